Source: an optimization exercise on an open RTL-to-GDS flow (aim: a short achievable clock period and few clock cycles). Production flows keep margins and buffers that such runs may drop.
Where RTL was checked, it was by simulation tests only, not by an equivalence proof against the original.
Runs are listed by start time; runs that overlapped did not see each other's results, and the first one shown may already differ from the original design.
The series may have gaps, and a smaller design here may also do less where the tests do not look.
No functional check of the RTL was part of runs 3 to 5, 7, 13, 14 and 16.
Power and IR drop assume default switching activity.

==> design/flow/design.v <==
`timescale 1ns / 1ps
module cpu(
input clk,
input reset,
input [15:0] din,
output reg [15:0] dout,
output reg dout_valid,
output [15:0] imem_addr,
input [31:0] imem_data,
output halted
    );
 reg [31:0] IR;
 reg [15:0] GPR[31:0];
 reg [15:0] SGPR;
 reg carry,zero,sign,overflow;
 wire [4:0] opcode = IR[31:27];
 reg jump_flag,stop_flag;
 wire decode_x;
 reg [15:0] PC;
 assign imem_addr = PC;
 reg [15:0] data_mem[15:0];
 integer  j;
 wire [15:0] opa = GPR[IR[21:17]];
 wire [15:0] opb = (IR[16] == 1) ? IR[15:0] : GPR[IR[15:11]];
 wire [16:0] sum  = {1'b0,opa} + {1'b0,opb};
 wire [15:0] diff = opa - opb;
 wire [31:0] prod = opa * opb;
 reg  [15:0] alu_res;
 always @(*)
 begin
    case(opcode)
    5'b00000: alu_res = SGPR;
    5'b00001:     alu_res = (IR[16] == 1) ? IR[15:0] : opa;
    5'b00010:     alu_res = sum[15:0];
    5'b00011:     alu_res = diff;
    5'b00100:     alu_res = prod[15:0];
    5'b00101:     alu_res = opa | opb;
    5'b00110:    alu_res = opa & opb;
    5'b00111:    alu_res = opa ^ opb;
    5'b01000:   alu_res = opa ~^ opb;
    5'b01001:   alu_res = ~(opa & opb);
    5'b01010:    alu_res = ~(opa | opb);
    5'b01011:    alu_res = (IR[16] == 1) ? ~(IR[15:0]) : ~opa;
    default:  alu_res = 16'd0;
    endcase
 end
  always @(posedge clk)
  begin
  if(reset) begin
    SGPR<=16'd0;
    for(j=0;j<32;j=j+1)
      GPR[j]<=16'd0;
    carry<=1'b0;
    zero<=1'b1;
    sign<=1'b0;
    overflow<=1'b0;
    dout_valid<=1'b0;
  end
  else
  begin
    dout_valid <= 1'b0;
    if (decode_x)
    begin
    jump_flag <= 0;
    stop_flag <=0;
    if (opcode <= 5'b01011) begin
       if (opcode == 5'b00100) begin
          zero <= ~(|prod);
          sign <= prod[31];
       end
       else begin
          zero <= ~(|alu_res);
          sign <= alu_res[15];
       end
       carry <= (opcode == 5'b00010) ? sum[16] : 1'b0;
       if (opcode == 5'b00010)
          overflow <= (opa[15] == opb[15]) && (alu_res[15] != opa[15]);
       else if (opcode == 5'b00011)
          overflow <= (opa[15] != opb[15]) && (alu_res[15] != opa[15]);
       else
          overflow <= 1'b0;
       if (opcode == 5'b00100)
          SGPR <= prod[31:16];
       GPR[IR[26:22]] <= alu_res;
    end
    case(opcode)
    5'b01101: data_mem[IR[3:0]] <= GPR[IR[21:17]];
    5'b01110: data_mem[IR[3:0]] <= din;
    5'b01111: GPR[IR[26:22]] <= data_mem[IR[3:0]];
    5'b10001: begin
         dout <= data_mem[IR[3:0]];
         dout_valid <= 1'b1;
       end
    5'b10010:        jump_flag <= 1;
    5'b10011:     jump_flag <= carry;
    5'b10100:    jump_flag <= ~carry;
    5'b10101:      jump_flag <= sign;
    5'b10110:     jump_flag <= ~sign;
    5'b10111:      jump_flag <= zero;
    5'b11000:     jump_flag <= ~zero;
    5'b11001:  jump_flag <= overflow;
    5'b11010: jump_flag <= ~overflow;
    5'b11011: stop_flag<=1;
    default: ;
    endcase
    end
  end
  end
 parameter Idle =0,Fetch=1,Decode=2,UpdatePC = 3,SenseHalt=4;
 reg [2:0] cs,ns;
 assign decode_x = (cs == Decode);
 assign halted = (cs == SenseHalt) && stop_flag;
 always@(posedge clk)
    if(reset) cs <=Idle;
    else cs<=ns;
 always@(*)
 begin
    case(cs)
        Idle:      ns = Fetch;
        Fetch:     ns = Decode;
        Decode:    ns = UpdatePC;
        UpdatePC:  ns = SenseHalt;
        SenseHalt: ns = stop_flag ? SenseHalt : Fetch;
        default:   ns = Idle;
    endcase
 end
 always@(posedge clk)
    if(reset) begin
        IR <= 32'd0;
        PC <= 16'd0;
    end
    else begin
        if (cs == Fetch)
            IR <= imem_data;
        if (cs == UpdatePC)
            PC <= jump_flag ? IR[15:0] : PC + 16'd1;
    end
endmodule
==> design/flow/run.sh <==
#!/bin/bash
# synth_recipe.tcl (not shown) runs the flow's synth.tcl, then flattens the netlist and writes it again
# the make line also repeats each setting of config.mk as NAME=value (left out here)
make -C /OpenROAD-flow-scripts/flow DESIGN_CONFIG=/design/flow/config.mk WORK_HOME=/design/flow/orfs CLKGATE_MAP_FILE= SYNTH_SCRIPT=/design/flow/synth_recipe.tcl finish
==> design/flow/config.mk <==
export PLATFORM = sky130hd
export DESIGN_NAME = cpu
export DESIGN_NICKNAME = cpu
export VERILOG_FILES = /design/flow/design.v
export SDC_FILE = /design/flow/constraint.sdc
export NUM_CORES = 4
export LEC_CHECK = 0
export CAP_MARGIN = 20
export CORE_MARGIN = 2
export CORE_UTILIZATION = 40
export PLACE_DENSITY = 0.6
export SLEW_MARGIN = 20
==> design/flow/constraint.sdc <==
create_clock -name core_clock -period 11.0 [get_ports {clk}]
set_input_delay 2.2000 -clock core_clock [delete_from_list [all_inputs] [get_ports {clk}]]
set_output_delay 2.2000 -clock core_clock [all_outputs]
set_load 0.01 [all_outputs]
==> results of run 1 <==
## report_power, final
group / total (W) / internal (W) / switching, W
Combinational: 0.00763 / 0.00270 / 0.00493
Sequential: 0.00387 / 0.00375 / 0.000118
Clock: 0.00331 / 0.00189 / 0.00143
Total: 0.0148 / 0.00834 / 0.00647
## layout by cell type (no fill, tap or decap), types with 77 or more instances in the layout
cell / synthesis / routed
mux4_2: 339 / 339
buf_4: 5 / 161
o21ai_0: 87 / 86
fa_1: 195 / 195
nor2_1: 781 / 768
edfxtp_1: 786 / 786
mux2i_1: 78 / 77
inv_1: 283 / 283
a21oi_1: 157 / 141
clkbuf_16: 0 / 93
nand2_1: 353 / 353
clkdlybuf4s50_1: 0 / 82
ha_1: 154 / 154
## cell type report
| class | count | share of cell area |
|---|---|---|
| Sequential cell | 872 | 0.431 |
| Multi-Input combinational cell | 2764 | 0.420 |
| Clock buffer | 107 | 0.0407 |
| Timing Repair Buffer | 253 | 0.0380 |
| Tap cell | 1742 | 0.0371 |
| Inverter | 297 | 0.0190 |
| Clock inverter | 65 | 0.0136 |
| Antenna cell | 1 | 0.0000426 |
## routing by layer
metal | share of wire | wire [microns]
met5 | 0.00036 | 69
met4 | 0.064 | 12100
met3 | 0.11 | 20500
met2 | 0.44 | 84300
met1 | 0.38 | 72800
## cell families after synthesis
family,Yosys count,synth area share
XOR/XNOR,32,0.00538
AO/OA/AOI/OAI,514,0.0654
multiplexers,439,0.168
flip-flops,872,0.486
adder cells (fa/ha/maj),349,0.112
AND/OR/NAND/NOR,1430,0.117
buffers and inverters,594,0.0464
## sequential cells by signal, summed over array words and instances (netlist names), 3 cells and up, named ones only
register and count:
IR 32, data_mem 256, dout 16, cs 3, SGPR 16, GPR 512, PC 16
## worst max-delay path: cells and delay by family, from the launching register on
family,cells,cell delay (ns)
muxes,3,1.43
AOI/OAI and AO/OA,5,1.23
and+or+nand+nor,6,1.62
DFF,1,0.74
adders and majority gates,8,3.66
buffers and inverters,7,1.14
xor gates and xnor gates,1,0.18
## metrics by stage
step           power (W)  setup WS (ns)
6_report          0.0148          0.877
5_1_grt           0.0156          0.367
4_1_cts           0.0147          0.901
3_5_place_dp      0.0114          0.962
2_1_floorplan    0.00894           2.07
3_3_place_gp      0.0113           1.23
## how the worst max path moves through the flow
stage | from | to | slack, ns | cells past startpoint
floorplan | flop | zero | 2.07 | 29
global placement | flop | zero | 1.23 | 30
detailed placement | flop | zero | 0.96 | 30
CTS | flop | zero | 0.90 | 30
global route | flop | zero | 0.37 | 30
finish | flop | zero | 0.88 | 30
==> impl_metrics.yaml, run 1 <==
outcome:
  status: "no timing/DRC/antenna violations"
setup_path:
  r2r-end: "zero"
  required_ns: 11.62
  reg2reg_slack_ns: 0.88
  worst_setup_path_end_kind: "flop"
  critPathMaxStageDelay_ns: 0.74
  crit_slowest_cell: "dfxtp_4"
  cp_common_cell: "fa_1"
  crit_type: "flop to flop"
  arrival_ns: 10.75
  cp_max_fo: 25
  critPathLaunchType: "flop"
  ff2ff_path_depth: 30
synth:
  ys_warn_count: 1
  ys_seq_area_frac: 0.486
  yosysTopAreaCell: "edfxtp_1"
  yosys-top-cells-area: "edfxtp_1 (45%), mux4_2 (15%), fa_1 (7.5%)"
  netlist_top_cells_count: "edfxtp_1 (786), nor2_1 (781), nand2_1 (353), mux4_2 (339), inv_1 (283)"
  ys_seq_elements: 872
  synth_area_sq_um: 52100
  synthDominantCellAreaShare: 0.453
  syn_inst: 4230
  synthFlopType: "edfxtp_1"
  avgSynthCellArea_sq_um: 12.3
  yosys.cell_types.count: 95
  synthesis.nets: 4629
  yosysMostFrequentCell: "edfxtp_1"
  synth_edf_count: 786
  synthArstFlopShare: 0
cts:
  holdBufCountCts: 0
  clock_latency_ns: 0.74
  cts.clk_slew.worst_paths_ns: 0.07
  cts.sinks: 872
  cts-root-buf: "clkbuf_16"
  numCtsBuffers: 93
  htree_levels: 3
  post_cts_buffers: 0
  clockBufferDepth: 3
  post_cts_resized: 0
  cts_tree: "done"
layout:
  stdcell_count: 6101
  nFillCells: 11700
  multi_input_area_sq_um: 24700
  area_delta_synth_final_pct: 12.8
  design_area_sq_um: 58800
  seqCellArea_sq_um: 25400
  finish.utilization: 0.454
  drive_gt1_frac: 0.173
  fin_nets: 4680
route:
  wl_per_cell_microns: 31.1
  wirelength_microns: 190000
  ant_nets: 0
  viasPerCell: 6.11
  first_iter_violations: 5079
  vias: 37300
  drc_errors: 0
  first_pass_iters: 8
power_and_ir_drop:
  powerDensity_nw_per_um2: 252
  power.leakage_nw: 20.9
  peakVddDrop_mv: 0.368
sta:
  maxSlewViolCount: 0
  slew_headroom: 0.183
  fin_crit_sh: 0.920
  max_freq_mhz: 98.8
  hold-worst-slack_ns: 0.467
  fin_tns_setup_ns: 0
  worst_pin_slew_ns: 1.21
  timing_hold_violations_final: 0
  rsz0062_at_grt: "no"
  finalSetupViolations: 0
  fin_skew_ns: 0.0547
  fin_crit_ns: 10.12
placement:
  place_congestion: 1.04
  place_area_sq_um: 55600
  portBuffers: 83
  dpl.hpwl_microns: 135000
  dp.cells: 5928
hold_path:
  hold_class: "flop to flop"
  min-delay-start: "IR[19]"
  whs_path_depth: 2
grt:
  met2_usage: 0.432
  use_met3: 0.0663
  grt_pass1_wl_microns: 269000
  grt_overflow_total: 0
  grt_antenna_before_repair: 9
  grt_max_degree: 54
  grt_usage: 0.285
  globalRoute.busiestLayer: "met2"
  grtUsageMet1: 0.377
  grt_pass1_vias: 36500
die:
  io_pins: 84
  die_w_microns: 365
  die_h_microns: 365
  dieArea_sq_um: 133000
  coreArea_sq_um: 129000
  fp-row-count: 132
  start_util: 0.403
run:
  drv_cap: 0
==> run 2: changes to the inputs <==
==> design/flow/design.v (replaced) <==
`timescale 1ns / 1ps
module cpu(
input clk,
input reset,
input [15:0] din,
output reg [15:0] dout,
output reg dout_valid,
output [15:0] imem_addr,
input [31:0] imem_data,
output halted
    );
 reg [15:0] PC;
 reg [31:0] IR;
 reg        irv;
 reg        halt_r;
 reg [15:0] GPR [0:31];
 reg [15:0] SGPR;
 reg        carry, zero, sign, overflow;
 reg [15:0] data_mem [0:15];
 reg [15:0] din_r;
 reg        mv;
 reg [15:0] mA, mB;
 reg [4:0]  mrd;
 reg        mzero;
 integer j;
 assign imem_addr = PC;
 assign halted    = halt_r;
 wire [4:0]  op    = IR[31:27];
 wire [4:0]  rd    = IR[26:22];
 wire [4:0]  rs1   = IR[21:17];
 wire        mode  = IR[16];
 wire [4:0]  rs2   = IR[15:11];
 wire [15:0] imm   = IR[15:0];
 wire [15:0] opa = GPR[rs1];
 wire [15:0] opb = mode ? imm : GPR[rs2];
 wire is_alu = (op <= 5'b01011);
 wire is_mul = (op == 5'b00100);
 wire rd_a   = is_alu | (op == 5'b01101);
 wire hazard = mv & ((op == 5'b00000) |
                     (rd_a & (rs1 == mrd)) |
                     (rd_a & ~mode & (rs2 == mrd)));
 wire stall_e = irv & hazard;
 wire ex      = irv & ~hazard;
 wire [16:0] sum  = {1'b0, opa} + {1'b0, opb};
 wire [15:0] diff = opa - opb;
 reg  [15:0] alu_res;
 always @(*) begin
    case (op)
    5'b00000: alu_res = SGPR;
    5'b00001:     alu_res = mode ? imm : opa;
    5'b00010:     alu_res = sum[15:0];
    5'b00011:     alu_res = diff;
    5'b00101:      alu_res = opa | opb;
    5'b00110:     alu_res = opa & opb;
    5'b00111:     alu_res = opa ^ opb;
    5'b01000:    alu_res = opa ~^ opb;
    5'b01001:    alu_res = ~(opa & opb);
    5'b01010:     alu_res = ~(opa | opb);
    5'b01011:     alu_res = mode ? ~imm : ~opa;
    default:     alu_res = 16'd0;
    endcase
 end
 wire z_add = ((opa ^ opb) == {opa[14:0] | opb[14:0], 1'b0});
 wire z_sub = (opa == opb);
 wire n_zero = (op == 5'b00010) ? z_add :
               (op == 5'b00011) ? z_sub : ~(|alu_res);
 wire n_sign = alu_res[15];
 wire n_carry = (op == 5'b00010) & sum[16];
 wire n_ovf   = ((op == 5'b00010) & (opa[15] == opb[15]) & (sum[15] != opa[15])) |
                ((op == 5'b00011) & (opa[15] != opb[15]) & (diff[15] != opa[15]));
 wire alu_flags = ex & is_alu & ~is_mul;
 wire f_zero  = alu_flags ? n_zero  : zero;
 wire f_sign  = alu_flags ? n_sign  : sign;
 wire f_carry = alu_flags ? n_carry : carry;
 wire f_ovf   = alu_flags ? n_ovf   : overflow;
 wire [31:0] prod = mA * mB;
 wire [4:0] fop = imem_data[31:27];
 wire f_cond = (fop >= 5'b10011) && (fop <= 5'b11010);
 reg  f_take;
 always @(*) begin
    case (fop)
    5'b10010: f_take = 1'b1;
    5'b10011:  f_take = f_carry;
    5'b10100: f_take = ~f_carry;
    5'b10101:  f_take = f_sign;
    5'b10110: f_take = ~f_sign;
    5'b10111:  f_take = f_zero;
    5'b11000: f_take = ~f_zero;
    5'b11001:  f_take = f_ovf;
    5'b11010: f_take = ~f_ovf;
    default: f_take = 1'b0;
    endcase
 end
 wire f_wait = f_cond & (mv | (irv & is_mul));
 wire acc    = ~halt_r & ~stall_e & ~f_wait;
 always @(posedge clk) begin
    din_r <= din;
    if (reset) begin
       PC     <= 16'd0;
       IR     <= 32'd0;
       irv    <= 1'b0;
       halt_r <= 1'b0;
    end else begin
       if (acc) begin
          IR <= imem_data;
          PC <= f_take ? imem_data[15:0] : PC + 16'd1;
          if (fop == 5'b11011)
             halt_r <= 1'b1;
       end
       irv <= acc | stall_e;
    end
 end
 always @(posedge clk) begin
    mA  <= opa;
    mB  <= opb;
    mrd <= rd;
    mzero <= (opa == 16'd0) | (opb == 16'd0);
    if (reset) begin
       SGPR <= 16'd0;
       for (j = 0; j < 32; j = j + 1)
          GPR[j] <= 16'd0;
       carry      <= 1'b0;
       zero       <= 1'b1;
       sign       <= 1'b0;
       overflow   <= 1'b0;
       dout_valid <= 1'b0;
       mv         <= 1'b0;
    end else begin
       dout_valid <= 1'b0;
       mv <= ex & is_mul;
       if (mv) begin
          GPR[mrd] <= prod[15:0];
          SGPR     <= prod[31:16];
          zero     <= mzero;
          sign     <= prod[31];
          carry    <= 1'b0;
          overflow <= 1'b0;
       end
       if (alu_flags) begin
          GPR[rd]  <= alu_res;
          zero     <= n_zero;
          sign     <= n_sign;
          carry    <= n_carry;
          overflow <= n_ovf;
       end
       if (ex) begin
          case (op)
          5'b01101:  data_mem[IR[3:0]] <= opa;
          5'b01110:  data_mem[IR[3:0]] <= din_r;
          5'b01111:  GPR[rd] <= data_mem[IR[3:0]];
          5'b10001: begin
                dout       <= data_mem[IR[3:0]];
                dout_valid <= 1'b1;
             end
          default: ;
          endcase
       end
    end
 end
endmodule
==> run 2 against run 1 <==
  * Still clean
  * First-iteration DRC count grew 25%
  * Critical path depth shrank 9
  * Die area is 11% higher
  * Setup slack gained 2.2 ns
  * Global-route usage fell by 1.3 points
  * Flip-flop and latch count rose by 52
  * Sequential share of layout area shrank 2.2 points
  * Fmax rose by 28%
  * Critical path type unchanged
  * Largest cell class is now multi-input gates
  * Highest routed layer unchanged
==> impl_metrics.yaml, run 2 <==
sta:
  hold-worst-slack_ns: 0.465
  fin_crit_ns: 7.90
  timing_hold_violations_final: 0
  fin_crit_sh: 0.718
  slew_headroom: 0.173
  fin_tns_setup_ns: 0
  fin_skew_ns: 0.0290
  rsz0062_at_grt: "no"
  maxSlewViolCount: 0
  worst_pin_slew_ns: 1.24
  max_freq_mhz: 127
  finalSetupViolations: 0
grt:
  grt_pass1_wl_microns: 296000
  grt_antenna_before_repair: 11
  grtUsageMet1: 0.365
  globalRoute.busiestLayer: "met2"
  use_met3: 0.0552
  grt_overflow_total: 0
  grt_pass1_vias: 43000
  grt_max_degree: 70
  grt_usage: 0.272
  met2_usage: 0.411
die:
  start_util: 0.404
  fp-row-count: 139
  dieArea_sq_um: 148000
  io_pins: 84
  coreArea_sq_um: 144000
  die_h_microns: 385
  die_w_microns: 385
synth:
  synth_area_sq_um: 58100
  yosys.cell_types.count: 94
  synthesis.nets: 5480
  synthArstFlopShare: 0
  syn_inst: 5082
  ys_seq_area_frac: 0.453
  yosys-top-cells-area: "edfxtp_1 (41%), mux4_2 (12%), fa_1 (6.8%)"
  ys_seq_elements: 924
  netlist_top_cells_count: "edfxtp_1 (784), nand2_1 (586), nand3_1 (417), o21ai_0 (382), clkbuf_1 (355)"
  yosysTopAreaCell: "edfxtp_1"
  synthDominantCellAreaShare: 0.405
  ys_warn_count: 1
  synth_edf_count: 784
  yosysMostFrequentCell: "edfxtp_1"
  synthFlopType: "edfxtp_1"
  avgSynthCellArea_sq_um: 11.4
cts:
  cts.clk_slew.worst_paths_ns: 0.07
  holdBufCountCts: 0
  numCtsBuffers: 97
  post_cts_buffers: 0
  clock_latency_ns: 0.75
  cts-root-buf: "clkbuf_16"
  cts.sinks: 924
  clockBufferDepth: 3
  cts_tree: "done"
  post_cts_resized: 0
  htree_levels: 3
setup_path:
  critPathLaunchType: "flop"
  arrival_ns: 8.56
  worst_setup_path_end_kind: "flop"
  crit_type: "flop to flop"
  cp_max_fo: 26
  required_ns: 11.66
outcome:
  status: "no timing/DRC/antenna violations"
power_and_ir_drop:
  powerDensity_nw_per_um2: 306
  peakVddDrop_mv: 1.51
  power.leakage_nw: 22.5
hold_path:
  hold_class: "flop to flop"
layout:
  design_area_sq_um: 64400
  final_cell_mix: "edfxtp_1 (784), nand2_1 (585), nand3_1 (399)"
  largest_register: "GPR"
  largest_reg_flops: 512
  area_delta_synth_final_pct: 10.8
  fin_nets: 5341
  nFillCells: 13000
  drive_gt1_frac: 0.143
  stdcell_count: 6934
  mostFrequentLayoutCell: "edfxtp_1"
route:
  wl_per_cell_microns: 29.3
  ant_nets: 0
  first_iter_violations: 6342
  vias: 44300
  viasPerCell: 6.39
  wirelength_microns: 203000
  first_pass_iters: 6
  drc_errors: 0
placement:
  dp.cells: 6744
  place_area_sq_um: 60800
  dpl.hpwl_microns: 141000
  portBuffers: 83
  place_congestion: 0.988
run:
  drv_cap: 0
## run 2: cell count changes in the layout (fill, tap and decap cells not counted), sizes merged, moves of 84 or more
cell,change
nor2,-576
nand3,+374
o21ai,+292
nand2,+233
o31ai,+192
and2,+84
## run 2: stage by stage
step,power [W],util,worst slack (ns)
2_1_floorplan,0.0111,-,4.24
3_3_place_gp,0.0158,0.422,3.22
3_5_place_dp,0.0159,0.423,3.22
4_1_cts,0.0195,0.447,3.20
5_1_grt,0.0206,0.448,2.86
6_report,0.0197,0.448,3.10
## run 2: area by class of cell
class | instances | area, sq um | share of cell area
multi-input cells | 3426 | 29300 | 0.454
flip-flops and latches | 924 | 26400 | 0.410
clock buffers | 121 | 2570 | 0.0399
well taps | 1903 | 2380 | 0.0370
repair buffers | 208 | 1900 | 0.0296
inverters | 286 | 1070 | 0.0167
clock inverters | 58 | 805 | 0.0125
diodes | 8 | 20.0 | 0.000311
## run 2: final timing paths
check	start	end	slack, ns	cells after the start
setup / recovery	flop	PC[1]	3.10	21
hold / removal	IR[7]	IR[7]	0.47	2
setup reg to reg	flop	PC[1]	3.10	21
hold reg to reg	IR[7]	IR[7]	0.47	2
## run 2: critical path, stage by stage, from the launching register on
cell,delay [ns]
dfxtp_4,0.69
buf_4,0.55
mux4_2,0.58
mux4_2,0.53
mux2i_1,0.41
nor2_1,0.08
a21oi_1,0.41
inv_1,0.13
ha_1,0.37
or4_1,0.58
a211o_1,0.28
a31o_2,0.26
a21o_1,0.21
a221o_1,0.36
a211oi_1,0.36
o2111a_1,0.23
and4_1,0.27
a21oi_2,0.09
a2111oi_4,0.36
or2_1,0.60
a211oi_1,0.17
nor4_1,0.26
## run 2: layer usage
metal | vias up | part of all wire
met3 | 574 | 0.11
met5 | - | 0.00010
met1 | 22100 | 0.38
met2 | 2851 | 0.45
li1 | 18700 | -
met4 | 4 | 0.062
## run 2: where the power goes
| part | internal (W) | switching [W] |
|---|---|---|
| Combinational | 0.00333 | 0.00863 |
| Sequential | 0.00397 | 0.000220 |
| Clock | 0.00203 | 0.00151 |
## run 2: cell families after synthesis
kind of cell	count (synthesis)	synth area share
AND/OR/NAND/NOR	1558	0.127
AO/OA/AOI/OAI	1006	0.110
flip-flops	924	0.453
buffers and inverters	732	0.0500
multiplexers	457	0.150
adder cells (fa/ha/maj)	348	0.100
XOR/XNOR	57	0.00859
Testbench counts for the RTL of run 2, summed over its fixed seeds: cycles 213,892.
==> run 3: changes to the inputs <==
==> design/flow/design.v (replaced) <==
`timescale 1ns / 1ps
module cpu(
input clk,
input reset,
input [15:0] din,
output reg [15:0] dout,
output reg dout_valid,
output [15:0] imem_addr,
input [31:0] imem_data,
output halted
    );
 integer j;
 reg [15:0] PC;
 reg        halt_r;
 reg        dv;             
 reg [31:0] IR;
 reg        d_pred;         
 reg [15:0] d_pcinc;        
 reg        ev;             
 reg [4:0]  e_rd;
 reg [3:0]  e_addr;
 reg [15:0] ea, eb;         
 reg        e_wr, e_flg, e_mul, e_st, e_stdin, e_ld;
 reg        s_sgpr, s_pa, s_pb, s_na, s_nb, s_add, s_sub, s_or, s_and,
            s_xor, s_xnor, s_nand, s_nor;
 reg [15:0] mA, mB;         
 reg        mv;             
 reg [4:0]  mrd;
 reg        mzero;
 reg [31:0] mr0, mr1, mr2;  
 reg [15:0] GPR [0:31];
 reg [15:0] SGPR;
 reg        carry, zero, sign, overflow;
 reg [15:0] data_mem [0:15];
 reg [15:0] din_r;
 assign imem_addr = PC;
 assign halted    = halt_r;
 wire [16:0] sum  = {1'b0, ea} + {1'b0, eb};
 wire [15:0] diff = ea - eb;
 wire [15:0] ld_data = data_mem[e_addr];
 wire [15:0] log_res =
      ({16{s_sgpr}} & SGPR)      | ({16{s_pa}}  & ea)            |
      ({16{s_pb}}   & eb)        | ({16{s_na}}  & ~ea)           |
      ({16{s_nb}}   & ~eb)       | ({16{s_or}}  & (ea | eb))     |
      ({16{s_and}}  & (ea & eb)) | ({16{s_xor}} & (ea ^ eb))     |
      ({16{s_xnor}} & ~(ea ^ eb))| ({16{s_nand}} & ~(ea & eb))   |
      ({16{s_nor}}  & ~(ea | eb));
 wire [15:0] alu_res = log_res | ({16{s_add}} & sum[15:0]) | ({16{s_sub}} & diff);
 wire [15:0] e_res = e_ld ? ld_data : alu_res;
 wire z_add = ((ea ^ eb) == {ea[14:0] | eb[14:0], 1'b0});
 wire z_sub = (ea == eb);
 wire n_zero  = s_add ? z_add : s_sub ? z_sub : ~(|log_res);
 wire n_sign  = s_add ? sum[15] : s_sub ? diff[15] : log_res[15];
 wire n_carry = s_add & sum[16];
 wire n_ovf   = (s_add & (ea[15] == eb[15]) & (sum[15] != ea[15])) |
                (s_sub & (ea[15] != eb[15]) & (diff[15] != ea[15]));
 wire e_wr_now  = ev & e_wr;
 wire e_flg_now = ev & e_flg;
 wire e_mul_now = ev & e_mul;
 wire [18:0] bz = {2'b00, mB, 1'b0};
 wire [31:0] pp [0:8];
 wire [8:0]  bneg;
 genvar gi;
 generate
   for (gi = 0; gi < 9; gi = gi + 1) begin : g_booth
     wire b2 = bz[2*gi+2], b1 = bz[2*gi+1], b0 = bz[2*gi];
     wire one = b1 ^ b0;
     wire two = (b2 & ~b1 & ~b0) | (~b2 & b1 & b0);
     wire [16:0] mag = ({17{one}} & {1'b0, mA}) | ({17{two}} & {mA, 1'b0});
     wire [31:0] row = ({15'd0, mag} ^ {32{b2}}) << (2*gi);
     assign bneg[gi] = b2;
     if (gi == 0) begin : g_first
       assign pp[gi] = row;
     end else begin : g_rest
       assign pp[gi] = row | ({31'd0, bneg[gi-1]} << (2*gi-2));
     end
   end
 endgenerate
 function [63:0] csa;
   input [31:0] a, b, c;
   begin
     csa[63:32] = a ^ b ^ c;
     csa[31:0]  = {(a[30:0] & b[30:0]) | (a[30:0] & c[30:0]) | (b[30:0] & c[30:0]), 1'b0};
   end
 endfunction
 wire [63:0] l1a = csa(pp[0], pp[1], pp[2]);
 wire [63:0] l1b = csa(pp[3], pp[4], pp[5]);
 wire [63:0] l1c = csa(pp[6], pp[7], pp[8]);
 wire [63:0] l2a = csa(l1a[63:32], l1a[31:0], l1b[63:32]);
 wire [63:0] l2b = csa(l1b[31:0], l1c[63:32], l1c[31:0]);
 wire [63:0] l3a = csa(l2a[63:32], l2a[31:0], l2b[63:32]);
 wire [63:0] l4a  = csa(mr0, mr1, mr2);
 wire [31:0] prod = l4a[63:32] + l4a[31:0];
 wire [4:0]  op   = IR[31:27];
 wire [4:0]  rd   = IR[26:22];
 wire [4:0]  rs1  = IR[21:17];
 wire        mode = IR[16];
 wire [4:0]  rs2  = IR[15:11];
 wire [15:0] imm  = IR[15:0];
 wire d_alu   = (op <= 5'b01011);
 wire d_mul   = (op == 5'b00100);
 wire d_cond  = (op >= 5'b10011) && (op <= 5'b11010);
 wire d_two   = (op >= 5'b00010) && (op <= 5'b01010);           
 wire reads_a = d_two | (op == 5'b01101) |
                (((op == 5'b00001) | (op == 5'b01011)) & ~mode);
 wire reads_b = d_two & ~mode;
 wire stall_d = dv & (
     (e_mul_now & ((reads_a & (rs1 == e_rd)) | (reads_b & (rs2 == e_rd)) |
                   (op == 5'b00000))) |
     (d_cond & (e_mul_now | (mv & ~e_flg_now))));
 wire go_d = dv & ~stall_d;
 wire [15:0] ra = GPR[rs1];
 wire [15:0] rb = GPR[rs2];
 wire [15:0] fa = (e_wr_now & (e_rd == rs1)) ? e_res :
                  (mv & (mrd == rs1)) ? prod[15:0] : ra;
 wire [15:0] fb = (e_wr_now & (e_rd == rs2)) ? e_res :
                  (mv & (mrd == rs2)) ? prod[15:0] : rb;
 wire [15:0] na = fa;
 wire [15:0] nb = mode ? imm : fb;
 wire c_zero  = e_flg_now ? n_zero  : zero;
 wire c_sign  = e_flg_now ? n_sign  : sign;
 wire c_carry = e_flg_now ? n_carry : carry;
 wire c_ovf   = e_flg_now ? n_ovf   : overflow;
 reg  taken;
 always @(*) begin
    case (op)
    5'b10011:  taken = c_carry;
    5'b10100: taken = ~c_carry;
    5'b10101:  taken = c_sign;
    5'b10110: taken = ~c_sign;
    5'b10111:  taken = c_zero;
    5'b11000: taken = ~c_zero;
    5'b11001:  taken = c_ovf;
    5'b11010: taken = ~c_ovf;
    default: taken = 1'b0;
    endcase
 end
 wire mis = go_d & d_cond & (taken != d_pred);
 wire        st_hit  = ev & e_st & (e_addr == IR[3:0]);
 wire [15:0] st_data = e_stdin ? din_r : ea;
 wire [15:0] out_data = st_hit ? st_data : data_mem[IR[3:0]];
 wire [4:0]  fop  = imem_data[31:27];
 wire [15:0] fimm = imem_data[15:0];
 wire f_cond = (fop >= 5'b10011) && (fop <= 5'b11010);
 wire f_pred = (fop == 5'b10010) | (f_cond & (fimm <= PC));
 wire [15:0] pc_inc = PC + 16'd1;
 always @(posedge clk) begin
    din_r <= din;
    if (reset) begin
       PC     <= 16'd0;
       halt_r <= 1'b0;
       dv     <= 1'b0;
    end else if (mis) begin
       PC <= d_pred ? d_pcinc : IR[15:0];
       dv <= 1'b0;
    end else if (~stall_d) begin
       if (~halt_r) begin
          PC     <= f_pred ? fimm : pc_inc;
          IR     <= imem_data;
          d_pred <= f_pred;
          d_pcinc <= pc_inc;
          if (fop == 5'b11011)
             halt_r <= 1'b1;
       end
       dv <= ~halt_r;
    end
 end
 always @(posedge clk) begin
    if (reset)
       ev <= 1'b0;
    else
       ev <= go_d;
    e_rd   <= rd;
    e_addr <= IR[3:0];
    ea     <= na;
    eb     <= nb;
    if (go_d & d_mul) begin
       mA <= na;
       mB <= nb;
    end
    e_wr    <= (d_alt_w(op));
    e_flg   <= d_alu & ~d_mul;
    e_mul   <= d_mul;
    e_st    <= (op == 5'b01101) | (op == 5'b01110);
    e_stdin <= (op == 5'b01110);
    e_ld    <= (op == 5'b01111);
    s_sgpr  <= (op == 5'b00000);
    s_pa    <= (op == 5'b00001) & ~mode;
    s_pb    <= (op == 5'b00001) & mode;
    s_na    <= (op == 5'b01011) & ~mode;
    s_nb    <= (op == 5'b01011) & mode;
    s_add   <= (op == 5'b00010);
    s_sub   <= (op == 5'b00011);
    s_or    <= (op == 5'b00101);
    s_and   <= (op == 5'b00110);
    s_xor   <= (op == 5'b00111);
    s_xnor  <= (op == 5'b01000);
    s_nand  <= (op == 5'b01001);
    s_nor   <= (op == 5'b01010);
 end
 function d_alt_w;
   input [4:0] o;
   d_alt_w = ((o <= 5'b01011) && (o != 5'b00100)) || (o == 5'b01111);
 endfunction
 always @(posedge clk) begin
    if (reset)
       mv <= 1'b0;
    else
       mv <= e_mul_now;
    mrd   <= e_rd;
    mzero <= (mA == 16'd0) | (mB == 16'd0);
    mr0   <= l3a[63:32];
    mr1   <= l3a[31:0];
    mr2   <= l2b[31:0];
 end
 always @(posedge clk) begin
    if (reset) begin
       SGPR <= 16'd0;
       for (j = 0; j < 32; j = j + 1)
          GPR[j] <= 16'd0;
       carry      <= 1'b0;
       zero       <= 1'b1;
       sign       <= 1'b0;
       overflow   <= 1'b0;
       dout_valid <= 1'b0;
    end else begin
       dout_valid <= go_d & (op == 5'b10001);
       if (go_d & (op == 5'b10001))
          dout <= out_data;
       if (mv) begin
          GPR[mrd] <= prod[15:0];
          SGPR     <= prod[31:16];
          zero     <= mzero;
          sign     <= prod[31];
          carry    <= 1'b0;
          overflow <= 1'b0;
       end
       if (e_wr_now)
          GPR[e_rd] <= e_res;
       if (e_flg_now) begin
          zero     <= n_zero;
          sign     <= n_sign;
          carry    <= n_carry;
          overflow <= n_ovf;
       end
       if (ev & e_st)
          data_mem[e_addr] <= st_data;
    end
 end
endmodule
==> design/flow/flow/run.sh (new file) <==
#!/bin/bash
# Standard ORFS layout; timing repair aims well below the clock period so the
# design is optimised for the period it can reach, not just for 11 ns.
set -o pipefail
export SETUP_SLACK_MARGIN=8.0
export TNS_END_PERCENT=5
export BUFFER_PORTS_ARGS="-buffer_cell sky130_fd_sc_hd__buf_4"
bash standard.sh > flow_standard.log 2>&1
==> design/flow/standard.sh (new file) <==
#!/bin/bash
# synth_recipe.tcl (not shown) runs the flow's synth.tcl, then flattens the netlist and writes it again
# the make line also repeats each setting of config.mk as NAME=value (left out here)
make -C /OpenROAD-flow-scripts/flow DESIGN_CONFIG=/design/flow/config.mk WORK_HOME=/design/flow/orfs CLKGATE_MAP_FILE= SYNTH_SCRIPT=/design/flow/synth_recipe.tcl "${@:-finish}"
--- a/design/flow/config.mk
+++ b/design/flow/config.mk
@@ -5,6 +5,7 @@
 export SDC_FILE = /design/flow/constraint.sdc
 export NUM_CORES = 4
 export LEC_CHECK = 0
+export ABC_CLOCK_PERIOD_IN_PS = 1000
 export CAP_MARGIN = 20
 export CORE_MARGIN = 2
 export CORE_UTILIZATION = 40
removed: design/flow/run.sh
==> run 3 against run 2 <==
  * Hold slack got worse by 0.13 ns
  * Flip-flop and latch count rose by 154
  * Count of clock-buffer cells in the layout rose by 20
  * Final cell count rose by 14%
  * Core utilization rose by 2.3 points
  * Synthesized area rose by 13%
  * Sequential share of layout area fell by 1.4 points
  * Register-to-register slack improved by 3.7 ns
  * Critical path type is now input port to flop
  * Largest cell class unchanged
==> impl_metrics.yaml, run 3 <==
outcome:
  status: "no timing/DRC/antenna violations"
placement:
  dp.cells: 7442
  portBuffers: 83
  place_congestion: 0.961
  dpl.hpwl_microns: 156000
  place_area_sq_um: 68600
die:
  io_pins: 84
  fp-row-count: 148
  die_w_microns: 409
  dieArea_sq_um: 167000
  coreArea_sq_um: 163000
  start_util: 0.403
  die_h_microns: 409
power_and_ir_drop:
  power_frac_clock: 0.303
  power.leakage_nw: 26.5
  power_frac_comb: 0.326
  finalPower_w: 0.0131
  powerDensity_nw_per_um2: 170
  seqPwrFrac: 0.371
  intPower_w: 0.00833
  switchingPower_w: 0.00474
  p_sw_frac: 0.363
  peakVddDrop_mv: 0.146
route:
  ant_nets: 0
  wl_per_cell_microns: 32.0
  viasPerCell: 6.60
  first_iter_violations: 8184
  first_pass_iters: 7
  drc_errors: 0
  wirelength_microns: 252000
  vias: 52000
layout:
  final_cell_mix: "edfxtp_1 (865), o21ai_0 (482), mux4_2 (480)"
  nFillCells: 14400
  seqCellArea_sq_um: 30300
  design_area_sq_um: 76600
  fin_nets: 5896
  drive_gt1_frac: 0.271
  mostFrequentLayoutCell: "edfxtp_1"
  area_delta_synth_final_pct: 17.0
  largest_reg_flops: 512
  multi_input_area_sq_um: 34300
  largest_register: "GPR"
  stdcell_count: 7873
sta:
  rsz0062_at_grt: "yes"
  timing_hold_violations_final: 0
  worst_pin_slew_ns: 1.26
  slew_headroom: 0.153
  maxSlewViolCount: 0
  fin_crit_ns: 4.17
  max_freq_mhz: 240
  fin_skew_ns: 0.0441
  fin_tns_setup_ns: 0
  fin_crit_sh: 0.379
  finalSetupViolations: 0
run:
  drv_cap: 0
cts:
  cts.sinks: 1078
  cts.clk_slew.worst_paths_ns: 0.07
  clock_latency_ns: 0.80
  htree_levels: 3
  cts_tree: "done"
  clockBufferDepth: 3
  cts-root-buf: "clkbuf_16"
  holdBufCountCts: 0
  numCtsBuffers: 114
setup_path:
  worst_setup_path_end_kind: "flop"
  crit_type: "input port to flop"
  r2r-start: "ea[11]"
  required_ns: 11.67
  reg2reg_slack_ns: 6.84
  ff2ff_path_depth: 15
  cp_max_fo: 5
  critPathLaunchType: "input port"
  arrival_ns: 4.83
synth:
  synthDominantCellAreaShare: 0.396
  yosys-top-cells-area: "edfxtp_1 (40%), mux4_2 (16%), dfxtp_1 (6.5%)"
  synthArstFlopShare: 0
  yosys.cell_types.count: 82
  synthFlopType: "edfxtp_1"
  ys_seq_elements: 1078
  yosysMostFrequentCell: "edfxtp_1"
  synth_area_sq_um: 65500
  avgSynthCellArea_sq_um: 11.7
  ys_warn_count: 1
  syn_inst: 5578
  yosysTopAreaCell: "edfxtp_1"
  synthesis.nets: 5879
  ys_seq_area_frac: 0.461
  netlist_top_cells_count: "edfxtp_1 (865), o21ai_0 (519), mux4_2 (480), clkbuf_1 (461), nand2_1 (432)"
  synth_edf_count: 865
grt:
  grt_max_degree: 77
  grt_usage: 0.285
  grt_pass1_wl_microns: 347000
  grt_overflow_total: 0
  grt_antenna_before_repair: 22
  grt_pass1_vias: 48000
hold_path:
  hold_class: "flop to flop"
  min-delay-start: "IR[23]"
  min_to: "e_rd[1]"
  whs_path_depth: 0
run 3: cell count changes after synthesis, moves of 110 or more:
cell	change
o31ai_1	-184
nand2_1	-154
mux4_2	+162
o21ai_0	+137
o22ai_1	+201
nor2_1	+110
run 3: routing by layer:
metal | part of all wire | vias up | track usage
met2 | 0.42 | 3769 | 0.405
met1 | 0.38 | 26200 | 0.395
li1 | - | 21400 | -
met5 | 0.00032 | - | 0
met4 | 0.053 | 12 | 0.131
met3 | 0.14 | 622 | 0.0893
run 3: layout make-up:
cell class / count / share of cell area
multi-input combinational: 3730 / 0.448
timing repair buffer: 454 / 0.0597
sequential: 1078 / 0.396
antenna: 4 / 0.000131
tap: 2175 / 0.0355
inverter: 214 / 0.0113
timing repair inverter: 3 / 0.000294
clock buffer: 141 / 0.0407
clock inverter: 74 / 0.00862
run 3: timing repair:
| action | CTS | global route |
|---|---|---|
| gates cloned | 13 | 23 |
| gates resized for setup | 253 | 272 |
| setup endpoints to repair | 1600 | 1604 |
| buffers inserted | 79 | 96 |
| hold endpoints to repair | 0 | 0 |
| pin swaps | 47 | 61 |
run 3: power groups by stage:
stage / clock network, W / logic (W) / registers (W)
2_1_floorplan: 0 / 0.00209 / 0.00483
3_3_place_gp: 0 / 0.00355 / 0.00493
3_5_place_dp: 0 / 0.00358 / 0.00494
4_1_cts: 0.00395 / 0.00383 / 0.00485
5_1_grt: 0.00412 / 0.00431 / 0.00486
6_report: 0.00396 / 0.00426 / 0.00485
run 3: kinds of logic (layout without fill, tap and decap cells):
| logic type | after synthesis | count (layout) | synth area share |
|---|---|---|---|
| xor gates and xnor gates | 138 | 138 | 0.0184 |
| buffers and inverters | 773 | 886 | 0.0449 |
| other | 0 | 4 | 0 |
| AOI/OAI and AO/OA | 1282 | 1282 | 0.119 |
| DFF | 1078 | 1078 | 0.461 |
| adders and majority gates | 302 | 302 | 0.0712 |
| and+or+nand+nor | 1367 | 1370 | 0.0950 |
| muxes | 638 | 638 | 0.191 |
run 3: worst max path at each step:
stage,from,to,slack [ns],cells after the start
after CTS,imem_data[7],PC[5],6.87,14
final,imem_data[7],PC[7],6.83,15
after detailed placement,reset,GPR[5][6],4.89,9
after global placement,reset,GPR[5][11],4.94,9
after global routing,imem_data[7],PC[5],6.74,15
after floorplan,imem_data[12],PC[2],6.50,13
run 3: through the flow:
step	hold slack (ns)	setup WS (ns)	util
2_1_floorplan	0.323	6.50	-
4_1_cts	0.341	6.87	0.456
3_3_place_gp	0.328	4.94	0.421
5_1_grt	0.342	6.74	0.471
6_report	0.340	6.83	0.471
3_5_place_dp	0.328	4.89	0.421
run 3: worst max-delay path: stages:
cell and delay (ns):
buf_8 0.10, ha_4 0.25, nand4_1 0.09, or4_4 0.56
a21oi_4 0.17, nor4_4 0.07, a211oi_2 0.18, nor3_2 0.06
nand2_2 0.17, buf_12 0.15, clkinvlp_4 0.09, buf_6 0.14
o31a_1 0.30, o22ai_2 0.18, a2111oi_2 0.10
==> run 4: changes to the inputs <==
--- a/design/flow/design.v
+++ b/design/flow/design.v
@@ -14,7 +14,6 @@
  reg        halt_r;
  reg        dv;             
  reg [31:0] IR;
- reg        d_pred;         
  reg [15:0] d_pcinc;        
  reg        ev;             
  reg [4:0]  e_rd;
@@ -35,8 +34,10 @@
  reg [15:0] din_r;
  assign imem_addr = PC;
  assign halted    = halt_r;
- wire [16:0] sum  = {1'b0, ea} + {1'b0, eb};
- wire [15:0] diff = ea - eb;
+ wire [15:0] ebx  = eb ^ {16{s_sub}};
+ wire [17:0] asum = {1'b0, ea, 1'b1} + {1'b0, ebx, s_sub};
+ wire [15:0] ares = asum[16:1];
+ wire        s_arith = s_add | s_sub;
  wire [15:0] ld_data = data_mem[e_addr];
  wire [15:0] log_res =
       ({16{s_sgpr}} & SGPR)      | ({16{s_pa}}  & ea)            |
@@ -45,15 +46,14 @@
       ({16{s_and}}  & (ea & eb)) | ({16{s_xor}} & (ea ^ eb))     |
       ({16{s_xnor}} & ~(ea ^ eb))| ({16{s_nand}} & ~(ea & eb))   |
       ({16{s_nor}}  & ~(ea | eb));
- wire [15:0] alu_res = log_res | ({16{s_add}} & sum[15:0]) | ({16{s_sub}} & diff);
+ wire [15:0] alu_res = s_arith ? ares : log_res;
  wire [15:0] e_res = e_ld ? ld_data : alu_res;
  wire z_add = ((ea ^ eb) == {ea[14:0] | eb[14:0], 1'b0});
  wire z_sub = (ea == eb);
  wire n_zero  = s_add ? z_add : s_sub ? z_sub : ~(|log_res);
- wire n_sign  = s_add ? sum[15] : s_sub ? diff[15] : log_res[15];
- wire n_carry = s_add & sum[16];
- wire n_ovf   = (s_add & (ea[15] == eb[15]) & (sum[15] != ea[15])) |
-                (s_sub & (ea[15] != eb[15]) & (diff[15] != ea[15]));
+ wire n_sign  = s_arith ? ares[15] : log_res[15];
+ wire n_carry = s_add & asum[17];
+ wire n_ovf   = s_arith & (ea[15] == ebx[15]) & (ares[15] != ea[15]);
  wire e_wr_now  = ev & e_wr;
  wire e_flg_now = ev & e_flg;
  wire e_mul_now = ev & e_mul;
@@ -135,30 +135,30 @@
     default: taken = 1'b0;
     endcase
  end
- wire mis = go_d & d_cond & (taken != d_pred);
+ wire mis = go_d & d_cond & ~taken;
  wire        st_hit  = ev & e_st & (e_addr == IR[3:0]);
  wire [15:0] st_data = e_stdin ? din_r : ea;
  wire [15:0] out_data = st_hit ? st_data : data_mem[IR[3:0]];
  wire [4:0]  fop  = imem_data[31:27];
  wire [15:0] fimm = imem_data[15:0];
- wire f_cond = (fop >= 5'b10011) && (fop <= 5'b11010);
- wire f_pred = (fop == 5'b10010) | (f_cond & (fimm <= PC));
+ wire f_pred = (fop >= 5'b10010) && (fop <= 5'b11010);
  wire [15:0] pc_inc = PC + 16'd1;
  always @(posedge clk) begin
     din_r <= din;
+    if (~stall_d) begin
+       IR      <= imem_data;
+       d_pcinc <= pc_inc;
+    end
     if (reset) begin
        PC     <= 16'd0;
        halt_r <= 1'b0;
        dv     <= 1'b0;
     end else if (mis) begin
-       PC <= d_pred ? d_pcinc : IR[15:0];
+       PC <= d_pcinc;
        dv <= 1'b0;
     end else if (~stall_d) begin
        if (~halt_r) begin
-          PC     <= f_pred ? fimm : pc_inc;
-          IR     <= imem_data;
-          d_pred <= f_pred;
-          d_pcinc <= pc_inc;
+          PC <= f_pred ? fimm : pc_inc;
           if (fop == 5'b11011)
              halt_r <= 1'b1;
        end
@@ -178,7 +178,7 @@
        mA <= na;
        mB <= nb;
     end
-    e_wr    <= (d_alt_w(op));
+    e_wr    <= d_wr_dec(op);
     e_flg   <= d_alu & ~d_mul;
     e_mul   <= d_mul;
     e_st    <= (op == 5'b01101) | (op == 5'b01110);
@@ -198,9 +198,9 @@
     s_nand  <= (op == 5'b01001);
     s_nor   <= (op == 5'b01010);
  end
- function d_alt_w;
+ function d_wr_dec;
    input [4:0] o;
-   d_alt_w = ((o <= 5'b01011) && (o != 5'b00100)) || (o == 5'b01111);
+   d_wr_dec = ((o <= 5'b01011) && (o != 5'b00100)) || (o == 5'b01111);
  endfunction
  always @(posedge clk) begin
     if (reset)
==> run 4 against run 3 <==
  * The layout now fails its checks (capacitance limit, slew limit)
  * Die area decreased by 1.7%
  * First-iteration DRC count up 12%
  * Combinational power decreased by about 30%
  * Fmax increased by 7.5%
  * Synthesized area fell by 1.7%
  * Setup slack improved by 0.29 ns
==> impl_metrics.yaml, run 4 <==
outcome:
  status: "failed layout checks"
  so.violations: "capacitance limit, slew limit"
synth:
  avgSynthCellArea_sq_um: 11.9
  synthDominantCellAreaShare: 0.403
  synth_edf_count: 864
  synthFlopType: "edfxtp_1"
  yosys.cell_types.count: 79
  yosysMostFrequentCell: "edfxtp_1"
  netlist_top_cells_count: "edfxtp_1 (864), o21ai_0 (512), mux4_2 (480), nand2_1 (449), clkbuf_1 (411)"
  synth_area_sq_um: 64400
  ys_seq_area_frac: 0.469
  synthArstFlopShare: 0
  synthesis.nets: 5675
  ys_warn_count: 1
  yosysTopAreaCell: "edfxtp_1"
  yosys-top-cells-area: "edfxtp_1 (40%), mux4_2 (17%), dfxtp_1 (6.6%)"
  ys_seq_elements: 1077
  syn_inst: 5391
layout:
  seqCellArea_sq_um: 30300
  mostFrequentLayoutCell: "edfxtp_1"
  multi_input_area_sq_um: 34400
  largest_reg_flops: 512
  area_delta_synth_final_pct: 22.1
  final_cell_mix: "edfxtp_1 (864), mux4_2 (480), o21ai_0 (433)"
  drive_gt1_frac: 0.318
  fin_nets: 5804
  largest_register: "GPR"
  nFillCells: 13600
  stdcell_count: 7790
sta:
  maxSlewViolCount: 6
  finalSetupViolations: 0
  timing_hold_violations_final: 0
  hold-worst-slack_ns: 0.322
  rsz0062_at_grt: "yes"
  fin_skew_ns: 0.0495
  max_freq_mhz: 258
  fin_crit_ns: 3.88
  worst_pin_slew_ns: 1.63
  slew_headroom: -0.0918
  fin_tns_setup_ns: 0
  fin_crit_sh: 0.352
cts:
  htree_levels: 3
  clock_latency_ns: 0.80
  clockBufferDepth: 3
  cts-root-buf: "clkbuf_16"
  cts_tree: "done"
  cts.clk_slew.worst_paths_ns: 0.07
  holdBufCountCts: 0
  cts.sinks: 1077
  numCtsBuffers: 113
grt:
  grt_antenna_before_repair: 13
  grt_max_degree: 84
  grt_usage: 0.281
  grt_pass1_wl_microns: 335000
  grt_pass1_vias: 46100
  grt_overflow_total: 0
die:
  start_util: 0.402
  die_h_microns: 405
  fp-row-count: 147
  io_pins: 84
  die_w_microns: 405
  dieArea_sq_um: 164000
  coreArea_sq_um: 160000
setup_path:
  cp_max_fo: 26
  ff2ff_path_depth: 15
  required_ns: 11.50
  crit_type: "input port to flop"
  critPathLaunchType: "input port"
  worst_setup_path_end_kind: "flop"
  arrival_ns: 4.38
route:
  first_pass_iters: 8
  ant_nets: 0
  first_iter_violations: 9200
  wirelength_microns: 261000
  drc_errors: 0
  wl_per_cell_microns: 33.5
  viasPerCell: 6.73
  vias: 52500
power_and_ir_drop:
  finalPower_w: 0.0117
  power_frac_comb: 0.253
  seqPwrFrac: 0.404
  p_sw_frac: 0.325
  switchingPower_w: 0.00381
  power_frac_clock: 0.343
  powerDensity_nw_per_um2: 149
  intPower_w: 0.00791
  power.leakage_nw: 27.4
  peakVddDrop_mv: 0.145
placement:
  place_congestion: 0.999
  portBuffers: 83
  dp.cells: 7239
  dpl.hpwl_microns: 147000
hold_path:
  hold_class: "flop to flop"
  whs_path_depth: 0
run:
  drv_cap: 1
-- run 4: changes by cell type after synthesis, moves of 14 or more --
cell	before	now
ha_1	116	101
inv_1	209	181
a21oi_1	189	166
mux2_2	34	65
xor2_1	65	79
a31oi_1	29	10
nor3_1	67	32
nand3_1	354	336
clkbuf_1	461	411
buf_2	15	39
nand2_1	432	449
o21bai_1	17	2
-- run 4: power groups by stage --
stage / Sequential, W / Clock, W / Combinational [W]
floorplan: 0.00472 / 0 / 0.00126
global placement: 0.00481 / 0 / 0.00211
detailed placement: 0.00482 / 0 / 0.00212
CTS: 0.00472 / 0.00400 / 0.00227
global route: 0.00474 / 0.00415 / 0.00296
finish: 0.00473 / 0.00402 / 0.00297
-- run 4: layer usage --
metal / up-vias / GRT usage / routed length, microns
met4: 16 / 0.126 / 18500
li1: 20900 / - / -
met2: 4536 / 0.412 / 109000
met5: - / 0.00684 / 411
met1: 26000 / 0.383 / 92400
met3: 1022 / 0.0867 / 40000
-- run 4: final timing paths --
kind / endpoint / slack [ns] / start
max: GPR[16][14] / 7.12 / reset
min: e_rd[2] / 0.32 / IR[24]
max reg2reg: PC[0] / 7.26 / s_sub
min reg2reg: e_rd[2] / 0.32 / IR[24]
-- run 4: repair_timing --
action                      CTS  global route
gates cloned                 10            64
resized for setup           222           679
setup endpoints to repair  1606          1605
pin swaps                    27           165
setup buffers                42           210
-- run 4: cell families after synthesis --
family                   Yosys count  share of synthesized area
AO/OA/AOI/OAI                   1191                      0.110
XOR/XNOR                         148                     0.0201
adder cells (fa/ha/maj)          286                     0.0690
buffers and inverters            724                     0.0437
flip-flops                      1077                      0.469
multiplexers                     667                      0.198
AND/OR/NAND/NOR                 1298                     0.0903
-- run 4: layout make-up --
type,instances,share of cell area
clock inverters,76,0.0105
clock buffers,136,0.0376
diodes,13,0.000414
repair buffers,548,0.0838
inverters,182,0.00953
multi-input cells,3597,0.438
flip-flops and latches,1077,0.386
well taps,2160,0.0344
repair inverters,1,0.000143
-- run 4: stage by stage --
| step | util | worst slack [ns] | cell area (sq um) |
|---|---|---|---|
| 3_3_place_gp | 0.421 | 5.29 | 67400 |
| 3_5_place_dp | 0.421 | 5.21 | 67400 |
| 2_1_floorplan | - | 7.11 | 64800 |
| 6_report | 0.491 | 7.12 | 78600 |
| 4_1_cts | 0.455 | 7.19 | 72800 |
| 5_1_grt | 0.491 | 7.11 | 78600 |
-- run 4: critical path, stage by stage --
cell and delay, ns:
buf_16 0.16, nor4_4 0.23, buf_4 0.37, nand2_1 0.70, nand2_2 0.51, o22ai_1 0.16
==> run 5: changes to the inputs <==
--- a/design/flow/design.v
+++ b/design/flow/design.v
@@ -26,17 +26,18 @@
  reg        mv;             
  reg [4:0]  mrd;
  reg        mzero;
- reg [31:0] mr0, mr1, mr2;  
+ reg [31:0] mr0, mr1, mr2, mr3;  
  reg [15:0] GPR [0:31];
  reg [15:0] SGPR;
  reg        carry, zero, sign, overflow;
  reg [15:0] data_mem [0:15];
  reg [15:0] din_r;
+ reg        reset_r;        
  assign imem_addr = PC;
  assign halted    = halt_r;
- wire [15:0] ebx  = eb ^ {16{s_sub}};
- wire [17:0] asum = {1'b0, ea, 1'b1} + {1'b0, ebx, s_sub};
- wire [15:0] ares = asum[16:1];
+ wire [16:0] sum  = {1'b0, ea} + {1'b0, eb};
+ wire [16:0] dif  = {1'b0, ea} - {1'b0, eb};
+ wire [15:0] ares = s_sub ? dif[15:0] : sum[15:0];
  wire        s_arith = s_add | s_sub;
  wire [15:0] ld_data = data_mem[e_addr];
  wire [15:0] log_res =
@@ -51,9 +52,10 @@
  wire z_add = ((ea ^ eb) == {ea[14:0] | eb[14:0], 1'b0});
  wire z_sub = (ea == eb);
  wire n_zero  = s_add ? z_add : s_sub ? z_sub : ~(|log_res);
- wire n_sign  = s_arith ? ares[15] : log_res[15];
- wire n_carry = s_add & asum[17];
- wire n_ovf   = s_arith & (ea[15] == ebx[15]) & (ares[15] != ea[15]);
+ wire n_sign  = s_add ? sum[15] : s_sub ? dif[15] : log_res[15];
+ wire n_carry = s_add & sum[16];
+ wire n_ovf   = (s_add & (ea[15] == eb[15]) & (sum[15] != ea[15])) |
+                (s_sub & (ea[15] != eb[15]) & (dif[15] != ea[15]));
  wire e_wr_now  = ev & e_wr;
  wire e_flg_now = ev & e_flg;
  wire e_mul_now = ev & e_mul;
@@ -88,8 +90,8 @@
  wire [63:0] l1c = csa(pp[6], pp[7], pp[8]);
  wire [63:0] l2a = csa(l1a[63:32], l1a[31:0], l1b[63:32]);
  wire [63:0] l2b = csa(l1b[31:0], l1c[63:32], l1c[31:0]);
- wire [63:0] l3a = csa(l2a[63:32], l2a[31:0], l2b[63:32]);
- wire [63:0] l4a  = csa(mr0, mr1, mr2);
+ wire [63:0] l3a  = csa(mr0, mr1, mr2);
+ wire [63:0] l4a  = csa(l3a[63:32], l3a[31:0], mr3);
  wire [31:0] prod = l4a[63:32] + l4a[31:0];
  wire [4:0]  op   = IR[31:27];
  wire [4:0]  rd   = IR[26:22];
@@ -209,12 +211,14 @@
        mv <= e_mul_now;
     mrd   <= e_rd;
     mzero <= (mA == 16'd0) | (mB == 16'd0);
-    mr0   <= l3a[63:32];
-    mr1   <= l3a[31:0];
-    mr2   <= l2b[31:0];
- end
- always @(posedge clk) begin
-    if (reset) begin
+    mr0   <= l2a[63:32];
+    mr1   <= l2a[31:0];
+    mr2   <= l2b[63:32];
+    mr3   <= l2b[31:0];
+ end
+ always @(posedge clk) begin
+    reset_r <= reset;
+    if (reset_r) begin
        SGPR <= 16'd0;
        for (j = 0; j < 32; j = j + 1)
           GPR[j] <= 16'd0;
@@ -222,11 +226,7 @@
        zero       <= 1'b1;
        sign       <= 1'b0;
        overflow   <= 1'b0;
-       dout_valid <= 1'b0;
     end else begin
-       dout_valid <= go_d & (op == 5'b10001);
-       if (go_d & (op == 5'b10001))
-          dout <= out_data;
        if (mv) begin
           GPR[mrd] <= prod[15:0];
           SGPR     <= prod[31:16];
@@ -243,8 +243,15 @@
           carry    <= n_carry;
           overflow <= n_ovf;
        end
-       if (ev & e_st)
-          data_mem[e_addr] <= st_data;
-    end
+    end
+ end
+ always @(posedge clk) begin
+    if (ev & e_st)
+       data_mem[e_addr] <= st_data;
+    dout <= out_data;    
+    if (reset)
+       dout_valid <= 1'b0;
+    else
+       dout_valid <= go_d & (op == 5'b10001);
  end
 endmodule
==> design/flow/config.mk (replaced) <==
export PLATFORM = sky130hd
export DESIGN_NAME = cpu
export DESIGN_NICKNAME = cpu
export VERILOG_FILES = /design/flow/design.v
export SDC_FILE = /design/flow/constraint.sdc
export NUM_CORES = 4
export LEC_CHECK = 0
export ABC_CLOCK_PERIOD_IN_PS = 1000
export CAP_MARGIN = 35
export CORE_MARGIN = 2
export CORE_UTILIZATION = 55
export CTS_CLUSTER_DIAMETER = 100
export CTS_CLUSTER_SIZE = 30
export PLACE_DENSITY = 0.7
export SLEW_MARGIN = 35
==> run 5 against run 4 <==
  * Synthesized area is 2.8% lower
  * The run now fails in detailed routing
  * Synthesized cell count is 2.2% lower
  * Global-route usage is 9.0 points higher
==> impl_metrics.yaml, run 5 <==
cts:
  htree_levels: 2
  cts.sinks: 1080
  holdBufCountCts: 0
  cts-root-buf: "clkbuf_16"
  numCtsBuffers: 45
  clockBufferDepth: 3
synth:
  yosysMostFrequentCell: "edfxtp_1"
  synthArstFlopShare: 0
  synthFlopType: "edfxtp_1"
  ys_seq_elements: 1080
  yosysTopAreaCell: "edfxtp_1"
  ys_warn_count: 1
  netlist_top_cells_count: "edfxtp_1 (848), o21ai_0 (502), clkbuf_1 (413), mux4_2 (400), nand2_1 (399)"
  synth_area_sq_um: 62600
  synthesis.nets: 5559
  syn_inst: 5274
  ys_seq_area_frac: 0.481
  yosys-top-cells-area: "edfxtp_1 (41%), mux4_2 (14%), dfxtp_1 (7.4%)"
  synthDominantCellAreaShare: 0.407
  yosys.cell_types.count: 89
  avgSynthCellArea_sq_um: 11.9
  synth_edf_count: 848
sta:
  timing.grt.repair.worst_endpoint: "dout[14]"
  worstEndpointType: "output port"
placement:
  place_congestion: 0.977
  portBuffers: 83
  dp_slack_ns: 6.10
  dp.cells: 6511
  dpl.hpwl_microns: 142000
grt:
  grt_max_degree: 80
  grt_overflow_total: 0
  grt_pass1_vias: 45400
  grt_antenna_before_repair: 18
  grt_pass1_wl_microns: 314000
  grt_usage: 0.371
outcome:
  status: "aborted with a tool error"
  stop_error: "[ERROR DRT-1231] Pin _8397_/A does not have access point"
  haltStage: "detailed routing"
die:
  die_h_microns: 341
  io_pins: 84
  fp-row-count: 123
  start_util: 0.556
  die_w_microns: 341
==> run 5: kinds of logic after synthesis <==
family,Yosys count,synth area share
muxes,544,0.168
DFF,1080,0.481
and+or+nand+nor,1261,0.0947
AOI/OAI and AO/OA,1288,0.123
adders and majority gates,295,0.0727
xor gates and xnor gates,130,0.0182
buffers and inverters,676,0.0421
==> run 5: through the flow <==
stage	total power, W	utilization	cell area (sq um)
5_1_grt	0.00966	0.618	69600
3_3_place_gp	0.00667	0.575	64700
3_5_place_dp	0.00674	0.576	64900
2_1_floorplan	0.00599	-	62700
4_1_cts	0.00911	0.606	68200
==> run 5: power groups by stage <==
stage | registers [W] | logic, W | clock network, W
after detailed placement | 0.00479 | 0.00195 | 0
after global placement | 0.00478 | 0.00189 | 0
after floorplan | 0.00471 | 0.00128 | 0
after CTS | 0.00470 | 0.00219 | 0.00223
after global routing | 0.00471 | 0.00259 | 0.00236
==> run 5: layer usage <==
layer / GRT usage
met1: 0.496
met2: 0.520
met3: 0.157
met4: 0.180
met5: 0
==> run 5: timing repair <==
action / in CTS / in global routing
gates resized for setup: 191 / 122
buffers inserted: 61 / 59
pin swaps: 32 / 38
cloned: 15 / 9
setup endpoints to repair: 1207 / 1299
hold endpoints to repair: 0 / 0
==> run 5: worst max-delay path by stage <==
stage	from	end	slack [ns]	depth (start not counted)
floorplan	e_addr[0]	dout[12]	7.08	5
CTS	e_addr[0]	dout[7]	6.04	4
global route	e_addr[0]	dout[14]	5.98	5
detailed placement	ea[0]	mA[14]	6.10	11
global placement	e_addr[0]	dout[7]	5.91	4
==> run 6: changes to the inputs <==
--- a/design/flow/design.v
+++ b/design/flow/design.v
@@ -248,7 +248,8 @@
  always @(posedge clk) begin
     if (ev & e_st)
        data_mem[e_addr] <= st_data;
-    dout <= out_data;    
+    if (go_d & (op == 5'b10001))
+       dout <= out_data;
     if (reset)
        dout_valid <= 1'b0;
     else
==> design/flow/config.mk (replaced) <==
export PLATFORM = sky130hd
export DESIGN_NAME = cpu
export DESIGN_NICKNAME = cpu
export VERILOG_FILES = /design/flow/design.v
export SDC_FILE = /design/flow/constraint.sdc
export NUM_CORES = 4
export LEC_CHECK = 0
export ABC_CLOCK_PERIOD_IN_PS = 1000
export CAP_MARGIN = 20
export CORE_MARGIN = 2
export CORE_UTILIZATION = 40
export PLACE_DENSITY = 0.6
export SLEW_MARGIN = 20
==> run 6 against run 5 <==
  * The run now finishes clean
  * Synthesized cell count up 4.0%
  * Global-route usage down 8.8 points
  * Synthesized area up 4.4%
==> impl_metrics.yaml, run 6 <==
outcome:
  status: "no timing/DRC/antenna violations"
grt:
  grt_usage: 0.283
  grt_overflow_total: 0
  grt_antenna_before_repair: 13
  grt_max_degree: 80
  grt_pass1_wl_microns: 347000
  grt_pass1_vias: 48900
placement:
  dp.cells: 7384
  portBuffers: 83
  place_area_sq_um: 68500
  dpl.hpwl_microns: 149000
  place_congestion: 0.938
synth:
  netlist_top_cells_count: "edfxtp_1 (864), o21ai_0 (529), mux4_2 (480), clkbuf_1 (441), nand2_1 (404)"
  syn_inst: 5485
  yosys-top-cells-area: "edfxtp_1 (40%), mux4_2 (17%), dfxtp_1 (7.1%)"
  yosys.cell_types.count: 86
  avgSynthCellArea_sq_um: 11.9
  synth_edf_count: 864
  synthArstFlopShare: 0
  ys_seq_elements: 1096
  ys_seq_area_frac: 0.468
  yosysMostFrequentCell: "edfxtp_1"
  yosysTopAreaCell: "edfxtp_1"
  synthesis.nets: 5770
  synthFlopType: "edfxtp_1"
  synth_area_sq_um: 65400
  ys_warn_count: 1
  synthDominantCellAreaShare: 0.397
layout:
  diodes: 0
  stdcell_count: 7781
  design_area_sq_um: 76700
  mostFrequentLayoutCell: "edfxtp_1"
  largest_reg_flops: 512
  fin_nets: 5791
  final_cell_mix: "edfxtp_1 (864), o21ai_0 (496), mux4_2 (480)"
  largest_register: "GPR"
  area_delta_synth_final_pct: 17.3
  drive_gt1_frac: 0.269
setup_path:
  ff2ff_path_depth: 13
  critPathMaxStageDelay_ns: 0.70
  required_ns: 8.80
  arrival_ns: 1.66
  path_buf_inv: 1
  cp_num_cells: 1
  worst_setup_path_end_kind: "output port"
  critPathLaunchType: "flop"
  crit_type: "flop to output port"
  r2r-end: "mB[10]"
  r2r-start: "eb[0]"
  cp_top_family: "flip-flops"
  reg2reg_slack_ns: 7.40
  cp_max_fo: 1
  path_cells: "buf_6"
  crit_slowest_cell: "edfxtp_1"
power_and_ir_drop:
  peakVddDrop_mv: 0.148
  power.leakage_nw: 26.6
  powerDensity_nw_per_um2: 155
sta:
  maxSlewViolCount: 0
  finalSetupViolations: 0
  fin_crit_sh: 0.351
  fin_crit_ns: 3.86
  fin_tns_setup_ns: 0
  timing_hold_violations_final: 0
  slew_headroom: 0.209
  max_freq_mhz: 259
  fin_skew_ns: 0.0818
  rsz0062_at_grt: "yes"
  worst_pin_slew_ns: 1.18
die:
  start_util: 0.402
  die_h_microns: 408
  dieArea_sq_um: 167000
  coreArea_sq_um: 163000
  die_w_microns: 408
  fp-row-count: 148
  io_pins: 84
route:
  wl_per_cell_microns: 31.1
  drc_errors: 0
  vias: 50800
  first_iter_violations: 7479
  wirelength_microns: 242000
  ant_nets: 0
  first_pass_iters: 9
  viasPerCell: 6.53
hold_path:
  min-delay-start: "IR[22]"
  min_to: "e_rd[0]"
  hold_class: "flop to flop"
  whs_path_depth: 0
run:
  drv_cap: 0
cts:
  cts.sinks: 1096
  htree_levels: 3
  cts_tree: "done"
  clock_latency_ns: 0.81
  clockBufferDepth: 3
  holdBufCountCts: 0
  numCtsBuffers: 114
  cts.clk_slew.worst_paths_ns: 0.06
  cts-root-buf: "clkbuf_16"
[run 6: repair_timing]
item	4_1_cts	5_1_grt
setup endpoints to repair	1449	1314
gates cloned	23	6
resized for setup	388	99
pin swaps	78	40
setup buffers	122	29
[run 6: metrics by stage]
| stage | worst slack, ns | power, W | util | hold slack [ns] |
|---|---|---|---|---|
| after CTS | 7.17 | 0.0116 | 0.467 | 0.346 |
| after global routing | 7.20 | 0.0121 | 0.472 | 0.359 |
| after global placement | 6.43 | 0.00689 | 0.421 | 0.328 |
| after floorplan | 7.36 | 0.00612 | - | 0.323 |
| after detailed placement | 6.46 | 0.00692 | 0.421 | 0.327 |
| final | 7.14 | 0.0119 | 0.472 | 0.343 |
[run 6: cell families (layout without fill, tap and decap cells)]
group	after synthesis	after routing	share of synthesized area
mux	682	682	0.198
flops	1096	1096	0.468
compound gates	1258	1266	0.113
simple gates	1307	1308	0.0908
fa+ha+maj	295	295	0.0697
buf+inv	718	830	0.0428
xor+xnor	129	129	0.0173
[run 6: worst max path at each step]
stage	startpoint	end	slack [ns]
after CTS	dout[2]	dout[2]	7.17
final	dout[2]	dout[2]	7.14
after floorplan	imem_data[28]	PC[10]	7.36
after global placement	eb[9]	PC[11]	6.43
after detailed placement	ea[5]	mB[15]	6.46
after global routing	dout[2]	dout[2]	7.20
[run 6: power by group]
group	total (W)	switching, W	internal [W]
combinational	0.00303	0.00176	0.00126
sequential	0.00476	0.000122	0.00463
clock	0.00411	0.00179	0.00231
total	0.0119	0.00368	0.00821
[run 6: layer usage]
metal,part of all wire,track usage
met1,0.38,0.382
met4,0.058,0.142
met3,0.14,0.0843
met5,0.00038,0.00259
met2,0.43,0.414
[run 6: final cells by class]
type                    instances  area [sq um]
flip-flops and latches       1096         30700
inverters                     151           582
clock buffers                 156          3240
well taps                    2175          2720
fillers                     14400         85900
clock inverters                60           699
multi-input cells            3680         33900
repair buffers                463          4780
Testbench counts for the RTL of run 6, summed over its fixed seeds: cycles 218,010.
==> run 7: changes to the inputs <==
--- a/design/flow/design.v
+++ b/design/flow/design.v
@@ -10,6 +10,54 @@
 output halted
     );
  integer j;
+ function [16:0] ks16;
+   input [15:0] a, b;
+   input        cin;
+   reg   [15:0] g, p, gg, pp;
+   integer i, d;
+   begin
+     g = a & b;
+     p = a ^ b;
+     gg = g;
+     pp = p;
+     gg[0] = g[0] | (p[0] & cin);
+     for (d = 1; d < 16; d = d * 2)
+       for (i = 15; i >= d; i = i - 1) begin
+         gg[i] = gg[i] | (pp[i] & gg[i-d]);
+         pp[i] = pp[i] & pp[i-d];
+       end
+     ks16[0] = p[0] ^ cin;
+     for (i = 1; i < 16; i = i + 1)
+       ks16[i] = p[i] ^ gg[i-1];
+     ks16[16] = gg[15];
+   end
+ endfunction
+ function [31:0] ks32;
+   input [31:0] a, b;
+   reg   [31:0] g, p, gg, pp;
+   integer i, d;
+   begin
+     g = a & b;
+     p = a ^ b;
+     gg = g;
+     pp = p;
+     for (d = 1; d < 32; d = d * 2)
+       for (i = 31; i >= d; i = i - 1) begin
+         gg[i] = gg[i] | (pp[i] & gg[i-d]);
+         pp[i] = pp[i] & pp[i-d];
+       end
+     ks32[0] = p[0];
+     for (i = 1; i < 32; i = i + 1)
+       ks32[i] = p[i] ^ gg[i-1];
+   end
+ endfunction
+ function [63:0] csa;
+   input [31:0] a, b, c;
+   begin
+     csa[63:32] = a ^ b ^ c;
+     csa[31:0]  = {(a[30:0] & b[30:0]) | (a[30:0] & c[30:0]) | (b[30:0] & c[30:0]), 1'b0};
+   end
+ endfunction
  reg [15:0] PC;
  reg        halt_r;
  reg        dv;             
@@ -23,23 +71,23 @@
  reg        s_sgpr, s_pa, s_pb, s_na, s_nb, s_add, s_sub, s_or, s_and,
             s_xor, s_xnor, s_nand, s_nor;
  reg [15:0] mA, mB;         
+ reg        wv;             
  reg        mv;             
- reg [4:0]  mrd;
+ reg [4:0]  w_rd;
+ reg [15:0] w_data;
  reg        mzero;
- reg [31:0] mr0, mr1, mr2, mr3;  
+ reg [31:0] mr0, mr1, mr2;  
  reg [15:0] GPR [0:31];
  reg [15:0] SGPR;
  reg        carry, zero, sign, overflow;
- reg [15:0] data_mem [0:15];
+ reg [255:0] dmem;         
  reg [15:0] din_r;
  reg        reset_r;        
  assign imem_addr = PC;
  assign halted    = halt_r;
- wire [16:0] sum  = {1'b0, ea} + {1'b0, eb};
- wire [16:0] dif  = {1'b0, ea} - {1'b0, eb};
- wire [15:0] ares = s_sub ? dif[15:0] : sum[15:0];
- wire        s_arith = s_add | s_sub;
- wire [15:0] ld_data = data_mem[e_addr];
+ wire [16:0] sum = ks16(ea, eb, 1'b0);
+ wire [16:0] dif = ks16(ea, ~eb, 1'b1);      
+ wire [15:0] ld_data = dmem[16*e_addr +: 16];
  wire [15:0] log_res =
       ({16{s_sgpr}} & SGPR)      | ({16{s_pa}}  & ea)            |
       ({16{s_pb}}   & eb)        | ({16{s_na}}  & ~ea)           |
@@ -47,8 +95,8 @@
       ({16{s_and}}  & (ea & eb)) | ({16{s_xor}} & (ea ^ eb))     |
       ({16{s_xnor}} & ~(ea ^ eb))| ({16{s_nand}} & ~(ea & eb))   |
       ({16{s_nor}}  & ~(ea | eb));
- wire [15:0] alu_res = s_arith ? ares : log_res;
- wire [15:0] e_res = e_ld ? ld_data : alu_res;
+ wire [15:0] e_res = s_add ? sum[15:0] : s_sub ? dif[15:0] :
+                     e_ld ? ld_data : log_res;
  wire z_add = ((ea ^ eb) == {ea[14:0] | eb[14:0], 1'b0});
  wire z_sub = (ea == eb);
  wire n_zero  = s_add ? z_add : s_sub ? z_sub : ~(|log_res);
@@ -78,21 +126,15 @@
      end
    end
  endgenerate
- function [63:0] csa;
-   input [31:0] a, b, c;
-   begin
-     csa[63:32] = a ^ b ^ c;
-     csa[31:0]  = {(a[30:0] & b[30:0]) | (a[30:0] & c[30:0]) | (b[30:0] & c[30:0]), 1'b0};
-   end
- endfunction
  wire [63:0] l1a = csa(pp[0], pp[1], pp[2]);
  wire [63:0] l1b = csa(pp[3], pp[4], pp[5]);
  wire [63:0] l1c = csa(pp[6], pp[7], pp[8]);
  wire [63:0] l2a = csa(l1a[63:32], l1a[31:0], l1b[63:32]);
  wire [63:0] l2b = csa(l1b[31:0], l1c[63:32], l1c[31:0]);
- wire [63:0] l3a  = csa(mr0, mr1, mr2);
- wire [63:0] l4a  = csa(l3a[63:32], l3a[31:0], mr3);
- wire [31:0] prod = l4a[63:32] + l4a[31:0];
+ wire [63:0] l3a = csa(l2a[63:32], l2a[31:0], l2b[63:32]);
+ wire [63:0] l4a  = csa(mr0, mr1, mr2);
+ wire [31:0] prod = ks32(l4a[63:32], l4a[31:0]);
+ wire [15:0] w_res = mv ? prod[15:0] : w_data;
  wire [4:0]  op   = IR[31:27];
  wire [4:0]  rd   = IR[26:22];
  wire [4:0]  rs1  = IR[21:17];
@@ -106,19 +148,22 @@
  wire reads_a = d_two | (op == 5'b01101) |
                 (((op == 5'b00001) | (op == 5'b01011)) & ~mode);
  wire reads_b = d_two & ~mode;
+ wire d_wr    = (d_alu & ~d_mul) | (op == 5'b01111);
  wire stall_d = dv & (
      (e_mul_now & ((reads_a & (rs1 == e_rd)) | (reads_b & (rs2 == e_rd)) |
                    (op == 5'b00000))) |
      (d_cond & (e_mul_now | (mv & ~e_flg_now))));
  wire go_d = dv & ~stall_d;
+ wire e_fa = e_wr_now & (e_rd == rs1);
+ wire e_fb = e_wr_now & (e_rd == rs2) & ~mode;
+ wire w_fa = wv & (w_rd == rs1);
+ wire w_fb = wv & (w_rd == rs2);
  wire [15:0] ra = GPR[rs1];
  wire [15:0] rb = GPR[rs2];
- wire [15:0] fa = (e_wr_now & (e_rd == rs1)) ? e_res :
-                  (mv & (mrd == rs1)) ? prod[15:0] : ra;
- wire [15:0] fb = (e_wr_now & (e_rd == rs2)) ? e_res :
-                  (mv & (mrd == rs2)) ? prod[15:0] : rb;
- wire [15:0] na = fa;
- wire [15:0] nb = mode ? imm : fb;
+ wire [15:0] na_early = w_fa ? w_res : ra;
+ wire [15:0] nb_early = mode ? imm : w_fb ? w_res : rb;
+ wire [15:0] na = e_fa ? e_res : na_early;
+ wire [15:0] nb = e_fb ? e_res : nb_early;
  wire c_zero  = e_flg_now ? n_zero  : zero;
  wire c_sign  = e_flg_now ? n_sign  : sign;
  wire c_carry = e_flg_now ? n_carry : carry;
@@ -138,12 +183,12 @@
     endcase
  end
  wire mis = go_d & d_cond & ~taken;
- wire        st_hit  = ev & e_st & (e_addr == IR[3:0]);
- wire [15:0] st_data = e_stdin ? din_r : ea;
- wire [15:0] out_data = st_hit ? st_data : data_mem[IR[3:0]];
- wire [4:0]  fop  = imem_data[31:27];
- wire [15:0] fimm = imem_data[15:0];
- wire f_pred = (fop >= 5'b10010) && (fop <= 5'b11010);
+ wire        st_hit   = ev & e_st & (e_addr == IR[3:0]);
+ wire [15:0] st_data  = e_stdin ? din_r : ea;
+ wire [15:0] out_data = st_hit ? st_data : dmem[16*IR[3:0] +: 16];
+ wire [4:0]  fop    = imem_data[31:27];
+ wire [15:0] fimm   = imem_data[15:0];
+ wire        f_pred = (fop >= 5'b10010) && (fop <= 5'b11010);
  wire [15:0] pc_inc = PC + 16'd1;
  always @(posedge clk) begin
     din_r <= din;
@@ -180,7 +225,7 @@
        mA <= na;
        mB <= nb;
     end
-    e_wr    <= d_wr_dec(op);
+    e_wr    <= d_wr;
     e_flg   <= d_alu & ~d_mul;
     e_mul   <= d_mul;
     e_st    <= (op == 5'b01101) | (op == 5'b01110);
@@ -200,21 +245,20 @@
     s_nand  <= (op == 5'b01001);
     s_nor   <= (op == 5'b01010);
  end
- function d_wr_dec;
-   input [4:0] o;
-   d_wr_dec = ((o <= 5'b01011) && (o != 5'b00100)) || (o == 5'b01111);
- endfunction
- always @(posedge clk) begin
-    if (reset)
+ always @(posedge clk) begin
+    if (reset) begin
+       wv <= 1'b0;
        mv <= 1'b0;
-    else
+    end else begin
+       wv <= e_wr_now | e_mul_now;
        mv <= e_mul_now;
-    mrd   <= e_rd;
-    mzero <= (mA == 16'd0) | (mB == 16'd0);
-    mr0   <= l2a[63:32];
-    mr1   <= l2a[31:0];
-    mr2   <= l2b[63:32];
-    mr3   <= l2b[31:0];
+    end
+    w_rd   <= e_rd;
+    w_data <= e_res;
+    mzero  <= (mA == 16'd0) | (mB == 16'd0);
+    mr0    <= l3a[63:32];
+    mr1    <= l3a[31:0];
+    mr2    <= l2b[31:0];
  end
  always @(posedge clk) begin
     reset_r <= reset;
@@ -227,16 +271,15 @@
        sign       <= 1'b0;
        overflow   <= 1'b0;
     end else begin
+       if (wv)
+          GPR[w_rd] <= w_res;
        if (mv) begin
-          GPR[mrd] <= prod[15:0];
           SGPR     <= prod[31:16];
           zero     <= mzero;
           sign     <= prod[31];
           carry    <= 1'b0;
           overflow <= 1'b0;
        end
-       if (e_wr_now)
-          GPR[e_rd] <= e_res;
        if (e_flg_now) begin
           zero     <= n_zero;
           sign     <= n_sign;
@@ -246,10 +289,10 @@
     end
  end
  always @(posedge clk) begin
-    if (ev & e_st)
-       data_mem[e_addr] <= st_data;
-    if (go_d & (op == 5'b10001))
-       dout <= out_data;
+    for (j = 0; j < 16; j = j + 1)
+       if (ev & e_st & (e_addr == j))
+          dmem[16*j +: 16] <= st_data;
+    dout <= out_data;    
     if (reset)
        dout_valid <= 1'b0;
     else
==> design/flow/flow/run.sh (replaced) <==
#!/bin/bash
# Standard ORFS layout; timing repair aims well below the clock period so the
# design is optimised for the period it can reach, not just for 11 ns.
set -o pipefail
export SETUP_SLACK_MARGIN=8.0
export TNS_END_PERCENT=100
export BUFFER_PORTS_ARGS="-buffer_cell sky130_fd_sc_hd__buf_4"
bash standard.sh > flow_standard.log 2>&1
==> design/flow/config.mk (replaced) <==
export PLATFORM = sky130hd
export DESIGN_NAME = cpu
export DESIGN_NICKNAME = cpu
export VERILOG_FILES = /design/flow/design.v
export SDC_FILE = /design/flow/constraint.sdc
export NUM_CORES = 4
export LEC_CHECK = 0
export ABC_CLOCK_PERIOD_IN_PS = 1000
export CAP_MARGIN = 35
export CORE_MARGIN = 2
export CORE_UTILIZATION = 50
export PLACE_DENSITY = 0.65
export SLEW_MARGIN = 35
==> run 7 against run 6 <==
  * Clock skew rose by 0.014 ns
  * Still clean
  * Clock power fell by 2%
  * Critical path depth rose by 15
  * Final area rose by 1.3%
  * Fmax rose by 3.1%
  * Largest cell class unchanged
  * Final cell count fell by 9.1%
  * Highest routed layer unchanged
  * Sequential power barely moved
  * Register-to-register slack got worse by 0.14 ns
  * Via count fell by 8.7%
  * Critical endpoint is now PC[11]
  * Wire length fell by 13%
  * Count of clock-buffer cells in the layout fell by 10
==> impl_metrics.yaml, run 7 <==
sta:
  max_freq_mhz: 267
  slew_headroom: 0.384
  worst_pin_slew_ns: 0.923
  fin_crit_ns: 3.74
  maxSlewViolCount: 0
  finalSetupViolations: 0
  setup_ws_ns: 7.26
  timing_hold_violations_final: 0
  fin_skew_ns: 0.0962
  fin_tns_setup_ns: 0
  fin_crit_sh: 0.340
  rsz0062_at_grt: "yes"
layout:
  diodes: 0
  largest_reg_flops: 512
  drive_gt1_frac: 0.378
  area_delta_synth_final_pct: 24.9
  mostFrequentLayoutCell: "edfxtp_1"
  nFillCells: 9108
  design_area_sq_um: 77700
  largest_register: "GPR"
  multi_input_area_sq_um: 32800
  seqCellArea_sq_um: 30600
  fin_nets: 5625
  final_cell_mix: "edfxtp_1 (848), nor2_1 (699), mux4_2 (480)"
synth:
  synthDominantCellAreaShare: 0.409
  syn_inst: 5044
  ys_warn_count: 1
  synthArstFlopShare: 0
  ys_seq_area_frac: 0.489
  synth_edf_count: 848
  netlist_top_cells_count: "edfxtp_1 (848), nor2_1 (802), mux4_2 (480), clkbuf_1 (364), nand2_1 (325)"
  yosys-top-cells-area: "edfxtp_1 (41%), mux4_2 (17%), dfxtp_1 (7.9%)"
  yosysMostFrequentCell: "edfxtp_1"
  yosysTopAreaCell: "edfxtp_1"
  synthesis.nets: 5329
  ys_seq_elements: 1095
  synth_area_sq_um: 62200
  avgSynthCellArea_sq_um: 12.3
  synthFlopType: "edfxtp_1"
  yosys.cell_types.count: 85
placement:
  portBuffers: 83
  dpl.hpwl_microns: 124000
  place_congestion: 0.961
  place_area_sq_um: 64800
  dp_slack_ns: 6.08
cts:
  clockBufferDepth: 3
  numCtsBuffers: 114
  cts.clk_slew.worst_paths_ns: 0.06
  htree_levels: 3
  clock_latency_ns: 0.79
  cts-root-buf: "clkbuf_16"
  cts_tree: "done"
  holdBufCountCts: 0
  cts.sinks: 1095
setup_path:
  required_ns: 11.66
  arrival_ns: 4.40
  crit_type: "flop to flop"
  critPathMaxStageDelay_ns: 0.56
  critPathLaunchType: "flop"
  r2r-start: "eb[9]"
  reg2reg_slack_ns: 7.26
  cp_max_fo: 5
  worst_setup_path_end_kind: "flop"
  r2r-end: "PC[11]"
  crit_slowest_cell: "or4_4"
  path_cells: "inv_2 > ha_4 > or4_4 > or3_4 > a221oi_4 > buf_12 > o21a_4 > a2111oi_4 > a211oi_2 > mux2i_1 > o211ai_2 > nor2_4 > buf_12 > buf_16 > buf_6 > mux2i_1"
  ff2ff_path_depth: 16
power_and_ir_drop:
  peakVddDrop_mv: 0.167
  power.leakage_nw: 27.9
  powerDensity_nw_per_um2: 142
grt:
  grt_max_degree: 75
  grt_pass1_vias: 44500
  grt_usage: 0.319
  grt_overflow_total: 0
  grt_antenna_before_repair: 3
  grt_pass1_wl_microns: 298000
route:
  drc_errors: 0
  wl_per_cell_microns: 29.8
  first_pass_iters: 6
  ant_nets: 0
  viasPerCell: 6.56
  wirelength_microns: 211000
  vias: 46400
  first_iter_violations: 6273
hold_path:
  min_to: "e_rd[2]"
  whs_path_depth: 0
  min-delay-start: "IR[24]"
  hold_class: "flop to flop"
die:
  fp-row-count: 129
  die_h_microns: 357
  io_pins: 84
  coreArea_sq_um: 124000
  start_util: 0.503
  dieArea_sq_um: 127000
  die_w_microns: 357
outcome:
  status: "no timing/DRC/antenna violations"
run:
  drv_cap: 0
[run 7: changes by cell type in the layout (fill, tap and decap cells not counted), moves of 34 or more]
| cell | previous run | this run |
|---|---|---|
| nor2_1 | 288 | 699 |
| o21ai_0 | 496 | 116 |
| nand3_1 | 368 | 44 |
| o22ai_1 | 238 | 6 |
| nand2_1 | 389 | 291 |
| buf_6 | 19 | 112 |
| nor2_4 | 6 | 62 |
| fa_1 | 133 | 95 |
| fa_2 | 2 | 40 |
| inv_2 | 14 | 48 |
| o21ai_1 | 18 | 52 |
[run 7: worst max-delay path by stage]
stage | startpoint | end | slack, ns | cells after the start
finish | eb[9] | PC[11] | 7.26 | 16
global route | eb[9] | PC[10] | 7.18 | 16
CTS | ea[6] | PC[10] | 7.28 | 14
detailed placement | ea[4] | PC[0] | 6.08 | 12
global placement | ea[4] | PC[0] | 6.20 | 12
floorplan | eb[10] | PC[5] | 7.55 | 14
[run 7: what timing repair did]
item / in CTS / in global routing
gates cloned: 43 / 18
endpoints found under the setup margin: 676 / 646
pin swaps: 168 / 211
setup buffers: 212 / 142
gates resized for setup: 710 / 466
[run 7: per-layer routing]
metal | wire length [microns] | global-route usage
met4 | 12500 | 0.153
met5 | 13 | 0
met2 | 98600 | 0.502
met1 | 77600 | 0.433
met3 | 22100 | 0.0548
[run 7: metrics by stage]
step                       util  instances  total power [W]  hold WS (ns)
after floorplan               -       5044          0.00591         0.323
after global placement    0.523       6440          0.00648         0.334
after detailed placement  0.524       6446          0.00650         0.334
after CTS                 0.601       6916           0.0108         0.348
after global routing      0.628       7076           0.0113         0.357
final                     0.628       7076           0.0110         0.339
[run 7: cell families after synthesis]
kind of cell    Yosys count  synth area share
simple gates           1464             0.101
mux                     631             0.199
flops                  1095             0.489
buf+inv                 661            0.0405
fa+ha+maj               289            0.0723
xor+xnor                132            0.0186
compound gates          772            0.0792
[run 7: power by group]
group | internal, W | total [W] | leakage, nW | switching, W
clock network | 0.00226 | 0.00401 | 1.88 | 0.00175
registers | 0.00464 | 0.00478 | 10.5 | 0.000140
logic | 0.00101 | 0.00225 | 15.5 | 0.00124
[run 7: layout make-up]
type / count / area share
sequential: 1095 / 0.393
inverter: 205 / 0.0108
multi-input combinational: 3290 / 0.422
clock inverter: 69 / 0.00912
tap: 1637 / 0.0264
clock buffer: 146 / 0.0408
timing repair buffer: 634 / 0.0977
[run 7: critical path: cells and delay by family (launching register included)]
kind	cells	cell delay [ns]
buf+inv	5	0.57
compound gates	5	0.88
flops	1	0.38
simple gates	3	1.13
fa+ha+maj	1	0.25
mux	2	0.41
==> run 8: changes to the inputs <==
--- a/design/flow/design.v
+++ b/design/flow/design.v
@@ -66,11 +66,17 @@
  reg        ev;             
  reg [4:0]  e_rd;
  reg [3:0]  e_addr;
- reg [15:0] ea, eb;         
+ reg [15:0] aA, aB;         
+ reg [15:0] sA, sB;         
+ reg [15:0] lA, lB;         
+ reg [15:0] stA;            
  reg        e_wr, e_flg, e_mul, e_st, e_stdin, e_ld;
  reg        s_sgpr, s_pa, s_pb, s_na, s_nb, s_add, s_sub, s_or, s_and,
             s_xor, s_xnor, s_nand, s_nor;
  reg [15:0] mA, mB;         
+ reg        e_br;           
+ reg [4:0]  e_op;
+ reg [15:0] e_pcinc;
  reg        wv;             
  reg        mv;             
  reg [4:0]  w_rd;
@@ -85,25 +91,39 @@
  reg        reset_r;        
  assign imem_addr = PC;
  assign halted    = halt_r;
- wire [16:0] sum = ks16(ea, eb, 1'b0);
- wire [16:0] dif = ks16(ea, ~eb, 1'b1);      
+ wire [16:0] sum = ks16(aA, aB, 1'b0);
+ wire [16:0] dif = ks16(sA, ~sB, 1'b1);      
  wire [15:0] ld_data = dmem[16*e_addr +: 16];
  wire [15:0] log_res =
-      ({16{s_sgpr}} & SGPR)      | ({16{s_pa}}  & ea)            |
-      ({16{s_pb}}   & eb)        | ({16{s_na}}  & ~ea)           |
-      ({16{s_nb}}   & ~eb)       | ({16{s_or}}  & (ea | eb))     |
-      ({16{s_and}}  & (ea & eb)) | ({16{s_xor}} & (ea ^ eb))     |
-      ({16{s_xnor}} & ~(ea ^ eb))| ({16{s_nand}} & ~(ea & eb))   |
-      ({16{s_nor}}  & ~(ea | eb));
- wire [15:0] e_res = s_add ? sum[15:0] : s_sub ? dif[15:0] :
-                     e_ld ? ld_data : log_res;
- wire z_add = ((ea ^ eb) == {ea[14:0] | eb[14:0], 1'b0});
- wire z_sub = (ea == eb);
+      ({16{s_sgpr}} & SGPR)      | ({16{s_pa}}  & lA)            |
+      ({16{s_pb}}   & lB)        | ({16{s_na}}  & ~lA)           |
+      ({16{s_nb}}   & ~lB)       | ({16{s_or}}  & (lA | lB))     |
+      ({16{s_and}}  & (lA & lB)) | ({16{s_xor}} & (lA ^ lB))     |
+      ({16{s_xnor}} & ~(lA ^ lB))| ({16{s_nand}} & ~(lA & lB))   |
+      ({16{s_nor}}  & ~(lA | lB));
+ wire [15:0] e_res = sum[15:0] | dif[15:0] | log_res | ({16{e_ld}} & ld_data);
+ wire z_add = ((aA ^ aB) == {aA[14:0] | aB[14:0], 1'b0});
+ wire z_sub = (sA == sB);
  wire n_zero  = s_add ? z_add : s_sub ? z_sub : ~(|log_res);
- wire n_sign  = s_add ? sum[15] : s_sub ? dif[15] : log_res[15];
- wire n_carry = s_add & sum[16];
- wire n_ovf   = (s_add & (ea[15] == eb[15]) & (sum[15] != ea[15])) |
-                (s_sub & (ea[15] != eb[15]) & (dif[15] != ea[15]));
+ wire n_sign  = sum[15] | dif[15] | log_res[15];
+ wire n_carry = sum[16];
+ wire n_ovf   = ((aA[15] == aB[15]) & (sum[15] != aA[15])) |
+                ((sA[15] != sB[15]) & (dif[15] != sA[15]));
+ reg  e_taken;
+ always @(*) begin
+    case (e_op)
+    5'b10011:  e_taken = carry;
+    5'b10100: e_taken = ~carry;
+    5'b10101:  e_taken = sign;
+    5'b10110: e_taken = ~sign;
+    5'b10111:  e_taken = zero;
+    5'b11000: e_taken = ~zero;
+    5'b11001:  e_taken = overflow;
+    5'b11010: e_taken = ~overflow;
+    default: e_taken = 1'b1;
+    endcase
+ end
+ wire e_mis = ev & e_br & ~e_taken;
  wire e_wr_now  = ev & e_wr;
  wire e_flg_now = ev & e_flg;
  wire e_mul_now = ev & e_mul;
@@ -149,11 +169,15 @@
                 (((op == 5'b00001) | (op == 5'b01011)) & ~mode);
  wire reads_b = d_two & ~mode;
  wire d_wr    = (d_alu & ~d_mul) | (op == 5'b01111);
+ wire d_log   = (op == 5'b00001) | (op == 5'b01011) |
+                ((op >= 5'b00101) && (op <= 5'b01010));
  wire stall_d = dv & (
      (e_mul_now & ((reads_a & (rs1 == e_rd)) | (reads_b & (rs2 == e_rd)) |
                    (op == 5'b00000))) |
      (d_cond & (e_mul_now | (mv & ~e_flg_now))));
- wire go_d = dv & ~stall_d;
+ wire d_zc    = (op == 5'b10111) | (op == 5'b11000);
+ wire defer_d = d_cond & e_flg_now & ~(d_zc & s_sub);
+ wire go_d    = dv & ~stall_d & ~e_mis;
  wire e_fa = e_wr_now & (e_rd == rs1);
  wire e_fb = e_wr_now & (e_rd == rs2) & ~mode;
  wire w_fa = wv & (w_rd == rs1);
@@ -164,32 +188,30 @@
  wire [15:0] nb_early = mode ? imm : w_fb ? w_res : rb;
  wire [15:0] na = e_fa ? e_res : na_early;
  wire [15:0] nb = e_fb ? e_res : nb_early;
- wire c_zero  = e_flg_now ? n_zero  : zero;
- wire c_sign  = e_flg_now ? n_sign  : sign;
- wire c_carry = e_flg_now ? n_carry : carry;
- wire c_ovf   = e_flg_now ? n_ovf   : overflow;
+ wire z_d = e_flg_now ? z_sub : zero;
  reg  taken;
  always @(*) begin
     case (op)
-    5'b10011:  taken = c_carry;
-    5'b10100: taken = ~c_carry;
-    5'b10101:  taken = c_sign;
-    5'b10110: taken = ~c_sign;
-    5'b10111:  taken = c_zero;
-    5'b11000: taken = ~c_zero;
-    5'b11001:  taken = c_ovf;
-    5'b11010: taken = ~c_ovf;
+    5'b10011:  taken = carry;
+    5'b10100: taken = ~carry;
+    5'b10101:  taken = sign;
+    5'b10110: taken = ~sign;
+    5'b10111:  taken = z_d;
+    5'b11000: taken = ~z_d;
+    5'b11001:  taken = overflow;
+    5'b11010: taken = ~overflow;
     default: taken = 1'b0;
     endcase
  end
- wire mis = go_d & d_cond & ~taken;
+ wire mis = go_d & d_cond & ~defer_d & ~taken;
  wire        st_hit   = ev & e_st & (e_addr == IR[3:0]);
- wire [15:0] st_data  = e_stdin ? din_r : ea;
+ wire [15:0] st_data  = stA | ({16{e_stdin}} & din_r);
  wire [15:0] out_data = st_hit ? st_data : dmem[16*IR[3:0] +: 16];
  wire [4:0]  fop    = imem_data[31:27];
  wire [15:0] fimm   = imem_data[15:0];
  wire        f_pred = (fop >= 5'b10010) && (fop <= 5'b11010);
  wire [15:0] pc_inc = PC + 16'd1;
+ wire f_hold = dv & defer_d & (fop == 5'b11011);
  always @(posedge clk) begin
     din_r <= din;
     if (~stall_d) begin
@@ -200,16 +222,19 @@
        PC     <= 16'd0;
        halt_r <= 1'b0;
        dv     <= 1'b0;
+    end else if (e_mis) begin
+       PC <= e_pcinc;
+       dv <= 1'b0;
     end else if (mis) begin
        PC <= d_pcinc;
        dv <= 1'b0;
     end else if (~stall_d) begin
-       if (~halt_r) begin
+       if (~halt_r & ~f_hold) begin
           PC <= f_pred ? fimm : pc_inc;
           if (fop == 5'b11011)
              halt_r <= 1'b1;
        end
-       dv <= ~halt_r;
+       dv <= ~halt_r & ~f_hold;
     end
  end
  always @(posedge clk) begin
@@ -219,12 +244,18 @@
        ev <= go_d;
     e_rd   <= rd;
     e_addr <= IR[3:0];
-    ea     <= na;
-    eb     <= nb;
-    if (go_d & d_mul) begin
-       mA <= na;
-       mB <= nb;
-    end
+    e_br   <= go_d & defer_d;
+    e_op   <= op;
+    e_pcinc <= d_pcinc;
+    aA     <= (go_d & (op == 5'b00010)) ? na : 16'd0;
+    aB     <= (go_d & (op == 5'b00010)) ? nb : 16'd0;
+    sA     <= (go_d & (op == 5'b00011)) ? na : 16'd0;
+    sB     <= (go_d & (op == 5'b00011)) ? nb : 16'd0;
+    lA     <= (go_d & d_log) ? na : 16'd0;
+    lB     <= (go_d & d_log) ? nb : 16'd0;
+    stA    <= (go_d & (op == 5'b01101)) ? na : 16'd0;
+    mA     <= (go_d & d_mul) ? na : 16'd0;
+    mB     <= (go_d & d_mul) ? nb : 16'd0;
     e_wr    <= d_wr;
     e_flg   <= d_alu & ~d_mul;
     e_mul   <= d_mul;
==> run 8 against run 7 <==
  * Critical endpoint is now imem_addr[8]
  * Largest cell class unchanged
  * Hold slack improved by 0.0026 ns
  * Still clean on timing, DRC and antenna
  * Via count grew 3.9%
  * Critical path depth fell by 15
  * Non-clock buffer count down 126
==> impl_metrics.yaml, run 8 <==
outcome:
  status: "no timing/DRC/antenna violations"
setup_path:
  crit_slowest_cell: "dfxtp_4"
  worst_setup_path_end_kind: "output port"
  cp_top_family: "flip-flops"
  reg2reg_slack_ns: 7.74
  critPathMaxStageDelay_ns: 0.37
  critPathLaunchType: "flop"
  startpoint: "PC[8]"
  arrival_ns: 1.24
  r2r-start: "mr0[11]"
  path_cells: "buf_6"
  crit_type: "flop to output port"
  path_buf_inv: 1
  required_ns: 8.80
  cp_max_fo: 4
hold_path:
  hold_class: "flop to flop"
  min-delay-start: "IR[26]"
placement:
  place_congestion: 0.947
  portBuffers: 83
  dpl.hpwl_microns: 130000
route:
  wirelength_microns: 228000
  wl_per_cell_microns: 31.1
  first_pass_iters: 7
  first_iter_violations: 6713
  vias: 48300
  viasPerCell: 6.58
  ant_nets: 0
  drc_errors: 0
synth:
  synth_area_sq_um: 64900
  ys_seq_elements: 1197
  netlist_top_cells_count: "nor2_1 (907), edfxtp_1 (816), mux4_2 (479), dfxtp_1 (381)"
  yosys.cell_types.count: 92
  yosysMostFrequentCell: "nor2_1"
  synthArstFlopShare: 0
  syn_inst: 5305
  ys_warn_count: 1
  ys_seq_area_frac: 0.495
  synth_edf_count: 816
  synthesis.nets: 5621
  yosysTopAreaCell: "edfxtp_1"
  synthDominantCellAreaShare: 0.377
  synthFlopType: "edfxtp_1"
  yosys-top-cells-area: "edfxtp_1 (38%), mux4_2 (17%), dfxtp_1 (12%)"
  avgSynthCellArea_sq_um: 12.2
sta:
  finalSetupViolations: 0
  fin_crit_ns: 3.44
  rsz0062_at_grt: "yes"
  fin_skew_ns: 0.0436
  slew_headroom: 0.283
  max_freq_mhz: 291
  fin_crit_sh: 0.313
  worst_pin_slew_ns: 1.07
  timing_hold_violations_final: 0
  fin_tns_setup_ns: 0
  maxSlewViolCount: 0
layout:
  mostFrequentLayoutCell: "nor2_1"
  finish.utilization: 0.610
  fin_nets: 5805
  largest_register: "GPR"
  largest_reg_flops: 512
  area_delta_synth_final_pct: 21.3
  nFillCells: 9824
  final_cell_mix: "nor2_1 (872), edfxtp_1 (816), mux4_2 (479)"
  drive_gt1_frac: 0.321
  diodes: 0
cts:
  clock_latency_ns: 0.77
  cts.clk_slew.worst_paths_ns: 0.07
  cts-root-buf: "clkbuf_16"
  numCtsBuffers: 119
  clockBufferDepth: 3
  cts_tree: "done"
  cts.sinks: 1197
  htree_levels: 3
power_and_ir_drop:
  intPower_w: 0.00790
  power.leakage_nw: 27.8
  power_frac_clock: 0.407
  power_frac_comb: 0.119
  peakVddDrop_mv: 0.139
  switchingPower_w: 0.00264
  seqPwrFrac: 0.474
  powerDensity_nw_per_um2: 134
  p_sw_frac: 0.251
grt:
  grt_usage: 0.325
  grt_pass1_vias: 45900
  grt_antenna_before_repair: 5
  grt_max_degree: 74
  grt_pass1_wl_microns: 314000
  grt_overflow_total: 0
run:
  drv_cap: 0
die:
  start_util: 0.503
  fp-row-count: 132
  dieArea_sq_um: 133000
  coreArea_sq_um: 129000
  die_h_microns: 364
  die_w_microns: 364
  io_pins: 84
run 8: cell types whose count changed after synthesis, moves of 21 or more:
cell / previous run / this run
mux2_2: 38 / 60
edfxtp_1: 848 / 816
o21ai_0: 202 / 167
clkbuf_1: 364 / 339
nor2_1: 802 / 907
a211oi_1: 98 / 77
dfxtp_1: 247 / 381
ha_1: 100 / 131
a21oi_1: 204 / 183
mux2i_1: 109 / 77
buf_1: 79 / 58
inv_1: 200 / 245
buf_2: 10 / 42
run 8: through the flow:
| stage | total power [W] | hold WS, ns | setup slack [ns] | instances | cell area (sq um) |
|---|---|---|---|---|---|
| after floorplan | 0.00568 | 0.323 | 7.60 | 5305 | 65100 |
| after global routing | 0.0108 | 0.348 | 7.53 | 7333 | 78700 |
| after global placement | 0.00604 | 0.330 | 6.50 | 6800 | 67200 |
| final | 0.0105 | 0.342 | 7.56 | 7333 | 78700 |
| after CTS | 0.0104 | 0.342 | 7.51 | 7167 | 75200 |
| after detailed placement | 0.00606 | 0.335 | 6.49 | 6804 | 67400 |
run 8: layout make-up:
cell class	instances	area, sq um	share of cell area
clock inverters	56	663	0.00842
well taps	1742	2180	0.0277
repair buffers	508	6450	0.0819
flip-flops and latches	1197	32300	0.411
clock buffers	167	3430	0.0436
inverters	253	1000	0.0127
multi-input cells	3410	32700	0.415
run 8: logic make-up (layout without fill, tap and decap cells):
family | count (synthesis) | count (layout) | share of synthesized area
DFF | 1197 | 1197 | 0.495
buffers and inverters | 702 | 984 | 0.0423
adders and majority gates | 319 | 319 | 0.0750
xor gates and xnor gates | 126 | 126 | 0.0170
muxes | 616 | 616 | 0.188
AOI/OAI and AO/OA | 772 | 773 | 0.0786
and+or+nand+nor | 1573 | 1576 | 0.104
run 8: worst paths after layout:
path / end / depth (start not counted)
worst max-delay path: imem_addr[8] / 1
worst min-delay path: e_rd[4] / 0
worst max register to register: sB[14] / 10
worst min register to register: e_rd[4] / 0
run 8: layer usage:
| layer | part of all wire | GRT usage | vias up |
|---|---|---|---|
| li1 | - | - | 19900 |
| met1 | 0.36 | 0.426 | 24100 |
| met2 | 0.45 | 0.509 | 3367 |
| met3 | 0.12 | 0.0703 | 820 |
| met4 | 0.070 | 0.171 | 4 |
| met5 | 0.00038 | 0 | - |
run 8: power by group through the flow:
stage	Clock, W	Sequential (W)	Combinational [W]
after detailed placement	0	0.00511	0.000946
after global routing	0.00448	0.00501	0.00129
after CTS	0.00430	0.00500	0.00113
after global placement	0	0.00511	0.000928
final	0.00429	0.00500	0.00126
after floorplan	0	0.00505	0.000625
run 8: timing repair:
item                                    CTS  global route
resized for setup                       432           421
hold buffers                              0             0
cloned                                   33            41
endpoints found under the setup margin  744           360
buffers inserted                        107           124
pin swaps                                44           218
Testbench counts for the RTL of run 8, summed over its fixed seeds: cycles 218,753.
==> run 9: changes to the inputs <==
--- a/design/flow/design.v
+++ b/design/flow/design.v
@@ -74,9 +74,6 @@
  reg        s_sgpr, s_pa, s_pb, s_na, s_nb, s_add, s_sub, s_or, s_and,
             s_xor, s_xnor, s_nand, s_nor;
  reg [15:0] mA, mB;         
- reg        e_br;           
- reg [4:0]  e_op;
- reg [15:0] e_pcinc;
  reg        wv;             
  reg        mv;             
  reg [4:0]  w_rd;
@@ -109,21 +106,6 @@
  wire n_carry = sum[16];
  wire n_ovf   = ((aA[15] == aB[15]) & (sum[15] != aA[15])) |
                 ((sA[15] != sB[15]) & (dif[15] != sA[15]));
- reg  e_taken;
- always @(*) begin
-    case (e_op)
-    5'b10011:  e_taken = carry;
-    5'b10100: e_taken = ~carry;
-    5'b10101:  e_taken = sign;
-    5'b10110: e_taken = ~sign;
-    5'b10111:  e_taken = zero;
-    5'b11000: e_taken = ~zero;
-    5'b11001:  e_taken = overflow;
-    5'b11010: e_taken = ~overflow;
-    default: e_taken = 1'b1;
-    endcase
- end
- wire e_mis = ev & e_br & ~e_taken;
  wire e_wr_now  = ev & e_wr;
  wire e_flg_now = ev & e_flg;
  wire e_mul_now = ev & e_mul;
@@ -175,9 +157,7 @@
      (e_mul_now & ((reads_a & (rs1 == e_rd)) | (reads_b & (rs2 == e_rd)) |
                    (op == 5'b00000))) |
      (d_cond & (e_mul_now | (mv & ~e_flg_now))));
- wire d_zc    = (op == 5'b10111) | (op == 5'b11000);
- wire defer_d = d_cond & e_flg_now & ~(d_zc & s_sub);
- wire go_d    = dv & ~stall_d & ~e_mis;
+ wire go_d = dv & ~stall_d;
  wire e_fa = e_wr_now & (e_rd == rs1);
  wire e_fb = e_wr_now & (e_rd == rs2) & ~mode;
  wire w_fa = wv & (w_rd == rs1);
@@ -188,22 +168,25 @@
  wire [15:0] nb_early = mode ? imm : w_fb ? w_res : rb;
  wire [15:0] na = e_fa ? e_res : na_early;
  wire [15:0] nb = e_fb ? e_res : nb_early;
- wire z_d = e_flg_now ? z_sub : zero;
+ wire c_zero  = e_flg_now ? n_zero  : zero;
+ wire c_sign  = e_flg_now ? n_sign  : sign;
+ wire c_carry = e_flg_now ? n_carry : carry;
+ wire c_ovf   = e_flg_now ? n_ovf   : overflow;
  reg  taken;
  always @(*) begin
     case (op)
-    5'b10011:  taken = carry;
-    5'b10100: taken = ~carry;
-    5'b10101:  taken = sign;
-    5'b10110: taken = ~sign;
-    5'b10111:  taken = z_d;
-    5'b11000: taken = ~z_d;
-    5'b11001:  taken = overflow;
-    5'b11010: taken = ~overflow;
+    5'b10011:  taken = c_carry;
+    5'b10100: taken = ~c_carry;
+    5'b10101:  taken = c_sign;
+    5'b10110: taken = ~c_sign;
+    5'b10111:  taken = c_zero;
+    5'b11000: taken = ~c_zero;
+    5'b11001:  taken = c_ovf;
+    5'b11010: taken = ~c_ovf;
     default: taken = 1'b0;
     endcase
  end
- wire mis = go_d & d_cond & ~defer_d & ~taken;
+ wire mis = go_d & d_cond & ~taken;
  wire        st_hit   = ev & e_st & (e_addr == IR[3:0]);
  wire [15:0] st_data  = stA | ({16{e_stdin}} & din_r);
  wire [15:0] out_data = st_hit ? st_data : dmem[16*IR[3:0] +: 16];
@@ -211,7 +194,6 @@
  wire [15:0] fimm   = imem_data[15:0];
  wire        f_pred = (fop >= 5'b10010) && (fop <= 5'b11010);
  wire [15:0] pc_inc = PC + 16'd1;
- wire f_hold = dv & defer_d & (fop == 5'b11011);
  always @(posedge clk) begin
     din_r <= din;
     if (~stall_d) begin
@@ -222,19 +204,16 @@
        PC     <= 16'd0;
        halt_r <= 1'b0;
        dv     <= 1'b0;
-    end else if (e_mis) begin
-       PC <= e_pcinc;
-       dv <= 1'b0;
     end else if (mis) begin
        PC <= d_pcinc;
        dv <= 1'b0;
     end else if (~stall_d) begin
-       if (~halt_r & ~f_hold) begin
+       if (~halt_r) begin
           PC <= f_pred ? fimm : pc_inc;
           if (fop == 5'b11011)
              halt_r <= 1'b1;
        end
-       dv <= ~halt_r & ~f_hold;
+       dv <= ~halt_r;
     end
  end
  always @(posedge clk) begin
@@ -244,9 +223,6 @@
        ev <= go_d;
     e_rd   <= rd;
     e_addr <= IR[3:0];
-    e_br   <= go_d & defer_d;
-    e_op   <= op;
-    e_pcinc <= d_pcinc;
     aA     <= (go_d & (op == 5'b00010)) ? na : 16'd0;
     aB     <= (go_d & (op == 5'b00010)) ? nb : 16'd0;
     sA     <= (go_d & (op == 5'b00011)) ? na : 16'd0;
==> run 9 against run 8 <==
  * Still clean on timing, DRC and antenna
  * Count of clock-buffer cells in the layout shrank 4
  * Flip-flop and latch count is 22 lower
  * Critical path depth unchanged
  * Die area down 0.94%
  * Final area grew 2.0%
  * Clock power about the same
  * Synthesized cell count decreased by 1.3%
  * Clock skew grew 0.021 ns
  * Final cell count shrank 0.33%
  * Combinational power is 6% higher
  * Sequential share of layout area shrank 1.3 points
  * Largest power group unchanged
==> impl_metrics.yaml, run 9 <==
sta:
  finalSetupViolations: 0
  fin_crit_sh: 0.317
  timing_hold_violations_final: 0
  setup_ws_ns: 7.52
  fin_tns_setup_ns: 0
  max_freq_mhz: 287
  fin_skew_ns: 0.0649
  fin_crit_ns: 3.48
  worst_pin_slew_ns: 1.01
  rsz0062_at_grt: "yes"
  maxSlewViolCount: 0
  slew_headroom: 0.330
route:
  vias: 48600
  drc_errors: 0
  ant_nets: 0
  viasPerCell: 6.65
  wirelength_microns: 227000
  first_iter_violations: 6649
  first_pass_iters: 8
  wl_per_cell_microns: 31.1
synth:
  ys_warn_count: 1
  yosys.cell_types.count: 84
  netlist_top_cells_count: "nor2_1 (894), edfxtp_1 (816), mux4_2 (476), dfxtp_1 (359), clkbuf_1 (337)"
  synth_area_sq_um: 64300
  ys_seq_area_frac: 0.493
  synthesis.nets: 5554
  synthArstFlopShare: 0
  yosysMostFrequentCell: "nor2_1"
  yosysTopAreaCell: "edfxtp_1"
  ys_seq_elements: 1175
  synthFlopType: "edfxtp_1"
  synth_edf_count: 816
  syn_inst: 5238
  synthDominantCellAreaShare: 0.381
  yosys-top-cells-area: "edfxtp_1 (38%), mux4_2 (17%), dfxtp_1 (11%)"
  avgSynthCellArea_sq_um: 12.3
cts:
  numCtsBuffers: 119
  cts_tree: "done"
  cts-root-buf: "clkbuf_16"
  cts.clk_slew.worst_paths_ns: 0.07
  cts.sinks: 1175
  htree_levels: 3
  holdBufCountCts: 0
  clock_latency_ns: 0.79
  clockBufferDepth: 3
setup_path:
  cp_top_family: "flip-flops"
  r2r-end: "SGPR[15]"
  required_ns: 8.80
  crit_path_end: "imem_addr[3]"
  crit_slowest_cell: "dfxtp_4"
  path_cells: "buf_6"
  cp_num_cells: 1
  cp_max_fo: 5
  startpoint: "PC[3]"
  reg2reg_slack_ns: 7.69
  critPathLaunchType: "flop"
  worst_setup_path_end_kind: "output port"
  arrival_ns: 1.28
  r2r-start: "mr2[13]"
  ff2ff_path_depth: 14
  crit_type: "flop to output port"
  path_buf_inv: 1
  critPathMaxStageDelay_ns: 0.40
layout:
  finish.utilization: 0.629
  fin_nets: 5852
  drive_gt1_frac: 0.360
  mostFrequentLayoutCell: "nor2_1"
  area_delta_synth_final_pct: 24.9
  design_area_sq_um: 80300
  final_cell_mix: "nor2_1 (844), edfxtp_1 (816), mux4_2 (476)"
  nFillCells: 9016
  largest_register: "GPR"
  largest_reg_flops: 512
grt:
  grt_pass1_vias: 46000
  grt_antenna_before_repair: 12
  grt_overflow_total: 0
  grt_usage: 0.324
  grt_max_degree: 74
  grt_pass1_wl_microns: 311000
placement:
  dp_slack_ns: 6.74
  portBuffers: 83
  dpl.hpwl_microns: 126000
  place_area_sq_um: 66700
  place_congestion: 0.895
outcome:
  status: "no timing/DRC/antenna violations"
power_and_ir_drop:
  peakVddDrop_mv: 0.144
  finalPower_w: 0.0105
  powerDensity_nw_per_um2: 131
  power.leakage_nw: 28.4
die:
  die_w_microns: 363
  die_h_microns: 363
  start_util: 0.504
  coreArea_sq_um: 128000
  dieArea_sq_um: 132000
  io_pins: 84
  fp-row-count: 131
hold_path:
  hold_class: "flop to flop"
run:
  drv_cap: 0
-- run 9: changes by cell type in the layout (fill, tap and decap cells not counted), moves of 28 or more --
cell / change
buf_6: +38
dfxtp_1: -56
nand2_1: -29
buf_4: +43
nor2_1: -28
buf_12: +31
-- run 9: power breakdown --
group          total (W)  switching (W)  internal [W]
sequential       0.00493       0.000105       0.00482
clock            0.00426        0.00184       0.00243
combinational    0.00134       0.000742      0.000598
-- run 9: layout make-up --
cell class              instances  area (sq um)  share of cell area
clock inverters                62           749             0.00933
flip-flops and latches       1175         32000               0.398
multi-input cells            3374         33400               0.415
well taps                    1662          2080              0.0259
diodes                          7          17.5            0.000218
inverters                     245           975              0.0121
repair buffers                621          7850              0.0978
clock buffers                 163          3330              0.0414
-- run 9: metrics by stage --
stage                     hold slack [ns]  instances
after floorplan                     0.323       5238
after global placement              0.328       6652
after detailed placement            0.333       6663
after CTS                           0.346       7102
after global routing                0.349       7309
final                               0.345       7309
-- run 9: timing repair --
| action | CTS | global route |
|---|---|---|
| buffers inserted | 172 | 169 |
| gates cloned | 42 | 31 |
| resized for setup | 616 | 542 |
| pin swaps | 101 | 279 |
| setup endpoints to repair | 645 | 450 |
-- run 9: cells by family after synthesis --
| kind of cell | after synthesis | synth area share |
|---|---|---|
| AOI/OAI and AO/OA | 789 | 0.0813 |
| xor gates and xnor gates | 123 | 0.0168 |
| adders and majority gates | 319 | 0.0758 |
| buffers and inverters | 697 | 0.0432 |
| DFF | 1175 | 0.493 |
| muxes | 609 | 0.189 |
| and+or+nand+nor | 1526 | 0.102 |
-- run 9: per-layer routing --
layer | track usage | vias up | wire length (microns)
met1 | 0.425 | 24300 | 79100
met4 | 0.181 | 10 | 17300
li1 | - | 19900 | -
met3 | 0.0661 | 883 | 26300
met2 | 0.507 | 3520 | 104000
met5 | 0 | - | 51
-- run 9: worst min path at each step --
stage | end | startpoint | depth (start not counted)
floorplan | e_rd[0] | IR[22] | 0
global placement | e_rd[1] | IR[23] | 0
detailed placement | e_rd[0] | IR[22] | 0
CTS | e_rd[0] | IR[22] | 0
global route | e_rd[0] | IR[22] | 0
finish | e_rd[0] | IR[22] | 0
Testbench counts for the RTL of run 9, summed over its fixed seeds: cycles 218,010.
==> run 10: changes to the inputs <==
--- a/design/flow/config.mk
+++ b/design/flow/config.mk
@@ -9,5 +9,7 @@
 export CAP_MARGIN = 35
 export CORE_MARGIN = 2
 export CORE_UTILIZATION = 50
+export CTS_CLUSTER_DIAMETER = 100
+export CTS_CLUSTER_SIZE = 20
 export PLACE_DENSITY = 0.65
 export SLEW_MARGIN = 35
==> run 10 against run 9 <==
  * Synthesized cell count did not move
  * Flip-flop and latch count did not move
  * Critical endpoint unchanged
  * Final cell count fell by 1.4%
  * Combinational power barely moved
  * Non-clock buffer count up 16
  * Sequential share of layout area is 0.95 points higher
  * First-iteration DRC count increased by 1.5%
  * Highest routed layer unchanged
==> impl_metrics.yaml, run 10 <==
outcome:
  status: "no timing/DRC/antenna violations"
sta:
  maxSlewViolCount: 0
  worst_pin_slew_ns: 0.971
  fin_crit_ns: 3.41
  timing_hold_violations_final: 0
  finalSetupViolations: 0
  fin_skew_ns: 0.0360
  fin_crit_sh: 0.310
  rsz0062_at_grt: "yes"
  slew_headroom: 0.353
  max_freq_mhz: 294
  fin_tns_setup_ns: 0
die:
  die_h_microns: 363
  coreArea_sq_um: 128000
  dieArea_sq_um: 132000
  start_util: 0.504
  io_pins: 84
  die_w_microns: 363
  fp-row-count: 131
route:
  first_iter_violations: 6749
  first_pass_iters: 9
  drc_errors: 0
  wirelength_microns: 224000
  wl_per_cell_microns: 31.1
  ant_nets: 0
  viasPerCell: 6.69
  vias: 48200
synth:
  synth_area_sq_um: 64300
  yosys.cell_types.count: 84
  yosys-top-cells-area: "edfxtp_1 (38%), mux4_2 (17%), dfxtp_1 (11%)"
  yosys.area_share.xor_xnor: 0.0168
  netlist_top_cells_count: "nor2_1 (894), edfxtp_1 (816), mux4_2 (476), dfxtp_1 (359), clkbuf_1 (337)"
  synthFlopType: "edfxtp_1"
  ys_warn_count: 1
  synth_top_family_by_area: "multiplexers"
  synthesis.nets: 5554
  muxShareOfSynthArea: 0.189
  syn_inst: 5238
  synth_compound_area_frac: 0.0813
  synthAdderAreaFrac: 0.0758
  yosysMostFrequentCell: "nor2_1"
  avgSynthCellArea_sq_um: 12.3
  ys_seq_elements: 1175
  synthSimpleGateAreaFrac: 0.102
  yosysTopAreaCell: "edfxtp_1"
  synthDominantCellAreaShare: 0.381
  ys_seq_area_frac: 0.493
  synth_edf_count: 816
  synthArstFlopShare: 0
grt:
  globalRoute.busiestLayer: "met2"
  grt_antenna_before_repair: 8
  grtUsageMet1: 0.424
  grt_pass1_vias: 45400
  use_met3: 0.0617
  grt_overflow_total: 0
  grt_usage: 0.322
  grt_max_degree: 74
  grt_pass1_wl_microns: 309000
  met2_usage: 0.509
hold_path:
  hold_class: "flop to flop"
setup_path:
  cp_top_family: "flip-flops"
  critPathMaxStageDelay_ns: 0.41
  required_ns: 8.80
  path_buf_inv: 1
  crit_type: "flop to output port"
  cp_max_fo: 4
  crit_slowest_cell: "dfxtp_4"
  critPathLaunchType: "flop"
  arrival_ns: 1.21
  worst_setup_path_end_kind: "output port"
  path_cells: "buf_6"
cts:
  cts_tree: "done"
  cts-root-buf: "clkbuf_16"
  numCtsBuffers: 69
  clock_latency_ns: 0.68
  htree_levels: 3
  clockBufferDepth: 3
  cts.clk_slew.worst_paths_ns: 0.09
  cts.sinks: 1175
layout:
  largest_register: "GPR"
  mostFrequentLayoutCell: "nor2_1"
  fin_nets: 5817
  largest_reg_flops: 512
  nFillCells: 9294
  stdcell_count: 7204
  final_cell_mix: "nor2_1 (834), edfxtp_1 (816), mux4_2 (476)"
  area_delta_synth_final_pct: 22.0
  drive_gt1_frac: 0.350
run:
  drv_cap: 0
power_and_ir_drop:
  peakVddDrop_mv: 0.149
  power.leakage_nw: 27.4
  powerDensity_nw_per_um2: 115
placement:
  place_congestion: 0.895
  dpl.hpwl_microns: 126000
  dp.cells: 6663
  portBuffers: 83
[run 10: changes by cell type in the layout (fill, tap and decap cells not counted), sizes merged, moves of 2 or more]
| cell | change |
|---|---|
| buf | +10 |
| bufbuf | +2 |
| bufinv | -13 |
| clkbuf | -56 |
| clkinv | -42 |
| clkinvlp | -5 |
| diode | -3 |
| inv | +3 |
[run 10: cell type report]
cell class / instances / area [sq um] / share of cell area
Multi-Input combinational cell: 3373 / 33400 / 0.426
Inverter: 245 / 975 / 0.0124
Tap cell: 1662 / 2080 / 0.0265
Antenna cell: 4 / 10.0 / 0.000128
Clock buffer: 103 / 1960 / 0.0250
Sequential cell: 1175 / 32000 / 0.407
Timing Repair Buffer: 637 / 8010 / 0.102
Clock inverter: 5 / 63.8 / 0.000813
[run 10: logic make-up after synthesis]
| logic type | Yosys count |
|---|---|
| and+or+nand+nor | 1526 |
| DFF | 1175 |
| AOI/OAI and AO/OA | 789 |
| buffers and inverters | 697 |
| muxes | 609 |
| adders and majority gates | 319 |
| xor gates and xnor gates | 123 |
[run 10: final timing paths]
path,start,endpoint,slack (ns),cells after the start
max,PC[3],imem_addr[3],7.59,1
min reg2reg,IR[22],e_rd[0],0.34,0
max reg2reg,aA[10],PC[4],7.69,15
min,IR[22],e_rd[0],0.34,0
[run 10: power by group]
part | switching (W) | leakage, nW | total [W] | internal [W]
logic | 0.000740 | 15.7 | 0.00135 | 0.000608
clock network | 0.00150 | 0.974 | 0.00275 | 0.00125
registers | 0.000104 | 10.7 | 0.00492 | 0.00482
[run 10: per-layer routing]
metal	share of wire	vias up
li1	-	19800
met1	0.35	23900
met2	0.46	3596
met3	0.12	870
met4	0.070	8
met5	0.00025	-
[run 10: timing repair]
item	4_1_cts	5_1_grt
hold buffers	0	0
gates resized for setup	599	546
endpoints found under the setup margin	644	479
pin swaps	100	270
buffers inserted	176	174
cloned	43	35
[run 10: per-stage QoR]
step	util	setup WS, ns	total power (W)	cell area [sq um]	hold WS [ns]
after floorplan	-	7.41	0.00560	64400	0.323
after global placement	0.520	6.52	0.00595	66400	0.328
after detailed placement	0.522	6.74	0.00597	66700	0.333
after CTS	0.580	7.56	0.00885	74000	0.341
after global routing	0.614	7.57	0.00923	78400	0.364
final	0.614	7.59	0.00902	78400	0.343
==> run 11: changes to the inputs <==
==> design/flow/design.v: back to that of run 8 <==
==> run 11 against run 10 <==
  * Synthesized cell count increased by 1.3%
  * Largest cell class unchanged
  * First-iteration DRC count increased by 1.8%
  * Highest routed layer unchanged
  * Critical endpoint is now dout_valid
  * Fmax about the same
  * Die area increased by 0.95%
  * Sequential share of layout area increased by 1.3 points
  * Largest power group unchanged
==> impl_metrics.yaml, run 11 <==
cts:
  clock_latency_ns: 0.73
  cts.clk_slew.worst_paths_ns: 0.08
  clockBufferDepth: 3
  cts.sinks: 1197
  holdBufCountCts: 0
  htree_levels: 3
  numCtsBuffers: 70
  cts_tree: "done"
  cts-root-buf: "clkbuf_16"
grt:
  grt_antenna_before_repair: 8
  grt_pass1_vias: 45500
  grt_max_degree: 74
  grt_pass1_wl_microns: 311000
  grt_overflow_total: 0
  grt_usage: 0.322
layout:
  fin_nets: 5770
  final_cell_mix: "nor2_1 (862), edfxtp_1 (816), mux4_2 (479)"
  finish.utilization: 0.595
  nFillCells: 10000
  drive_gt1_frac: 0.311
  area_delta_synth_final_pct: 18.4
  design_area_sq_um: 76900
  largest_register: "GPR"
  largest_reg_flops: 512
  mostFrequentLayoutCell: "nor2_1"
outcome:
  status: "no timing/DRC/antenna violations"
synth:
  synth_area_sq_um: 64900
  yosysTopAreaCell: "edfxtp_1"
  avgSynthCellArea_sq_um: 12.2
  synthesis.nets: 5621
  synthFlopType: "edfxtp_1"
  ys_seq_area_frac: 0.495
  ys_warn_count: 1
  yosysMostFrequentCell: "nor2_1"
  syn_inst: 5305
  yosys-top-cells-area: "edfxtp_1 (38%), mux4_2 (17%), dfxtp_1 (12%)"
  synth_edf_count: 816
  yosys.cell_types.count: 92
  netlist_top_cells_count: "nor2_1 (907), edfxtp_1 (816), mux4_2 (479), dfxtp_1 (381)"
  synthDominantCellAreaShare: 0.377
  ys_seq_elements: 1197
  synthArstFlopShare: 0
sta:
  finalSetupViolations: 0
  maxSlewViolCount: 0
  fin_tns_setup_ns: 0
  max_freq_mhz: 294
  worst_pin_slew_ns: 1.07
  slew_headroom: 0.288
  timing_hold_violations_final: 0
  fin_crit_sh: 0.309
  fin_skew_ns: 0.0397
  rsz0062_at_grt: "yes"
  fin_crit_ns: 3.40
setup_path:
  r2r-start: "mr0[11]"
  path_cells: "buf_6"
  path_buf_inv: 1
  critPathMaxStageDelay_ns: 0.39
  startpoint: "dout_valid"
  critPathLaunchType: "flop"
  crit_type: "flop to output port"
  crit_slowest_cell: "dfxtp_4"
  arrival_ns: 1.20
  ff2ff_path_depth: 11
  r2r-end: "sB[14]"
  cp_top_family: "flip-flops"
  worst_setup_path_end_kind: "output port"
  cp_max_fo: 1
  crit_path_end: "dout_valid"
  required_ns: 8.80
  reg2reg_slack_ns: 7.79
  cp_num_cells: 1
power_and_ir_drop:
  peakVddDrop_mv: 0.136
  powerDensity_nw_per_um2: 118
  power.leakage_nw: 26.8
run:
  drv_cap: 0
route:
  first_iter_violations: 6872
  wirelength_microns: 226000
  vias: 47800
  ant_nets: 0
  drc_errors: 0
  wl_per_cell_microns: 31.2
  viasPerCell: 6.61
  first_pass_iters: 8
die:
  fp-row-count: 132
  io_pins: 84
  die_w_microns: 364
  dieArea_sq_um: 133000
  die_h_microns: 364
  start_util: 0.503
  coreArea_sq_um: 129000
placement:
  dpl.hpwl_microns: 130000
  place_area_sq_um: 67400
  portBuffers: 83
  place_congestion: 0.947
hold_path:
  hold_class: "flop to flop"
-- run 11: worst min-delay path by stage --
stage,from,endpoint,slack (ns),depth (start not counted)
after detailed placement,IR[26],e_rd[4],0.33,0
after floorplan,IR[22],e_rd[0],0.32,0
final,IR[26],e_rd[4],0.35,0
after global routing,IR[26],e_rd[4],0.35,0
after CTS,IR[26],e_rd[4],0.35,0
after global placement,IR[26],e_rd[4],0.33,0
-- run 11: metal layers --
metal  vias up  share of wire  track usage
met5         -        0.00027            0
met1     23900           0.35        0.418
met2      3314           0.45        0.504
met3       782           0.12       0.0777
met4        10          0.070        0.169
li1      19800              -            -
-- run 11: report_power, final --
| group | internal [W] | switching [W] | leakage (nW) |
|---|---|---|---|
| sequential | 0.00490 | 0.0000933 | 10.9 |
| clock | 0.00122 | 0.00154 | 0.970 |
| combinational | 0.000548 | 0.000732 | 15.0 |
| total | 0.00667 | 0.00237 | 26.8 |
-- run 11: cells by family after synthesis --
family | share of synthesized area
simple gates | 0.104
flops | 0.495
compound gates | 0.0786
buf+inv | 0.0423
mux | 0.188
fa+ha+maj | 0.0750
xor+xnor | 0.0170
-- run 11: through the flow --
step / std cells / hold WS [ns] / power (W) / worst slack [ns]
3_3_place_gp: 6800 / 0.330 / 0.00604 / 6.50
3_5_place_dp: 6804 / 0.335 / 0.00606 / 6.49
5_1_grt: 7235 / 0.354 / 0.00924 / 7.56
4_1_cts: 7071 / 0.346 / 0.00892 / 7.56
2_1_floorplan: 5305 / 0.323 / 0.00568 / 7.60
6_report: 7236 / 0.347 / 0.00904 / 7.60
-- run 11: worst register-to-register path: stages (launching register included) --
cell      delay (ns)
dfxtp_2         0.33
fa_1            0.58
ha_4            0.22
a21o_1          0.16
a21o_1          0.15
a21o_1          0.19
buf_6           0.14
a31o_4          0.22
or3_4           0.40
a222oi_1        0.32
mux2i_1         0.20
nor2b_2         0.20
-- run 11: timing repair --
action                     4_1_cts  5_1_grt
pin swaps                       78      178
gates resized for setup        466      411
cloned                          33       41
setup buffers                  123      123
setup endpoints to repair      732      448
-- run 11: cell type report --
type / instances / area, sq um / share of cell area
clock buffer: 99 / 1860 / 0.0242
clock inverter: 12 / 153 / 0.00199
sequential: 1197 / 32300 / 0.421
timing repair buffer: 522 / 6640 / 0.0864
multi-input combinational: 3410 / 32700 / 0.425
antenna: 1 / 2.50 / 0.0000326
tap: 1742 / 2180 / 0.0284
inverter: 253 / 996 / 0.0130
Testbench counts for the RTL of run 11, summed over its fixed seeds: cycles 218,753.
==> run 12: changes to the inputs <==
--- a/design/flow/config.mk
+++ b/design/flow/config.mk
@@ -11,5 +11,6 @@
 export CORE_UTILIZATION = 50
 export CTS_CLUSTER_DIAMETER = 100
 export CTS_CLUSTER_SIZE = 20
+export GPL_TIMING_DRIVEN = 1
 export PLACE_DENSITY = 0.65
 export SLEW_MARGIN = 35
==> run 12 against run 11 <==
  * Still clean
  * Flip-flop and latch count did not move
  * Clock power barely moved
  * Non-clock buffer count is the same
  * Wire length stayed put
  * Largest cell class unchanged
==> impl_metrics.yaml, run 12 <==
setup_path:
  path_buf_inv: 1
  required_ns: 8.80
  arrival_ns: 1.20
  cp_max_fo: 1
  cp_top_family: "flip-flops"
  crit_type: "flop to output port"
  critPathMaxStageDelay_ns: 0.39
  worst_setup_path_end_kind: "output port"
  critPathLaunchType: "flop"
  path_cells: "buf_6"
  crit_slowest_cell: "dfxtp_4"
synth:
  synthArstFlopShare: 0
  avgSynthCellArea_sq_um: 12.2
  muxShareOfSynthArea: 0.188
  ys_warn_count: 1
  synth_area_sq_um: 64900
  yosysMostFrequentCell: "nor2_1"
  synthesis.nets: 5621
  ys_seq_elements: 1197
  synthFlopType: "edfxtp_1"
  ys_seq_area_frac: 0.495
  synth_top_family_by_area: "multiplexers"
  netlist_top_cells_count: "nor2_1 (907), edfxtp_1 (816), mux4_2 (479), dfxtp_1 (381)"
  yosys.cell_types.count: 92
  synth_edf_count: 816
  syn_inst: 5305
  synth_compound_area_frac: 0.0786
  synthAdderAreaFrac: 0.0750
  synthSimpleGateAreaFrac: 0.104
  yosys-top-cells-area: "edfxtp_1 (38%), mux4_2 (17%), dfxtp_1 (12%)"
  yosysTopAreaCell: "edfxtp_1"
  yosys.area_share.xor_xnor: 0.0170
  synthDominantCellAreaShare: 0.377
sta:
  finalSetupViolations: 0
  fin_crit_sh: 0.309
  maxSlewViolCount: 0
  timing_hold_violations_final: 0
  hold-worst-slack_ns: 0.347
  fin_skew_ns: 0.0397
  worst_pin_slew_ns: 1.07
  max_freq_mhz: 294
  rsz0062_at_grt: "yes"
  fin_crit_ns: 3.40
  fin_tns_setup_ns: 0
  slew_headroom: 0.288
placement:
  dpl.hpwl_microns: 130000
  portBuffers: 83
  dp.cells: 6804
  place_congestion: 0.947
layout:
  largest_register: "GPR"
  largest_reg_flops: 512
  area_delta_synth_final_pct: 18.4
  mostFrequentLayoutCell: "nor2_1"
  final_cell_mix: "nor2_1 (862), edfxtp_1 (816), mux4_2 (479)"
  drive_gt1_frac: 0.311
  stdcell_count: 7236
  fin_nets: 5770
die:
  fp-row-count: 132
  coreArea_sq_um: 129000
  die_w_microns: 364
  dieArea_sq_um: 133000
  io_pins: 84
  die_h_microns: 364
  start_util: 0.503
run:
  drv_cap: 0
grt:
  grt_usage: 0.322
  grt_overflow_total: 0
  grt_pass1_vias: 45500
  grt_antenna_before_repair: 8
  grt_pass1_wl_microns: 311000
  grt_max_degree: 74
cts:
  clock_latency_ns: 0.73
  cts.clk_slew.worst_paths_ns: 0.08
  htree_levels: 3
  cts-root-buf: "clkbuf_16"
  cts.sinks: 1197
  numCtsBuffers: 70
  clockBufferDepth: 3
  cts_tree: "done"
route:
  viasPerCell: 6.61
  first_pass_iters: 8
  vias: 47800
  drc_errors: 0
  first_iter_violations: 6872
  ant_nets: 0
  wirelength_microns: 226000
  wl_per_cell_microns: 31.2
power_and_ir_drop:
  peakVddDrop_mv: 0.136
  power.leakage_nw: 26.8
  finalPower_w: 0.00904
  powerDensity_nw_per_um2: 118
hold_path:
  hold_class: "flop to flop"
outcome:
  status: "no timing/DRC/antenna violations"
==> run 12: final timing paths <==
kind	depth (start not counted)	end	from	slack [ns]
min	0	e_rd[4]	IR[26]	0.35
max	1	dout_valid	dout_valid	7.60
min reg2reg	0	e_rd[4]	IR[26]	0.35
max reg2reg	11	sB[14]	mr0[11]	7.79
==> run 12: cell type report <==
class / instances / area (sq um)
Antenna cell: 1 / 2.50
Clock buffer: 99 / 1860
Clock inverter: 12 / 153
Fill cell: 10000 / 52300
Inverter: 253 / 996
Multi-Input combinational cell: 3410 / 32700
Sequential cell: 1197 / 32300
Tap cell: 1742 / 2180
Timing Repair Buffer: 522 / 6640
==> run 12: power breakdown <==
group | total (W) | switching, W | internal (W)
Clock | 0.00276 | 0.00154 | 0.00122
Sequential | 0.00499 | 0.0000933 | 0.00490
Combinational | 0.00128 | 0.000732 | 0.000548
==> run 12: kinds of logic after synthesis <==
family | after synthesis
buf+inv | 702
xor+xnor | 126
simple gates | 1573
mux | 616
fa+ha+maj | 319
compound gates | 772
flops | 1197
==> run 12: through the flow <==
stage	instance area, sq um	util	setup WS, ns
3_5_place_dp	67400	0.522	6.49
4_1_cts	73300	0.568	7.56
6_report	76900	0.595	7.60
3_3_place_gp	67200	0.520	6.50
5_1_grt	76900	0.595	7.56
2_1_floorplan	65100	-	7.60
==> run 12: repair_timing <==
action | CTS | global route
hold endpoints to repair | 0 | 0
hold buffers | 0 | 0
resized for setup | 466 | 411
setup endpoints to repair | 732 | 448
buffers inserted | 123 | 123
gates cloned | 33 | 41
pin swaps | 78 | 178
==> run 12: metal layers <==
metal | wire [microns] | global-route usage | up-vias | share of wire
met4 | 15800 | 0.169 | 10 | 0.070
li1 | - | - | 19800 | -
met3 | 27600 | 0.0777 | 782 | 0.12
met1 | 79700 | 0.418 | 23900 | 0.35
met2 | 103000 | 0.504 | 3314 | 0.45
met5 | 62 | 0 | - | 0.00027
==> run 13: changes to the inputs <==
--- a/design/flow/design.v
+++ b/design/flow/design.v
@@ -63,6 +63,7 @@
  reg        dv;             
  reg [31:0] IR;
  reg [15:0] d_pcinc;        
+ reg        d_same;         
  reg        ev;             
  reg [4:0]  e_rd;
  reg [3:0]  e_addr;
@@ -74,9 +75,6 @@
  reg        s_sgpr, s_pa, s_pb, s_na, s_nb, s_add, s_sub, s_or, s_and,
             s_xor, s_xnor, s_nand, s_nor;
  reg [15:0] mA, mB;         
- reg        e_br;           
- reg [4:0]  e_op;
- reg [15:0] e_pcinc;
  reg        wv;             
  reg        mv;             
  reg [4:0]  w_rd;
@@ -109,21 +107,7 @@
  wire n_carry = sum[16];
  wire n_ovf   = ((aA[15] == aB[15]) & (sum[15] != aA[15])) |
                 ((sA[15] != sB[15]) & (dif[15] != sA[15]));
- reg  e_taken;
- always @(*) begin
-    case (e_op)
-    5'b10011:  e_taken = carry;
-    5'b10100: e_taken = ~carry;
-    5'b10101:  e_taken = sign;
-    5'b10110: e_taken = ~sign;
-    5'b10111:  e_taken = zero;
-    5'b11000: e_taken = ~zero;
-    5'b11001:  e_taken = overflow;
-    5'b11010: e_taken = ~overflow;
-    default: e_taken = 1'b1;
-    endcase
- end
- wire e_mis = ev & e_br & ~e_taken;
+ wire mz_now = (mA == 16'd0) | (mB == 16'd0);    
  wire e_wr_now  = ev & e_wr;
  wire e_flg_now = ev & e_flg;
  wire e_mul_now = ev & e_mul;
@@ -164,6 +148,7 @@
  wire d_alu   = (op <= 5'b01011);
  wire d_mul   = (op == 5'b00100);
  wire d_cond  = (op >= 5'b10011) && (op <= 5'b11010);
+ wire d_sgn   = (op == 5'b10101) | (op == 5'b10110);
  wire d_two   = (op >= 5'b00010) && (op <= 5'b01010);           
  wire reads_a = d_two | (op == 5'b01101) |
                 (((op == 5'b00001) | (op == 5'b01011)) & ~mode);
@@ -174,10 +159,8 @@
  wire stall_d = dv & (
      (e_mul_now & ((reads_a & (rs1 == e_rd)) | (reads_b & (rs2 == e_rd)) |
                    (op == 5'b00000))) |
-     (d_cond & (e_mul_now | (mv & ~e_flg_now))));
- wire d_zc    = (op == 5'b10111) | (op == 5'b11000);
- wire defer_d = d_cond & e_flg_now & ~(d_zc & s_sub);
- wire go_d    = dv & ~stall_d & ~e_mis;
+     (d_sgn & (e_mul_now | (mv & ~e_flg_now))));
+ wire go_d = dv & ~stall_d;
  wire e_fa = e_wr_now & (e_rd == rs1);
  wire e_fb = e_wr_now & (e_rd == rs2) & ~mode;
  wire w_fa = wv & (w_rd == rs1);
@@ -188,22 +171,26 @@
  wire [15:0] nb_early = mode ? imm : w_fb ? w_res : rb;
  wire [15:0] na = e_fa ? e_res : na_early;
  wire [15:0] nb = e_fb ? e_res : nb_early;
- wire z_d = e_flg_now ? z_sub : zero;
+ wire mul_flg = e_mul_now | (mv & ~e_flg_now);
+ wire c_zero  = e_flg_now ? n_zero  : e_mul_now ? mz_now : mv ? mzero : zero;
+ wire c_sign  = e_flg_now ? n_sign  : sign;
+ wire c_carry = e_flg_now ? n_carry : ~mul_flg & carry;
+ wire c_ovf   = e_flg_now ? n_ovf   : ~mul_flg & overflow;
  reg  taken;
  always @(*) begin
     case (op)
-    5'b10011:  taken = carry;
-    5'b10100: taken = ~carry;
-    5'b10101:  taken = sign;
-    5'b10110: taken = ~sign;
-    5'b10111:  taken = z_d;
-    5'b11000: taken = ~z_d;
-    5'b11001:  taken = overflow;
-    5'b11010: taken = ~overflow;
+    5'b10011:  taken = c_carry;
+    5'b10100: taken = ~c_carry;
+    5'b10101:  taken = c_sign;
+    5'b10110: taken = ~c_sign;
+    5'b10111:  taken = c_zero;
+    5'b11000: taken = ~c_zero;
+    5'b11001:  taken = c_ovf;
+    5'b11010: taken = ~c_ovf;
     default: taken = 1'b0;
     endcase
  end
- wire mis = go_d & d_cond & ~defer_d & ~taken;
+ wire mis = go_d & d_cond & ~taken & ~d_same;
  wire        st_hit   = ev & e_st & (e_addr == IR[3:0]);
  wire [15:0] st_data  = stA | ({16{e_stdin}} & din_r);
  wire [15:0] out_data = st_hit ? st_data : dmem[16*IR[3:0] +: 16];
@@ -211,30 +198,28 @@
  wire [15:0] fimm   = imem_data[15:0];
  wire        f_pred = (fop >= 5'b10010) && (fop <= 5'b11010);
  wire [15:0] pc_inc = PC + 16'd1;
- wire f_hold = dv & defer_d & (fop == 5'b11011);
+ wire        f_same = (fimm == pc_inc);
  always @(posedge clk) begin
     din_r <= din;
     if (~stall_d) begin
        IR      <= imem_data;
        d_pcinc <= pc_inc;
+       d_same  <= f_same;
     end
     if (reset) begin
        PC     <= 16'd0;
        halt_r <= 1'b0;
        dv     <= 1'b0;
-    end else if (e_mis) begin
-       PC <= e_pcinc;
-       dv <= 1'b0;
     end else if (mis) begin
        PC <= d_pcinc;
        dv <= 1'b0;
     end else if (~stall_d) begin
-       if (~halt_r & ~f_hold) begin
+       if (~halt_r) begin
           PC <= f_pred ? fimm : pc_inc;
           if (fop == 5'b11011)
              halt_r <= 1'b1;
        end
-       dv <= ~halt_r & ~f_hold;
+       dv <= ~halt_r;
     end
  end
  always @(posedge clk) begin
@@ -244,9 +229,6 @@
        ev <= go_d;
     e_rd   <= rd;
     e_addr <= IR[3:0];
-    e_br   <= go_d & defer_d;
-    e_op   <= op;
-    e_pcinc <= d_pcinc;
     aA     <= (go_d & (op == 5'b00010)) ? na : 16'd0;
     aB     <= (go_d & (op == 5'b00010)) ? nb : 16'd0;
     sA     <= (go_d & (op == 5'b00011)) ? na : 16'd0;
@@ -286,7 +268,7 @@
     end
     w_rd   <= e_rd;
     w_data <= e_res;
-    mzero  <= (mA == 16'd0) | (mB == 16'd0);
+    mzero  <= mz_now;
     mr0    <= l3a[63:32];
     mr1    <= l3a[31:0];
     mr2    <= l2b[31:0];
--- a/design/flow/config.mk
+++ b/design/flow/config.mk
@@ -11,6 +11,5 @@
 export CORE_UTILIZATION = 50
 export CTS_CLUSTER_DIAMETER = 100
 export CTS_CLUSTER_SIZE = 20
-export GPL_TIMING_DRIVEN = 1
 export PLACE_DENSITY = 0.65
 export SLEW_MARGIN = 35
==> run 13 against run 12 <==
  * Synthesized cell count down 2.8%
  * Critical path depth up 14
  * Wire length down 3.4%
  * Still clean
==> impl_metrics.yaml, run 13 <==
sta:
  fin_crit_ns: 3.64
  fin_skew_ns: 0.0444
  rsz0062_at_grt: "yes"
  fin_crit_sh: 0.331
  maxSlewViolCount: 0
  max_freq_mhz: 275
  setup_ws_ns: 7.36
  worst_pin_slew_ns: 0.932
  timing_hold_violations_final: 0
  slew_headroom: 0.378
  fin_tns_setup_ns: 0
  finalSetupViolations: 0
synth:
  avgSynthCellArea_sq_um: 12.4
  yosys.area_share.xor_xnor: 0.0170
  ys_seq_area_frac: 0.497
  ys_seq_elements: 1176
  synthDominantCellAreaShare: 0.384
  synthAdderAreaFrac: 0.0703
  yosys.cell_types.count: 86
  yosysMostFrequentCell: "nor2_1"
  muxShareOfSynthArea: 0.191
  synth_edf_count: 817
  synthArstFlopShare: 0
  synth_compound_area_frac: 0.0834
  synth_top_family_by_area: "multiplexers"
  synth_area_sq_um: 63900
  yosys-top-cells-area: "edfxtp_1 (38%), mux4_2 (17%), dfxtp_1 (11%)"
  netlist_top_cells_count: "nor2_1 (874), edfxtp_1 (817), mux4_2 (480), dfxtp_1 (359), clkbuf_1 (346)"
  syn_inst: 5154
  yosysTopAreaCell: "edfxtp_1"
  synthesis.nets: 5470
  ys_warn_count: 1
  synthSimpleGateAreaFrac: 0.0997
  synthFlopType: "edfxtp_1"
cts:
  htree_levels: 3
  clockBufferDepth: 3
  clock_latency_ns: 0.71
  cts-root-buf: "clkbuf_16"
  cts.sinks: 1176
  numCtsBuffers: 69
  cts_tree: "done"
  holdBufCountCts: 0
  cts.clk_slew.worst_paths_ns: 0.09
die:
  start_util: 0.502
  fp-row-count: 131
  io_pins: 84
  die_h_microns: 361
  coreArea_sq_um: 127000
  dieArea_sq_um: 131000
  die_w_microns: 361
grt:
  grt_usage: 0.319
  grt_pass1_vias: 45100
  grt_max_degree: 63
  grt_pass1_wl_microns: 306000
  grt_antenna_before_repair: 7
  grt_overflow_total: 0
route:
  first_iter_violations: 6287
  drc_errors: 0
  first_pass_iters: 7
  wirelength_microns: 218000
  wl_per_cell_microns: 31.0
  viasPerCell: 6.68
  ant_nets: 0
  vias: 46900
layout:
  nFillCells: 9655
  drive_gt1_frac: 0.326
  largest_reg_flops: 512
  fin_nets: 5636
  largest_register: "GPR"
  seqCellArea_sq_um: 32000
  area_delta_synth_final_pct: 19.3
  mostFrequentLayoutCell: "nor2_1"
  multi_input_area_sq_um: 32600
  final_cell_mix: "nor2_1 (822), edfxtp_1 (817), mux4_2 (480)"
  finish.utilization: 0.599
placement:
  place_congestion: 0.935
  dpl.hpwl_microns: 127000
  portBuffers: 83
  dp_slack_ns: 6.19
setup_path:
  path_cells: "inv_1 > ha_1 > and3_4 > nand3_2 > a211oi_4 > o31ai_2 > buf_4 > xnor2_2 > a2111oi_0 > or4_1 > a221o_2 > buf_12 > buf_16 > o21ai_4 > o41ai_4"
  crit_type: "flop to flop"
  worst_setup_path_end_kind: "flop"
  arrival_ns: 4.21
  cp_max_fo: 6
  required_ns: 11.58
  critPathLaunchType: "flop"
  crit_slowest_cell: "or4_1"
  cp_top_family: "compound AO/OA/AOI/OAI gates"
  path_buf_inv: 4
  critPathMaxStageDelay_ns: 0.52
power_and_ir_drop:
  power.leakage_nw: 26.4
  powerDensity_nw_per_um2: 118
  peakVddDrop_mv: 0.151
  finalPower_w: 0.00896
outcome:
  status: "no timing/DRC/antenna violations"
run:
  drv_cap: 0
hold_path:
  hold_class: "flop to flop"
## run 13: final cells by class
class	instances	share of cell area
inverters	238	0.0120
well taps	1662	0.0273
clock inverters	8	0.00136
repair buffers	543	0.0873
diodes	2	0.0000657
multi-input cells	3292	0.428
flip-flops and latches	1176	0.419
clock buffers	100	0.0247
## run 13: worst paths after layout
kind / depth (start not counted) / startpoint / endpoint / slack, ns
max: 15 / sB[9] / PC[6] / 7.36
min: 0 / IR[26] / e_rd[4] / 0.35
max reg2reg: 15 / sB[9] / PC[6] / 7.36
min reg2reg: 0 / IR[26] / e_rd[4] / 0.35
## run 13: worst reg2reg max path: stages (launching register included)
cell and delay (ns):
dfxtp_1 0.32, inv_1 0.04, ha_1 0.38, and3_4 0.25, nand3_2 0.14, a211oi_4 0.33, o31ai_2 0.12, buf_4 0.17
xnor2_2 0.18, a2111oi_0 0.12, or4_1 0.52, a221o_2 0.37, buf_12 0.17, buf_16 0.15, o21ai_4 0.16, o41ai_4 0.10
## run 13: cell families after synthesis
logic type,Yosys count
xor+xnor,124
flops,1176
fa+ha+maj,281
simple gates,1440
compound gates,826
mux,614
buf+inv,693
## run 13: through the flow
stage	hold slack, ns	cells	cell area [sq um]
2_1_floorplan	0.323	5154	64200
3_3_place_gp	0.331	6601	66500
3_5_place_dp	0.335	6609	66700
4_1_cts	0.354	6886	73000
5_1_grt	0.357	7021	76200
6_report	0.351	7021	76200
## run 13: report_power, final
part | switching, W | internal [W] | leakage (nW) | total [W]
Combinational | 0.000725 | 0.000578 | 14.7 | 0.00130
Sequential | 0.0000996 | 0.00482 | 10.7 | 0.00492
Clock | 0.00151 | 0.00123 | 0.956 | 0.00274
Total | 0.00234 | 0.00662 | 26.4 | 0.00896
## run 13: layer usage
metal / track usage / vias to the layer above / part of all wire
met3: 0.0573 / 701 / 0.11
met1: 0.422 / 23600 / 0.36
met5: 0 / - / 0.00017
li1: - / 19400 / -
met2: 0.517 / 3172 / 0.47
met4: 0.145 / 6 / 0.062
## run 13: timing repair
| item | in CTS | in global routing |
|---|---|---|
| cloned | 42 | 18 |
| endpoints found under the setup margin | 451 | 347 |
| setup buffers | 127 | 114 |
| gates resized for setup | 541 | 448 |
| pin swaps | 66 | 233 |
==> run 14: changes to the inputs <==
--- a/design/flow/design.v
+++ b/design/flow/design.v
@@ -75,6 +75,10 @@
  reg        s_sgpr, s_pa, s_pb, s_na, s_nb, s_add, s_sub, s_or, s_and,
             s_xor, s_xnor, s_nand, s_nor;
  reg [15:0] mA, mB;         
+ reg        e_br;           
+ reg [4:0]  e_op;
+ reg [15:0] e_pcinc;
+ reg        e_same;
  reg        wv;             
  reg        mv;             
  reg [4:0]  w_rd;
@@ -87,7 +91,8 @@
  reg [255:0] dmem;         
  reg [15:0] din_r;
  reg        reset_r;        
- assign imem_addr = PC;
+ reg [15:0] PC_o;
+ assign imem_addr = PC_o;
  assign halted    = halt_r;
  wire [16:0] sum = ks16(aA, aB, 1'b0);
  wire [16:0] dif = ks16(sA, ~sB, 1'b1);      
@@ -107,6 +112,21 @@
  wire n_carry = sum[16];
  wire n_ovf   = ((aA[15] == aB[15]) & (sum[15] != aA[15])) |
                 ((sA[15] != sB[15]) & (dif[15] != sA[15]));
+ reg  e_taken;
+ always @(*) begin
+    case (e_op)
+    5'b10011:  e_taken = carry;
+    5'b10100: e_taken = ~carry;
+    5'b10101:  e_taken = sign;
+    5'b10110: e_taken = ~sign;
+    5'b10111:  e_taken = zero;
+    5'b11000: e_taken = ~zero;
+    5'b11001:  e_taken = overflow;
+    5'b11010: e_taken = ~overflow;
+    default: e_taken = 1'b1;
+    endcase
+ end
+ wire e_mis = ev & e_br & ~e_taken & ~e_same;
  wire mz_now = (mA == 16'd0) | (mB == 16'd0);    
  wire e_wr_now  = ev & e_wr;
  wire e_flg_now = ev & e_flg;
@@ -159,8 +179,11 @@
  wire stall_d = dv & (
      (e_mul_now & ((reads_a & (rs1 == e_rd)) | (reads_b & (rs2 == e_rd)) |
                    (op == 5'b00000))) |
-     (d_sgn & (e_mul_now | (mv & ~e_flg_now))));
- wire go_d = dv & ~stall_d;
+     (d_sgn & (e_mul_now | (mv & ~e_flg_now))) |
+     (op == 5'b11011));           
+ wire d_zc    = (op == 5'b10111) | (op == 5'b11000);
+ wire defer_d = d_cond & e_flg_now & ~(d_zc & s_sub) & ~d_same;
+ wire go_d    = dv & ~stall_d & ~e_mis;
  wire e_fa = e_wr_now & (e_rd == rs1);
  wire e_fb = e_wr_now & (e_rd == rs2) & ~mode;
  wire w_fa = wv & (w_rd == rs1);
@@ -172,25 +195,24 @@
  wire [15:0] na = e_fa ? e_res : na_early;
  wire [15:0] nb = e_fb ? e_res : nb_early;
  wire mul_flg = e_mul_now | (mv & ~e_flg_now);
- wire c_zero  = e_flg_now ? n_zero  : e_mul_now ? mz_now : mv ? mzero : zero;
- wire c_sign  = e_flg_now ? n_sign  : sign;
- wire c_carry = e_flg_now ? n_carry : ~mul_flg & carry;
- wire c_ovf   = e_flg_now ? n_ovf   : ~mul_flg & overflow;
+ wire z_d = e_flg_now ? z_sub : e_mul_now ? mz_now : mv ? mzero : zero;
+ wire c_d = ~mul_flg & carry;
+ wire v_d = ~mul_flg & overflow;
  reg  taken;
  always @(*) begin
     case (op)
-    5'b10011:  taken = c_carry;
-    5'b10100: taken = ~c_carry;
-    5'b10101:  taken = c_sign;
-    5'b10110: taken = ~c_sign;
-    5'b10111:  taken = c_zero;
-    5'b11000: taken = ~c_zero;
-    5'b11001:  taken = c_ovf;
-    5'b11010: taken = ~c_ovf;
+    5'b10011:  taken = c_d;
+    5'b10100: taken = ~c_d;
+    5'b10101:  taken = sign;
+    5'b10110: taken = ~sign;
+    5'b10111:  taken = z_d;
+    5'b11000: taken = ~z_d;
+    5'b11001:  taken = v_d;
+    5'b11010: taken = ~v_d;
     default: taken = 1'b0;
     endcase
  end
- wire mis = go_d & d_cond & ~taken & ~d_same;
+ wire mis = go_d & d_cond & ~defer_d & ~taken & ~d_same;
  wire        st_hit   = ev & e_st & (e_addr == IR[3:0]);
  wire [15:0] st_data  = stA | ({16{e_stdin}} & din_r);
  wire [15:0] out_data = st_hit ? st_data : dmem[16*IR[3:0] +: 16];
@@ -198,7 +220,9 @@
  wire [15:0] fimm   = imem_data[15:0];
  wire        f_pred = (fop >= 5'b10010) && (fop <= 5'b11010);
  wire [15:0] pc_inc = PC + 16'd1;
+ wire [15:0] pc_inc_o = PC_o + 16'd1;
  wire        f_same = (fimm == pc_inc);
+ wire f_hold = dv & defer_d & (fop == 5'b11011);
  always @(posedge clk) begin
     din_r <= din;
     if (~stall_d) begin
@@ -208,18 +232,25 @@
     end
     if (reset) begin
        PC     <= 16'd0;
+       PC_o   <= 16'd0;
        halt_r <= 1'b0;
        dv     <= 1'b0;
+    end else if (e_mis) begin
+       PC   <= e_pcinc;
+       PC_o <= e_pcinc;
+       dv   <= 1'b0;
     end else if (mis) begin
-       PC <= d_pcinc;
-       dv <= 1'b0;
+       PC   <= d_pcinc;
+       PC_o <= d_pcinc;
+       dv   <= 1'b0;
     end else if (~stall_d) begin
-       if (~halt_r) begin
-          PC <= f_pred ? fimm : pc_inc;
+       if (~f_hold) begin
+          PC   <= f_pred ? fimm : pc_inc;
+          PC_o <= f_pred ? fimm : pc_inc_o;
           if (fop == 5'b11011)
              halt_r <= 1'b1;
        end
-       dv <= ~halt_r;
+       dv <= ~f_hold;
     end
  end
  always @(posedge clk) begin
@@ -229,6 +260,10 @@
        ev <= go_d;
     e_rd   <= rd;
     e_addr <= IR[3:0];
+    e_br   <= go_d & defer_d;
+    e_op   <= op;
+    e_pcinc <= d_pcinc;
+    e_same  <= d_same;
     aA     <= (go_d & (op == 5'b00010)) ? na : 16'd0;
     aB     <= (go_d & (op == 5'b00010)) ? nb : 16'd0;
     sA     <= (go_d & (op == 5'b00011)) ? na : 16'd0;
--- a/design/flow/config.mk
+++ b/design/flow/config.mk
@@ -8,8 +8,8 @@
 export ABC_CLOCK_PERIOD_IN_PS = 1000
 export CAP_MARGIN = 35
 export CORE_MARGIN = 2
-export CORE_UTILIZATION = 50
+export CORE_UTILIZATION = 58
 export CTS_CLUSTER_DIAMETER = 100
 export CTS_CLUSTER_SIZE = 20
-export PLACE_DENSITY = 0.65
+export PLACE_DENSITY = 0.72
 export SLEW_MARGIN = 35
==> run 14 against run 13 <==
  * Largest power group unchanged
  * Die area is 11% lower
  * Still clean on timing, DRC and antenna
  * Non-clock buffer count rose by 58
  * Wire length rose by 8.9%
  * Core utilization rose by 10 points
  * Clock skew down 0.015 ns
  * Critical endpoint is now imem_addr[7]
==> impl_metrics.yaml, run 14 <==
layout:
  final_cell_mix: "nor2_1 (926), edfxtp_1 (817), mux4_2 (477)"
  multi_input_area_sq_um: 34200
  drive_gt1_frac: 0.327
  mostFrequentLayoutCell: "nor2_1"
  area_delta_synth_final_pct: 19.7
  seqCellArea_sq_um: 32700
  largest_register: "GPR"
  fin_nets: 6040
  nFillCells: 7153
  largest_reg_flops: 512
grt:
  grt_pass1_wl_microns: 324000
  use_met3: 0.102
  grt_usage: 0.381
  grt_max_degree: 74
  grt_overflow_total: 0
  grtUsageMet1: 0.496
  grt_pass1_vias: 47900
  grt_antenna_before_repair: 8
  met2_usage: 0.577
  globalRoute.busiestLayer: "met2"
cts:
  numCtsBuffers: 72
  clockBufferDepth: 3
  cts_tree: "done"
  cts.sinks: 1215
  clock_latency_ns: 0.70
  htree_levels: 3
  cts.clk_slew.worst_paths_ns: 0.09
  cts-root-buf: "clkbuf_16"
synth:
  ys_seq_area_frac: 0.491
  synthDominantCellAreaShare: 0.371
  avgSynthCellArea_sq_um: 12.0
  yosysMostFrequentCell: "nor2_1"
  ys_warn_count: 1
  yosysTopAreaCell: "edfxtp_1"
  yosys.cell_types.count: 86
  netlist_top_cells_count: "nor2_1 (1005), edfxtp_1 (817), mux4_2 (477), dfxtp_1 (398), clkbuf_1 (353)"
  synth_area_sq_um: 66200
  synthFlopType: "edfxtp_1"
  yosys-top-cells-area: "edfxtp_1 (37%), mux4_2 (16%), dfxtp_1 (12%)"
  syn_inst: 5508
  synthesis.nets: 5825
  synth_edf_count: 817
  synthArstFlopShare: 0
  ys_seq_elements: 1215
run:
  drv_cap: 0
placement:
  dpl.hpwl_microns: 137000
  dp_slack_ns: 6.40
  place_congestion: 0.963
  portBuffers: 83
route:
  vias: 51200
  first_iter_violations: 8167
  wl_per_cell_microns: 32.6
  viasPerCell: 7.04
  drc_errors: 0
  first_pass_iters: 9
  ant_nets: 0
  wirelength_microns: 237000
setup_path:
  critPathMaxStageDelay_ns: 0.41
  worst_setup_path_end_kind: "output port"
  crit_slowest_cell: "dfxtp_4"
  required_ns: 8.80
  reg2reg_slack_ns: 7.73
  cp_num_cells: 1
  cp_max_fo: 2
  r2r-end: "sign"
  path_buf_inv: 1
  critPathLaunchType: "flop"
  arrival_ns: 1.22
  ff2ff_path_depth: 12
  path_cells: "buf_6"
  crit_path_end: "imem_addr[7]"
  crit_type: "flop to output port"
  cp_top_family: "flip-flops"
  r2r-start: "mr0[16]"
  startpoint: "PC_o[7]"
power_and_ir_drop:
  peakVddDrop_mv: 0.144
  powerDensity_nw_per_um2: 119
  power.leakage_nw: 27.8
hold_path:
  hold_class: "flop to flop"
die:
  dieArea_sq_um: 117000
  start_util: 0.587
  io_pins: 84
  coreArea_sq_um: 113000
  fp-row-count: 123
  die_w_microns: 342
  die_h_microns: 342
sta:
  finalSetupViolations: 0
  worst_pin_slew_ns: 0.967
  timing_hold_violations_final: 0
  fin_crit_ns: 3.42
  fin_skew_ns: 0.0291
  maxSlewViolCount: 0
  max_freq_mhz: 292
  setup_ws_ns: 7.58
  rsz0062_at_grt: "yes"
  fin_tns_setup_ns: 0
  slew_headroom: 0.354
  fin_crit_sh: 0.311
outcome:
  status: "no timing/DRC/antenna violations"
## run 14: cell types whose count changed after synthesis, moves of 29 or more
cell and change:
a22oi_1 -36, o21ai_0 +45, nand2_1 +87, dfxtp_1 +39
o211ai_1 +44, o22ai_1 -81, nor2_1 +131, buf_1 -29
## run 14: cell families (layout without fill, tap and decap cells)
| family | count (synthesis) | count (layout) | share of synthesized area |
|---|---|---|---|
| DFF | 1215 | 1215 | 0.491 |
| and+or+nand+nor | 1689 | 1694 | 0.109 |
| buffers and inverters | 712 | 964 | 0.0429 |
| other | 0 | 9 | 0 |
| muxes | 605 | 605 | 0.183 |
| xor gates and xnor gates | 156 | 156 | 0.0206 |
| adders and majority gates | 298 | 298 | 0.0705 |
| AOI/OAI and AO/OA | 833 | 835 | 0.0824 |
## run 14: cell type report
class / instances / share of cell area
Tap cell: 1500 / 0.0237
Antenna cell: 9 / 0.000284
Timing Repair Buffer: 601 / 0.0937
Clock buffer: 108 / 0.0247
Clock inverter: 10 / 0.00118
Multi-Input combinational cell: 3588 / 0.431
Sequential cell: 1215 / 0.413
Inverter: 245 / 0.0123
## run 14: worst min-delay path by stage
stage	startpoint	end	cells after the start
global route	IR[26]	e_rd[4]	0
detailed placement	IR[26]	e_rd[4]	0
CTS	IR[26]	e_rd[4]	0
finish	IR[26]	e_rd[4]	0
floorplan	IR[22]	e_rd[0]	0
global placement	IR[22]	e_rd[0]	0
## run 14: timing repair
action,CTS,global route
hold buffers,0,0
gates resized for setup,561,534
gates cloned,39,29
setup endpoints to repair,712,436
buffers inserted,160,160
pin swaps,123,274
## run 14: metrics by stage
stage               hold slack, ns   util  instance area (sq um)  instances  power, W
detailed placement           0.330  0.606                  68400       6760   0.00625
finish                       0.350  0.702                  79200       7276   0.00940
global placement             0.329  0.605                  68200       6754   0.00623
floorplan                    0.323      -                  66400       5508   0.00585
global route                 0.356  0.702                  79200       7272   0.00957
CTS                          0.350  0.666                  75100       7077   0.00916
## run 14: metal layers
metal	vias up	part of all wire
met4	9	0.088
met5	-	0.00037
met2	4571	0.44
li1	20600	-
met1	24800	0.33
met3	1169	0.14
## run 14: report_power, final
| group | leakage [nW] | internal (W) | total [W] | switching [W] |
|---|---|---|---|---|
| clock network | 0.989 | 0.00125 | 0.00285 | 0.00160 |
| logic | 15.8 | 0.000626 | 0.00144 | 0.000814 |
| registers | 11.0 | 0.00498 | 0.00511 | 0.000129 |
==> run 15: changes to the inputs <==
==> design/flow/design.v: back to that of run 8 <==
==> run 15 against run 14 <==
  * Still clean on timing, DRC and antenna
  * Count of clock-buffer cells in the layout did not move
  * Clock power fell by 2%
  * Combinational power fell by 14%
  * Via count fell by 5.9%
  * Clock skew rose by 0.0035 ns
  * Flip-flop and latch count fell by 18
  * Global-route usage fell by 2.2 points
  * Synthesized cell count fell by 3.7%
  * Hold slack got worse by 0.0059 ns
  * Core utilization fell by 1.7 points
  * Fmax rose by 1.6%
  * Largest cell class unchanged
  * Largest power group unchanged
==> impl_metrics.yaml, run 15 <==
sta:
  timing_hold_violations_final: 0
  fin_tns_setup_ns: 0
  max_freq_mhz: 297
  rsz0062_at_grt: "yes"
  slew_headroom: 0.347
  setup_ws_ns: 7.63
  fin_crit_sh: 0.306
  finalSetupViolations: 0
  fin_crit_ns: 3.37
  maxSlewViolCount: 0
  fin_skew_ns: 0.0326
  worst_pin_slew_ns: 0.978
setup_path:
  required_ns: 8.80
  cp_top_family: "flip-flops"
  cp_num_cells: 1
  reg2reg_slack_ns: 7.84
  critPathMaxStageDelay_ns: 0.37
  cp_max_fo: 2
  r2r-start: "mr2[11]"
  crit_type: "flop to output port"
  crit_slowest_cell: "dfxtp_4"
  r2r-end: "aB[14]"
  path_buf_inv: 1
  worst_setup_path_end_kind: "output port"
  path_cells: "buf_6"
  arrival_ns: 1.17
  ff2ff_path_depth: 10
  critPathLaunchType: "flop"
synth:
  netlist_top_cells_count: "nor2_1 (907), edfxtp_1 (816), mux4_2 (479), dfxtp_1 (381)"
  syn_inst: 5305
  synthArstFlopShare: 0
  synthFlopType: "edfxtp_1"
  ys_warn_count: 1
  synthesis.nets: 5621
  yosysTopAreaCell: "edfxtp_1"
  avgSynthCellArea_sq_um: 12.2
  synth_edf_count: 816
  yosysMostFrequentCell: "nor2_1"
  yosys-top-cells-area: "edfxtp_1 (38%), mux4_2 (17%), dfxtp_1 (12%)"
  synth_area_sq_um: 64900
  synthDominantCellAreaShare: 0.377
  ys_seq_area_frac: 0.495
  yosys.cell_types.count: 92
  ys_seq_elements: 1197
placement:
  place_congestion: 0.960
  dpl.hpwl_microns: 124000
  dp_slack_ns: 6.48
  portBuffers: 83
cts:
  cts-root-buf: "clkbuf_16"
  htree_levels: 3
  clock_latency_ns: 0.70
  cts.clk_slew.worst_paths_ns: 0.08
  cts_tree: "done"
  clockBufferDepth: 3
  cts.sinks: 1197
  numCtsBuffers: 70
hold_path:
  whs_path_depth: 0
  hold_class: "flop to flop"
  min_to: "e_rd[3]"
  min-delay-start: "IR[25]"
grt:
  grt_antenna_before_repair: 5
  grt_usage: 0.358
  grt_overflow_total: 0
  grt_pass1_vias: 46400
  grt_pass1_wl_microns: 304000
  grt_max_degree: 74
layout:
  largest_register: "GPR"
  nFillCells: 7502
  fin_nets: 5758
  drive_gt1_frac: 0.302
  final_cell_mix: "nor2_1 (856), edfxtp_1 (816), mux4_2 (479)"
  area_delta_synth_final_pct: 17.0
  largest_reg_flops: 512
  mostFrequentLayoutCell: "nor2_1"
  multi_input_area_sq_um: 32500
  seqCellArea_sq_um: 32300
outcome:
  status: "no timing/DRC/antenna violations"
power_and_ir_drop:
  finalPower_w: 0.00904
  powerDensity_nw_per_um2: 119
  peakVddDrop_mv: 0.130
  power.leakage_nw: 26.6
die:
  io_pins: 84
  coreArea_sq_um: 111000
  die_h_microns: 339
  dieArea_sq_um: 115000
  start_util: 0.586
  die_w_microns: 339
  fp-row-count: 122
route:
  wirelength_microns: 215000
  vias: 48200
  first_pass_iters: 6
  first_iter_violations: 7472
  wl_per_cell_microns: 30.9
  viasPerCell: 6.91
  drc_errors: 0
  ant_nets: 0
run:
  drv_cap: 0
run 15: cell types whose count changed in the layout (fill, tap and decap cells not counted), moves of 22 or more:
cell	delta
buf_6	-28
a221oi_2	-22
nand2b_2	-28
nor2_2	-27
a211oi_2	-22
nand2_2	+25
nor2_1	-70
buf_4	-31
nor3_1	-27
maj3_1	+25
run 15: logic make-up after synthesis:
group	Yosys count	synth area share
AO/OA/AOI/OAI	772	0.0786
XOR/XNOR	126	0.0170
adder cells (fa/ha/maj)	319	0.0750
buffers and inverters	702	0.0423
flip-flops	1197	0.495
multiplexers	616	0.188
AND/OR/NAND/NOR	1573	0.104
run 15: cell type report:
cell class	instances	share of cell area
multi-input combinational	3409	0.427
sequential	1197	0.426
timing repair buffer	511	0.0825
clock buffer	108	0.0249
tap	1488	0.0245
inverter	253	0.0131
clock inverter	11	0.00189
antenna	2	0.0000659
run 15: timing repair:
| item | 4_1_cts | 5_1_grt |
|---|---|---|
| buffers inserted | 129 | 108 |
| cloned | 35 | 24 |
| resized for setup | 427 | 401 |
| pin swaps | 84 | 140 |
| hold endpoints to repair | 0 | 0 |
| setup endpoints to repair | 706 | 480 |
| hold buffers | 0 | 0 |
run 15: through the flow:
stage               area, sq um  cells  hold WS [ns]  utilization
floorplan                 65100   5305         0.323            -
global placement          67000   6556         0.326        0.604
detailed placement        67100   6560         0.331        0.606
CTS                       73000   6843         0.350        0.659
global route              76000   6979         0.354        0.685
finish                    76000   6979         0.344        0.685
run 15: power by group:
part	internal (W)	switching (W)	total, W
sequential	0.00490	0.0000975	0.00500
combinational	0.000540	0.000704	0.00124
clock	0.00124	0.00156	0.00280
run 15: worst max-delay path by stage:
stage	from	end	slack (ns)
CTS	PC[6]	imem_addr[6]	7.61
detailed placement	sB[9]	PC[15]	6.48
global placement	sB[9]	PC[13]	6.56
finish	PC[4]	imem_addr[4]	7.63
floorplan	imem_data[27]	PC[3]	7.60
global route	PC[12]	imem_addr[12]	7.61
run 15: metal layers:
| layer | global-route usage | vias up | wire (microns) | part of all wire |
|---|---|---|---|---|
| met4 | 0.220 | 6 | 17600 | 0.082 |
| met2 | 0.562 | 3753 | 98700 | 0.46 |
| met5 | 0 | - | 34 | 0.00016 |
| li1 | - | 19800 | - | - |
| met1 | 0.461 | 23800 | 72600 | 0.34 |
| met3 | 0.0757 | 917 | 26500 | 0.12 |
Testbench counts for the RTL of run 15, summed over its fixed seeds: cycles 218,753.
==> run 16: changes to the inputs <==
--- a/design/flow/design.v
+++ b/design/flow/design.v
@@ -63,6 +63,7 @@
  reg        dv;             
  reg [31:0] IR;
  reg [15:0] d_pcinc;        
+ reg        d_same;         
  reg        ev;             
  reg [4:0]  e_rd;
  reg [3:0]  e_addr;
@@ -77,6 +78,7 @@
  reg        e_br;           
  reg [4:0]  e_op;
  reg [15:0] e_pcinc;
+ reg        e_same;
  reg        wv;             
  reg        mv;             
  reg [4:0]  w_rd;
@@ -89,7 +91,8 @@
  reg [255:0] dmem;         
  reg [15:0] din_r;
  reg        reset_r;        
- assign imem_addr = PC;
+ reg [15:0] PC_o;
+ assign imem_addr = PC_o;
  assign halted    = halt_r;
  wire [16:0] sum = ks16(aA, aB, 1'b0);
  wire [16:0] dif = ks16(sA, ~sB, 1'b1);      
@@ -123,7 +126,8 @@
     default: e_taken = 1'b1;
     endcase
  end
- wire e_mis = ev & e_br & ~e_taken;
+ wire e_mis = ev & e_br & ~e_taken & ~e_same;
+ wire mz_now = (mA == 16'd0) | (mB == 16'd0);    
  wire e_wr_now  = ev & e_wr;
  wire e_flg_now = ev & e_flg;
  wire e_mul_now = ev & e_mul;
@@ -164,6 +168,7 @@
  wire d_alu   = (op <= 5'b01011);
  wire d_mul   = (op == 5'b00100);
  wire d_cond  = (op >= 5'b10011) && (op <= 5'b11010);
+ wire d_sgn   = (op == 5'b10101) | (op == 5'b10110);
  wire d_two   = (op >= 5'b00010) && (op <= 5'b01010);           
  wire reads_a = d_two | (op == 5'b01101) |
                 (((op == 5'b00001) | (op == 5'b01011)) & ~mode);
@@ -174,9 +179,10 @@
  wire stall_d = dv & (
      (e_mul_now & ((reads_a & (rs1 == e_rd)) | (reads_b & (rs2 == e_rd)) |
                    (op == 5'b00000))) |
-     (d_cond & (e_mul_now | (mv & ~e_flg_now))));
+     (d_sgn & (e_mul_now | (mv & ~e_flg_now))) |
+     (op == 5'b11011));           
  wire d_zc    = (op == 5'b10111) | (op == 5'b11000);
- wire defer_d = d_cond & e_flg_now & ~(d_zc & s_sub);
+ wire defer_d = d_cond & e_flg_now & ~(d_zc & s_sub) & ~d_same;
  wire go_d    = dv & ~stall_d & ~e_mis;
  wire e_fa = e_wr_now & (e_rd == rs1);
  wire e_fb = e_wr_now & (e_rd == rs2) & ~mode;
@@ -188,53 +194,68 @@
  wire [15:0] nb_early = mode ? imm : w_fb ? w_res : rb;
  wire [15:0] na = e_fa ? e_res : na_early;
  wire [15:0] nb = e_fb ? e_res : nb_early;
- wire z_d = e_flg_now ? z_sub : zero;
+ wire mul_flg = e_mul_now | (mv & ~e_flg_now);
+ wire z_d = e_flg_now ? z_sub : e_mul_now ? mz_now : mv ? mzero : zero;
+ wire c_d = ~mul_flg & carry;
+ wire v_d = ~mul_flg & overflow;
  reg  taken;
  always @(*) begin
     case (op)
-    5'b10011:  taken = carry;
-    5'b10100: taken = ~carry;
+    5'b10011:  taken = c_d;
+    5'b10100: taken = ~c_d;
     5'b10101:  taken = sign;
     5'b10110: taken = ~sign;
     5'b10111:  taken = z_d;
     5'b11000: taken = ~z_d;
-    5'b11001:  taken = overflow;
-    5'b11010: taken = ~overflow;
+    5'b11001:  taken = v_d;
+    5'b11010: taken = ~v_d;
     default: taken = 1'b0;
     endcase
  end
- wire mis = go_d & d_cond & ~defer_d & ~taken;
+ wire mis = go_d & d_cond & ~defer_d & ~taken & ~d_same;
  wire        st_hit   = ev & e_st & (e_addr == IR[3:0]);
  wire [15:0] st_data  = stA | ({16{e_stdin}} & din_r);
  wire [15:0] out_data = st_hit ? st_data : dmem[16*IR[3:0] +: 16];
  wire [4:0]  fop    = imem_data[31:27];
  wire [15:0] fimm   = imem_data[15:0];
  wire        f_pred = (fop >= 5'b10010) && (fop <= 5'b11010);
+ wire        f_zj   = (fop == 5'b10111) | (fop == 5'b11000);
+ wire        f_zok  = dv & (op == 5'b00011) & mode & ~e_fa & ~w_fa;
+ wire        f_zero = (ra == imm);
+ wire        f_res  = f_zj & f_zok;
+ wire        f_jump = f_res ? ((fop == 5'b10111) ? f_zero : ~f_zero) : f_pred;
  wire [15:0] pc_inc = PC + 16'd1;
+ wire [15:0] pc_inc_o = PC_o + 16'd1;
+ wire        f_same = (fimm == pc_inc);
  wire f_hold = dv & defer_d & (fop == 5'b11011);
  always @(posedge clk) begin
     din_r <= din;
     if (~stall_d) begin
        IR      <= imem_data;
        d_pcinc <= pc_inc;
+       d_same  <= f_same | f_res;
     end
     if (reset) begin
        PC     <= 16'd0;
+       PC_o   <= 16'd0;
        halt_r <= 1'b0;
        dv     <= 1'b0;
     end else if (e_mis) begin
-       PC <= e_pcinc;
-       dv <= 1'b0;
+       PC   <= e_pcinc;
+       PC_o <= e_pcinc;
+       dv   <= 1'b0;
     end else if (mis) begin
-       PC <= d_pcinc;
-       dv <= 1'b0;
+       PC   <= d_pcinc;
+       PC_o <= d_pcinc;
+       dv   <= 1'b0;
     end else if (~stall_d) begin
-       if (~halt_r & ~f_hold) begin
-          PC <= f_pred ? fimm : pc_inc;
+       if (~f_hold) begin
+          PC   <= f_jump ? fimm : pc_inc;
+          PC_o <= f_jump ? fimm : pc_inc_o;
           if (fop == 5'b11011)
              halt_r <= 1'b1;
        end
-       dv <= ~halt_r & ~f_hold;
+       dv <= ~f_hold;
     end
  end
  always @(posedge clk) begin
@@ -247,6 +268,7 @@
     e_br   <= go_d & defer_d;
     e_op   <= op;
     e_pcinc <= d_pcinc;
+    e_same  <= d_same;
     aA     <= (go_d & (op == 5'b00010)) ? na : 16'd0;
     aB     <= (go_d & (op == 5'b00010)) ? nb : 16'd0;
     sA     <= (go_d & (op == 5'b00011)) ? na : 16'd0;
@@ -286,7 +308,7 @@
     end
     w_rd   <= e_rd;
     w_data <= e_res;
-    mzero  <= (mA == 16'd0) | (mB == 16'd0);
+    mzero  <= mz_now;
     mr0    <= l3a[63:32];
     mr1    <= l3a[31:0];
     mr2    <= l2b[31:0];
==> run 16 against run 15 <==
  * Still clean
  * Count of clock-buffer cells in the layout increased by 2
  * Wire length increased by 17%
  * Total power grew 7.4%
  * Final area is 5.0% higher
  * Hold slack better by 0.035 ns
  * Critical path type is now input port to flop
  * Largest cell class unchanged
==> impl_metrics.yaml, run 16 <==
setup_path:
  r2r-end: "PC_o[7]"
  arrival_ns: 4.77
  crit_path_end: "PC[7]"
  ff2ff_path_depth: 15
  cp_max_fo: 6
  critPathLaunchType: "input port"
  crit_type: "input port to flop"
  required_ns: 11.62
  worst_setup_path_end_kind: "flop"
  startpoint: "imem_data[29]"
  reg2reg_slack_ns: 6.88
power_and_ir_drop:
  power_frac_comb: 0.176
  switchingPower_w: 0.00277
  peakVddDrop_mv: 0.155
  intPower_w: 0.00695
  seqPwrFrac: 0.526
  p_sw_frac: 0.285
  power.leakage_nw: 29.7
  power_frac_clock: 0.298
  finalPower_w: 0.00971
  powerDensity_nw_per_um2: 122
layout:
  fin_nets: 6129
  mostFrequentLayoutCell: "edfxtp_1"
  area_delta_synth_final_pct: 22.6
  final_cell_mix: "edfxtp_1 (817), nor2_1 (718), nand2_1 (389)"
  nFillCells: 7018
  largest_reg_flops: 512
  multi_input_area_sq_um: 34100
  largest_register: "GPR"
  drive_gt1_frac: 0.332
  seqCellArea_sq_um: 32700
placement:
  dpl.hpwl_microns: 147000
  portBuffers: 83
  place_congestion: 1.01
sta:
  slew_headroom: 0.316
  fin_crit_sh: 0.378
  timing_hold_violations_final: 0
  max_freq_mhz: 241
  finalSetupViolations: 0
  rsz0062_at_grt: "yes"
  fin_skew_ns: 0.0429
  fin_crit_ns: 4.16
  fin_tns_setup_ns: 0
  worst_pin_slew_ns: 1.02
  maxSlewViolCount: 0
synth:
  synthesis.nets: 5816
  synth_area_sq_um: 65000
  ys_seq_area_frac: 0.500
  ys_warn_count: 1
  synth_edf_count: 817
  yosys.cell_types.count: 86
  avgSynthCellArea_sq_um: 11.8
  netlist_top_cells_count: "nor2_1 (836), edfxtp_1 (817), nand2_1 (456), dfxtp_1 (398), mux4_2 (381)"
  synthArstFlopShare: 0
  ys_seq_elements: 1215
  yosysMostFrequentCell: "nor2_1"
  yosys-top-cells-area: "edfxtp_1 (38%), mux4_2 (13%), dfxtp_1 (12%)"
  yosysTopAreaCell: "edfxtp_1"
  synthFlopType: "edfxtp_1"
  syn_inst: 5499
  synthDominantCellAreaShare: 0.377
run:
  drv_cap: 0
hold_path:
  min-delay-start: "d_pcinc[14]"
  hold_class: "flop to flop"
cts:
  cts-root-buf: "clkbuf_16"
  clockBufferDepth: 3
  cts_tree: "done"
  htree_levels: 3
  cts.clk_slew.worst_paths_ns: 0.10
  cts.sinks: 1215
  numCtsBuffers: 72
  holdBufCountCts: 0
  clock_latency_ns: 0.72
die:
  start_util: 0.586
  io_pins: 84
  die_w_microns: 339
  fp-row-count: 122
  dieArea_sq_um: 115000
  coreArea_sq_um: 111000
  die_h_microns: 339
route:
  vias: 52200
  wl_per_cell_microns: 34.2
  first_iter_violations: 8026
  drc_errors: 0
  ant_nets: 0
  first_pass_iters: 8
  wirelength_microns: 251000
  viasPerCell: 7.09
grt:
  grt_usage: 0.411
  grt_antenna_before_repair: 8
  grt_overflow_total: 0
  grt_pass1_vias: 48700
  grt_pass1_wl_microns: 341000
  grt_max_degree: 53
outcome:
  status: "no timing/DRC/antenna violations"
[run 16: cell count changes after synthesis, sizes merged, moves of 40 or more]
| cell | previous run | this run |
|---|---|---|
| a22oi | 12 | 119 |
| nand2 | 339 | 457 |
| maj3 | 53 | 0 |
| mux2i | 77 | 227 |
| mux4 | 479 | 381 |
| nand3 | 42 | 82 |
| nor2 | 907 | 836 |
[run 16: layout make-up]
type                            instances  area share
Inverter                              261      0.0125
Multi-Input combinational cell       3590       0.428
Tap cell                             1488      0.0234
Clock inverter                         12     0.00166
Timing Repair Buffer                  672      0.0993
Sequential cell                      1215       0.410
Antenna cell                            8    0.000251
Clock buffer                          110      0.0248
[run 16: worst max-delay path, cell delays in order]
cell      delay, ns
buf_12         0.11
nand2b_4       0.14
nor3_2         0.13
a31oi_1        0.06
nor2_1         0.22
nand4_1        0.17
buf_6          0.20
buf_12         0.12
nor4b_4        0.19
buf_4          0.19
mux2i_4        0.10
buf_6          0.15
buf_4          0.14
nand2_8        0.09
buf_8          0.15
nor2_2         0.06
a211oi_1       0.32
[run 16: cells by family after synthesis]
group,Yosys count,synth area share
AND/OR/NAND/NOR,1687,0.112
adder cells (fa/ha/maj),267,0.0670
buffers and inverters,712,0.0427
multiplexers,650,0.174
XOR/XNOR,149,0.0201
AO/OA/AOI/OAI,819,0.0844
flip-flops,1215,0.500
[run 16: worst min path at each step]
stage,to,slack [ns],cells after the start
after global routing,e_pcinc[14],0.39,0
after floorplan,e_rd[0],0.32,0
final,e_pcinc[14],0.38,0
after detailed placement,e_pcinc[13],0.36,0
after global placement,e_pcinc[14],0.35,0
after CTS,e_pcinc[9],0.38,0
[run 16: routing by layer]
metal  track usage  vias up  routed length, microns
met1         0.530    25600                   82700
met4         0.272        4                   23600
met2         0.601     4684                  107000
met5             0        -                      44
met3         0.129     1171                   38100
li1              -    20700                       -
[run 16: repair_timing]
action                                  in CTS  in global routing
resized for setup                          666                618
hold endpoints to repair                     0                  0
cloned                                      47                 24
setup buffers                              231                161
endpoints found under the setup margin     804                585
pin swaps                                  192                292
[run 16: power groups by stage]
stage	sequential, W	combinational [W]	clock, W
2_1_floorplan	0.00514	0.000686	0
3_3_place_gp	0.00522	0.00110	0
3_5_place_dp	0.00523	0.00111	0
4_1_cts	0.00510	0.00146	0.00285
5_1_grt	0.00512	0.00171	0.00301
6_report	0.00511	0.00171	0.00289
[run 16: per-stage QoR]
step	worst slack (ns)	cell area (sq um)	cells	util	hold WS, ns
detailed placement	4.85	67600	6762	0.609	0.360
floorplan	7.07	65400	5499	-	0.323
global route	6.83	79700	7348	0.718	0.391
global placement	4.33	67400	6758	0.607	0.351
CTS	7.07	75400	7162	0.680	0.382
finish	6.84	79700	7356	0.718	0.379
==> run 17: changes to the inputs <==
--- a/design/flow/design.v
+++ b/design/flow/design.v
@@ -91,8 +91,7 @@
  reg [255:0] dmem;         
  reg [15:0] din_r;
  reg        reset_r;        
- reg [15:0] PC_o;
- assign imem_addr = PC_o;
+ assign imem_addr = PC;
  assign halted    = halt_r;
  wire [16:0] sum = ks16(aA, aB, 1'b0);
  wire [16:0] dif = ks16(sA, ~sB, 1'b1);      
@@ -179,8 +178,7 @@
  wire stall_d = dv & (
      (e_mul_now & ((reads_a & (rs1 == e_rd)) | (reads_b & (rs2 == e_rd)) |
                    (op == 5'b00000))) |
-     (d_sgn & (e_mul_now | (mv & ~e_flg_now))) |
-     (op == 5'b11011));           
+     (d_sgn & (e_mul_now | (mv & ~e_flg_now))));
  wire d_zc    = (op == 5'b10111) | (op == 5'b11000);
  wire defer_d = d_cond & e_flg_now & ~(d_zc & s_sub) & ~d_same;
  wire go_d    = dv & ~stall_d & ~e_mis;
@@ -219,13 +217,7 @@
  wire [4:0]  fop    = imem_data[31:27];
  wire [15:0] fimm   = imem_data[15:0];
  wire        f_pred = (fop >= 5'b10010) && (fop <= 5'b11010);
- wire        f_zj   = (fop == 5'b10111) | (fop == 5'b11000);
- wire        f_zok  = dv & (op == 5'b00011) & mode & ~e_fa & ~w_fa;
- wire        f_zero = (ra == imm);
- wire        f_res  = f_zj & f_zok;
- wire        f_jump = f_res ? ((fop == 5'b10111) ? f_zero : ~f_zero) : f_pred;
  wire [15:0] pc_inc = PC + 16'd1;
- wire [15:0] pc_inc_o = PC_o + 16'd1;
  wire        f_same = (fimm == pc_inc);
  wire f_hold = dv & defer_d & (fop == 5'b11011);
  always @(posedge clk) begin
@@ -233,29 +225,25 @@
     if (~stall_d) begin
        IR      <= imem_data;
        d_pcinc <= pc_inc;
-       d_same  <= f_same | f_res;
+       d_same  <= f_same;
     end
     if (reset) begin
        PC     <= 16'd0;
-       PC_o   <= 16'd0;
        halt_r <= 1'b0;
        dv     <= 1'b0;
     end else if (e_mis) begin
-       PC   <= e_pcinc;
-       PC_o <= e_pcinc;
-       dv   <= 1'b0;
+       PC <= e_pcinc;
+       dv <= 1'b0;
     end else if (mis) begin
-       PC   <= d_pcinc;
-       PC_o <= d_pcinc;
-       dv   <= 1'b0;
+       PC <= d_pcinc;
+       dv <= 1'b0;
     end else if (~stall_d) begin
-       if (~f_hold) begin
-          PC   <= f_jump ? fimm : pc_inc;
-          PC_o <= f_jump ? fimm : pc_inc_o;
+       if (~halt_r & ~f_hold) begin
+          PC <= f_pred ? fimm : pc_inc;
           if (fop == 5'b11011)
              halt_r <= 1'b1;
        end
-       dv <= ~f_hold;
+       dv <= ~halt_r & ~f_hold;
     end
  end
  always @(posedge clk) begin
==> run 17 against run 16 <==
  * Flip-flop and latch count shrank 16
  * Synthesized area down 0.10%
  * Combinational power shrank 22%
  * Sequential power fell by 2%
  * Wire length down 10%
  * Clock skew increased by 0.0075 ns
  * Register-to-register slack improved by 0.74 ns
  * Hold slack worse by 0.028 ns
  * Core utilization shrank 2.1 points
  * Die area about the same
  * Non-clock buffer count shrank 117
  * Critical path type unchanged
  * Critical endpoint is now PC[0]
==> impl_metrics.yaml, run 17 <==
outcome:
  status: "no timing/DRC/antenna violations"
setup_path:
  critPathLaunchType: "input port"
  cp_max_fo: 4
  worst_setup_path_end_kind: "flop"
  crit_type: "input port to flop"
  required_ns: 11.54
  arrival_ns: 4.07
sta:
  max_freq_mhz: 283
  rsz0062_at_grt: "yes"
  fin_skew_ns: 0.0504
  timing_hold_violations_final: 0
  finalSetupViolations: 0
  fin_crit_sh: 0.321
  fin_crit_ns: 3.53
  fin_tns_setup_ns: 0
  maxSlewViolCount: 0
  slew_headroom: 0.363
  hold-worst-slack_ns: 0.351
  worst_pin_slew_ns: 0.955
placement:
  place_congestion: 0.937
  dp.cells: 6607
  portBuffers: 83
  dpl.hpwl_microns: 127000
synth:
  synth_area_sq_um: 65000
  synthArstFlopShare: 0
  ys_seq_area_frac: 0.495
  yosysMostFrequentCell: "nor2_1"
  synthDominantCellAreaShare: 0.378
  ys_seq_elements: 1199
  yosys.cell_types.count: 79
  netlist_top_cells_count: "nor2_1 (955), edfxtp_1 (817), mux4_2 (475), dfxtp_1 (382), clkbuf_1 (346)"
  yosysTopAreaCell: "edfxtp_1"
  syn_inst: 5368
  yosys-top-cells-area: "edfxtp_1 (38%), mux4_2 (16%), dfxtp_1 (12%)"
  ys_warn_count: 1
  avgSynthCellArea_sq_um: 12.1
  synthesis.nets: 5684
  synthFlopType: "edfxtp_1"
  synth_edf_count: 817
route:
  wl_per_cell_microns: 31.8
  drc_errors: 0
  viasPerCell: 6.96
  ant_nets: 0
  vias: 49300
  first_pass_iters: 8
  first_iter_violations: 8124
  wirelength_microns: 225000
grt:
  grt_pass1_wl_microns: 310000
  globalRoute.busiestLayer: "met2"
  grt_overflow_total: 0
  grt_antenna_before_repair: 4
  grt_pass1_vias: 46300
  grt_max_degree: 74
  grt_usage: 0.367
  use_met3: 0.0915
  grtUsageMet1: 0.485
  met2_usage: 0.557
hold_path:
  hold_class: "flop to flop"
layout:
  mostFrequentLayoutCell: "nor2_1"
  largest_reg_flops: 512
  final_cell_mix: "nor2_1 (872), edfxtp_1 (817), mux4_2 (475)"
  stdcell_count: 7088
  drive_gt1_frac: 0.313
  area_delta_synth_final_pct: 19.0
  nFillCells: 7282
  largest_register: "GPR"
  fin_nets: 5865
die:
  die_h_microns: 339
  io_pins: 84
  coreArea_sq_um: 111000
  fp-row-count: 122
  dieArea_sq_um: 115000
  start_util: 0.586
  die_w_microns: 339
power_and_ir_drop:
  powerDensity_nw_per_um2: 119
  power.leakage_nw: 27.1
  peakVddDrop_mv: 0.150
cts:
  cts.sinks: 1199
  cts-root-buf: "clkbuf_16"
  htree_levels: 3
  clockBufferDepth: 3
  numCtsBuffers: 70
  holdBufCountCts: 0
  cts.clk_slew.worst_paths_ns: 0.08
  cts_tree: "done"
  clock_latency_ns: 0.72
run:
  drv_cap: 0
run 17: changes by cell type after synthesis, moves of 27 or more:
cell | previous run | this run
a211oi_1 | 42 | 109
a221oi_1 | 73 | 37
a22oi_1 | 119 | 13
inv_1 | 260 | 233
maj3_1 | 0 | 31
mux2i_1 | 227 | 97
mux4_2 | 381 | 475
nand2_1 | 456 | 340
nand4_1 | 60 | 32
nor2_1 | 836 | 955
o211ai_1 | 28 | 55
o21ai_0 | 141 | 169
run 17: repair_timing:
| item | CTS | global route |
|---|---|---|
| gates resized for setup | 493 | 532 |
| endpoints found under the setup margin | 787 | 672 |
| gates cloned | 39 | 28 |
| buffers inserted | 165 | 126 |
| pin swaps | 66 | 192 |
run 17: critical path, cell delays in order:
cell and delay [ns]:
buf_8 0.08, nand4_1 0.32, nor2_2 0.30, nand2_2 0.11, o31ai_4 0.22, a21oi_2 0.09, or2_4 0.29, or2_4 0.25
o21ai_1 0.14, a21oi_1 0.06
run 17: layer usage:
metal / wire length (microns) / share of wire / vias to the layer above
met4: 17000 / 0.075 / 6
met3: 30700 / 0.14 / 966
met1: 76100 / 0.34 / 24200
li1: - / - / 20100
met2: 102000 / 0.45 / 4059
met5: 38 / 0.00017 / -
run 17: worst paths after layout:
path | startpoint | end | slack, ns | depth (start not counted)
worst max register to register | sB[9] | PC[6] | 7.62 | 13
worst min register to register | IR[24] | e_rd[2] | 0.35 | 0
worst min-delay path | IR[24] | e_rd[2] | 0.35 | 0
worst max-delay path | imem_data[30] | PC[0] | 7.47 | 10
run 17: metrics by stage:
step | setup WS [ns] | util | cell area (sq um) | power (W)
6_report | 7.47 | 0.698 | 77300 | 0.00919
5_1_grt | 7.42 | 0.698 | 77300 | 0.00938
4_1_cts | 7.59 | 0.664 | 73600 | 0.00898
3_5_place_dp | 6.43 | 0.606 | 67100 | 0.00607
3_3_place_gp | 6.45 | 0.604 | 67000 | 0.00604
2_1_floorplan | 7.42 | - | 65200 | 0.00568
run 17: logic make-up (layout without fill, tap and decap cells):
logic type      count (synthesis)  in the layout  synth area share
buf+inv                       692            918            0.0414
fa+ha+maj                     297            297            0.0716
other cells                     0              1                 0
mux                           611            611             0.186
compound gates                805            805            0.0798
flops                        1199           1199             0.495
xor+xnor                      146            146            0.0197
simple gates                 1618           1623             0.106
run 17: cell type report:
cell class	instances	area, sq um	area share
multi-input combinational	3482	33100	0.428
sequential	1199	32400	0.419
timing repair buffer	555	6960	0.0900
clock buffer	114	1980	0.0256
tap	1488	1860	0.0241
inverter	241	963	0.0125
clock inverter	8	138	0.00178
antenna	1	2.50	0.0000324
run 17: power breakdown:
part	switching [W]	internal (W)
clock network	0.00157	0.00128
registers	0.000102	0.00491
logic	0.000763	0.000569
Testbench counts for the RTL of run 17, summed over its fixed seeds: cycles 217,627.
==> run 18: changes to the inputs <==
--- a/design/flow/design.v
+++ b/design/flow/design.v
@@ -126,7 +126,6 @@
     endcase
  end
  wire e_mis = ev & e_br & ~e_taken & ~e_same;
- wire mz_now = (mA == 16'd0) | (mB == 16'd0);    
  wire e_wr_now  = ev & e_wr;
  wire e_flg_now = ev & e_flg;
  wire e_mul_now = ev & e_mul;
@@ -178,7 +177,8 @@
  wire stall_d = dv & (
      (e_mul_now & ((reads_a & (rs1 == e_rd)) | (reads_b & (rs2 == e_rd)) |
                    (op == 5'b00000))) |
-     (d_sgn & (e_mul_now | (mv & ~e_flg_now))));
+     (d_cond & e_mul_now) |
+     (d_sgn & mv & ~e_flg_now));
  wire d_zc    = (op == 5'b10111) | (op == 5'b11000);
  wire defer_d = d_cond & e_flg_now & ~(d_zc & s_sub) & ~d_same;
  wire go_d    = dv & ~stall_d & ~e_mis;
@@ -192,10 +192,10 @@
  wire [15:0] nb_early = mode ? imm : w_fb ? w_res : rb;
  wire [15:0] na = e_fa ? e_res : na_early;
  wire [15:0] nb = e_fb ? e_res : nb_early;
- wire mul_flg = e_mul_now | (mv & ~e_flg_now);
- wire z_d = e_flg_now ? z_sub : e_mul_now ? mz_now : mv ? mzero : zero;
- wire c_d = ~mul_flg & carry;
- wire v_d = ~mul_flg & overflow;
+ wire mul_w = mv & ~e_flg_now;
+ wire z_d = e_flg_now ? z_sub : mv ? mzero : zero;
+ wire c_d = ~mul_w & carry;
+ wire v_d = ~mul_w & overflow;
  reg  taken;
  always @(*) begin
     case (op)
@@ -296,7 +296,7 @@
     end
     w_rd   <= e_rd;
     w_data <= e_res;
-    mzero  <= mz_now;
+    mzero  <= (mA == 16'd0) | (mB == 16'd0);
     mr0    <= l3a[63:32];
     mr1    <= l3a[31:0];
     mr2    <= l2b[31:0];
==> run 18 against run 17 <==
  * Synthesized area increased by 0.77%
  * Flip-flop and latch count unchanged
  * Wire length is 1.1% higher
==> impl_metrics.yaml, run 18 <==
outcome:
  status: "no timing/DRC/antenna violations"
grt:
  grt_pass1_wl_microns: 313000
  grt_usage: 0.370
  grt_pass1_vias: 46700
  grt_max_degree: 74
  grt_overflow_total: 0
  grt_antenna_before_repair: 12
placement:
  portBuffers: 83
  place_congestion: 0.969
  dp.cells: 6630
  dpl.hpwl_microns: 132000
  place_area_sq_um: 67600
sta:
  fin_tns_setup_ns: 0
  hold-worst-slack_ns: 0.349
  finalSetupViolations: 0
  fin_skew_ns: 0.0353
  rsz0062_at_grt: "yes"
  fin_crit_sh: 0.307
  fin_crit_ns: 3.37
  maxSlewViolCount: 0
  worst_pin_slew_ns: 0.927
  timing_hold_violations_final: 0
  max_freq_mhz: 296
  slew_headroom: 0.382
setup_path:
  cp_max_fo: 5
  critPathLaunchType: "flop"
  reg2reg_slack_ns: 7.77
  arrival_ns: 1.17
  critPathMaxStageDelay_ns: 0.40
  r2r-start: "mB[7]"
  cp_top_family: "flip-flops"
  path_buf_inv: 1
  crit_type: "flop to output port"
  ff2ff_path_depth: 11
  r2r-end: "mr0[19]"
  required_ns: 8.80
  cp_num_cells: 1
  worst_setup_path_end_kind: "output port"
  path_cells: "buf_6"
  crit_slowest_cell: "dfxtp_4"
power_and_ir_drop:
  powerDensity_nw_per_um2: 119
  power.leakage_nw: 26.9
  peakVddDrop_mv: 0.120
cts:
  numCtsBuffers: 72
  htree_levels: 3
  clockBufferDepth: 3
  cts-root-buf: "clkbuf_16"
  cts_tree: "done"
  cts.clk_slew.worst_paths_ns: 0.08
  cts.sinks: 1199
  clock_latency_ns: 0.70
  holdBufCountCts: 0
synth:
  yosysMostFrequentCell: "nor2_1"
  synthesis.nets: 5676
  synthDominantCellAreaShare: 0.375
  synthArstFlopShare: 0
  netlist_top_cells_count: "nor2_1 (890), edfxtp_1 (817), mux4_2 (472), dfxtp_1 (382), clkbuf_1 (345)"
  ys_seq_elements: 1199
  yosys.cell_types.count: 95
  syn_inst: 5360
  ys_warn_count: 1
  yosys-top-cells-area: "edfxtp_1 (37%), mux4_2 (16%), dfxtp_1 (12%)"
  avgSynthCellArea_sq_um: 12.2
  synth_edf_count: 817
  synth_area_sq_um: 65500
  yosysTopAreaCell: "edfxtp_1"
  synthFlopType: "edfxtp_1"
  ys_seq_area_frac: 0.492
route:
  top_layer: "met5"
  wl_per_cell_microns: 32.2
  ant_nets: 0
  viasPerCell: 6.99
  vias: 49500
  drc_errors: 0
  first_pass_iters: 14
  wl_met3_microns: 29900
  met2_length_microns: 102000
  wl_met1_microns: 75200
  wirelength_microns: 228000
  first_iter_violations: 7978
hold_path:
  hold_class: "flop to flop"
  min-delay-start: "IR[24]"
  whs_path_depth: 0
  min_to: "e_rd[2]"
die:
  start_util: 0.583
  die_w_microns: 340
  fp-row-count: 123
  io_pins: 84
  die_h_microns: 340
  coreArea_sq_um: 112000
  dieArea_sq_um: 116000
layout:
  area_delta_synth_final_pct: 16.9
  fin_nets: 5832
  largest_reg_flops: 512
  mostFrequentLayoutCell: "nor2_1"
  design_area_sq_um: 76500
  final_cell_mix: "nor2_1 (850), edfxtp_1 (817), mux4_2 (472)"
  largest_register: "GPR"
  nFillCells: 7524
  stdcell_count: 7081
  drive_gt1_frac: 0.296
run:
  drv_cap: 0
-- run 18: cell types whose count changed after synthesis, sizes merged, moves of 16 or more --
cell	before	now
a211oi	109	66
a21oi	229	213
a22oi	13	39
maj3	31	53
nand2	340	321
nand2b	30	69
nor2	958	890
nor2b	54	34
nor3	36	60
-- run 18: cells by family after synthesis --
group,synth area share
XOR/XNOR,0.0185
multiplexers,0.186
adder cells (fa/ha/maj),0.0744
AO/OA/AOI/OAI,0.0833
buffers and inverters,0.0422
flip-flops,0.492
AND/OR/NAND/NOR,0.104
-- run 18: stage by stage --
step	utilization	worst slack, ns	power (W)
detailed placement	0.603	6.73	0.00609
CTS	0.653	7.60	0.00894
floorplan	-	7.47	0.00571
global route	0.682	7.60	0.00927
finish	0.682	7.63	0.00911
global placement	0.601	6.60	0.00606
-- run 18: worst max path at each step --
stage / start / slack (ns) / endpoint
3_3_place_gp: imem_data[28] / 6.60 / PC[0]
5_1_grt: PC[8] / 7.60 / imem_addr[8]
3_5_place_dp: imem_data[28] / 6.73 / PC[0]
6_report: PC[11] / 7.63 / imem_addr[11]
2_1_floorplan: imem_data[28] / 7.47 / PC[14]
4_1_cts: PC[5] / 7.60 / imem_addr[5]
-- run 18: power breakdown --
group / switching, W / internal (W) / total (W) / leakage (nW)
combinational: 0.000730 / 0.000532 / 0.00126 / 14.9
clock: 0.00157 / 0.00127 / 0.00283 / 1.01
sequential: 0.000107 / 0.00491 / 0.00501 / 11.0
-- run 18: routing by layer --
metal,global-route usage,vias up
met1,0.476,24300
met2,0.571,4125
met5,0,-
met4,0.237,2
li1,-,20100
met3,0.0836,1061
-- run 18: area by class of cell --
cell class / instances / area [sq um] / area share
Multi-Input combinational cell: 3478 / 32800 / 0.429
Sequential cell: 1199 / 32400 / 0.423
Timing Repair Buffer: 533 / 6360 / 0.0832
Clock buffer: 117 / 1990 / 0.0260
Tap cell: 1500 / 1880 / 0.0245
Inverter: 232 / 920 / 0.0120
Clock inverter: 11 / 108 / 0.00141
Antenna cell: 11 / 27.5 / 0.000360
-- run 18: repair_timing --
item | 4_1_cts | 5_1_grt
gates resized for setup | 424 | 373
pin swaps | 96 | 167
setup endpoints to repair | 470 | 367
gates cloned | 33 | 24
setup buffers | 105 | 150
Testbench counts for the RTL of run 18, summed over its fixed seeds: cycles 217,866.

==> port drivers added, routing unchanged <==
In the flow no input, the clock included, has a driving cell. The finished layouts below were timed again as built, in two steps. Step 1 sets driving cells, clkbuf_16 on the clock port and buf_2 on the other inputs (assumed; they add their load-dependent delay and slew). Step 2 moves the port delays by t, midway between the first and last clock arrival at a register: inputs arrive t later, outputs are due t later. That takes back most of the time a late clock gives input paths. a / b / c = no drivers / after step 1 / after step 2; a / b = the first two.
| run | t (ns) | slack for setup (ns) | hold WS [ns] |
|---|---|---|---|
| run 1 | 0.793 | 0.877 / 0.877 / 0.877 | 0.467 / 0.467 / 0.467 |
| run 2 | 0.810 | 3.097 / 3.097 / 3.097 | 0.465 / 0.465 / 0.465 |
| run 3 | 0.859 | 6.834 / 6.837 / 5.985 | 0.340 / 0.340 / 0.340 |
| run 4 | 0.857 | 7.125 / 7.025 / 6.168 | 0.322 / 0.322 / 0.322 |
| run 6 | 0.851 | 7.144 / 7.067 / 6.919 | 0.343 / 0.343 / 0.343 |
| run 7 | 0.819 | 7.259 / 7.259 / 7.110 | 0.339 / 0.339 / 0.339 |
| run 8 | 0.826 | 7.558 / 7.484 / 7.295 | 0.342 / 0.342 / 0.342 |
| run 9 | 0.839 | 7.517 / 7.438 / 7.132 | 0.345 / 0.345 / 0.345 |
| run 10 | 0.750 | 7.595 / 7.514 / 7.120 | 0.343 / 0.343 / 0.343 |
| run 11 | 0.782 | 7.597 / 7.521 / 7.313 | 0.347 / 0.347 / 0.347 |
| run 12 | 0.782 | 7.597 / 7.521 / 7.313 | 0.347 / 0.347 / 0.347 |
| run 13 | 0.760 | 7.363 / 7.363 / 7.083 | 0.351 / 0.351 / 0.351 |
| run 14 | 0.770 | 7.579 / 7.500 / 6.814 | 0.350 / 0.350 / 0.350 |
| run 15 | 0.758 | 7.633 / 7.558 / 7.334 | 0.344 / 0.344 / 0.344 |
| run 16 | 0.778 | 6.844 / 6.872 / 6.094 | 0.379 / 0.379 / 0.379 |
| run 17 | 0.768 | 7.470 / 7.492 / 6.725 | 0.351 / 0.351 / 0.351 |
| run 18 | 0.756 | 7.626 / 7.549 / 6.972 | 0.349 / 0.349 / 0.349 |
For run 4, which loses most, drivers alone change the setup slack by -0.100 ns; drivers and shift together by -0.957 ns.
